From an optimization exercise on the open Yosys and OpenROAD flow, aimed at small area; shortcuts taken in it are not production practice.
The RTL was checked by simulation tests, not by an equivalence proof against the original design.
Order is by start time. A run may have started before the one above it ended, and the first run may already hold edits.
Not every run is shown, and edits may drop behaviour that the tests do not exercise.

`flow/config.mk`:
```
export PLATFORM = sky130hd
export DESIGN_NAME = mst_fifo_top
export DESIGN_NICKNAME = mst_fifo_top
export VERILOG_FILES = /design/flow/design.v
export SDC_FILE = /design/flow/constraint.sdc
export NUM_CORES = 4
export LEC_CHECK = 0
export CAP_MARGIN = 20
export CORE_MARGIN = 2
export CORE_UTILIZATION = 40
export SLEW_MARGIN = 20
```
`flow/constraint.sdc`:
```
create_clock -name core_clock -period 10.0 [get_ports {CLK}]
set_input_delay 2.0000 -clock core_clock [delete_from_list [all_inputs] [get_ports {CLK}]]
set_output_delay 2.0000 -clock core_clock [all_outputs]
set_load 0.01 [all_outputs]
```
`flow/run.sh`:
```
#!/bin/bash
# synth_recipe.tcl (not shown) runs the flow's synth.tcl, then flattens the netlist and writes it again
# the make line also repeats each setting of config.mk as NAME=value (left out here)
make -C /OpenROAD-flow-scripts/flow DESIGN_CONFIG=/design/flow/config.mk WORK_HOME=/design/flow/orfs CLKGATE_MAP_FILE= SYNTH_SCRIPT=/design/flow/synth_recipe.tcl finish
```
`flow/design.v`:
```
module sp_sram #(
  parameter AW = 5,
  parameter DW = 36
) (
  input  wire          clk,
  input  wire          we,
  input  wire [AW-1:0] a,
  input  wire [DW-1:0] d,
  output reg  [DW-1:0] q
);
  reg [DW-1:0] mem [0:(1<<AW)-1];
  always @(posedge clk)
  begin
    if (we)
    begin
      mem[a] <= d;
      q      <= d;
    end
    else
      q      <= mem[a];
  end
endmodule
module mst_fifo_ctl #(
  parameter AW = 5               
) (
  input  clk,
  input  rst_n,
  input  mltcn, 
  input  fiford,    
  input  [1:0] fifordid,  
  input  fifowr,
  input  [1:0] fifowrid,     
  output reg [3:0] fifoafull,  
  output wire [3:0] fifonempt,  
  input  [35:0] fifo_din,
  output wire [35:0] fifo_dout, 
  output  wire mem_we,           
  output  wire [AW-1:0] mem_a,     
  output  wire [35:0] mem_d,	 
  input   wire [35:0] mem_q	 
  );
localparam [AW:0] AFULL_CH  = (1 << (AW-2)) - 5;  
localparam [AW:0] AFULL_ALL = (1 << AW) - 5;      
wire mem_re;
reg [AW-1:0] wrcnt0;
reg [AW-3:0] wrcnt1;
reg [AW-3:0] wrcnt2;
reg [AW-3:0] wrcnt3;
reg [AW-3:0] wrcnt;
reg [AW-1:0] rdcnt0;
reg [AW-3:0] rdcnt1;
reg [AW-3:0] rdcnt2;
reg [AW-3:0] rdcnt3;
reg [AW-3:0] rdcnt;
wire [AW-1:0] mem_wa;
assign      mem_wa = mltcn ? {fifowrid,wrcnt} : wrcnt0;
wire [AW-1:0] mem_ra;
assign      mem_ra = mltcn ? {fifordid,rdcnt} : rdcnt0;
always @ (*)  
  begin 
  case (fifowrid)
    2'b00: wrcnt = wrcnt0[AW-3:0];
    2'b01: wrcnt = wrcnt1;
    2'b10: wrcnt = wrcnt2;
    2'b11: wrcnt = wrcnt3;
  endcase
  end  
always @ (*)  
  begin 
  case (fifordid)
    2'b00: rdcnt = rdcnt0[AW-3:0];
    2'b01: rdcnt = rdcnt1;
    2'b10: rdcnt = rdcnt2;
    2'b11: rdcnt = rdcnt3;
  endcase
  end 
assign mem_a = mem_we ? mem_wa : mem_ra;
assign mem_d = fifo_din;
assign fifo_dout = mem_q; 
always @(posedge clk or negedge rst_n)
  begin
  if(!rst_n)
    wrcnt0 <= {AW{1'b0}};   
  else if (mem_we & (fifowrid == 2'b00)) 
    wrcnt0 <= wrcnt0 + 1'b1;
  end
always @(posedge clk or negedge rst_n)
  begin
  if(!rst_n)
    wrcnt1 <= {(AW-2){1'b0}};   
  else if (mem_we & (fifowrid == 2'b01)) 
    wrcnt1 <= wrcnt1 + 1'b1;
  end
always @(posedge clk or negedge rst_n)
  begin
  if(!rst_n)
    wrcnt2 <= {(AW-2){1'b0}};   
  else if (mem_we & (fifowrid == 2'b10)) 
    wrcnt2 <= wrcnt2 + 1'b1;
  end
always @(posedge clk or negedge rst_n)
  begin
  if(!rst_n)
    wrcnt3 <= {(AW-2){1'b0}};   
  else if (mem_we & (fifowrid == 2'b11)) 
    wrcnt3 <= wrcnt3 + 1'b1;
  end
always @(posedge clk or negedge rst_n)
  begin
  if(!rst_n)
    rdcnt0 <= {AW{1'b0}};   
  else if (mem_re & (fifordid == 2'b00)) 
    rdcnt0 <= rdcnt0 + 1'b1;
  end
always @(posedge clk or negedge rst_n)
  begin
  if(!rst_n)
    rdcnt1 <= {(AW-2){1'b0}};   
  else if (mem_re & (fifordid == 2'b01)) 
    rdcnt1 <= rdcnt1 + 1'b1;
  end
always @(posedge clk or negedge rst_n)
  begin
  if(!rst_n)
    rdcnt2 <= {(AW-2){1'b0}};   
  else if (mem_re & (fifordid == 2'b10)) 
    rdcnt2 <= rdcnt2 + 1'b1;
  end
always @(posedge clk or negedge rst_n)
  begin
  if(!rst_n)
    rdcnt3 <= {(AW-2){1'b0}};   
  else if (mem_re & (fifordid == 2'b11)) 
    rdcnt3 <= rdcnt3 + 1'b1;
  end
wire [3:0] fifofull;
wire full;
assign full  =   fifofull[fifowrid];
wire notempty;
assign notempty    =   fifonempt[fifordid];
assign mem_we      =   fifowr & (!full);
assign mem_re      =   fiford & (notempty);
reg [AW:0] fifolen0;
reg [AW-2:0] fifolen1;
reg [AW-2:0] fifolen2;
reg [AW-2:0] fifolen3;
assign fifonempt[0] = |fifolen0;
assign fifonempt[1] = |fifolen1;
assign fifonempt[2] = |fifolen2;
assign fifonempt[3] = |fifolen3; 
assign fifofull[0] = mltcn ? fifolen0[AW-2] : fifolen0[AW];
assign fifofull[1] = mltcn ? fifolen1[AW-2] : 1'b0;
assign fifofull[2] = mltcn ? fifolen2[AW-2] : 1'b0; 
assign fifofull[3] = mltcn ? fifolen3[AW-2] : 1'b0; 
always @ (posedge clk or negedge rst_n)
  begin 
    if (!rst_n) 
      fifolen0 <= {(AW+1){1'b0}};
    else if (mem_we & (fifowrid == 2'b00))
      fifolen0 <= fifolen0 + 1'b1;
    else if (mem_re & (fifordid == 2'b00))
      fifolen0 <= fifolen0 - 1'b1;
  end 
always @ (posedge clk or negedge rst_n)
  begin 
    if (!rst_n) 
      fifolen1 <= {(AW-1){1'b0}};
    else if (mem_we & (fifowrid == 2'b01))
      fifolen1 <= fifolen1 + 1'b1;
    else if (mem_re & (fifordid == 2'b01))
      fifolen1 <= fifolen1 - 1'b1;
  end 
always @ (posedge clk or negedge rst_n)
  begin 
    if (!rst_n) 
      fifolen2 <= {(AW-1){1'b0}};
    else if (mem_we & (fifowrid == 2'b10))
      fifolen2 <= fifolen2 + 1'b1;
    else if (mem_re & (fifordid == 2'b10))
      fifolen2 <= fifolen2 - 1'b1;
  end 
always @ (posedge clk or negedge rst_n)
  begin 
    if (!rst_n) 
      fifolen3 <= {(AW-1){1'b0}};
    else if (mem_we & (fifowrid == 2'b11))
      fifolen3 <= fifolen3 + 1'b1;
    else if (mem_re & (fifordid == 2'b11))
      fifolen3 <= fifolen3 - 1'b1;
  end 
always @ (posedge clk or negedge rst_n)
  begin 
    if (!rst_n)
      fifoafull <= 4'h0;
    else if (mltcn) 
      begin
      fifoafull[0] <= (fifolen0 >= AFULL_CH);
      fifoafull[1] <= (fifolen1 >= AFULL_CH);
      fifoafull[2] <= (fifolen2 >= AFULL_CH);
      fifoafull[3] <= (fifolen3 >= AFULL_CH);
      end
    else  
      begin
      fifoafull[0] <= (fifolen0 >= AFULL_ALL);
      fifoafull[1] <= 1'b0;
      fifoafull[2] <= 1'b0; 
      fifoafull[3] <= 1'b0;
      end
  end 
endmodule
module mst_data_gen (
  input rst_n, 
  input clk,
  input clr,      
  input bus16,
  input ch0_req,
  input ch1_req,
  input ch2_req,
  input ch3_req,
  output reg [31:0] ch0_dat,
  output reg [31:0] ch1_dat,
  output reg [31:0] ch2_dat,
  output reg [31:0] ch3_dat 
);
  always @ (posedge clk or negedge rst_n)
  begin
    if (!rst_n)
        ch0_dat <= 32'hFFFF_FFFF;
    else if (clr)
        ch0_dat <= 32'hFFFF_FFFF;
    else if (ch0_req)  
      if (bus16) 
            ch0_dat <= (&ch0_dat[15:0]) ? 32'h0000_0000 : {16'h0000,ch0_dat[15:0] + 1'b1};
      else  
            ch0_dat <= (&ch0_dat) ? 32'h0000_0000 : ch0_dat + 1'b1;
  end 
  always @ (posedge clk or negedge rst_n)
  begin
    if (!rst_n)
        ch1_dat <= 32'hFFFF_FFFF;
    else if (clr)
        ch1_dat <= 32'hFFFF_FFFF;
    else if (ch1_req)  
      if (bus16) 
            ch1_dat <= (&ch1_dat[15:0]) ? 32'h0000_0000 : {16'h0000,ch1_dat[15:0] + 1'b1};
      else  
            ch1_dat <= (&ch1_dat) ? 32'h0000_0000 : ch1_dat + 1'b1;
  end 
  always @ (posedge clk or negedge rst_n)
  begin
    if (!rst_n)
        ch2_dat <= 32'hFFFF_FFFF;
    else if (clr)
        ch2_dat <= 32'hFFFF_FFFF;
    else if (ch2_req)  
      if (bus16) 
            ch2_dat <= (&ch2_dat[15:0]) ? 32'h0000_0000 : {16'h0000,ch2_dat[15:0] + 1'b1};
      else  
            ch2_dat <= (&ch2_dat) ? 32'h0000_0000 : ch2_dat + 1'b1;
  end 
  always @ (posedge clk or negedge rst_n)
  begin
    if (!rst_n)
        ch3_dat <= 32'hFFFF_FFFF;
    else if (clr)
        ch3_dat <= 32'hFFFF_FFFF;
    else if (ch3_req)  
      if (bus16) 
            ch3_dat <= (&ch3_dat[15:0]) ? 32'h0000_0000 : {16'h0000,ch3_dat[15:0] + 1'b1};
      else  
            ch3_dat <= (&ch3_dat) ? 32'h0000_0000 : ch3_dat + 1'b1;
  end
endmodule 
module mst_data_chk (
  input  rst_n, 
  input  clk,
  input  clr,     
  input  bus16,
  input  erdis, 
  input  ch0_vld,
  input  ch1_vld,
  input  ch2_vld,
  input  ch3_vld,
  input  [31:0] rdata,
  output wire [3:0] seq_err 
);
  reg [31:0] cmp0_dat;
  reg [31:0] cmp1_dat;
  reg [31:0] cmp2_dat;
  reg [31:0] cmp3_dat;
  reg cmp0_err;
  reg cmp1_err;
  reg cmp2_err;
  reg cmp3_err;
  assign seq_err = {cmp3_err,cmp2_err,cmp1_err,cmp0_err} & {4{!erdis}};
  always @ (posedge clk or negedge rst_n)
  begin
    if (!rst_n)
      begin 
        cmp0_dat <= 32'h0000_0000;
        cmp0_err <= 1'b0;
      end 
    else if (clr)
      begin 
        cmp0_dat <= 32'h0000_0000;
        cmp0_err <= 1'b0;
      end 
    else if (ch0_vld & (!cmp0_err) & (!erdis))
      if (bus16) 
        if (rdata[15:0] == cmp0_dat[15:0])
          begin  
            cmp0_dat <= (&cmp0_dat[15:0]) ? 32'h0000_0000 : {16'h0000,cmp0_dat[15:0] + 1'b1};
            cmp0_err <= 1'b0;
          end 
        else
          begin 
            cmp0_dat <= cmp0_dat;
            cmp0_err <= 1'b1;
          end 
      else  
        if (rdata == cmp0_dat)
          begin  
            cmp0_dat <= (&cmp0_dat) ? 32'h0000_0000 : cmp0_dat + 1'b1;
            cmp0_err <= 1'b0;
          end 
        else
          begin 
            cmp0_dat <= cmp0_dat;
            cmp0_err <= 1'b1;
          end
  end 
  always @ (posedge clk or negedge rst_n)
  begin
    if (!rst_n)
      begin 
        cmp1_dat <= 32'h0000_0000;
        cmp1_err <= 1'b0;
      end 
    else if (clr)
      begin 
        cmp1_dat <= 32'h0000_0000;
        cmp1_err <= 1'b0;
      end 
    else if (ch1_vld & (!cmp1_err) & (!erdis)) 
      if (bus16) 
        if (rdata[15:0] == cmp1_dat[15:0])
          begin  
            cmp1_dat <= (&cmp1_dat[15:0]) ? 32'h0000_0000 : {16'h0000,cmp1_dat[15:0] + 1'b1};
            cmp1_err <= 1'b0;
          end 
        else
          begin 
            cmp1_dat <= cmp1_dat;
            cmp1_err <= 1'b1;
          end 
      else  
        if (rdata == cmp1_dat)
          begin  
            cmp1_dat <= (&cmp1_dat) ? 32'h0000_0000 : cmp1_dat + 1'b1;
            cmp1_err <= 1'b0;
          end 
        else
          begin 
            cmp1_dat <= cmp1_dat;
            cmp1_err <= 1'b1;
          end
  end 
  always @ (posedge clk or negedge rst_n)
  begin
    if (!rst_n)
      begin 
        cmp2_dat <= 32'h0000_0000;
        cmp2_err <= 1'b0;
      end 
    else if (clr)
      begin 
        cmp2_dat <= 32'h0000_0000;
        cmp2_err <= 1'b0;
      end 
    else if (ch2_vld & (!cmp2_err) & (!erdis)) 
      if (bus16) 
        if (rdata[15:0] == cmp2_dat[15:0])
          begin  
            cmp2_dat <= (&cmp2_dat[15:0]) ? 32'h0000_0000 : {16'h0000,cmp2_dat[15:0] + 1'b1};
            cmp2_err <= 1'b0;
          end 
        else
          begin 
            cmp2_dat <= cmp2_dat;
            cmp2_err <= 1'b1;
          end 
      else  
        if (rdata == cmp2_dat)
          begin  
            cmp2_dat <= (&cmp2_dat) ? 32'h0000_0000 : cmp2_dat + 1'b1;
            cmp2_err <= 1'b0;
          end 
        else
          begin 
            cmp2_dat <= cmp2_dat;
            cmp2_err <= 1'b1;
          end
  end 
  always @ (posedge clk or negedge rst_n)
  begin
    if (!rst_n)
      begin 
        cmp3_dat <= 32'h0000_0000;
        cmp3_err <= 1'b0;
      end 
    else if (clr)
      begin 
        cmp3_dat <= 32'h0000_0000;
        cmp3_err <= 1'b0;
      end 
    else if (ch3_vld & (!cmp3_err) & (!erdis)) 
      if (bus16) 
        if (rdata[15:0] == cmp3_dat[15:0])
          begin  
            cmp3_dat <= (&cmp3_dat[15:0]) ? 32'h0000_0000 : {16'h0000,cmp3_dat[15:0] + 1'b1};
            cmp3_err <= 1'b0;
          end 
        else
          begin 
            cmp3_dat <= cmp3_dat;
            cmp3_err <= 1'b1;
          end 
      else  
        if (rdata == cmp3_dat)
          begin  
            cmp3_dat <= (&cmp3_dat) ? 32'h0000_0000 : cmp3_dat + 1'b1;
            cmp3_err <= 1'b0;
          end 
        else
          begin 
            cmp3_dat <= cmp3_dat;
            cmp3_err <= 1'b1;
          end
  end 
endmodule 
module mst_pre_fet 
    (
     clk,
     rst_n,
     prefena,        
     prefreq,        
     prefmod,	     
     prefchn,	     
     prefnempt,      
     prefdout,       
     ififord,        
     ifnempt,        
     ififodat,       
     gen0req,         
     gen1req,         
     gen2req,         
     gen3req,         
     gen0dat,         
     gen1dat,         
     gen2dat,         
     gen3dat          
     );
parameter ADDRBIT = 2;
parameter LENGTH  = 4;
parameter WIDTH   = 36;
input clk;
input rst_n;
input prefena;      
input prefreq;      
input prefmod;	    
input [1:0]  prefchn;
output[3:0]  prefnempt;      
output[WIDTH -1:0]  prefdout;      
output ififord;
input [3:0] ifnempt;
input [WIDTH -1:0] ififodat; 
output gen0req;
output gen1req;
output gen2req;
output gen3req;
input[WIDTH-5:0]  gen0dat; 
input[WIDTH-5:0]  gen1dat; 
input[WIDTH-5:0]  gen2dat; 
input[WIDTH-5:0]  gen3dat; 
reg     [WIDTH-1:0]     pref_dat0 [LENGTH-1:0];
reg     [WIDTH-1:0]     pref_dat1 [LENGTH-1:0];
reg     [WIDTH-1:0]     pref_dat2 [LENGTH-1:0];
reg     [WIDTH-1:0]     pref_dat3 [LENGTH-1:0];
reg     [ADDRBIT:0]     pref_len0;
reg     [ADDRBIT:0]     pref_len1;
reg     [ADDRBIT:0]     pref_len2;
reg     [ADDRBIT:0]     pref_len3;
reg     [ADDRBIT-1:0]   wrcnt0;
reg     [ADDRBIT-1:0]   wrcnt1;
reg     [ADDRBIT-1:0]   wrcnt2;
reg     [ADDRBIT-1:0]   wrcnt3;
wire    [3:0] prefnempt; 
assign  prefnempt[0]    =   (pref_len0!={1'b0,{ADDRBIT{1'b0}}});
assign  prefnempt[1]    =   (pref_len1!={1'b0,{ADDRBIT{1'b0}}});
assign  prefnempt[2]    =   (pref_len2!={1'b0,{ADDRBIT{1'b0}}});
assign  prefnempt[3]    =   (pref_len3!={1'b0,{ADDRBIT{1'b0}}});
wire    [3:0] preffull;
assign  preffull[0]    =   (pref_len0[ADDRBIT]);
assign  preffull[1]    =   (pref_len1[ADDRBIT]);
assign  preffull[2]    =   (pref_len2[ADDRBIT]);
assign  preffull[3]    =   (pref_len3[ADDRBIT]);
wire    prefwr; 
wire    write;
assign  write       =   (prefwr & !preffull[prefchn]);
wire    read;
assign  read        =   (prefreq & prefnempt[prefchn]);
wire    [ADDRBIT-1:0]   rdcnt0;
wire    [ADDRBIT-1:0]   rdcnt1;
wire    [ADDRBIT-1:0]   rdcnt2;
wire    [ADDRBIT-1:0]   rdcnt3;
assign  rdcnt0       =   wrcnt0 - pref_len0[ADDRBIT-1:0];
assign  rdcnt1       =   wrcnt1 - pref_len1[ADDRBIT-1:0];
assign  rdcnt2       =   wrcnt2 - pref_len2[ADDRBIT-1:0];
assign  rdcnt3       =   wrcnt3 - pref_len3[ADDRBIT-1:0];
integer     i;
reg [WIDTH-1:0] prefdat0 [LENGTH-1:0];
reg [WIDTH-1:0] prefdat1 [LENGTH-1:0];
reg [WIDTH-1:0] prefdat2 [LENGTH-1:0];
reg [WIDTH-1:0] prefdat3 [LENGTH-1:0];
reg [WIDTH-1:0] prefdin; 
always @(posedge clk or negedge rst_n)
begin
  if(!rst_n) 
    for(i=0; i<LENGTH; i=i+1)
    begin 
      prefdat0[i]      <= {WIDTH{1'b0}};
      prefdat1[i]      <= {WIDTH{1'b0}};
      prefdat2[i]      <= {WIDTH{1'b0}};
      prefdat3[i]      <= {WIDTH{1'b0}};
    end 
  else if(write)
    case (prefchn) 
      2'b00 :  prefdat0[wrcnt0] <= prefdin;
      2'b01 :  prefdat1[wrcnt1] <= prefdin;
      2'b10 :  prefdat2[wrcnt2] <= prefdin;
      2'b11 :  prefdat3[wrcnt3] <= prefdin;
    endcase 
end
always @(posedge clk or negedge rst_n)
begin
  if(!rst_n) 
  begin
    wrcnt0 <= {ADDRBIT{1'b0}};
    wrcnt1 <= {ADDRBIT{1'b0}};
    wrcnt2 <= {ADDRBIT{1'b0}};
    wrcnt3 <= {ADDRBIT{1'b0}};
  end 
  else if(write)
    case (prefchn)
      2'b00:  wrcnt0 <= wrcnt0 + 1'b1;
      2'b01:  wrcnt1 <= wrcnt1 + 1'b1;
      2'b10:  wrcnt2 <= wrcnt2 + 1'b1;
      2'b11:  wrcnt3 <= wrcnt3 + 1'b1;
    endcase
end  
always @(posedge clk or negedge rst_n)
begin
  if(!rst_n) pref_len0  <= {1'b0,{ADDRBIT{1'b0}}};
  else if (prefchn == 2'b00)
    case({read,write})
      2'b01:   pref_len0 <= pref_len0 + 1'b1;
      2'b10:   pref_len0 <= pref_len0 - 1'b1;
      default: pref_len0 <= pref_len0;
    endcase
end
always @(posedge clk or negedge rst_n)
begin
  if(!rst_n) pref_len1  <= {1'b0,{ADDRBIT{1'b0}}};
  else if (prefchn == 2'b01)
    case({read,write})
      2'b01:   pref_len1 <= pref_len1 + 1'b1;
      2'b10:   pref_len1 <= pref_len1 - 1'b1;
      default: pref_len1 <= pref_len1;
    endcase
end
always @(posedge clk or negedge rst_n)
begin
  if(!rst_n) pref_len2  <= {1'b0,{ADDRBIT{1'b0}}};
  else if (prefchn == 2'b10)
    case({read,write})
      2'b01:   pref_len2 <= pref_len2 + 1'b1;
      2'b10:   pref_len2 <= pref_len2 - 1'b1;
      default: pref_len2 <= pref_len2;
    endcase
end
always @(posedge clk or negedge rst_n)
begin
  if(!rst_n) pref_len3  <= {1'b0,{ADDRBIT{1'b0}}};
  else if (prefchn == 2'b11)
    case({read,write})
      2'b01:   pref_len3 <= pref_len3 + 1'b1;
      2'b10:   pref_len3 <= pref_len3 - 1'b1;
      default: pref_len3 <= pref_len3;
    endcase
end
wire [WIDTH-1:0] pref_dout[3:0];
assign pref_dout[0] = prefdat0[rdcnt0]; 
assign pref_dout[1] = prefdat1[rdcnt1]; 
assign pref_dout[2] = prefdat2[rdcnt2]; 
assign pref_dout[3] = prefdat3[rdcnt3];
wire [WIDTH-1:0] prefdout;  
assign prefdout = pref_dout[prefchn];
wire[3:0] prenotful; 
assign prenotful[0] = (pref_len0 < 3);
assign prenotful[1] = (pref_len1 < 3);
assign prenotful[2] = (pref_len2 < 3);
assign prenotful[3] = (pref_len3 < 3);
wire datareq;
wire ififord;  
assign datareq = prefena && prenotful[prefchn] && (ifnempt[prefchn] | prefmod) ;
assign ififord = datareq && (!prefmod);  
reg datareq_p1;
always @(posedge clk or negedge rst_n)
begin
  if(!rst_n) 
    datareq_p1 <= 1'b0;
  else
    datareq_p1 <= datareq; 
end
assign prefwr = datareq_p1;
always @(*)  
begin 
  if (!prefmod)
    prefdin = ififodat; 
  else 
    case (prefchn)
      2'b00: prefdin = {4'hf,gen0dat};
      2'b01: prefdin = {4'hf,gen1dat}; 
      2'b10: prefdin = {4'hf,gen2dat}; 
      2'b11: prefdin = {4'hf,gen3dat}; 
    endcase 
end 
wire gen0req;
wire gen1req;
wire gen2req;
wire gen3req;
assign gen0req = datareq & (prefchn == 2'b00) & prefmod; 
assign gen1req = datareq & (prefchn == 2'b01) & prefmod; 
assign gen2req = datareq & (prefchn == 2'b10) & prefmod; 
assign gen3req = datareq & (prefchn == 2'b11) & prefmod;
endmodule 
module mst_fifo_fsm (
  input  rst_n,
  input  clk,
  input  txe_n,
  input  rxf_n,
  input  [31:0] idata,
  input  [3:0]  ibe,
  input  mltcn,
  input  stren,
  input  r_oob,
  input  w_oob,  
  input  [3:0] mst_rd_n,
  input  [3:0] mst_wr_n,
  output  reg [31:0] odata,
  output  reg [3:0]  obe,
  output  reg dt_oe_n,
  output  reg be_oe_n,
  output  wire siwu_n,
  output  reg wr_n,    
  output  reg rd_n,
  output  reg oe_n,
  output  [3:0] tp_debug_sig,  
  output  ch0_vld,
  output  ch1_vld,
  output  ch2_vld,
  output  ch3_vld,
  output  [31:0] chk_data,
  input	  [3:0] chk_err,  
  input  [3:0] ififoafull,  
  input  [3:0] ififonempt, 
  output  ififowr,
  output  [ 1:0] ififowrid,
  output  [35:0] ififo_wdat,
  output wire prefena,
  output wire prefreq,
  output wire prefmod,
  output wire [1:0] prefchn,
  input [ 3:0]  prefnempt, 
  input [35:0]  prefdout
);
  localparam IDLE	= 4'b0001;
  localparam MTRD	= 4'b0010;
  localparam MDLE	= 4'b0100;
  localparam MTWR	= 4'b1000;
  reg [3:0] nxt_state, cur_stap1, cur_stap2, cur_stap3, cur_stap4;
  wire [3:0] cur_state;  
  assign tp_debug_sig[3:0] 	= 4'b1010; 
  assign siwu_n		= 1'b1;
  wire [3:0] imst_rd_n;
  wire [3:0] imst_wr_n;
  reg  [3:0] mst_rd_n_p1;
  reg  [3:0] mst_wr_n_p1;
  reg  [3:0] mst_rd_n_p2;
  reg  [3:0] mst_wr_n_p2;
  reg        mst_wr_n_p3;
  reg        mst_wr_n_p4;
  wire [3:0] ibuf_ful;
  wire [3:0] ibuf_nep;
  reg  [1:0] ichannel;
  reg  [36:0] remain[3:0]; 
  reg  rxf_n_p1;
  reg  txe_n_p1; 
  reg  w_oob_p1;
  reg  w_oob_p2;
  reg  r_oob_p1;
  reg  r_oob_p2;
  reg  r_oob_p3;
  reg  w_1byte;
  reg  w_1flag; 
  assign imst_rd_n = mst_rd_n_p2;
  assign imst_wr_n = mst_wr_n_p2;
  assign ibuf_ful  = ififoafull; 
  assign ibuf_nep  = ififonempt | prefnempt | {remain[3][36],remain[2][36],remain[1][36],remain[0][36]};
  reg [3:0] irxf_n;
  reg [3:0] itxe_n;
  always @ (posedge clk or negedge rst_n)
  begin
    if (~rst_n)
    begin 
      irxf_n	<=	4'hf;
      itxe_n 	<=	4'hf;
    end 
    else if (((cur_stap2 == IDLE) || (cur_stap2 == MDLE)) && (!txe_n) && wr_n)
      begin
        irxf_n    <= mltcn ? idata[15:12] : {3'b111,rxf_n}; 
        itxe_n    <= mltcn ? idata[11:8]  : {3'b111,txe_n}; 
      end
  end
  always @ (posedge clk or negedge rst_n)
  begin
    if (~rst_n)
      w_1byte <= 1'b0;
    else if (r_oob_p2 & (!r_oob_p3))
      w_1byte <= 1'b1;
    else if (w_1byte && (cur_stap1 == IDLE) && (cur_stap2 == MTWR))
      w_1byte <= 1'b0;
    else if (!r_oob_p2)
      w_1byte <= 1'b0; 
  end 
  always @ (posedge clk or negedge rst_n)
  begin
    if (~rst_n)
      w_1flag <= 1'b0;
    else if (!r_oob_p2) 
      w_1flag <= 1'b0;
    else if (w_1byte & (cur_stap2 == MTWR))
      w_1flag <= 1'b1;
  end 
  reg [3:0] ifsm_cond;
  wire r_oobe;
  assign r_oobe = r_oob_p2 | ((!mltcn) & (!wr_n) & (obe != 4'hF)); 
  always @ (posedge clk or negedge rst_n)
  begin
    if (~rst_n)
      ifsm_cond <= 4'h0;
    else if (!mltcn)
    begin
      ifsm_cond[0] <= (cur_stap1 == IDLE) & (!imst_rd_n[0]) & (!rxf_n)& (!ibuf_ful[0]); 
      ifsm_cond[1] <= (cur_state == MTRD) & ( imst_rd_n[0]  | (rxf_n  & (!rxf_n_p1))  | ibuf_ful[0]) ; 
      ifsm_cond[2] <= (cur_state == MDLE) & (!imst_wr_n[0]) & (!txe_n)& (ibuf_nep[0]  | stren | w_1byte) & (!w_1flag);
      ifsm_cond[3] <= (cur_stap3 == MTWR) & ( imst_wr_n[0]  | (txe_n  & (!txe_n_p1))  | r_oobe |
		                            ((!ififonempt[0]) & (!stren) & (!prefnempt[0]))) ; 
    end 
    else 
    begin 
      ifsm_cond[0] <= (!imst_rd_n[ichannel]) & (!irxf_n[ichannel])  & (!ibuf_ful[ichannel]) & (cur_stap3 == IDLE); 
      ifsm_cond[1] <= ( imst_rd_n[ichannel]  | (rxf_n & (!rxf_n_p1))|   ibuf_ful[ichannel]) & (cur_state == MTRD); 
      ifsm_cond[2] <= (!imst_wr_n[ichannel]) & (!itxe_n[ichannel])  & (ibuf_nep[ichannel] | stren) & (cur_stap3 == MDLE);
      ifsm_cond[3] <= ( imst_wr_n[ichannel]  | (rxf_n & (!rxf_n_p1))| 
			((!ififonempt[ichannel]) & (!stren) & (!prefnempt[ichannel]))) & (cur_stap3 == MTWR); 
    end 
  end 
  always @ (posedge clk, negedge rst_n)
  begin
    if (~rst_n) begin
      cur_stap1 <= IDLE;
      cur_stap2 <= IDLE;
      cur_stap3 <= IDLE;
      cur_stap4 <= IDLE;
    end
    else begin
      cur_stap1 <= cur_state;
      cur_stap2 <= cur_stap1; 
      cur_stap3 <= cur_stap2; 
      cur_stap4 <= cur_stap3; 
    end
  end
  assign cur_state = nxt_state;
  always @ (posedge clk, negedge rst_n) 
  begin
    if (~rst_n)
      nxt_state <= IDLE;
    else if (chk_err != 4'b0000)
      nxt_state <= MDLE;
    else 
      case (cur_state)
        IDLE : nxt_state <= ifsm_cond[0] ? MTRD : (((cur_stap4 == IDLE) & (cur_stap3 == IDLE)  & 
                                                 (cur_stap2 == IDLE) & (cur_stap1 == IDLE)) ? MDLE : IDLE); 
        MTRD : nxt_state <= ifsm_cond[1] ? MDLE : MTRD;
        MDLE : nxt_state <= ifsm_cond[2] ? MTWR : (((cur_stap4 == MDLE) & (cur_stap3 == MDLE)  & 
                                                 (cur_stap2 == MDLE) & (cur_stap1 == MDLE)) ? IDLE : MDLE); 
        MTWR : nxt_state <= (ifsm_cond[3] | (r_oobe & (!wr_n))) ? IDLE : MTWR; 
      endcase
  end
  always @ (posedge clk or negedge rst_n)
  begin 
    if (~rst_n) 
      ichannel <= 2'b00;
    else if (!mltcn)
      ichannel <= 2'b00;
    else if ((cur_stap1 == IDLE) & (cur_stap2 != IDLE))
      ichannel <= ichannel + 1'b1; 
  end 
reg  [31:0] rdata;
reg  [3:0] rbe; 
reg  rvalid;
wire [31:0] wdata;
wire [3:0] wbe; 
  always @ (posedge clk or negedge rst_n)
  begin
    if (~rst_n)
    begin 
      odata	<= 32'hFFFF_FFFF;
      obe	<=  4'hF;
    end
    else if ((cur_state == MTWR) || (cur_stap1 == MTWR)) 
      if (!mltcn) 
      begin
        odata <= r_oobe ? 32'h0000_0036 : (remain[0][36] ? remain[0][31:0]  : wdata[31:0]);
        obe   <= r_oobe ? 4'h1          : (remain[0][36] ? remain[0][35:32] : wbe);
      end 
      else 
      begin 
        if ((cur_stap1 != MTWR) | (cur_stap2 != MTWR))
        begin 
          odata[31:16] <= 16'hffff; 
          odata[15:8]  <= odata[15:8];
          odata[7:0]   <= {6'b000000,ichannel} + 1'b1; 
          obe          <= 4'h1;
        end 
        else 
        begin
          odata <= remain[ichannel][36] ? remain[ichannel][31:0]  : wdata[31:0];
          obe   <= remain[ichannel][36] ? remain[ichannel][35:32] : wbe;
        end 
      end 
    else if ((cur_state == MTRD) & mltcn)
      begin 
        odata[31:16] <= 16'hffff; 
        odata[15:8]  <= odata[15:8];
        odata[7:0]   <= {6'b000000,ichannel} + 1'b1; 
        obe	     <= 4'h0;
      end  
    else if ((cur_stap2 == IDLE) | (cur_stap2 == MDLE)) 
    begin 
      odata	<= 32'hFFFF_FFFF;
      obe	<=  4'hF;
    end
  end
  always @ (posedge clk or negedge rst_n)
  begin
    if (~rst_n)
    begin 
      rdata     <= 'b0;
      rbe	<= 'b0; 
      rvalid    <= 'b0; 
    end
    else if (cur_stap1 == MTRD)
    begin
      rdata 	<= idata;
      rbe	<= ibe;
      if (mltcn)
        rvalid	<= (rxf_n | wr_n) ? 1'b0 : 1'b1;
      else    
        rvalid 	<= (rxf_n | rd_n) ? 1'b0 : (!w_oob_p2);   
    end  
    else 
    begin 
      rdata     <= 'b0;
      rbe	<= 'b0; 
      rvalid    <= 'b0; 
    end
  end 
  always @ (posedge clk or negedge rst_n)
  begin
    if (~rst_n)
    begin 
      dt_oe_n	<= 'b1;
      be_oe_n 	<= 'b1;
      wr_n	<= 'b1;     
      rd_n	<= 'b1; 
      oe_n	<= 'b1;
    end
    else
    begin  
      if ((cur_state == IDLE) || (cur_state == MDLE)) 
      begin 
        dt_oe_n	<= mltcn;  
        be_oe_n	<= 'b0;
        wr_n	<= 'b1;     
        rd_n	<= 'b1; 
        oe_n	<= 'b1;
      end
      else if (cur_state == MTRD)
        if (!mltcn) 
        begin
          dt_oe_n 	<= 'b1;
          be_oe_n 	<= 'b1;
          wr_n		<= 'b1;     
          rd_n		<= (rxf_n | oe_n) ? 1'b1 : 1'b0; 
          oe_n		<=  rxf_n         ? 1'b1 : 1'b0; 
        end
        else
        begin
          be_oe_n 	<= !(cur_stap1 == IDLE);  
          wr_n		<= (rxf_n & (!rxf_n_p1)) ? 1'b1 : ((cur_stap1 == IDLE)?  1'b0 : wr_n); 
          rd_n		<= 1'b1; 
          oe_n		<= 1'b1;  
        end
      else if (cur_state == MTWR) 
        if (!mltcn) 
        begin
      	  dt_oe_n	<= 1'b0; 
      	  be_oe_n 	<= 1'b0;
          if ((cur_stap3 == MTWR) && (cur_stap4 == MDLE)) 
            wr_n        <= 1'b0; 
          else if (((!prefnempt[0]) & (!stren)) | r_oobe | txe_n)
	    wr_n 	<= 1'b1;
      	  rd_n		<= 'b1; 
      	  oe_n		<= 'b1;
        end 
        else 
        begin 
          dt_oe_n	<= wr_n;  
          be_oe_n 	<= 1'b0;
          if (rxf_n & (!rxf_n_p1))
            wr_n	<= 1'b1;
          else if (cur_stap1 == MDLE)
            wr_n	<= 1'b0;
          else if ((!rxf_n) & (((!stren) & (!prefnempt[ichannel])) | ifsm_cond[3])) 
            wr_n	<= 1'b1;
          rd_n		<= 1'b1; 
          oe_n		<= 1'b1; 
        end 
    end 
  end
  wire readburst;
  reg  readburst_p1; 
  wire rd245;
  wire rd600; 
  wire rema600;
  assign rd245 = (!mltcn) && (!txe_n) && (prefnempt[0] | stren) && (!r_oobe) && (cur_stap3 == MTWR) 
                          && (!remain[0][36]) && (!mst_wr_n_p4) && prefena;  
  assign rd600 =   mltcn  && (!rxf_n) && (!wr_n) && (prefnempt[ichannel] | stren) && (cur_stap3 == MTWR); 
  assign rema600 = (!remain[ichannel][36]) & (cur_stap2 == MTWR) & (cur_stap3 != MTWR) & mltcn;
  assign readburst  = rd245 | rd600;
  always @ (posedge clk or negedge rst_n)
  begin
    if (~rst_n)
      begin
        remain[0] <= 37'd0;
        remain[1] <= 37'd0;
        remain[2] <= 37'd0;
        remain[3] <= 37'd0;
      end
    else if ((cur_stap3 == MTWR) && (cur_stap4 == MDLE) && (!mltcn))
      remain[ichannel] <= 37'd0;
    else if ((cur_stap2 == MTWR) && (cur_stap3 == MDLE) && mltcn)
      remain[ichannel] <= 37'd0;
    else if (((!wr_n) & txe_n & readburst_p1  & (!mltcn)) |
             ((!wr_n) & rxf_n & readburst_p1  & mltcn)    | 
             ((wr_n) & (!rxf_n) & readburst_p1  & mltcn)  | 
             ((wr_n) & (rxf_n) & readburst_p1  & mltcn))
      remain[ichannel] <= {1'b1,obe,odata};
  end
  always @ (posedge clk or negedge rst_n)
  begin 
    if (~rst_n) 
    begin 
      readburst_p1<= 1'b0;
      rxf_n_p1	  <= 1'b1;
      txe_n_p1	  <= 1'b1;
      w_oob_p1    <= 1'b0;
      w_oob_p2    <= 1'b0;
      r_oob_p1    <= 1'b0;
      r_oob_p2    <= 1'b0;
      r_oob_p3    <= 1'b0;
      mst_rd_n_p1 <= 4'hF;
      mst_wr_n_p1 <= 4'hF;;
      mst_rd_n_p2 <= 4'hF;
      mst_wr_n_p2 <= 4'hF;;
      mst_wr_n_p3 <= 1'b1;;
      mst_wr_n_p4 <= 1'b1;;
    end 
    else
    begin 
      readburst_p1<= readburst;
      rxf_n_p1    <= rxf_n; 
      txe_n_p1    <= txe_n; 
      w_oob_p1    <= w_oob;		
      w_oob_p2    <= w_oob_p1;
      r_oob_p1    <= r_oob;		
      r_oob_p2    <= r_oob_p1;
      r_oob_p3    <= r_oob_p2;
      mst_rd_n_p1 <= mst_rd_n;
      mst_wr_n_p1 <= mst_wr_n;
      mst_rd_n_p2 <= mst_rd_n_p1;
      mst_wr_n_p2 <= mst_wr_n_p1;
      mst_wr_n_p3 <= mst_wr_n_p2[0];
      mst_wr_n_p4 <= mst_wr_n_p3;
    end 
  end
assign ch0_vld = rvalid & stren & (ichannel == 2'b00);
assign ch1_vld = rvalid & stren & (ichannel == 2'b01) & mltcn;
assign ch2_vld = rvalid & stren & (ichannel == 2'b10) & mltcn;
assign ch3_vld = rvalid & stren & (ichannel == 2'b11) & mltcn;
assign chk_data= rdata;
assign prefena = (cur_state == MTWR);
assign prefreq = readburst | rema600;
assign prefmod = stren;
assign prefchn = ichannel;
assign wdata   = prefdout[31:0];
assign wbe     = prefdout[35:32];
assign ififowr  	= rvalid & (!stren);
assign ififowrid 	= ichannel;
assign ififo_wdat 	= {rbe,rdata}; 
endmodule 
module mst_fifo_top (
  input  wire RST_N,
  input  wire MLTCN,  
  input  wire STREN,  
  input  wire ERDIS,  
  input  wire R_OOB,
  input  wire W_OOB,  
  input  wire CLK,
  input  wire [31:0] DATA_I,    
  input  wire [3:0]  BE_I,      
  output wire [31:0] DATA_O,    
  output wire [3:0]  BE_O,      
  output wire DT_OE_N,          
  output wire BE_OE_N,          
  input  wire RXF_N,     
  input  wire TXE_N,
  output wire WR_N,     
  output wire RD_N,
  output wire OE_N,
  output wire [3:0] STRER
);
  localparam AW = 5;
  wire [3:0] tp_seq_err;
  wire [3:0] tp_debug_sig;
  wire tp_siwu_n;
  assign STRER = tp_seq_err;
  wire ch0_vld;
  wire ch1_vld;
  wire ch2_vld;
  wire ch3_vld;
  wire [31:0] chk_data;
  wire ch0_req;
  wire ch1_req;
  wire ch2_req;
  wire ch3_req;
  wire [31:0] ch0_dat;
  wire [31:0] ch1_dat;
  wire [31:0] ch2_dat;
  wire [31:0] ch3_dat;
  wire ififord;
  wire ififowr;
  wire [1:0] ififowrid;
  wire [3:0] ififoafull;
  wire [3:0] ififonempt;
  wire [35:0] ififo_wdat;
  wire [35:0] ififo_rdat;
  wire prefena;
  wire prefreq;
  wire prefmod;
  wire[ 1:0]  prefchn;
  wire[ 3:0]  prefnempt;
  wire[35:0]  prefdout; 
  mst_fifo_fsm i1_fsm (
    .rst_n	(RST_N),
    .clk		(CLK),
    .txe_n	(TXE_N),
    .rxf_n	(RXF_N),
    .idata	(DATA_I),
    .ibe		(BE_I),
    .mltcn	(MLTCN),
    .stren	(STREN),
    .r_oob	(R_OOB),
    .w_oob	(W_OOB),
    .mst_rd_n	(4'h0),
    .mst_wr_n	(4'h0), 
    .odata	(DATA_O),
    .obe		(BE_O),
    .dt_oe_n(DT_OE_N),
    .be_oe_n(BE_OE_N),
    .siwu_n	(tp_siwu_n),
    .wr_n	(WR_N),
    .rd_n	(RD_N),
    .oe_n	(OE_N),
    .tp_debug_sig(tp_debug_sig),
    .ch0_vld	(ch0_vld),
    .ch1_vld	(ch1_vld),
    .ch2_vld	(ch2_vld),
    .ch3_vld	(ch3_vld),
    .chk_data	(chk_data),
    .chk_err	(tp_seq_err),
    .ififoafull	(ififoafull),
    .ififonempt	(ififonempt),
    .ififowr	(ififowr),
    .ififowrid	(ififowrid),
    .ififo_wdat	(ififo_wdat),
    .prefena   (prefena),
    .prefreq   (prefreq),
    .prefmod   (prefmod),
    .prefchn   (prefchn),
    .prefnempt (prefnempt),
    .prefdout  (prefdout)
  );
   mst_pre_fet i2_pref (
    .clk      (CLK),
    .rst_n    (RST_N),
    .prefena  (prefena),    
    .prefreq  (prefreq),    
    .prefmod  (prefmod),
    .prefchn  (prefchn),       
    .prefnempt(prefnempt),     
    .prefdout (prefdout),     
    .ififord  (ififord),
    .ifnempt  (ififonempt),    
    .ififodat (ififo_rdat),  
    .gen0req  (ch0_req),  
    .gen1req  (ch1_req), 
    .gen2req  (ch2_req),
    .gen3req  (ch3_req),
    .gen0dat  (ch0_dat),
    .gen1dat  (ch1_dat),
    .gen2dat  (ch2_dat),
    .gen3dat  (ch3_dat) 
     );
  mst_data_chk i3_chk(
    .rst_n	(RST_N),
    .clk	(CLK),
    .clr	(W_OOB),
    .bus16	(1'b0),
    .erdis 	(ERDIS), 
    .ch0_vld	(ch0_vld),
    .ch1_vld	(ch1_vld),
    .ch2_vld	(ch2_vld),
    .ch3_vld	(ch3_vld),
    .rdata	(chk_data),
    .seq_err	(tp_seq_err) 
  );
  mst_data_gen i4_gen(
    .rst_n	(RST_N),
    .clk	(CLK),
    .clr	(R_OOB),
    .bus16	(1'b0),
    .ch0_req	(ch0_req),
    .ch1_req	(ch1_req),
    .ch2_req	(ch2_req),
    .ch3_req	(ch3_req),
    .ch0_dat	(ch0_dat),
    .ch1_dat	(ch1_dat),
    .ch2_dat	(ch2_dat),
    .ch3_dat	(ch3_dat)
  ); 
  wire mem_w;       
  wire [AW-1:0] mem_a;
  wire [35:0] mem_d;   
  wire [35:0] mem_q; 
  mst_fifo_ctl #(.AW(AW)) i5_ctl(
    .clk	(CLK),
    .rst_n	(RST_N),
    .mltcn	(MLTCN),
    .fiford	(ififord),
    .fifordid	(prefchn),
    .fifowr	(ififowr),
    .fifowrid	(ififowrid),
    .fifoafull	(ififoafull),
    .fifonempt	(ififonempt),
    .fifo_din	(ififo_wdat),
    .fifo_dout	(ififo_rdat), 
    .mem_we	(mem_w),
    .mem_a	(mem_a),
    .mem_d	(mem_d),
    .mem_q	(mem_q) 
    );
  sp_sram #(.AW(AW), .DW(36)) i6_ram (
    .clk	(CLK),
    .we		(mem_w),
    .a		(mem_a),
    .d		(mem_d),
    .q		(mem_q) 
  );
endmodule
```
==> impl_metrics.tcl, run 1 <==
set metrics [dict create \
    grt_pass1_wl_um 451700 \
    async_reset_ff_share_pct 50.51 \
    required_ns 10.77 \
    firstDrtPassIters 8 \
    hold_violations 0 \
    synthFlopType "edfxtp_1" \
    setup_viol 0 \
    fin_crit_sh_pct 57.85 \
    synth_area_leaders "edfxtp_1 34%, dfrtp_1 24%, mux4_2 8.8%" \
    drtIter0Drc 8481 \
    grt_max_degree 178 \
    dieArea_um2 261800 \
    synth_top_family_by_area "compound AO/OA/AOI/OAI gates" \
    grtUsageTotal_pct 22.84 \
    area_delta_synth_final_pct 12.14 \
    synthXorXnorAreaFrac_pct 2.250 \
    synth.mux.area_fraction_pct 10.30 \
    nNetsFinal 7894 \
    remaining_drc_errors 0 \
    path_clk_slew_ns 0.06 \
    h-tree-depth 4 \
    yosys_register_bits 2338 \
    status "no timing/DRC/antenna violations" \
    wl_met2_um 140600 \
    met1_length_um 128500 \
    synth_cells 7857 \
    synth_fp_nets 7961 \
    worstSetupPathType "reg -> reg" \
    ys_seq_area_share_pct 62.55 \
    io_buffer_count 89 \
    clockBufferDepth 3 \
    yosys.area.top_type_share_pct 33.56 \
    synthAdderAreaFrac_pct 0.7744 \
    ctsHoldBuffers 0 \
    tritoncts "built" \
    dp_hpwl_um 188300 \
    drive_gt1_share_pct 16.71 \
    synth.avg_cell_area_um2 13.12 \
    yosysWarningCount 11 \
    yosysMostFrequentCell "edfxtp_1" \
    timing.fmax_mhz 172.9 \
    cp_max_fo 68 \
    cp-start-kind "flop" \
    tns_ns 0 \
    numCtsBuffers 235 \
    relSlewSlack_pct 19.97 \
    synth_commonest_cells "1152 x edfxtp_1, 1053 x nand2_1, 993 x dfrtp_1" \
    grt_pass1_vias 66680 \
    postCtsSetupBuffers 0 \
    hp-class "reg -> reg" \
    multi_input_area_um2 36440 \
    slew_violations 0 \
    synth_compound_area_share_pct 11.68 \
    grt-ovfl-total 0 \
    vias 68680 \
    netlist_area_um2 103100 \
    ys_types 97 \
    clock_latency_ns 0.89 \
    synth_area_leader_cell "edfxtp_1" \
    fin_worst_skew_ns 0.08308 \
    synth-simple-area-share_pct 9.896 \
    die_w_um 511.7 \
    wl_per_cell_um 26.65 \
    drt-vias-per-instance 6.033 \
    top_layer_used "met5" \
    critPathCaptureType "flop" \
    synth_edf_count 1152 \
    io_pins 90 \
    start_util_pct 40.20 \
    critPathArrivalTime_ns 6.56 \
    rsz0062_at_grt "false" \
    fin_crit_ns 5.785 \
    die_h_um 511.7 \
    clock-sinks 2338 \
    place_congestion 0.8966 \
    routed_wl_um 303400 \
    met3_length_um 25170 \
    cap_violations 0 \
    seq_area_um2 64520 \
    fp.coreArea_um2 256500 \
    rows 186 \
    antenna_found_initial 14 \
    final_antenna_net_count 0 \
    n_fill_cell 22760 \
    tightest_slew_ns 1.190 \
    post_cts_resized 0 \
    root_buffer "clkbuf_16" \
    hold_slack_ns 0.3360 \
]
==> cell usage in the layout, fill, tap and decap left out, types with 167 or more instances in the layout <==
cell	instances
dfrtp_1	976
nand2_1	1036
a21oi_1	247
nor2_1	175
mux4_2	402
clkbuf_16	237
o21ai_0	840
buf_4	175
nand3_1	167
edfxtp_1	1152
dfstp_2	188
==> per-stage QoR <==
stage | area, um^2 | cells | utilization [%] | setup WS, ns
5_1_grt | 115600 | 11380 | 45.07 | 3.945
3_5_place_dp | 107800 | 10940 | 42.02 | 3.512
3_3_place_gp | 107700 | 10940 | 42.01 | 3.533
6_report | 115600 | 11380 | 45.08 | 4.215
4_1_cts | 115500 | 11380 | 45.05 | 4.304
2_1_floorplan | 103100 | 7857 | - | 4.214
==> layout make-up <==
cell class | instances | area share, %
clock buffers | 337 | 5.744
repair buffers | 273 | 2.036
well taps | 3384 | 3.663
diodes | 5 | 0.01082
flip-flops and latches | 2338 | 55.81
clock inverters | 105 | 0.9871
multi-input cells | 4871 | 31.52
inverters | 71 | 0.2316
==> sequential cells by signal, summed over array words and instances (netlist names), 32 cells and up, named ones only <==
signal	flops
i3_chk.cmp3_dat	32
i2_pref.prefdat1	144
i3_chk.cmp0_dat	32
i4_gen.ch0_dat	32
i1_fsm.remain	148
i3_chk.cmp2_dat	32
i2_pref.prefdat0	144
i1_fsm.odata	32
i4_gen.ch1_dat	32
i4_gen.ch2_dat	32
i2_pref.prefdat3	144
i4_gen.ch3_dat	32
i2_pref.prefdat2	144
i1_fsm.rdata	32
i6_ram.mem	1152
i3_chk.cmp1_dat	32
==> layer usage <==
metal / vias to the layer above / track usage [%]
met5: - / 0
met4: 2 / 6.768
met3: 468 / 4.223
met2: 2970 / 35.72
met1: 35490 / 32.47
li1: 29750 / -
==> cells by family (layout without fill, tap and decap cells) <==
kind of cell	Yosys count	in the layout
compound gates	1862	1862
other cells	1	6
buf+inv	648	786
simple gates	2139	2139
xor+xnor	255	255
mux	555	555
fa+ha+maj	59	59
flops	2338	2338
==> critical path, stage by stage (launching register included) <==
cell and delay (ns):
dfrtp_1 0.36, buf_4 0.25, inv_1 0.39, ha_2 0.48, buf_4 0.77, clkinv_2 0.86, nor4_1 0.55, and4_1 0.35
a31oi_1 0.12, buf_4 0.26, or3_1 0.77, o41ai_1 0.47
==> final timing paths <==
check                                   start                    to  slack (ns)  depth (start not counted)
min in group asynchronous               RST_N  i1_fsm.remain[1][26]        1.02                          1
hold / removal             i1_fsm.mst_wr_n_p3    i1_fsm.mst_wr_n_p4        0.34                          0
setup reg to reg           i1_fsm.ichannel[0]   i3_chk.cmp0_dat[26]        4.21                         11
hold reg to reg            i1_fsm.mst_wr_n_p3    i1_fsm.mst_wr_n_p4        0.34                          0
max in group asynchronous               RST_N       i1_fsm.w_oob_p1        6.61                          3
setup / recovery           i1_fsm.ichannel[0]   i3_chk.cmp0_dat[26]        4.21                         11
Power of run 1 is not shown: the default activity estimate is doubtful for this run.
==> run 2, diff against run 1 <==
--- a/flow/design.v
+++ b/flow/design.v
@@ -211,437 +211,135 @@
 module mst_data_gen (
-  input rst_n, 
-  input clk,
-  input clr,      
-  input bus16,
-  input ch0_req,
-  input ch1_req,
-  input ch2_req,
-  input ch3_req,
-  output reg [31:0] ch0_dat,
-  output reg [31:0] ch1_dat,
-  output reg [31:0] ch2_dat,
-  output reg [31:0] ch3_dat 
+  input  wire        rst_n,
+  input  wire        clk,
+  input  wire        clr,      
+  input  wire [1:0]  ch,       
+  input  wire        req,      
+  output wire [31:0] dat       
 );
+  reg [31:0] cnt [0:3];
+  reg [3:0]  rst_v;            
+  assign dat = cnt[ch] | {32{rst_v[ch]}};
+  always @ (posedge clk)
+    if (req)
+      cnt[ch] <= dat + 1'b1;
   always @ (posedge clk or negedge rst_n)
-  begin
-    if (!rst_n)
-        ch0_dat <= 32'hFFFF_FFFF;
-    else if (clr)
-        ch0_dat <= 32'hFFFF_FFFF;
-    else if (ch0_req)  
-      if (bus16) 
-            ch0_dat <= (&ch0_dat[15:0]) ? 32'h0000_0000 : {16'h0000,ch0_dat[15:0] + 1'b1};
-      else  
-            ch0_dat <= (&ch0_dat) ? 32'h0000_0000 : ch0_dat + 1'b1;
-  end 
-  always @ (posedge clk or negedge rst_n)
-  begin
-    if (!rst_n)
-        ch1_dat <= 32'hFFFF_FFFF;
-    else if (clr)
-        ch1_dat <= 32'hFFFF_FFFF;
-    else if (ch1_req)  
-      if (bus16) 
-            ch1_dat <= (&ch1_dat[15:0]) ? 32'h0000_0000 : {16'h0000,ch1_dat[15:0] + 1'b1};
-      else  
-            ch1_dat <= (&ch1_dat) ? 32'h0000_0000 : ch1_dat + 1'b1;
-  end 
-  always @ (posedge clk or negedge rst_n)
-  begin
-    if (!rst_n)
-        ch2_dat <= 32'hFFFF_FFFF;
-    else if (clr)
-        ch2_dat <= 32'hFFFF_FFFF;
-    else if (ch2_req)  
-      if (bus16) 
-            ch2_dat <= (&ch2_dat[15:0]) ? 32'h0000_0000 : {16'h0000,ch2_dat[15:0] + 1'b1};
-      else  
-            ch2_dat <= (&ch2_dat) ? 32'h0000_0000 : ch2_dat + 1'b1;
-  end 
-  always @ (posedge clk or negedge rst_n)
-  begin
     if (!rst_n)
-        ch3_dat <= 32'hFFFF_FFFF;
+      rst_v <= 4'hf;
     else if (clr)
-        ch3_dat <= 32'hFFFF_FFFF;
-    else if (ch3_req)  
-      if (bus16) 
-            ch3_dat <= (&ch3_dat[15:0]) ? 32'h0000_0000 : {16'h0000,ch3_dat[15:0] + 1'b1};
-      else  
-            ch3_dat <= (&ch3_dat) ? 32'h0000_0000 : ch3_dat + 1'b1;
-  end
-endmodule 
+      rst_v <= 4'hf;
+    else if (req)
+      rst_v[ch] <= 1'b0;
+endmodule
 module mst_data_chk (
-  input  rst_n, 
-  input  clk,
-  input  clr,     
-  input  bus16,
-  input  erdis, 
-  input  ch0_vld,
-  input  ch1_vld,
-  input  ch2_vld,
-  input  ch3_vld,
-  input  [31:0] rdata,
-  output wire [3:0] seq_err 
+  input  wire        rst_n,
+  input  wire        clk,
+  input  wire        clr,     
+  input  wire        erdis,
+  input  wire [1:0]  ch,      
+  input  wire        vld,     
+  input  wire [31:0] rdata,
+  output wire [3:0]  seq_err
 );
-  reg [31:0] cmp0_dat;
-  reg [31:0] cmp1_dat;
-  reg [31:0] cmp2_dat;
-  reg [31:0] cmp3_dat;
-  reg cmp0_err;
-  reg cmp1_err;
-  reg cmp2_err;
-  reg cmp3_err;
-  assign seq_err = {cmp3_err,cmp2_err,cmp1_err,cmp0_err} & {4{!erdis}};
-  always @ (posedge clk or negedge rst_n)
-  begin
-    if (!rst_n)
-      begin 
-        cmp0_dat <= 32'h0000_0000;
-        cmp0_err <= 1'b0;
-      end 
-    else if (clr)
-      begin 
-        cmp0_dat <= 32'h0000_0000;
-        cmp0_err <= 1'b0;
-      end 
-    else if (ch0_vld & (!cmp0_err) & (!erdis))
-      if (bus16) 
-        if (rdata[15:0] == cmp0_dat[15:0])
-          begin  
-            cmp0_dat <= (&cmp0_dat[15:0]) ? 32'h0000_0000 : {16'h0000,cmp0_dat[15:0] + 1'b1};
-            cmp0_err <= 1'b0;
-          end 
-        else
-          begin 
-            cmp0_dat <= cmp0_dat;
-            cmp0_err <= 1'b1;
-          end 
-      else  
-        if (rdata == cmp0_dat)
-          begin  
-            cmp0_dat <= (&cmp0_dat) ? 32'h0000_0000 : cmp0_dat + 1'b1;
-            cmp0_err <= 1'b0;
-          end 
-        else
-          begin 
-            cmp0_dat <= cmp0_dat;
-            cmp0_err <= 1'b1;
-          end
-  end 
-  always @ (posedge clk or negedge rst_n)
-  begin
-    if (!rst_n)
-      begin 
-        cmp1_dat <= 32'h0000_0000;
-        cmp1_err <= 1'b0;
-      end 
-    else if (clr)
-      begin 
-        cmp1_dat <= 32'h0000_0000;
-        cmp1_err <= 1'b0;
-      end 
-    else if (ch1_vld & (!cmp1_err) & (!erdis)) 
-      if (bus16) 
-        if (rdata[15:0] == cmp1_dat[15:0])
-          begin  
-            cmp1_dat <= (&cmp1_dat[15:0]) ? 32'h0000_0000 : {16'h0000,cmp1_dat[15:0] + 1'b1};
-            cmp1_err <= 1'b0;
-          end 
-        else
-          begin 
-            cmp1_dat <= cmp1_dat;
-            cmp1_err <= 1'b1;
-          end 
-      else  
-        if (rdata == cmp1_dat)
-          begin  
-            cmp1_dat <= (&cmp1_dat) ? 32'h0000_0000 : cmp1_dat + 1'b1;
-            cmp1_err <= 1'b0;
-          end 
-        else
-          begin 
-            cmp1_dat <= cmp1_dat;
-            cmp1_err <= 1'b1;
-          end
-  end 
-  always @ (posedge clk or negedge rst_n)
-  begin
-    if (!rst_n)
-      begin 
-        cmp2_dat <= 32'h0000_0000;
-        cmp2_err <= 1'b0;
-      end 
-    else if (clr)
-      begin 
-        cmp2_dat <= 32'h0000_0000;
-        cmp2_err <= 1'b0;
-      end 
-    else if (ch2_vld & (!cmp2_err) & (!erdis)) 
-      if (bus16) 
-        if (rdata[15:0] == cmp2_dat[15:0])
-          begin  
-            cmp2_dat <= (&cmp2_dat[15:0]) ? 32'h0000_0000 : {16'h0000,cmp2_dat[15:0] + 1'b1};
-            cmp2_err <= 1'b0;
-          end 
-        else
-          begin 
-            cmp2_dat <= cmp2_dat;
-            cmp2_err <= 1'b1;
-          end 
-      else  
-        if (rdata == cmp2_dat)
-          begin  
-            cmp2_dat <= (&cmp2_dat) ? 32'h0000_0000 : cmp2_dat + 1'b1;
-            cmp2_err <= 1'b0;
-          end 
-        else
-          begin 
-            cmp2_dat <= cmp2_dat;
-            cmp2_err <= 1'b1;
-          end
-  end 
+  reg [31:0] cmp [0:3];
+  reg [3:0]  rst_v;           
+  reg [3:0]  err;
+  assign seq_err = err & {4{!erdis}};
+  wire [31:0] exp = cmp[ch] & {32{!rst_v[ch]}};
+  wire        upd = vld & !err[ch] & !erdis;
+  wire        eq  = (rdata == exp);
+  always @ (posedge clk)
+    if (upd & eq)
+      cmp[ch] <= exp + 1'b1;
   always @ (posedge clk or negedge rst_n)
-  begin
     if (!rst_n)
-      begin 
-        cmp3_dat <= 32'h0000_0000;
-        cmp3_err <= 1'b0;
-      end 
+    begin
+      rst_v <= 4'hf;
+      err   <= 4'h0;
+    end
     else if (clr)
-      begin 
-        cmp3_dat <= 32'h0000_0000;
-        cmp3_err <= 1'b0;
-      end 
-    else if (ch3_vld & (!cmp3_err) & (!erdis)) 
-      if (bus16) 
-        if (rdata[15:0] == cmp3_dat[15:0])
-          begin  
-            cmp3_dat <= (&cmp3_dat[15:0]) ? 32'h0000_0000 : {16'h0000,cmp3_dat[15:0] + 1'b1};
-            cmp3_err <= 1'b0;
-          end 
-        else
-          begin 
-            cmp3_dat <= cmp3_dat;
-            cmp3_err <= 1'b1;
-          end 
-      else  
-        if (rdata == cmp3_dat)
-          begin  
-            cmp3_dat <= (&cmp3_dat) ? 32'h0000_0000 : cmp3_dat + 1'b1;
-            cmp3_err <= 1'b0;
-          end 
-        else
-          begin 
-            cmp3_dat <= cmp3_dat;
-            cmp3_err <= 1'b1;
-          end
-  end 
-endmodule 
-module mst_pre_fet 
+    begin
+      rst_v <= 4'hf;
+      err   <= 4'h0;
+    end
+    else if (upd)
+    begin
+      if (eq)
+        rst_v[ch] <= 1'b0;
+      else
+        err[ch]   <= 1'b1;
+    end
+endmodule
+module mst_pre_fet
     (
-     clk,
-     rst_n,
-     prefena,        
-     prefreq,        
-     prefmod,	     
-     prefchn,	     
-     prefnempt,      
-     prefdout,       
-     ififord,        
-     ifnempt,        
-     ififodat,       
-     gen0req,         
-     gen1req,         
-     gen2req,         
-     gen3req,         
-     gen0dat,         
-     gen1dat,         
-     gen2dat,         
-     gen3dat          
+     input  wire        clk,
+     input  wire        rst_n,
+     input  wire        prefena,    
+     input  wire        prefreq,    
+     input  wire        prefmod,    
+     input  wire [1:0]  prefchn,    
+     output wire [3:0]  prefnempt,  
+     output wire [35:0] prefdout,   
+     output wire        ififord,    
+     input  wire [3:0]  ifnempt,    
+     input  wire [35:0] ififodat,   
+     output wire        genreq,     
+     input  wire [31:0] gendat      
      );
-parameter ADDRBIT = 2;
-parameter LENGTH  = 4;
-parameter WIDTH   = 36;
-input clk;
-input rst_n;
-input prefena;      
-input prefreq;      
-input prefmod;	    
-input [1:0]  prefchn;
-output[3:0]  prefnempt;      
-output[WIDTH -1:0]  prefdout;      
-output ififord;
-input [3:0] ifnempt;
-input [WIDTH -1:0] ififodat; 
-output gen0req;
-output gen1req;
-output gen2req;
-output gen3req;
-input[WIDTH-5:0]  gen0dat; 
-input[WIDTH-5:0]  gen1dat; 
-input[WIDTH-5:0]  gen2dat; 
-input[WIDTH-5:0]  gen3dat; 
-reg     [WIDTH-1:0]     pref_dat0 [LENGTH-1:0];
-reg     [WIDTH-1:0]     pref_dat1 [LENGTH-1:0];
-reg     [WIDTH-1:0]     pref_dat2 [LENGTH-1:0];
-reg     [WIDTH-1:0]     pref_dat3 [LENGTH-1:0];
-reg     [ADDRBIT:0]     pref_len0;
-reg     [ADDRBIT:0]     pref_len1;
-reg     [ADDRBIT:0]     pref_len2;
-reg     [ADDRBIT:0]     pref_len3;
-reg     [ADDRBIT-1:0]   wrcnt0;
-reg     [ADDRBIT-1:0]   wrcnt1;
-reg     [ADDRBIT-1:0]   wrcnt2;
-reg     [ADDRBIT-1:0]   wrcnt3;
-wire    [3:0] prefnempt; 
-assign  prefnempt[0]    =   (pref_len0!={1'b0,{ADDRBIT{1'b0}}});
-assign  prefnempt[1]    =   (pref_len1!={1'b0,{ADDRBIT{1'b0}}});
-assign  prefnempt[2]    =   (pref_len2!={1'b0,{ADDRBIT{1'b0}}});
-assign  prefnempt[3]    =   (pref_len3!={1'b0,{ADDRBIT{1'b0}}});
-wire    [3:0] preffull;
-assign  preffull[0]    =   (pref_len0[ADDRBIT]);
-assign  preffull[1]    =   (pref_len1[ADDRBIT]);
-assign  preffull[2]    =   (pref_len2[ADDRBIT]);
-assign  preffull[3]    =   (pref_len3[ADDRBIT]);
-wire    prefwr; 
-wire    write;
-assign  write       =   (prefwr & !preffull[prefchn]);
-wire    read;
-assign  read        =   (prefreq & prefnempt[prefchn]);
-wire    [ADDRBIT-1:0]   rdcnt0;
-wire    [ADDRBIT-1:0]   rdcnt1;
-wire    [ADDRBIT-1:0]   rdcnt2;
-wire    [ADDRBIT-1:0]   rdcnt3;
-assign  rdcnt0       =   wrcnt0 - pref_len0[ADDRBIT-1:0];
-assign  rdcnt1       =   wrcnt1 - pref_len1[ADDRBIT-1:0];
-assign  rdcnt2       =   wrcnt2 - pref_len2[ADDRBIT-1:0];
-assign  rdcnt3       =   wrcnt3 - pref_len3[ADDRBIT-1:0];
-integer     i;
-reg [WIDTH-1:0] prefdat0 [LENGTH-1:0];
-reg [WIDTH-1:0] prefdat1 [LENGTH-1:0];
-reg [WIDTH-1:0] prefdat2 [LENGTH-1:0];
-reg [WIDTH-1:0] prefdat3 [LENGTH-1:0];
-reg [WIDTH-1:0] prefdin; 
-always @(posedge clk or negedge rst_n)
-begin
-  if(!rst_n) 
-    for(i=0; i<LENGTH; i=i+1)
-    begin 
-      prefdat0[i]      <= {WIDTH{1'b0}};
-      prefdat1[i]      <= {WIDTH{1'b0}};
-      prefdat2[i]      <= {WIDTH{1'b0}};
-      prefdat3[i]      <= {WIDTH{1'b0}};
-    end 
-  else if(write)
-    case (prefchn) 
-      2'b00 :  prefdat0[wrcnt0] <= prefdin;
-      2'b01 :  prefdat1[wrcnt1] <= prefdin;
-      2'b10 :  prefdat2[wrcnt2] <= prefdin;
-      2'b11 :  prefdat3[wrcnt3] <= prefdin;
-    endcase 
-end
+reg  [35:0] pdat [0:15];
+reg  [15:0] pwf;
+reg  [11:0] plen;         
+reg  [7:0]  pwc;          
+reg         prefwr;
+wire [2:0] len  = plen[prefchn*3 +: 3];
+wire [1:0] wc   = pwc[prefchn*2 +: 2];
+wire       full = len[2];
+assign prefnempt[0] = |plen[2:0];
+assign prefnempt[1] = |plen[5:3];
+assign prefnempt[2] = |plen[8:6];
+assign prefnempt[3] = |plen[11:9];
+wire write = prefwr & !full;
+wire read  = prefreq & prefnempt[prefchn];
+wire [3:0]  wa = {prefchn, wc};
+wire [3:0]  ra = {prefchn, wc - len[1:0]};
+wire [35:0] prefdin = prefmod ? {4'hf, gendat} : ififodat;
+always @(posedge clk)
+  if (write)
+    pdat[wa] <= prefdin;
 always @(posedge clk or negedge rst_n)
-begin
-  if(!rst_n) 
-  begin
-    wrcnt0 <= {ADDRBIT{1'b0}};
-    wrcnt1 <= {ADDRBIT{1'b0}};
-    wrcnt2 <= {ADDRBIT{1'b0}};
-    wrcnt3 <= {ADDRBIT{1'b0}};
-  end 
-  else if(write)
-    case (prefchn)
-      2'b00:  wrcnt0 <= wrcnt0 + 1'b1;
-      2'b01:  wrcnt1 <= wrcnt1 + 1'b1;
-      2'b10:  wrcnt2 <= wrcnt2 + 1'b1;
-      2'b11:  wrcnt3 <= wrcnt3 + 1'b1;
-    endcase
-end  
-always @(posedge clk or negedge rst_n)
-begin
-  if(!rst_n) pref_len0  <= {1'b0,{ADDRBIT{1'b0}}};
-  else if (prefchn == 2'b00)
-    case({read,write})
-      2'b01:   pref_len0 <= pref_len0 + 1'b1;
-      2'b10:   pref_len0 <= pref_len0 - 1'b1;
-      default: pref_len0 <= pref_len0;
-    endcase
-end
-always @(posedge clk or negedge rst_n)
-begin
-  if(!rst_n) pref_len1  <= {1'b0,{ADDRBIT{1'b0}}};
-  else if (prefchn == 2'b01)
-    case({read,write})
-      2'b01:   pref_len1 <= pref_len1 + 1'b1;
-      2'b10:   pref_len1 <= pref_len1 - 1'b1;
-      default: pref_len1 <= pref_len1;
-    endcase
-end
-always @(posedge clk or negedge rst_n)
-begin
-  if(!rst_n) pref_len2  <= {1'b0,{ADDRBIT{1'b0}}};
-  else if (prefchn == 2'b10)
-    case({read,write})
-      2'b01:   pref_len2 <= pref_len2 + 1'b1;
-      2'b10:   pref_len2 <= pref_len2 - 1'b1;
-      default: pref_len2 <= pref_len2;
-    endcase
-end
-always @(posedge clk or negedge rst_n)
-begin
-  if(!rst_n) pref_len3  <= {1'b0,{ADDRBIT{1'b0}}};
-  else if (prefchn == 2'b11)
-    case({read,write})
-      2'b01:   pref_len3 <= pref_len3 + 1'b1;
-      2'b10:   pref_len3 <= pref_len3 - 1'b1;
-      default: pref_len3 <= pref_len3;
-    endcase
-end
-wire [WIDTH-1:0] pref_dout[3:0];
-assign pref_dout[0] = prefdat0[rdcnt0]; 
-assign pref_dout[1] = prefdat1[rdcnt1]; 
-assign pref_dout[2] = prefdat2[rdcnt2]; 
-assign pref_dout[3] = prefdat3[rdcnt3];
-wire [WIDTH-1:0] prefdout;  
-assign prefdout = pref_dout[prefchn];
-wire[3:0] prenotful; 
-assign prenotful[0] = (pref_len0 < 3);
-assign prenotful[1] = (pref_len1 < 3);
-assign prenotful[2] = (pref_len2 < 3);
-assign prenotful[3] = (pref_len3 < 3);
-wire datareq;
-wire ififord;  
-assign datareq = prefena && prenotful[prefchn] && (ifnempt[prefchn] | prefmod) ;
-assign ififord = datareq && (!prefmod);  
-reg datareq_p1;
+  if (!rst_n)
+    pwf <= 16'h0;
+  else if (write)
+    pwf[wa] <= 1'b1;
+assign prefdout = pdat[ra] & {36{pwf[ra]}};
+genvar g;
+generate
+  for (g = 0; g < 4; g = g + 1)
+  begin : g_len
+    wire sel = (prefchn == g);
+    always @(posedge clk or negedge rst_n)
+      if (!rst_n)
+      begin
+        plen[g*3 +: 3] <= 3'd0;
+        pwc[g*2 +: 2]  <= 2'd0;
+      end
+      else if (sel)
+      begin
+        if (write)
+          pwc[g*2 +: 2] <= wc + 1'b1;
+        if (write & !read)
+          plen[g*3 +: 3] <= len + 1'b1;
+        else if (read & !write)
+          plen[g*3 +: 3] <= len - 1'b1;
+      end
+  end
+endgenerate
+wire datareq = prefena && !(len[2] | (len[1] & len[0])) && (ifnempt[prefchn] | prefmod);
+assign ififord = datareq && (!prefmod);
+assign genreq  = datareq && prefmod;
 always @(posedge clk or negedge rst_n)
-begin
-  if(!rst_n) 
-    datareq_p1 <= 1'b0;
+  if (!rst_n)
+    prefwr <= 1'b0;
   else
-    datareq_p1 <= datareq; 
-end
-assign prefwr = datareq_p1;
-always @(*)  
-begin 
-  if (!prefmod)
-    prefdin = ififodat; 
-  else 
-    case (prefchn)
-      2'b00: prefdin = {4'hf,gen0dat};
-      2'b01: prefdin = {4'hf,gen1dat}; 
-      2'b10: prefdin = {4'hf,gen2dat}; 
-      2'b11: prefdin = {4'hf,gen3dat}; 
-    endcase 
-end 
-wire gen0req;
-wire gen1req;
-wire gen2req;
-wire gen3req;
-assign gen0req = datareq & (prefchn == 2'b00) & prefmod; 
-assign gen1req = datareq & (prefchn == 2'b01) & prefmod; 
-assign gen2req = datareq & (prefchn == 2'b10) & prefmod; 
-assign gen3req = datareq & (prefchn == 2'b11) & prefmod;
-endmodule 
+    prefwr <= datareq;
+endmodule
 module mst_fifo_fsm (
@@ -668,6 +366,3 @@
   output  [3:0] tp_debug_sig,  
-  output  ch0_vld,
-  output  ch1_vld,
-  output  ch2_vld,
-  output  ch3_vld,
+  output  chk_vld,
   output  [31:0] chk_data,
@@ -705,3 +400,3 @@
   reg  [1:0] ichannel;
-  reg  [36:0] remain[3:0]; 
+  wire [36:0] remain[3:0];
   reg  rxf_n_p1;
@@ -865,2 +560,7 @@
   end
+  always @ (posedge clk)
+  begin
+    rdata <= idata;
+    rbe   <= ibe;
+  end
   always @ (posedge clk or negedge rst_n)
@@ -868,23 +568,13 @@
     if (~rst_n)
-    begin 
-      rdata     <= 'b0;
-      rbe	<= 'b0; 
-      rvalid    <= 'b0; 
-    end
+      rvalid    <= 'b0;
     else if (cur_stap1 == MTRD)
     begin
-      rdata 	<= idata;
-      rbe	<= ibe;
       if (mltcn)
         rvalid	<= (rxf_n | wr_n) ? 1'b0 : 1'b1;
-      else    
-        rvalid 	<= (rxf_n | rd_n) ? 1'b0 : (!w_oob_p2);   
-    end  
-    else 
-    begin 
-      rdata     <= 'b0;
-      rbe	<= 'b0; 
-      rvalid    <= 'b0; 
+      else
+        rvalid 	<= (rxf_n | rd_n) ? 1'b0 : (!w_oob_p2);
     end
-  end 
+    else
+      rvalid    <= 'b0;
+  end
   always @ (posedge clk or negedge rst_n)
@@ -962,2 +652,7 @@
   assign readburst  = rd245 | rd600;
+  reg  [3:0] remv;
+  reg  [35:0] remd [3:0];
+  wire rem_clr = ((cur_stap3 == MTWR) && (cur_stap4 == MDLE) && (!mltcn)) ||
+                 ((cur_stap2 == MTWR) && (cur_stap3 == MDLE) && mltcn);
+  wire rem_set = readburst_p1 & (mltcn ? (wr_n | rxf_n) : ((!wr_n) & txe_n));
   always @ (posedge clk or negedge rst_n)
@@ -965,18 +660,15 @@
     if (~rst_n)
-      begin
-        remain[0] <= 37'd0;
-        remain[1] <= 37'd0;
-        remain[2] <= 37'd0;
-        remain[3] <= 37'd0;
-      end
-    else if ((cur_stap3 == MTWR) && (cur_stap4 == MDLE) && (!mltcn))
-      remain[ichannel] <= 37'd0;
-    else if ((cur_stap2 == MTWR) && (cur_stap3 == MDLE) && mltcn)
-      remain[ichannel] <= 37'd0;
-    else if (((!wr_n) & txe_n & readburst_p1  & (!mltcn)) |
-             ((!wr_n) & rxf_n & readburst_p1  & mltcn)    | 
-             ((wr_n) & (!rxf_n) & readburst_p1  & mltcn)  | 
-             ((wr_n) & (rxf_n) & readburst_p1  & mltcn))
-      remain[ichannel] <= {1'b1,obe,odata};
+      remv <= 4'h0;
+    else if (rem_clr)
+      remv[ichannel] <= 1'b0;
+    else if (rem_set)
+      remv[ichannel] <= 1'b1;
   end
+  always @ (posedge clk)
+    if (rem_set)
+      remd[ichannel] <= {obe,odata};
+  assign remain[0] = {remv[0], remd[0]};
+  assign remain[1] = {remv[1], remd[1]};
+  assign remain[2] = {remv[2], remd[2]};
+  assign remain[3] = {remv[3], remd[3]};
   always @ (posedge clk or negedge rst_n)
@@ -1018,6 +710,3 @@
   end
-assign ch0_vld = rvalid & stren & (ichannel == 2'b00);
-assign ch1_vld = rvalid & stren & (ichannel == 2'b01) & mltcn;
-assign ch2_vld = rvalid & stren & (ichannel == 2'b10) & mltcn;
-assign ch3_vld = rvalid & stren & (ichannel == 2'b11) & mltcn;
+assign chk_vld = rvalid & stren;
 assign chk_data= rdata;
@@ -1059,15 +748,6 @@
   assign STRER = tp_seq_err;
-  wire ch0_vld;
-  wire ch1_vld;
-  wire ch2_vld;
-  wire ch3_vld;
+  wire chk_vld;
   wire [31:0] chk_data;
-  wire ch0_req;
-  wire ch1_req;
-  wire ch2_req;
-  wire ch3_req;
-  wire [31:0] ch0_dat;
-  wire [31:0] ch1_dat;
-  wire [31:0] ch2_dat;
-  wire [31:0] ch3_dat;
+  wire gen_req;
+  wire [31:0] gen_dat;
   wire ififord;
@@ -1107,6 +787,3 @@
     .tp_debug_sig(tp_debug_sig),
-    .ch0_vld	(ch0_vld),
-    .ch1_vld	(ch1_vld),
-    .ch2_vld	(ch2_vld),
-    .ch3_vld	(ch3_vld),
+    .chk_vld	(chk_vld),
     .chk_data	(chk_data),
@@ -1137,10 +814,4 @@
     .ififodat (ififo_rdat),  
-    .gen0req  (ch0_req),  
-    .gen1req  (ch1_req), 
-    .gen2req  (ch2_req),
-    .gen3req  (ch3_req),
-    .gen0dat  (ch0_dat),
-    .gen1dat  (ch1_dat),
-    .gen2dat  (ch2_dat),
-    .gen3dat  (ch3_dat) 
+    .genreq   (gen_req),
+    .gendat   (gen_dat)
      );
@@ -1150,10 +821,7 @@
     .clr	(W_OOB),
-    .bus16	(1'b0),
-    .erdis 	(ERDIS), 
-    .ch0_vld	(ch0_vld),
-    .ch1_vld	(ch1_vld),
-    .ch2_vld	(ch2_vld),
-    .ch3_vld	(ch3_vld),
+    .erdis 	(ERDIS),
+    .ch	(prefchn),
+    .vld	(chk_vld),
     .rdata	(chk_data),
-    .seq_err	(tp_seq_err) 
+    .seq_err	(tp_seq_err)
   );
@@ -1163,16 +831,10 @@
     .clr	(R_OOB),
-    .bus16	(1'b0),
-    .ch0_req	(ch0_req),
-    .ch1_req	(ch1_req),
-    .ch2_req	(ch2_req),
-    .ch3_req	(ch3_req),
-    .ch0_dat	(ch0_dat),
-    .ch1_dat	(ch1_dat),
-    .ch2_dat	(ch2_dat),
-    .ch3_dat	(ch3_dat)
-  ); 
-  wire mem_w;       
+    .ch	(prefchn),
+    .req	(gen_req),
+    .dat	(gen_dat)
+  );
+  wire mem_w;
   wire [AW-1:0] mem_a;
-  wire [35:0] mem_d;   
-  wire [35:0] mem_q; 
+  wire [35:0] mem_d;
+  wire [35:0] mem_q;
   mst_fifo_ctl #(.AW(AW)) i5_ctl(
--- a/flow/config.mk
+++ b/flow/config.mk
@@ -9,3 +9,5 @@
 export CORE_MARGIN = 2
-export CORE_UTILIZATION = 40
+export CORE_UTILIZATION = 65
+export CTS_BUF_LIST = sky130_fd_sc_hd__clkbuf_8
+export PLACE_DENSITY = 0.75
 export SLEW_MARGIN = 20
==> impl_metrics.tcl, run 2 <==
set metrics [dict create \
    cap_violations 0 \
    slew_violations 0 \
    slowest_delay_ns 0.75 \
    fin_crit_ns 5.480 \
    worstSetupPathType "reg -> reg" \
    rows 139 \
    rr_startpoint "i1_fsm.ichannel[0]" \
    grt-ovfl-total 0 \
    h-tree-depth 5 \
    cp-start-kind "flop" \
    fin_worst_skew_ns 0.07021 \
    synth.avg_cell_area_um2 19.85 \
    regMostFlops "i6_ram.mem" \
    tightest_slew_ns 1.227 \
    grt_pass1_wl_um 333600 \
    yosys.area.top_type_share_pct 68.18 \
    timing.fmax_mhz 182.5 \
    hp-class "reg -> reg" \
    start_util_pct 65.40 \
    routed_wl_um 229700 \
    synth_commonest_cells "2128 x edfxtp_1, 559 x mux4_2, 224 x nor2_1" \
    final_cell_mix "2128 x edfxtp_1, 559 x mux4_2, 405 x clkbuf_8" \
    mostFrequentLayoutCell "edfxtp_1" \
    crit_chain "buf_4, inv_2, a21oi_1, o221a_2, mux2i_1, o21ai_1, nand3b_1, nor2_4, buf_4" \
    critPathCaptureType "flop" \
    final_cells 7268 \
    status "no timing/DRC/antenna violations" \
    synth_area_leader_cell "edfxtp_1" \
    ys_seq_area_share_pct 74.30 \
    antenna_found_initial 9 \
    ys_types 89 \
    place_congestion 0.8832 \
    grt_pass1_vias 49100 \
    clock_latency_ns 1.05 \
    path_common_cell "buf_4" \
    r2r_slack_ns 4.52 \
    placed_cells 6612 \
    tritoncts "built" \
    synth_fp_nets 4804 \
    yosysWarningCount 6 \
    met3_length_um 25350 \
    tns_ns 0 \
    post_cts_resized 0 \
    synthFlopType "edfxtp_1" \
    r2r-end "i6_ram.mem[12][20]" \
    synth_edf_count 2128 \
    relSlewSlack_pct 18.17 \
    critPathArrivalTime_ns 6.18 \
    die_h_um 383.7 \
    hold_violations 0 \
    crit_end "i6_ram.mem[12][20]" \
    required_ns 10.70 \
    n_fill_cell 8368 \
    wl_met2_um 112100 \
    wl_per_cell_um 31.60 \
    fp.coreArea_um2 143300 \
    crit_start "i1_fsm.ichannel[0]" \
    drive_gt1_share_pct 26.12 \
    firstDrtPassIters 6 \
    area_delta_synth_final_pct 11.28 \
    cp_num_buf_inv 3 \
    async_reset_ff_share_pct 8.171 \
    remaining_drc_errors 0 \
    path_clk_slew_ns 0.06 \
    path_delay_family "buffers and inverters" \
    die_w_um 383.7 \
    yosysMostFrequentCell "edfxtp_1" \
    dieArea_um2 147200 \
    rsz0062_at_grt "false" \
    drtIter0Drc 6513 \
    root_buffer "clkbuf_8" \
    rr_worst_depth 9 \
    postCtsSetupBuffers 0 \
    cp.depth 9 \
    grt_max_degree 142 \
    yosys_register_bits 2362 \
    io_pins 90 \
    fin_util_pct 72.77 \
    clockBufferDepth 4 \
    cp_max_fo 44 \
    final_antenna_net_count 0 \
    ctsHoldBuffers 0 \
    numCtsBuffers 375 \
    drt-vias-per-instance 6.789 \
    dp_hpwl_um 137800 \
    synth_cells 4721 \
    io_buffer_count 89 \
    nNetsFinal 5175 \
    met1_length_um 84430 \
    synth_area_leaders "edfxtp_1 68%, mux4_2 13%, dfrtp_1 3.3%" \
    vias 49340 \
    clock-sinks 2362 \
    netlist_area_um2 93720 \
    fin_crit_sh_pct 54.80 \
    top_regs "i6_ram.mem: 1152 flops, i2_pref.pdat: 576 flops, i1_fsm.remd: 144 flops" \
    grtUsageTotal_pct 31.73 \
    top_layer_used "met5" \
    cp_slowest_cell "buf_4" \
    largest_reg_flops 1152 \
    setup_viol 0 \
]
==> run 2: cell count changes in the layout (fill, tap and decap cells not counted), moves of 109 or more <==
cell and delta:
inv_1 +109, dfstp_2 -120, clkbuf_8 +372, a22o_1 -143
edfxtp_1 +976, clkbuf_16 -237, dfrtp_1 -853, nand3_1 -119
mux4_2 +157, a21oi_1 -167, o21ai_0 -714, nand2_1 -914
==> run 2: layout make-up <==
type / count / area (um^2) / share of cell area (%)
Inverter: 56 / 210.2 / 0.2016
Timing Repair Buffer: 240 / 2191 / 2.101
Antenna cell: 2 / 5.005 / 0.004799
Clock inverter: 244 / 1072 / 1.028
Sequential cell: 2362 / 69680 / 66.81
Tap cell: 1903 / 2381 / 2.283
Clock buffer: 404 / 5560 / 5.332
Multi-Input combinational cell: 2057 / 23190 / 22.24
==> run 2: metrics by stage <==
| step | worst slack (ns) | instance area (um^2) | hold WS, ns |
|---|---|---|---|
| after global placement | 3.745 | 97400 | 0.3399 |
| after detailed placement | 3.684 | 97510 | 0.3386 |
| after floorplan | 4.411 | 93720 | 0.3312 |
| after CTS | 4.445 | 104100 | 0.3562 |
| final | 4.520 | 104300 | 0.3561 |
| after global routing | 4.185 | 104300 | 0.3592 |
==> run 2: how the worst min path moves through the flow <==
| stage | from | cells past startpoint | endpoint | slack, ns |
|---|---|---|---|---|
| 2_1_floorplan | i1_fsm.r_oob_p1 | 0 | i1_fsm.r_oob_p2 | 0.33 |
| 3_3_place_gp | i1_fsm.w_oob_p1 | 0 | i1_fsm.w_oob_p2 | 0.34 |
| 3_5_place_dp | i1_fsm.w_oob_p1 | 0 | i1_fsm.w_oob_p2 | 0.34 |
| 4_1_cts | i1_fsm.w_oob_p1 | 0 | i1_fsm.w_oob_p2 | 0.36 |
| 5_1_grt | i1_fsm.mst_wr_n_p3 | 0 | i1_fsm.mst_wr_n_p4 | 0.36 |
| 6_report | i1_fsm.mst_rd_n_p1[2] | 0 | i1_fsm.mst_rd_n_p2[2] | 0.36 |
==> run 2: cells by family after synthesis <==
logic type,Yosys count,synth area share (%)
muxes,697,14.97
xor gates and xnor gates,116,1.144
and+or+nand+nor,620,3.303
AOI/OAI and AO/OA,585,4.370
other,1,0.004001
DFF,2362,74.30
adders and majority gates,38,0.5474
buffers and inverters,302,1.358
==> run 2: metal layers <==
metal,vias to the layer above,track usage [%]
met2,2996,50.02
met4,6,11.79
met1,25570,43.87
li1,20320,-
met5,-,0
met3,446,7.816
Power of run 2 is not shown: the default activity estimate is doubtful for this run.
==> run 3, diff against run 2 <==
--- a/flow/design.v
+++ b/flow/design.v
@@ -6,5 +6,6 @@
   input  wire          we,
-  input  wire [AW-1:0] a,
+  input  wire [AW-1:0] wa,
   input  wire [DW-1:0] d,
-  output reg  [DW-1:0] q
+  input  wire [AW-1:0] ra,
+  output wire [DW-1:0] q
 );
@@ -12,11 +13,14 @@
   always @(posedge clk)
-  begin
     if (we)
-    begin
-      mem[a] <= d;
-      q      <= d;
-    end
-    else
-      q      <= mem[a];
+      mem[wa] <= d;
+  wire [(1<<AW)-1:0] rsel = {{((1<<AW)-1){1'b0}}, 1'b1} << ra;
+  reg  [DW-1:0] qq;
+  integer i;
+  always @(*)
+  begin
+    qq = {DW{1'b0}};
+    for (i = 0; i < (1<<AW); i = i + 1)
+      qq = qq | (mem[i] & {DW{rsel[i]}});
   end
+  assign q = qq;
 endmodule
@@ -27,7 +31,7 @@
   input  rst_n,
-  input  mltcn, 
-  input  fiford,    
-  input  [1:0] fifordid,  
+  input  mltcn,
+  input  fiford,
+  input  [1:0] fifordid,         
   input  fifowr,
-  input  [1:0] fifowrid,     
+  input  [1:0] fifowrid,
   output reg [3:0] fifoafull,  
@@ -35,3 +39,3 @@
   input  [35:0] fifo_din,
-  output wire [35:0] fifo_dout, 
+  output wire [35:0] fifo_dout,
   output  wire mem_we,           
@@ -43,154 +47,69 @@
 localparam [AW:0] AFULL_ALL = (1 << AW) - 5;      
-wire mem_re;
-reg [AW-1:0] wrcnt0;
-reg [AW-3:0] wrcnt1;
-reg [AW-3:0] wrcnt2;
-reg [AW-3:0] wrcnt3;
-reg [AW-3:0] wrcnt;
-reg [AW-1:0] rdcnt0;
-reg [AW-3:0] rdcnt1;
-reg [AW-3:0] rdcnt2;
-reg [AW-3:0] rdcnt3;
-reg [AW-3:0] rdcnt;
-wire [AW-1:0] mem_wa;
-assign      mem_wa = mltcn ? {fifowrid,wrcnt} : wrcnt0;
-wire [AW-1:0] mem_ra;
-assign      mem_ra = mltcn ? {fifordid,rdcnt} : rdcnt0;
-always @ (*)  
-  begin 
-  case (fifowrid)
-    2'b00: wrcnt = wrcnt0[AW-3:0];
-    2'b01: wrcnt = wrcnt1;
-    2'b10: wrcnt = wrcnt2;
-    2'b11: wrcnt = wrcnt3;
-  endcase
-  end  
-always @ (*)  
-  begin 
-  case (fifordid)
-    2'b00: rdcnt = rdcnt0[AW-3:0];
-    2'b01: rdcnt = rdcnt1;
-    2'b10: rdcnt = rdcnt2;
-    2'b11: rdcnt = rdcnt3;
+wire [1:0] ch = fifowrid;
+reg [AW-1:0] wrcnt0, rdcnt0;
+reg [AW:0]   fifolen0;
+reg [AW-3:0] wrcnt1, wrcnt2, wrcnt3;
+reg [AW-3:0] rdcnt1, rdcnt2, rdcnt3;
+reg [AW-2:0] fifolen1, fifolen2, fifolen3;
+reg [AW-1:0] wrcnt, rdcnt;
+reg [AW:0]   fifolen;
+always @(*)
+  case (ch)
+    2'b00: begin wrcnt = wrcnt0; rdcnt = rdcnt0; fifolen = fifolen0; end
+    2'b01: begin wrcnt = {2'b00, wrcnt1}; rdcnt = {2'b00, rdcnt1}; fifolen = {2'b00, fifolen1}; end
+    2'b10: begin wrcnt = {2'b00, wrcnt2}; rdcnt = {2'b00, rdcnt2}; fifolen = {2'b00, fifolen2}; end
+    default: begin wrcnt = {2'b00, wrcnt3}; rdcnt = {2'b00, rdcnt3}; fifolen = {2'b00, fifolen3}; end
   endcase
-  end 
-assign mem_a = mem_we ? mem_wa : mem_ra;
+assign fifonempt[0] = |fifolen0;
+assign fifonempt[1] = |fifolen1;
+assign fifonempt[2] = |fifolen2;
+assign fifonempt[3] = |fifolen3;
+wire full     = mltcn ? fifolen[AW-2] : fifolen[AW];
+wire notempty = |fifolen;
+assign mem_we = fifowr & (!full);
+wire   mem_re = fiford & notempty;
+wire [AW-1:0] wrinc = wrcnt + 1'b1;
+wire [AW-1:0] rdinc = rdcnt + 1'b1;
+wire [AW:0]   lennx = mem_we ? fifolen + 1'b1 : fifolen - 1'b1;
+wire          lenup = mem_we | mem_re;
+assign mem_a = mltcn ? {ch, mem_we ? wrcnt[AW-3:0] : rdcnt[AW-3:0]}
+                     : (mem_we ? wrcnt0 : rdcnt0);
 assign mem_d = fifo_din;
-assign fifo_dout = mem_q; 
-always @(posedge clk or negedge rst_n)
-  begin
-  if(!rst_n)
-    wrcnt0 <= {AW{1'b0}};   
-  else if (mem_we & (fifowrid == 2'b00)) 
-    wrcnt0 <= wrcnt0 + 1'b1;
-  end
-always @(posedge clk or negedge rst_n)
-  begin
-  if(!rst_n)
-    wrcnt1 <= {(AW-2){1'b0}};   
-  else if (mem_we & (fifowrid == 2'b01)) 
-    wrcnt1 <= wrcnt1 + 1'b1;
-  end
-always @(posedge clk or negedge rst_n)
-  begin
-  if(!rst_n)
-    wrcnt2 <= {(AW-2){1'b0}};   
-  else if (mem_we & (fifowrid == 2'b10)) 
-    wrcnt2 <= wrcnt2 + 1'b1;
-  end
-always @(posedge clk or negedge rst_n)
-  begin
-  if(!rst_n)
-    wrcnt3 <= {(AW-2){1'b0}};   
-  else if (mem_we & (fifowrid == 2'b11)) 
-    wrcnt3 <= wrcnt3 + 1'b1;
-  end
-always @(posedge clk or negedge rst_n)
-  begin
-  if(!rst_n)
-    rdcnt0 <= {AW{1'b0}};   
-  else if (mem_re & (fifordid == 2'b00)) 
-    rdcnt0 <= rdcnt0 + 1'b1;
-  end
-always @(posedge clk or negedge rst_n)
-  begin
-  if(!rst_n)
-    rdcnt1 <= {(AW-2){1'b0}};   
-  else if (mem_re & (fifordid == 2'b01)) 
-    rdcnt1 <= rdcnt1 + 1'b1;
-  end
+assign fifo_dout = mem_q;
 always @(posedge clk or negedge rst_n)
+  if (!rst_n)
   begin
-  if(!rst_n)
-    rdcnt2 <= {(AW-2){1'b0}};   
-  else if (mem_re & (fifordid == 2'b10)) 
-    rdcnt2 <= rdcnt2 + 1'b1;
+    wrcnt0 <= {AW{1'b0}};   rdcnt0 <= {AW{1'b0}};   fifolen0 <= {(AW+1){1'b0}};
+    wrcnt1 <= {(AW-2){1'b0}}; rdcnt1 <= {(AW-2){1'b0}}; fifolen1 <= {(AW-1){1'b0}};
+    wrcnt2 <= {(AW-2){1'b0}}; rdcnt2 <= {(AW-2){1'b0}}; fifolen2 <= {(AW-1){1'b0}};
+    wrcnt3 <= {(AW-2){1'b0}}; rdcnt3 <= {(AW-2){1'b0}}; fifolen3 <= {(AW-1){1'b0}};
   end
-always @(posedge clk or negedge rst_n)
-  begin
-  if(!rst_n)
-    rdcnt3 <= {(AW-2){1'b0}};   
-  else if (mem_re & (fifordid == 2'b11)) 
-    rdcnt3 <= rdcnt3 + 1'b1;
-  end
-wire [3:0] fifofull;
-wire full;
-assign full  =   fifofull[fifowrid];
-wire notempty;
-assign notempty    =   fifonempt[fifordid];
-assign mem_we      =   fifowr & (!full);
-assign mem_re      =   fiford & (notempty);
-reg [AW:0] fifolen0;
-reg [AW-2:0] fifolen1;
-reg [AW-2:0] fifolen2;
-reg [AW-2:0] fifolen3;
-assign fifonempt[0] = |fifolen0;
-assign fifonempt[1] = |fifolen1;
-assign fifonempt[2] = |fifolen2;
-assign fifonempt[3] = |fifolen3; 
-assign fifofull[0] = mltcn ? fifolen0[AW-2] : fifolen0[AW];
-assign fifofull[1] = mltcn ? fifolen1[AW-2] : 1'b0;
-assign fifofull[2] = mltcn ? fifolen2[AW-2] : 1'b0; 
-assign fifofull[3] = mltcn ? fifolen3[AW-2] : 1'b0; 
-always @ (posedge clk or negedge rst_n)
-  begin 
-    if (!rst_n) 
-      fifolen0 <= {(AW+1){1'b0}};
-    else if (mem_we & (fifowrid == 2'b00))
-      fifolen0 <= fifolen0 + 1'b1;
-    else if (mem_re & (fifordid == 2'b00))
-      fifolen0 <= fifolen0 - 1'b1;
-  end 
-always @ (posedge clk or negedge rst_n)
-  begin 
-    if (!rst_n) 
-      fifolen1 <= {(AW-1){1'b0}};
-    else if (mem_we & (fifowrid == 2'b01))
-      fifolen1 <= fifolen1 + 1'b1;
-    else if (mem_re & (fifordid == 2'b01))
-      fifolen1 <= fifolen1 - 1'b1;
-  end 
-always @ (posedge clk or negedge rst_n)
-  begin 
-    if (!rst_n) 
-      fifolen2 <= {(AW-1){1'b0}};
-    else if (mem_we & (fifowrid == 2'b10))
-      fifolen2 <= fifolen2 + 1'b1;
-    else if (mem_re & (fifordid == 2'b10))
-      fifolen2 <= fifolen2 - 1'b1;
-  end 
-always @ (posedge clk or negedge rst_n)
-  begin 
-    if (!rst_n) 
-      fifolen3 <= {(AW-1){1'b0}};
-    else if (mem_we & (fifowrid == 2'b11))
-      fifolen3 <= fifolen3 + 1'b1;
-    else if (mem_re & (fifordid == 2'b11))
-      fifolen3 <= fifolen3 - 1'b1;
-  end 
+  else
+    case (ch)
+      2'b00: begin
+        if (mem_we) wrcnt0 <= wrinc;
+        if (mem_re) rdcnt0 <= rdinc;
+        if (lenup)  fifolen0 <= lennx;
+      end
+      2'b01: begin
+        if (mem_we) wrcnt1 <= wrinc[AW-3:0];
+        if (mem_re) rdcnt1 <= rdinc[AW-3:0];
+        if (lenup)  fifolen1 <= lennx[AW-2:0];
+      end
+      2'b10: begin
+        if (mem_we) wrcnt2 <= wrinc[AW-3:0];
+        if (mem_re) rdcnt2 <= rdinc[AW-3:0];
+        if (lenup)  fifolen2 <= lennx[AW-2:0];
+      end
+      default: begin
+        if (mem_we) wrcnt3 <= wrinc[AW-3:0];
+        if (mem_re) rdcnt3 <= rdinc[AW-3:0];
+        if (lenup)  fifolen3 <= lennx[AW-2:0];
+      end
+    endcase
 always @ (posedge clk or negedge rst_n)
-  begin 
+  begin
     if (!rst_n)
       fifoafull <= 4'h0;
-    else if (mltcn) 
+    else if (mltcn)
       begin
@@ -201,3 +120,3 @@
       end
-    else  
+    else
       begin
@@ -205,6 +124,6 @@
       fifoafull[1] <= 1'b0;
-      fifoafull[2] <= 1'b0; 
+      fifoafull[2] <= 1'b0;
       fifoafull[3] <= 1'b0;
       end
-  end 
+  end
 endmodule
@@ -216,10 +135,7 @@
   input  wire        req,      
+  input  wire [31:0] q,        
   output wire [31:0] dat       
 );
-  reg [31:0] cnt [0:3];
   reg [3:0]  rst_v;            
-  assign dat = cnt[ch] | {32{rst_v[ch]}};
-  always @ (posedge clk)
-    if (req)
-      cnt[ch] <= dat + 1'b1;
+  assign dat = q | {32{rst_v[ch]}};
   always @ (posedge clk or negedge rst_n)
@@ -240,5 +156,7 @@
   input  wire [31:0] rdata,
+  input  wire [31:0] q,       
+  output wire [31:0] exp,     
+  output wire        adv,     
   output wire [3:0]  seq_err
 );
-  reg [31:0] cmp [0:3];
   reg [3:0]  rst_v;           
@@ -246,8 +164,6 @@
   assign seq_err = err & {4{!erdis}};
-  wire [31:0] exp = cmp[ch] & {32{!rst_v[ch]}};
+  assign exp = q & {32{!rst_v[ch]}};
   wire        upd = vld & !err[ch] & !erdis;
   wire        eq  = (rdata == exp);
-  always @ (posedge clk)
-    if (upd & eq)
-      cmp[ch] <= exp + 1'b1;
+  assign adv = upd & eq;
   always @ (posedge clk or negedge rst_n)
@@ -312,3 +228,12 @@
     pwf[wa] <= 1'b1;
-assign prefdout = pdat[ra] & {36{pwf[ra]}};
+wire [15:0] rsel = (16'h1 << ra) & pwf;
+reg  [35:0] pout;
+integer i;
+always @(*)
+begin
+  pout = 36'h0;
+  for (i = 0; i < 16; i = i + 1)
+    pout = pout | (pdat[i] & {36{rsel[i]}});
+end
+assign prefdout = pout;
 genvar g;
@@ -381,8 +306,8 @@
 );
-  localparam IDLE	= 4'b0001;
-  localparam MTRD	= 4'b0010;
-  localparam MDLE	= 4'b0100;
-  localparam MTWR	= 4'b1000;
-  reg [3:0] nxt_state, cur_stap1, cur_stap2, cur_stap3, cur_stap4;
-  wire [3:0] cur_state;  
+  localparam IDLE	= 2'b00;
+  localparam MDLE	= 2'b01;
+  localparam MTRD	= 2'b10;
+  localparam MTWR	= 2'b11;
+  reg [1:0] nxt_state, cur_stap1, cur_stap2, cur_stap3, cur_stap4;
+  wire [1:0] cur_state;  
   assign tp_debug_sig[3:0] 	= 4'b1010; 
@@ -519,10 +444,5 @@
 wire [3:0] wbe; 
-  always @ (posedge clk or negedge rst_n)
+  always @ (posedge clk)
   begin
-    if (~rst_n)
-    begin 
-      odata	<= 32'hFFFF_FFFF;
-      obe	<=  4'hF;
-    end
-    else if ((cur_state == MTWR) || (cur_stap1 == MTWR)) 
+    if ((cur_state == MTWR) || (cur_stap1 == MTWR)) 
       if (!mltcn) 
@@ -817,2 +737,6 @@
      );
+  wire [31:0] mem_q32;
+  wire [31:0] chk_exp;
+  wire        chk_adv;
+  wire [AW-1:0] seq_a = {{(AW-3){1'b0}}, chk_vld, prefchn};
   mst_data_chk i3_chk(
@@ -825,2 +749,5 @@
     .rdata	(chk_data),
+    .q	(mem_q32),
+    .exp	(chk_exp),
+    .adv	(chk_adv),
     .seq_err	(tp_seq_err)
@@ -833,4 +760,7 @@
     .req	(gen_req),
+    .q	(mem_q32),
     .dat	(gen_dat)
   );
+  wire [31:0] seq_nxt = (chk_vld ? chk_exp : gen_dat) + 1'b1;
+  wire        seq_we  = chk_adv | gen_req;
   wire mem_w;
@@ -839,2 +769,5 @@
   wire [35:0] mem_q;
+  reg  [AW-1:0] mem_ar;    
+  always @(posedge CLK)
+    mem_ar <= mem_a;
   mst_fifo_ctl #(.AW(AW)) i5_ctl(
@@ -850,3 +783,3 @@
     .fifo_din	(ififo_wdat),
-    .fifo_dout	(ififo_rdat), 
+    .fifo_dout	(ififo_rdat),
     .mem_we	(mem_w),
@@ -854,3 +787,3 @@
     .mem_d	(mem_d),
-    .mem_q	(mem_q) 
+    .mem_q	(mem_q)
     );
@@ -858,7 +791,9 @@
     .clk	(CLK),
-    .we		(mem_w),
-    .a		(mem_a),
-    .d		(mem_d),
-    .q		(mem_q) 
+    .we		(mem_w | seq_we),
+    .wa		(STREN ? seq_a : mem_a),
+    .d		({mem_d[35:32], STREN ? seq_nxt : mem_d[31:0]}),
+    .ra		(STREN ? seq_a : mem_ar),
+    .q		(mem_q)
   );
+  assign mem_q32 = mem_q[31:0];
 endmodule
--- a/flow/config.mk
+++ b/flow/config.mk
@@ -11,2 +11,4 @@
 export CTS_BUF_LIST = sky130_fd_sc_hd__clkbuf_8
+export CTS_CLUSTER_DIAMETER = 45
+export CTS_CLUSTER_SIZE = 16
 export PLACE_DENSITY = 0.75
==> impl_metrics.tcl, run 3 <==
set metrics [dict create \
    synth_edf_count 1908 \
    n_fill_cell 8013 \
    regMostFlops "i6_ram.mem" \
    setup_viol 0 \
    required_ns 10.60 \
    cp-start-kind "input port" \
    nNetsFinal 5406 \
    rows 131 \
    synth_area_leaders "edfxtp_1 69%, dfrtp_1 3.6%, mux2i_1 2.7%" \
    grtUsageTotal_pct 40.35 \
    yosys.area.top_type_share_pct 68.93 \
    grt_max_degree 90 \
    clock_latency_ns 1.00 \
    start_util_pct 65.35 \
    h-tree-depth 4 \
    place_congestion 0.9997 \
    timing.fmax_mhz 127.5 \
    ys_seq_area_share_pct 74.38 \
    critPathCaptureType "flop" \
    tns_ns 0 \
    root_buffer "clkbuf_8" \
    holdPathEnd "i1_fsm.w_oob_p2" \
    fp.coreArea_um2 127200 \
    fin_worst_skew_ns 0.05970 \
    vias 53050 \
    grt-ovfl-total 0 \
    worstSetupPathType "in -> reg" \
    hold_violations 0 \
    remaining_drc_errors 0 \
    status "no timing/DRC/antenna violations" \
    critPathArrivalTime_ns 8.44 \
    rr_worst_depth 14 \
    synth_commonest_cells "1908 x edfxtp_1, 311 x nand2_1, 264 x a22oi_1" \
    r2r_slack_ns 2.80 \
    final_antenna_net_count 0 \
    hp-class "reg -> reg" \
    ctsHoldBuffers 0 \
    hp-start "i1_fsm.w_oob_p1" \
    mostFrequentLayoutCell "edfxtp_1" \
    grt_pass1_vias 50100 \
    postCtsSetupBuffers 0 \
    synthFlopType "edfxtp_1" \
    yosys_register_bits 2096 \
    wl_per_cell_um 36.98 \
    tightest_slew_ns 1.222 \
    pre_cts_ws_ns 1.529 \
    die_w_um 361.6 \
    routed_wl_um 264700 \
    path_clk_slew_ns 0.09 \
    tritoncts "built" \
    antenna_found_initial 5 \
    io_pins 90 \
    rr_startpoint "mem_ar[3]" \
    die_h_um 361.6 \
    grt_pass1_wl_um 370000 \
    clockBufferDepth 3 \
    synth_area_leader_cell "edfxtp_1" \
    io_buffer_count 89 \
    top_regs "i6_ram.mem: 1152 flops, i2_pref.pdat: 576 flops, i1_fsm.remd: 144 flops" \
    final_cells 7158 \
    synth_cells 5227 \
    slew_violations 0 \
    rsz0062_at_grt "false" \
    min_path_cells 0 \
    dieArea_um2 130800 \
    drtIter0Drc 9909 \
    async_reset_ff_share_pct 7.013 \
    area_delta_synth_final_pct 8.768 \
    netlist_area_um2 83130 \
    clock-sinks 2096 \
    yosysMostFrequentCell "edfxtp_1" \
    r2r-end "i6_ram.mem[5][3]" \
    numCtsBuffers 180 \
    post_cts_resized 0 \
    drt-vias-per-instance 7.412 \
    drive_gt1_share_pct 13.73 \
    cp_max_fo 43 \
    fin_crit_ns 7.844 \
    synth_fp_nets 5291 \
    cap_violations 0 \
    synth.avg_cell_area_um2 15.90 \
    fin_area_um2 90410 \
    placed_cells 6822 \
    dp_hpwl_um 157500 \
    yosysWarningCount 7 \
    fin_crit_sh_pct 78.44 \
    firstDrtPassIters 12 \
    largest_reg_flops 1152 \
    worst_slack_ns 2.156 \
    relSlewSlack_pct 18.50 \
    ys_types 110 \
    final_cell_mix "1908 x edfxtp_1, 311 x nand2_1, 263 x a22oi_1" \
    postPlaceCellArea_um2 86430 \
]
==> run 3: cell count changes after synthesis, moves of 67 or more <==
| cell | previous run | this run |
|---|---|---|
| mux4_2 | 559 | 15 |
| o22ai_1 | 3 | 75 |
| a22oi_1 | 55 | 264 |
| nand3_1 | 48 | 115 |
| a221oi_1 | 32 | 110 |
| mux2i_1 | 91 | 225 |
| a22o_1 | 3 | 150 |
| edfxtp_1 | 2128 | 1908 |
| nand2_1 | 122 | 311 |
==> run 3: layout make-up <==
| class | instances | area (um^2) | area share [%] |
|---|---|---|---|
| Sequential cell | 2096 | 61840 | 68.40 |
| Multi-Input combinational cell | 2756 | 20100 | 22.23 |
| Clock buffer | 183 | 2519 | 2.786 |
| Timing Repair Buffer | 262 | 2250 | 2.488 |
| Tap cell | 1662 | 2079 | 2.300 |
| Clock inverter | 147 | 1439 | 1.591 |
| Inverter | 46 | 172.7 | 0.1910 |
| Antenna cell | 6 | 15.01 | 0.01661 |
==> run 3: how the worst max path moves through the flow <==
stage	startpoint	endpoint	cells past startpoint
floorplan	STREN	i6_ram.mem[29][0]	14
global placement	STREN	i6_ram.mem[6][25]	14
detailed placement	STREN	i6_ram.mem[6][25]	14
CTS	STREN	i6_ram.mem[5][11]	14
global route	STREN	i6_ram.mem[6][21]	13
finish	STREN	i6_ram.mem[5][3]	14
==> run 3: critical path, cell delays in order <==
cell,delay (ns)
buf_4,0.32
nor4b_2,1.06
or2_4,0.70
buf_4,0.50
a22oi_1,0.17
a31o_2,0.27
nand4_1,0.52
nand2_1,0.12
o22ai_1,0.17
a22oi_1,0.16
nor4_1,0.54
nand4_1,0.76
a21oi_4,0.34
buf_4,0.61
==> run 3: per-stage QoR <==
stage	hold WS, ns	util [%]
2_1_floorplan	0.3312	-
3_3_place_gp	0.3311	67.93
3_5_place_dp	0.3364	67.95
4_1_cts	0.3613	71.06
5_1_grt	0.3587	71.08
6_report	0.3579	71.08
==> run 3: routing by layer <==
metal	wire length [um]	vias to the layer above	part of all wire [%]	GRT usage [%]
met5	13	-	0.0049	0
met4	19420	2	7.3	24.54
met3	37460	941	14	9.993
met2	117900	4601	45	60.29
met1	89910	26210	34	54.24
li1	-	21300	-	-
==> run 3: kinds of logic (layout without fill, tap and decap cells) <==
| logic type | count (synthesis) | after routing | synth area share, % |
|---|---|---|---|
| flip-flops | 2096 | 2096 | 74.38 |
| AO/OA/AOI/OAI | 1365 | 1365 | 12.25 |
| AND/OR/NAND/NOR | 986 | 986 | 5.961 |
| buffers and inverters | 375 | 638 | 2.166 |
| multiplexers | 325 | 325 | 4.270 |
| XOR/XNOR | 60 | 60 | 0.6668 |
| adder cells (fa/ha/maj) | 19 | 19 | 0.3040 |
| other | 1 | 7 | 0.004511 |
Power of run 3 is not shown: the default activity estimate is doubtful for this run.
==> run 4, diff against run 3 <==
--- a/flow/design.v
+++ b/flow/design.v
@@ -8,3 +8,3 @@
   input  wire [DW-1:0] d,
-  input  wire [AW-1:0] ra,
+  input  wire [AW-1:0] ra_nx,    
   output wire [DW-1:0] q
@@ -15,3 +15,5 @@
       mem[wa] <= d;
-  wire [(1<<AW)-1:0] rsel = {{((1<<AW)-1){1'b0}}, 1'b1} << ra;
+  reg  [(1<<AW)-1:0] rsel;
+  always @(posedge clk)
+    rsel <= {{((1<<AW)-1){1'b0}}, 1'b1} << ra_nx;
   reg  [DW-1:0] qq;
@@ -292,2 +294,3 @@
   output  chk_vld,
+  output  [2:0] seq_a_nx,    
   output  [31:0] chk_data,
@@ -430,11 +433,12 @@
   end
+  wire [1:0] ichannel_nx = (!mltcn) ? 2'b00 :
+                           ((cur_stap1 == IDLE) & (cur_stap2 != IDLE)) ? ichannel + 1'b1 :
+                           ichannel;
   always @ (posedge clk or negedge rst_n)
-  begin 
-    if (~rst_n) 
-      ichannel <= 2'b00;
-    else if (!mltcn)
+  begin
+    if (~rst_n)
       ichannel <= 2'b00;
-    else if ((cur_stap1 == IDLE) & (cur_stap2 != IDLE))
-      ichannel <= ichannel + 1'b1; 
-  end 
+    else
+      ichannel <= ichannel_nx;
+  end
 reg  [31:0] rdata;
@@ -485,2 +489,4 @@
   end
+  wire rvalid_nx = (cur_stap1 == MTRD) &
+                   (mltcn ? !(rxf_n | wr_n) : (!(rxf_n | rd_n) & !w_oob_p2));
   always @ (posedge clk or negedge rst_n)
@@ -489,11 +495,4 @@
       rvalid    <= 'b0;
-    else if (cur_stap1 == MTRD)
-    begin
-      if (mltcn)
-        rvalid	<= (rxf_n | wr_n) ? 1'b0 : 1'b1;
-      else
-        rvalid 	<= (rxf_n | rd_n) ? 1'b0 : (!w_oob_p2);
-    end
     else
-      rvalid    <= 'b0;
+      rvalid    <= rvalid_nx;
   end
@@ -631,2 +630,3 @@
 assign chk_vld = rvalid & stren;
+assign seq_a_nx = {rvalid_nx, ichannel_nx};
 assign chk_data= rdata;
@@ -708,2 +708,3 @@
     .chk_vld	(chk_vld),
+    .seq_a_nx	(seq_a_nx),
     .chk_data	(chk_data),
@@ -741,2 +742,3 @@
   wire [AW-1:0] seq_a = {{(AW-3){1'b0}}, chk_vld, prefchn};
+  wire [2:0]    seq_a_nx;
   mst_data_chk i3_chk(
@@ -769,5 +771,2 @@
   wire [35:0] mem_q;
-  reg  [AW-1:0] mem_ar;    
-  always @(posedge CLK)
-    mem_ar <= mem_a;
   mst_fifo_ctl #(.AW(AW)) i5_ctl(
@@ -794,3 +793,3 @@
     .d		({mem_d[35:32], STREN ? seq_nxt : mem_d[31:0]}),
-    .ra		(STREN ? seq_a : mem_ar),
+    .ra_nx	(STREN ? {{(AW-3){1'b0}}, seq_a_nx} : mem_a),
     .q		(mem_q)
==> impl_metrics.tcl, run 4 <==
set metrics [dict create \
    status "no timing/DRC/antenna violations" \
    async_reset_ff_share_pct 6.924 \
    h-tree-depth 4 \
    holdPathEnd "i1_fsm.mst_rd_n_p2[2]" \
    start_util_pct 65.69 \
    fin_crit_ns 6.009 \
    drive_gt1_share_pct 13.60 \
    setup_viol 0 \
    firstDrtPassIters 6 \
    final_antenna_net_count 0 \
    nNetsFinal 4951 \
    antenna_found_initial 7 \
    final_cell_mix "1908 x edfxtp_1, 569 x a22oi_1, 188 x clkbuf_8" \
    path_clk_slew_ns 0.09 \
    top_regs "i6_ram.mem: 1152 flops, i2_pref.pdat: 576 flops, i1_fsm.remd: 144 flops" \
    dp_hpwl_um 129300 \
    slew_violations 0 \
    synth_edf_count 1908 \
    min_path_cells 0 \
    clock-sinks 2123 \
    relSlewSlack_pct 26.52 \
    yosysMostFrequentCell "edfxtp_1" \
    ys_seq_area_share_pct 77.70 \
    die_w_um 355.4 \
    post_cts_resized 0 \
    wl_per_cell_um 34.91 \
    yosys_register_bits 2123 \
    synth_cells 4759 \
    yosys.area.top_type_share_pct 71.38 \
    clock_latency_ns 0.97 \
    remaining_drc_errors 0 \
    slowest_delay_ns 0.81 \
    root_buffer "clkbuf_8" \
    tritoncts "built" \
    ctsHoldBuffers 0 \
    drt-vias-per-instance 7.387 \
    path_common_cell "buf_4" \
    numCtsBuffers 178 \
    cp_max_fo 29 \
    rr_startpoint "i6_ram.rsel[3]" \
    r2r_slack_ns 3.99 \
    fin_crit_sh_pct 60.09 \
    fp.coreArea_um2 122200 \
    grt-ovfl-total 0 \
    critPathCaptureType "flop" \
    rsz0062_at_grt "false" \
    rr_worst_depth 11 \
    fin_util_pct 71.31 \
    largest_reg_flops 1152 \
    synthFlopType "edfxtp_1" \
    regMostFlops "i6_ram.mem" \
    postCtsSetupBuffers 0 \
    synth_commonest_cells "1908 x edfxtp_1, 569 x a22oi_1, 166 x nor2_1" \
    crit_chain "buf_4, a22o_1, a221oi_1, nand4_1, or3_1, a2111oi_0, a31oi_1, nor4_2, nand4_4, a211oi_4, buf_4" \
    place_congestion 0.8969 \
    cp-start-kind "flop" \
    routed_wl_um 231800 \
    synth_fp_nets 4824 \
    hold_slack_ns 0.3638 \
    die_h_um 355.4 \
    grt_pass1_wl_um 330000 \
    dieArea_um2 126300 \
    hp-class "reg -> reg" \
    worstSetupPathType "reg -> reg" \
    area_delta_synth_final_pct 8.560 \
    synth.avg_cell_area_um2 16.87 \
    postPlaceCellArea_um2 83390 \
    tns_ns 0 \
    grt_max_degree 80 \
    hold_violations 0 \
    vias 49050 \
    io_buffer_count 89 \
    grtUsageTotal_pct 36.84 \
    synth_area_leaders "edfxtp_1 71%, a22oi_1 5.3%, dfrtp_1 3.7%" \
    r2r-end "i6_ram.mem[7][32]" \
    yosysWarningCount 6 \
    cp_slowest_cell "a211oi_4" \
    io_pins 90 \
    grt_pass1_vias 46690 \
    netlist_area_um2 80270 \
    synth_area_leader_cell "edfxtp_1" \
    tightest_slew_ns 1.097 \
    critPathArrivalTime_ns 6.59 \
    mostFrequentLayoutCell "edfxtp_1" \
    rows 128 \
    timing.fmax_mhz 166.4 \
    hp-start "i1_fsm.mst_rd_n_p1[2]" \
    fin_area_um2 87140 \
    required_ns 10.58 \
    clockBufferDepth 3 \
    drtIter0Drc 8592 \
    n_fill_cell 7442 \
    fin_worst_skew_ns 0.04564 \
    ys_types 93 \
    cap_violations 0 \
]
[run 4: cell types whose count changed in the layout (fill, tap and decap cells not counted), moves of 26 or more]
cell,change
mux2i_1,-204
nand4_1,+114
a221oi_1,+30
o22ai_1,-68
dfxtp_2,+31
a221o_1,-34
nand3_1,-44
o211ai_1,-28
o22a_1,-26
nand2_1,-160
o21ai_0,-30
a22oi_1,+306
[run 4: layout make-up]
| type | count | area [um^2] | share of cell area (%) |
|---|---|---|---|
| sequential | 2123 | 62410 | 71.62 |
| tap | 1625 | 2033 | 2.333 |
| antenna | 2 | 5.005 | 0.005743 |
| inverter | 43 | 161.4 | 0.1852 |
| clock inverter | 119 | 1151 | 1.321 |
| clock buffer | 188 | 2587 | 2.969 |
| timing repair buffer | 238 | 2007 | 2.303 |
| multi-input combinational | 2302 | 16790 | 19.26 |
[run 4: kinds of logic (layout without fill, tap and decap cells)]
logic type,after synthesis,count (layout),synth area share (%)
adders and majority gates,20,20,0.3305
and+or+nand+nor,765,765,5.239
AOI/OAI and AO/OA,1369,1369,12.70
DFF,2123,2123,77.70
xor gates and xnor gates,55,55,0.6001
muxes,92,92,1.411
other,1,3,0.004672
buffers and inverters,334,588,2.015
[run 4: worst max path at each step]
stage               cells after the start                from  slack, ns            endpoint
floorplan                              10               STREN       2.78   i6_ram.mem[22][0]
detailed placement                     11               MLTCN       2.82   i6_ram.mem[7][30]
global placement                       12               MLTCN       2.59  i6_ram.mem[20][34]
global route                           11  i1_fsm.ichannel[1]       3.86   i6_ram.mem[7][35]
finish                                 11      i6_ram.rsel[3]       3.99   i6_ram.mem[7][32]
CTS                                    11  i1_fsm.ichannel[1]       3.83   i6_ram.mem[7][30]
[run 4: critical path, delay by kind of cell (launching register included)]
family	cells	cell delay [ns]
buffers and inverters	2	1.12
AO/OA/AOI/OAI	5	2.32
AND/OR/NAND/NOR	4	1.46
flip-flops	1	0.62
[run 4: metrics by stage]
step	cells	setup slack (ns)
floorplan	4759	2.780
global placement	6330	2.595
detailed placement	6331	2.820
CTS	6638	3.828
global route	6640	3.855
finish	6640	3.991
[run 4: layer usage]
layer / wire [um] / part of all wire (%) / track usage (%)
met3: 32080 / 14 / 8.713
met4: 12200 / 5.3 / 16.90
met5: 29 / 0.013 / 0
met1: 79250 / 34 / 49.64
met2: 108200 / 47 / 57.85
Power of run 4 is not shown: the default activity estimate is doubtful for this run.
==> run 5, diff against run 4 <==
--- a/flow/design.v
+++ b/flow/design.v
@@ -328,3 +328,4 @@
   reg  [1:0] ichannel;
-  wire [36:0] remain[3:0];
+  wire [3:0] remv;           
+  reg  [35:0] remd [3:0];    
   reg  rxf_n_p1;
@@ -341,3 +342,3 @@
   assign ibuf_ful  = ififoafull; 
-  assign ibuf_nep  = ififonempt | prefnempt | {remain[3][36],remain[2][36],remain[1][36],remain[0][36]};
+  assign ibuf_nep  = ififonempt | prefnempt | remv;
   reg [3:0] irxf_n;
@@ -453,4 +454,4 @@
       begin
-        odata <= r_oobe ? 32'h0000_0036 : (remain[0][36] ? remain[0][31:0]  : wdata[31:0]);
-        obe   <= r_oobe ? 4'h1          : (remain[0][36] ? remain[0][35:32] : wbe);
+        odata <= r_oobe ? 32'h0000_0036 : (remv[0] ? remd[0][31:0]  : wdata[31:0]);
+        obe   <= r_oobe ? 4'h1          : (remv[0] ? remd[0][35:32] : wbe);
       end 
@@ -467,4 +468,4 @@
         begin
-          odata <= remain[ichannel][36] ? remain[ichannel][31:0]  : wdata[31:0];
-          obe   <= remain[ichannel][36] ? remain[ichannel][35:32] : wbe;
+          odata <= remv[ichannel] ? remd[ichannel][31:0]  : wdata[31:0];
+          obe   <= remv[ichannel] ? remd[ichannel][35:32] : wbe;
         end 
@@ -567,8 +568,6 @@
   assign rd245 = (!mltcn) && (!txe_n) && (prefnempt[0] | stren) && (!r_oobe) && (cur_stap3 == MTWR) 
-                          && (!remain[0][36]) && (!mst_wr_n_p4) && prefena;  
+                          && (!remv[0]) && (!mst_wr_n_p4) && prefena;  
   assign rd600 =   mltcn  && (!rxf_n) && (!wr_n) && (prefnempt[ichannel] | stren) && (cur_stap3 == MTWR); 
-  assign rema600 = (!remain[ichannel][36]) & (cur_stap2 == MTWR) & (cur_stap3 != MTWR) & mltcn;
+  assign rema600 = (!remv[ichannel]) & (cur_stap2 == MTWR) & (cur_stap3 != MTWR) & mltcn;
   assign readburst  = rd245 | rd600;
-  reg  [3:0] remv;
-  reg  [35:0] remd [3:0];
   wire rem_clr = ((cur_stap3 == MTWR) && (cur_stap4 == MDLE) && (!mltcn)) ||
@@ -576,11 +575,22 @@
   wire rem_set = readburst_p1 & (mltcn ? (wr_n | rxf_n) : ((!wr_n) & txe_n));
-  always @ (posedge clk or negedge rst_n)
-  begin
-    if (~rst_n)
-      remv <= 4'h0;
-    else if (rem_clr)
-      remv[ichannel] <= 1'b0;
-    else if (rem_set)
-      remv[ichannel] <= 1'b1;
-  end
+  genvar gr;
+  generate
+    for (gr = 0; gr < 4; gr = gr + 1)
+    begin : g_remv
+      reg v;
+      always @ (posedge clk or negedge rst_n)
+      begin
+        if (~rst_n)
+          v <= 1'b0;
+        else if (ichannel == gr)
+        begin
+          if (rem_clr)
+            v <= 1'b0;
+          else if (rem_set)
+            v <= 1'b1;
+        end
+      end
+      assign remv[gr] = v;
+    end
+  endgenerate
   always @ (posedge clk)
@@ -588,6 +598,2 @@
       remd[ichannel] <= {obe,odata};
-  assign remain[0] = {remv[0], remd[0]};
-  assign remain[1] = {remv[1], remd[1]};
-  assign remain[2] = {remv[2], remd[2]};
-  assign remain[3] = {remv[3], remd[3]};
   always @ (posedge clk or negedge rst_n)
==> flow/flow/run.sh (new file) <==
#!/bin/bash
# Own layout flow: the standard layout (standard.sh) with two changes.
#  1. Synthesis is the standard synthesis script except that the final
#     ABC technology mapping uses flow/area.abc (Yosys's default ABC mapping
#     with more area recovery, under the clock-period delay target) instead
#     of ORFS's speed script.
#     Registers are mapped by the same dfflibmap step before ABC, so their
#     names and cell types are the standard synthesis's.
#  2. Clock tree synthesis does not insert dummy loads.
#  3. Port buffers (every input and output still gets one) are the
#     smallest buffer, buf_1, instead of the resizer's pick.
# Each step's full output is in orfs/logs/ (ORFS writes one log per step);
# make's own output is in flow_make.log.
set -euo pipefail
W=$(pwd)
mkdir -p "$W/myflow"
# synthesis script: synth_recipe.tcl sourcing a copy of ORFS's synth.tcl
sed "s#^  log_cmd abc {\\*}\$abc_args#  log_cmd abc -script $W/flow/area.abc {*}[lrange \$abc_args 2 end]#" \
  "$FLOW_HOME/scripts/synth.tcl" > "$W/myflow/synth.tcl"
grep -q "log_cmd abc -script $W/flow/area.abc" "$W/myflow/synth.tcl"
sed "s#source \$::env(SCRIPTS_DIR)/synth.tcl#source $W/myflow/synth.tcl#" \
  "$W/synth_recipe.tcl" > "$W/myflow/synth_recipe.tcl"
grep -q "source $W/myflow/synth.tcl" "$W/myflow/synth_recipe.tcl"
#
CTS="-sink_clustering_enable -repair_clock_nets -dont_use_dummy_load"
CTS="$CTS -sink_clustering_size 16 -sink_clustering_max_diameter 45"
CTS="$CTS -buf_list sky130_fd_sc_hd__clkbuf_8"
bash "$W/standard.sh" "SYNTH_SCRIPT=$W/myflow/synth_recipe.tcl" "CTS_ARGS=$CTS" \
  "BUFFER_PORTS_ARGS=-buffer_cell sky130_fd_sc_hd__buf_1" finish \
  > "$W/flow_make.log" 2>&1
test -s "$W/out/final.def"
==> flow/flow/area.abc (new file) <==
strash
&get -n
&fraig -x
&put
scorr
dc2
dretime
strash
&get -n
&dch -f
&nf -R 1000
&put
==> flow/standard.sh (new file) <==
#!/bin/bash
# synth_recipe.tcl (not shown) runs the flow's synth.tcl, then flattens the netlist and writes it again
# the make line also repeats each setting of config.mk as NAME=value (left out here)
make -C /OpenROAD-flow-scripts/flow DESIGN_CONFIG=/design/flow/config.mk WORK_HOME=/design/flow/orfs CLKGATE_MAP_FILE= SYNTH_SCRIPT=/design/flow/synth_recipe.tcl "${@:-finish}"
removed: flow/run.sh
==> impl_metrics.tcl, run 5 <==
set metrics [dict create \
    critPathArrivalTime_ns 8.86 \
    holdPathEnd "i1_fsm.w_oob_p2" \
    fin_crit_ns 8.278 \
    fin_area_um2 84400 \
    synth_cells 4332 \
    clockBufferDepth 3 \
    path_clk_slew_ns 0.08 \
    synth_commonest_cells "1908 x edfxtp_1, 406 x a222oi_1, 284 x nand2_1" \
    status "no timing/DRC/antenna violations" \
    crit_chain "clkbuf_4, nand2_1, buf_4, o22ai_1, nand2b_1, nor2_1, or4b_1, or3_1, or3_1, or3_1, or3_1, or4_1, or3_1, or3_1, or3_1, or4b_1, xnor2_1, a21oi_4" \
    clock-sinks 2123 \
    synth_edf_count 1908 \
    numCtsBuffers 180 \
    slowest_delay_ns 0.63 \
    cp_slowest_cell "a21oi_4" \
    path_common_cell "or3_1" \
    min_path_cells 0 \
    io_pins 90 \
    h-tree-depth 4 \
    io_buffer_count 89 \
    antenna_found_initial 6 \
    synth_compound_area_share_pct 10.82 \
    clock_latency_ns 0.93 \
    cp_num_buf_inv 2 \
    critPathCaptureType "flop" \
    nNetsFinal 4856 \
    postPlaceCellArea_um2 81780 \
    tns_ns 0 \
    place_congestion 0.9633 \
    synthXorXnorAreaFrac_pct 0.7905 \
    vias 48510 \
    postCtsSetupBuffers 0 \
    post_cts_resized 0 \
    routed_wl_um 237900 \
    rr_startpoint "i6_ram.rsel[19]" \
    synth_top_family_by_area "compound AO/OA/AOI/OAI gates" \
    timing.fmax_mhz 120.8 \
    fin_crit_sh_pct 82.78 \
    setup_viol 0 \
    grt_pass1_wl_um 331300 \
    pre_cts_ws_ns 0.6972 \
    largest_reg_flops 1152 \
    hold_slack_ns 0.3552 \
    drive_gt1_share_pct 12.00 \
    slew_violations 0 \
    synthFlopType "edfxtp_1" \
    synthAdderAreaFrac_pct 0.3259 \
    grt_pass1_vias 46420 \
    area_delta_synth_final_pct 8.822 \
    firstDrtPassIters 10 \
    die_h_um 349.4 \
    cp-start-kind "input port" \
    ys_types 63 \
    hp-class "reg -> reg" \
    netlist_area_um2 77560 \
    r2r-end "i6_ram.mem[30][30]" \
    root_buffer "clkbuf_8" \
    top_regs "i6_ram.mem: 1152 flops, i2_pref.pdat: 576 flops, i1_fsm.remd: 144 flops" \
    synth_area_leaders "edfxtp_1 74%, a222oi_1 5.2%, dfrtp_1 3.9%" \
    regMostFlops "i6_ram.mem" \
    dp_hpwl_um 138200 \
    hold_violations 0 \
    async_reset_ff_share_pct 6.924 \
    mostFrequentLayoutCell "edfxtp_1" \
    yosys_register_bits 2123 \
    grtUsageTotal_pct 38.90 \
    synth_area_leader_cell "edfxtp_1" \
    synth.avg_cell_area_um2 17.90 \
    worstSetupPathType "in -> reg" \
    required_ns 10.58 \
    relSlewSlack_pct 15.99 \
    final_antenna_net_count 0 \
    dieArea_um2 122100 \
    remaining_drc_errors 0 \
    die_w_um 349.4 \
    tightest_slew_ns 1.251 \
    synth.mux.area_fraction_pct 1.663 \
    ys_seq_area_share_pct 80.41 \
    grt_max_degree 72 \
    rows 126 \
    r2r_slack_ns 1.77 \
    yosysWarningCount 6 \
    wl_per_cell_um 37.58 \
    final_cell_mix "1908 x edfxtp_1, 406 x a222oi_1, 284 x nand2_1" \
    ctsHoldBuffers 0 \
    rr_worst_depth 21 \
    yosys.area.top_type_share_pct 73.87 \
    fp.coreArea_um2 118200 \
    tritoncts "built" \
    cap_violations 0 \
    cp_max_fo 32 \
    hp-start "i1_fsm.w_oob_p1" \
    worst_slack_ns 1.722 \
    fin_worst_skew_ns 0.09280 \
    drtIter0Drc 9735 \
    start_util_pct 65.60 \
    synth_fp_nets 4396 \
    yosysMostFrequentCell "edfxtp_1" \
    drt-vias-per-instance 7.662 \
    grt-ovfl-total 0 \
    path_delay_family "simple AND/OR/NAND/NOR gates" \
    synth-simple-area-share_pct 5.791 \
    rsz0062_at_grt "false" \
]
[run 5: cell count changes after synthesis, sizes merged, moves of 106 or more]
cell	change
a22oi	-404
a221oi	-106
nand2	+133
a222oi	+355
a22o	-118
clkbuf	-120
buf	-171
[run 5: through the flow]
stage,utilization [%],instances
6_report,71.38,6331
5_1_grt,71.38,6327
4_1_cts,71.26,6324
3_5_place_dp,69.17,6144
3_3_place_gp,69.10,6142
2_1_floorplan,-,4332
[run 5: how the worst max path moves through the flow]
stage | startpoint | to | depth (start not counted)
4_1_cts | i1_fsm.ichannel[0] | i6_ram.mem[2][30] | 20
6_report | STREN | i6_ram.mem[30][30] | 18
3_3_place_gp | STREN | i6_ram.mem[21][30] | 18
3_5_place_dp | STREN | i6_ram.mem[23][30] | 18
2_1_floorplan | i1_fsm.ichannel[0] | i6_ram.mem[0][30] | 20
5_1_grt | i6_ram.rsel[25] | i6_ram.mem[30][30] | 23
[run 5: cells by family (layout without fill, tap and decap cells)]
family / count (synthesis) / count (layout)
buffers and inverters: 39 / 497
AND/OR/NAND/NOR: 934 / 934
AO/OA/AOI/OAI: 1073 / 1073
other: 1 / 6
flip-flops: 2123 / 2123
XOR/XNOR: 70 / 70
multiplexers: 73 / 73
adder cells (fa/ha/maj): 19 / 19
[run 5: metal layers]
| layer | wire [um] | GRT usage, % | vias up | part of all wire, % |
|---|---|---|---|---|
| li1 | - | - | 19240 | - |
| met1 | 78360 | 52.75 | 23990 | 33 |
| met2 | 104100 | 57.30 | 4452 | 44 |
| met3 | 39870 | 11.88 | 814 | 17 |
| met4 | 15510 | 21.16 | 10 | 6.5 |
| met5 | 75 | 0 | - | 0.032 |
[run 5: layout make-up]
class	instances	area (um^2)
fill	7289	33840
multi-input combinational	2170	15590
sequential	2123	62420
inverter	39	146.4
clock buffer	180	2477
tap	1536	1922
timing repair buffer	278	1832
antenna	5	12.51
Power of run 5 is not shown: the default activity estimate is doubtful for this run.
==> run 6, diff against run 5 <==
--- a/flow/design.v
+++ b/flow/design.v
@@ -50,8 +50,7 @@
 wire [1:0] ch = fifowrid;
-reg [AW-1:0] wrcnt0, rdcnt0;
+reg [AW-1:0] wrcnt0;
 reg [AW:0]   fifolen0;
 reg [AW-3:0] wrcnt1, wrcnt2, wrcnt3;
-reg [AW-3:0] rdcnt1, rdcnt2, rdcnt3;
 reg [AW-2:0] fifolen1, fifolen2, fifolen3;
-reg [AW-1:0] wrcnt, rdcnt;
+reg [AW-1:0] wrcnt;
 reg [AW:0]   fifolen;
@@ -59,6 +58,6 @@
   case (ch)
-    2'b00: begin wrcnt = wrcnt0; rdcnt = rdcnt0; fifolen = fifolen0; end
-    2'b01: begin wrcnt = {2'b00, wrcnt1}; rdcnt = {2'b00, rdcnt1}; fifolen = {2'b00, fifolen1}; end
-    2'b10: begin wrcnt = {2'b00, wrcnt2}; rdcnt = {2'b00, rdcnt2}; fifolen = {2'b00, fifolen2}; end
-    default: begin wrcnt = {2'b00, wrcnt3}; rdcnt = {2'b00, rdcnt3}; fifolen = {2'b00, fifolen3}; end
+    2'b00: begin wrcnt = wrcnt0; fifolen = fifolen0; end
+    2'b01: begin wrcnt = {2'b00, wrcnt1}; fifolen = {2'b00, fifolen1}; end
+    2'b10: begin wrcnt = {2'b00, wrcnt2}; fifolen = {2'b00, fifolen2}; end
+    default: begin wrcnt = {2'b00, wrcnt3}; fifolen = {2'b00, fifolen3}; end
   endcase
@@ -73,3 +72,3 @@
 wire [AW-1:0] wrinc = wrcnt + 1'b1;
-wire [AW-1:0] rdinc = rdcnt + 1'b1;
+wire [AW-1:0] rdcnt = wrcnt - fifolen[AW-1:0];
 wire [AW:0]   lennx = mem_we ? fifolen + 1'b1 : fifolen - 1'b1;
@@ -77,3 +76,3 @@
 assign mem_a = mltcn ? {ch, mem_we ? wrcnt[AW-3:0] : rdcnt[AW-3:0]}
-                     : (mem_we ? wrcnt0 : rdcnt0);
+                     : (mem_we ? wrcnt0 : rdcnt);
 assign mem_d = fifo_din;
@@ -83,6 +82,6 @@
   begin
-    wrcnt0 <= {AW{1'b0}};   rdcnt0 <= {AW{1'b0}};   fifolen0 <= {(AW+1){1'b0}};
-    wrcnt1 <= {(AW-2){1'b0}}; rdcnt1 <= {(AW-2){1'b0}}; fifolen1 <= {(AW-1){1'b0}};
-    wrcnt2 <= {(AW-2){1'b0}}; rdcnt2 <= {(AW-2){1'b0}}; fifolen2 <= {(AW-1){1'b0}};
-    wrcnt3 <= {(AW-2){1'b0}}; rdcnt3 <= {(AW-2){1'b0}}; fifolen3 <= {(AW-1){1'b0}};
+    wrcnt0 <= {AW{1'b0}};     fifolen0 <= {(AW+1){1'b0}};
+    wrcnt1 <= {(AW-2){1'b0}}; fifolen1 <= {(AW-1){1'b0}};
+    wrcnt2 <= {(AW-2){1'b0}}; fifolen2 <= {(AW-1){1'b0}};
+    wrcnt3 <= {(AW-2){1'b0}}; fifolen3 <= {(AW-1){1'b0}};
   end
@@ -92,3 +91,2 @@
         if (mem_we) wrcnt0 <= wrinc;
-        if (mem_re) rdcnt0 <= rdinc;
         if (lenup)  fifolen0 <= lennx;
@@ -97,3 +95,2 @@
         if (mem_we) wrcnt1 <= wrinc[AW-3:0];
-        if (mem_re) rdcnt1 <= rdinc[AW-3:0];
         if (lenup)  fifolen1 <= lennx[AW-2:0];
@@ -102,3 +99,2 @@
         if (mem_we) wrcnt2 <= wrinc[AW-3:0];
-        if (mem_re) rdcnt2 <= rdinc[AW-3:0];
         if (lenup)  fifolen2 <= lennx[AW-2:0];
@@ -107,3 +103,2 @@
         if (mem_we) wrcnt3 <= wrinc[AW-3:0];
-        if (mem_re) rdcnt3 <= rdinc[AW-3:0];
         if (lenup)  fifolen3 <= lennx[AW-2:0];
@@ -387,7 +382,7 @@
     begin
-      ifsm_cond[0] <= (cur_stap1 == IDLE) & (!imst_rd_n[0]) & (!rxf_n)& (!ibuf_ful[0]); 
-      ifsm_cond[1] <= (cur_state == MTRD) & ( imst_rd_n[0]  | (rxf_n  & (!rxf_n_p1))  | ibuf_ful[0]) ; 
-      ifsm_cond[2] <= (cur_state == MDLE) & (!imst_wr_n[0]) & (!txe_n)& (ibuf_nep[0]  | stren | w_1byte) & (!w_1flag);
+      ifsm_cond[0] <= (cur_stap1 == IDLE) & (!imst_rd_n[0]) & (!rxf_n)& (!ibuf_ful[ichannel]); 
+      ifsm_cond[1] <= (cur_state == MTRD) & ( imst_rd_n[0]  | (rxf_n  & (!rxf_n_p1))  | ibuf_ful[ichannel]) ; 
+      ifsm_cond[2] <= (cur_state == MDLE) & (!imst_wr_n[0]) & (!txe_n)& (ibuf_nep[ichannel]  | stren | w_1byte) & (!w_1flag);
       ifsm_cond[3] <= (cur_stap3 == MTWR) & ( imst_wr_n[0]  | (txe_n  & (!txe_n_p1))  | r_oobe |
-		                            ((!ififonempt[0]) & (!stren) & (!prefnempt[0]))) ; 
+		                            ((!ififonempt[ichannel]) & (!stren) & (!prefnempt[ichannel]))) ; 
     end 
@@ -454,4 +449,4 @@
       begin
-        odata <= r_oobe ? 32'h0000_0036 : (remv[0] ? remd[0][31:0]  : wdata[31:0]);
-        obe   <= r_oobe ? 4'h1          : (remv[0] ? remd[0][35:32] : wbe);
+        odata <= r_oobe ? 32'h0000_0036 : (remv[ichannel] ? remd[ichannel][31:0]  : wdata[31:0]);
+        obe   <= r_oobe ? 4'h1          : (remv[ichannel] ? remd[ichannel][35:32] : wbe);
       end 
@@ -542,3 +537,3 @@
             wr_n        <= 1'b0; 
-          else if (((!prefnempt[0]) & (!stren)) | r_oobe | txe_n)
+          else if (((!prefnempt[ichannel]) & (!stren)) | r_oobe | txe_n)
 	    wr_n 	<= 1'b1;
@@ -567,4 +562,4 @@
   wire rema600;
-  assign rd245 = (!mltcn) && (!txe_n) && (prefnempt[0] | stren) && (!r_oobe) && (cur_stap3 == MTWR) 
-                          && (!remv[0]) && (!mst_wr_n_p4) && prefena;  
+  assign rd245 = (!mltcn) && (!txe_n) && (prefnempt[ichannel] | stren) && (!r_oobe) && (cur_stap3 == MTWR) 
+                          && (!remv[ichannel]) && (!mst_wr_n_p4) && prefena;  
   assign rd600 =   mltcn  && (!rxf_n) && (!wr_n) && (prefnempt[ichannel] | stren) && (cur_stap3 == MTWR); 
--- a/flow/config.mk
+++ b/flow/config.mk
@@ -7,3 +7,3 @@
 export LEC_CHECK = 0
-export CAP_MARGIN = 20
+export CAP_MARGIN = 10
 export CORE_MARGIN = 2
@@ -14,2 +14,2 @@
 export PLACE_DENSITY = 0.75
-export SLEW_MARGIN = 20
+export SLEW_MARGIN = 10
==> impl_metrics.tcl, run 6 <==
set metrics [dict create \
    status "no timing/DRC/antenna violations" \
    top_regs "i6_ram.mem: 1152 flops, i2_pref.pdat: 576 flops, i1_fsm.remd: 144 flops" \
    drtIter0Drc 9839 \
    drt-vias-per-instance 7.657 \
    ys_types 59 \
    remaining_drc_errors 0 \
    synth_area_leaders "edfxtp_1 75%, a222oi_1 5.3%, dfrtp_1 3.5%" \
    hold_violations 0 \
    tns_ns 0 \
    cp_num_buf_inv 1 \
    clock-sinks 2109 \
    final_cells 6084 \
    yosysWarningCount 6 \
    h-tree-depth 4 \
    ctsHoldBuffers 0 \
    die_h_um 346.8 \
    start_util_pct 65.63 \
    synth.avg_cell_area_um2 18.48 \
    grt-ovfl-total 0 \
    fin_crit_sh_pct 83.08 \
    drive_gt1_share_pct 11.62 \
    relSlewSlack_pct 14.38 \
    numCtsBuffers 176 \
    placed_cells 5902 \
    setup_viol 0 \
    cap_violations 0 \
    synth_fp_nets 4201 \
    netlist_area_um2 76370 \
    timing.fmax_mhz 120.4 \
    clock_latency_ns 0.96 \
    grtUsageTotal_pct 37.66 \
    yosysMostFrequentCell "edfxtp_1" \
    cp-start-kind "flop" \
    critPathCaptureType "flop" \
    path_clk_slew_ns 0.09 \
    tightest_slew_ns 1.281 \
    worstSetupPathType "reg -> reg" \
    post_cts_resized 0 \
    postCtsSetupBuffers 0 \
    path_common_cell "or3_1" \
    antenna_found_initial 6 \
    place_congestion 0.9664 \
    synth_edf_count 1908 \
    die_w_um 346.8 \
    fin_crit_ns 8.308 \
    largest_reg_flops 1152 \
    final_antenna_net_count 0 \
    fin_worst_skew_ns 0.09790 \
    async_reset_ff_share_pct 6.306 \
    hp-class "reg -> reg" \
    rsz0062_at_grt "false" \
    synthFlopType "edfxtp_1" \
    nNetsFinal 4624 \
    dp_hpwl_um 128500 \
    critPathArrivalTime_ns 8.86 \
    io_buffer_count 89 \
    crit_chain "a22o_1, a221oi_1, nand4_1, or3_1, nor2b_1, o22ai_1, clkinv_1, ha_1, nand2b_1, nor2_1, nand3b_1, or3_1, or3_1, or2_0, or3_1, or2_0, or3_1, or3_1, or3_1, or3_1, or4_1, xnor2_1, a21oi_2" \
    yosys.area.top_type_share_pct 75.02 \
    root_buffer "clkbuf_8" \
    grt_pass1_vias 44730 \
    routed_wl_um 227500 \
    fp.coreArea_um2 116400 \
    grt_pass1_wl_um 319200 \
    final_cell_mix "1908 x edfxtp_1, 406 x a222oi_1, 216 x nand2_1" \
    dieArea_um2 120200 \
    grt_max_degree 68 \
    cp_max_fo 32 \
    io_pins 90 \
    path_delay_family "simple AND/OR/NAND/NOR gates" \
    area_delta_synth_final_pct 8.328 \
    yosys_register_bits 2109 \
    ys_seq_area_share_pct 81.21 \
    fin_util_pct 71.10 \
    vias 46590 \
    clockBufferDepth 3 \
    cp_slowest_cell "dfxtp_2" \
    slowest_delay_ns 1.08 \
    firstDrtPassIters 13 \
    required_ns 10.55 \
    synth_commonest_cells "1908 x edfxtp_1, 406 x a222oi_1, 223 x nor2_1" \
    wl_per_cell_um 37.40 \
    rows 125 \
    regMostFlops "i6_ram.mem" \
    synth_area_leader_cell "edfxtp_1" \
    slew_violations 0 \
    tritoncts "built" \
    synth_cells 4133 \
    mostFrequentLayoutCell "edfxtp_1" \
]
[run 6: layer usage]
layer	global-route usage, %	up-vias	wire length, um
met5	0	-	45
met1	49.36	22890	73670
met3	10.61	905	35610
met2	58.44	4356	104000
met4	19.36	8	14220
li1	-	18430	-
[run 6: area by class of cell]
type	count	area, um^2
tap	1524	1907
fill	7065	33630
inverter	30	112.6
sequential	2109	62070
clock buffer	176	2422
timing repair buffer	245	1514
antenna	6	15.01
multi-input combinational	1994	14690
[run 6: logic make-up after synthesis]
family,synth area share (%)
xor gates and xnor gates,0.7569
AOI/OAI and AO/OA,10.40
adders and majority gates,0.4063
and+or+nand+nor,5.315
other,0.004910
buffers and inverters,0.1475
muxes,1.760
DFF,81.21
[run 6: stage by stage]
stage	hold slack, ns	area (um^2)	worst slack (ns)
2_1_floorplan	0.3312	76370	0.5954
3_3_place_gp	0.3311	80240	1.122
3_5_place_dp	0.3347	80240	1.107
4_1_cts	0.3563	82670	1.840
5_1_grt	0.3624	82720	1.240
6_report	0.3553	82730	1.692
[run 6: worst paths after layout]
| check | start | endpoint | slack [ns] | cells past startpoint |
|---|---|---|---|---|
| worst max-delay path | i6_ram.rsel[9] | i6_ram.mem[20][30] | 1.69 | 23 |
| worst min-delay path | i1_fsm.r_oob_p1 | i1_fsm.r_oob_p2 | 0.36 | 0 |
| worst max register to register | i6_ram.rsel[9] | i6_ram.mem[20][30] | 1.69 | 23 |
| worst min register to register | i1_fsm.r_oob_p1 | i1_fsm.r_oob_p2 | 0.36 | 0 |
| max in group asynchronous | RST_N | i1_fsm.ichannel[1] | 7.29 | 2 |
| min in group asynchronous | RST_N | i1_fsm.w_1byte | 1.26 | 1 |
Power of run 6 is not shown: the default activity estimate is doubtful for this run.
==> run 7, diff against run 6 <==
--- a/flow/design.v
+++ b/flow/design.v
@@ -192,2 +192,3 @@
      input  wire [1:0]  prefchn,    
+     input  wire        prefmask,   
      output wire [3:0]  prefnempt,  
@@ -225,3 +226,3 @@
     pwf[wa] <= 1'b1;
-wire [15:0] rsel = (16'h1 << ra) & pwf;
+wire [15:0] rsel = (16'h1 << ra) & pwf & {16{!prefmask}};
 reg  [35:0] pout;
@@ -302,3 +303,4 @@
   input [ 3:0]  prefnempt, 
-  input [35:0]  prefdout
+  input [35:0]  prefdout,     
+  output        prefmask      
 );
@@ -444,2 +446,11 @@
 wire [3:0] wbe; 
+  assign prefmask = remv[ichannel];
+  reg [35:0] wsel;
+  integer k;
+  always @(*)
+  begin
+    wsel = {wbe, wdata};
+    for (k = 0; k < 4; k = k + 1)
+      wsel = wsel | (remd[k] & {36{remv[k] & (ichannel == k)}});
+  end
   always @ (posedge clk)
@@ -449,4 +460,4 @@
       begin
-        odata <= r_oobe ? 32'h0000_0036 : (remv[ichannel] ? remd[ichannel][31:0]  : wdata[31:0]);
-        obe   <= r_oobe ? 4'h1          : (remv[ichannel] ? remd[ichannel][35:32] : wbe);
+        odata <= r_oobe ? 32'h0000_0036 : wsel[31:0];
+        obe   <= r_oobe ? 4'h1          : wsel[35:32];
       end 
@@ -463,4 +474,4 @@
         begin
-          odata <= remv[ichannel] ? remd[ichannel][31:0]  : wdata[31:0];
-          obe   <= remv[ichannel] ? remd[ichannel][35:32] : wbe;
+          odata <= wsel[31:0];
+          obe   <= wsel[35:32];
         end 
@@ -685,3 +696,4 @@
   wire[ 3:0]  prefnempt;
-  wire[35:0]  prefdout; 
+  wire[35:0]  prefdout;
+  wire        prefmask;
   mst_fifo_fsm i1_fsm (
@@ -722,3 +734,4 @@
     .prefnempt (prefnempt),
-    .prefdout  (prefdout)
+    .prefdout  (prefdout),
+    .prefmask  (prefmask)
   );
@@ -730,3 +743,4 @@
     .prefmod  (prefmod),
-    .prefchn  (prefchn),       
+    .prefchn  (prefchn),
+    .prefmask (prefmask),
     .prefnempt(prefnempt),     
==> flow/run.sh (new file) <==
#!/bin/bash
# synth_recipe.tcl (not shown) runs the flow's synth.tcl, then flattens the netlist and writes it again
# the make line also repeats each setting of config.mk as NAME=value (left out here)
make -C /OpenROAD-flow-scripts/flow DESIGN_CONFIG=/design/flow/config.mk WORK_HOME=/design/flow/orfs CLKGATE_MAP_FILE= SYNTH_SCRIPT=/design/flow/synth_recipe.tcl finish
--- a/flow/config.mk
+++ b/flow/config.mk
@@ -7,3 +7,3 @@
 export LEC_CHECK = 0
-export CAP_MARGIN = 10
+export CAP_MARGIN = 20
 export CORE_MARGIN = 2
@@ -14,2 +14,2 @@
 export PLACE_DENSITY = 0.75
-export SLEW_MARGIN = 10
+export SLEW_MARGIN = 20
removed: flow/flow/run.sh
removed: flow/flow/area.abc
removed: flow/standard.sh
==> impl_metrics.tcl, run 7 <==
set metrics [dict create \
    cp-start-kind "flop" \
    synthFlopType "edfxtp_1" \
    final_antenna_net_count 0 \
    area_delta_synth_final_pct 9.230 \
    slew_violations 0 \
    postCtsSetupBuffers 0 \
    synth_fp_nets 4758 \
    yosysMostFrequentCell "edfxtp_1" \
    required_ns 10.55 \
    firstDrtPassIters 9 \
    final_cell_mix "1908 x edfxtp_1, 778 x a22oi_1, 197 x nand2_1" \
    drive_gt1_share_pct 13.78 \
    status "no timing/DRC/antenna violations" \
    synth.avg_cell_area_um2 16.83 \
    netlist_area_um2 78910 \
    numCtsBuffers 180 \
    hp-class "reg -> reg" \
    synth_commonest_cells "1908 x edfxtp_1, 778 x a22oi_1, 197 x nand2_1" \
    grtUsageTotal_pct 38.43 \
    grtUsageMet3_pct 9.552 \
    dieArea_um2 124200 \
    mostFrequentLayoutCell "edfxtp_1" \
    io_buffer_count 89 \
    r2r_slack_ns 2.51 \
    grt_pass1_vias 47180 \
    rr_worst_depth 16 \
    nNetsFinal 4915 \
    min_path_cells 0 \
    fin_worst_skew_ns 0.07618 \
    yosys.area.top_type_share_pct 72.61 \
    synth_area_leaders "edfxtp_1 73%, a22oi_1 7.4%, dfrtp_1 3.4%" \
    ys_types 84 \
    cap_violations 0 \
    relSlewSlack_pct 23.09 \
    cp_max_fo 33 \
    worstSetupPathType "reg -> reg" \
    clock_latency_ns 0.96 \
    setup_viol 0 \
    grt-ovfl-total 0 \
    ctsHoldBuffers 0 \
    tightest_slew_ns 1.154 \
    holdPathEnd "i1_fsm.w_oob_p2" \
    largest_reg_flops 1152 \
    ys_seq_area_share_pct 78.59 \
    clockBufferDepth 3 \
    hp-start "i1_fsm.w_oob_p1" \
    die_h_um 352.4 \
    routed_wl_um 239400 \
    critPathCaptureType "flop" \
    synth_cells 4690 \
    start_util_pct 65.69 \
    yosys_register_bits 2109 \
    grt.busiest_layer "met2" \
    top_regs "i6_ram.mem: 1152 flops, i2_pref.pdat: 576 flops, i1_fsm.remd: 144 flops" \
    fin_crit_sh_pct 74.86 \
    place_congestion 0.9173 \
    tns_ns 0 \
    post_cts_resized 0 \
    drt-vias-per-instance 7.415 \
    antenna_found_initial 4 \
    fp.coreArea_um2 120100 \
    wl_per_cell_um 36.26 \
    remaining_drc_errors 0 \
    io_pins 90 \
    rows 127 \
    async_reset_ff_share_pct 6.306 \
    yosysWarningCount 6 \
    grt_util_met2_pct 59.96 \
    fin_area_um2 86200 \
    critPathArrivalTime_ns 8.04 \
    tritoncts "built" \
    die_w_um 352.4 \
    rr_startpoint "i1_fsm.ichannel[0]" \
    hold_violations 0 \
    postPlaceCellArea_um2 82250 \
    path_clk_slew_ns 0.09 \
    r2r-end "i6_ram.mem[18][13]" \
    regMostFlops "i6_ram.mem" \
    synth_edf_count 1908 \
    root_buffer "clkbuf_8" \
    drtIter0Drc 8383 \
    timing.fmax_mhz 133.6 \
    fin_crit_ns 7.486 \
    synth_area_leader_cell "edfxtp_1" \
    rsz0062_at_grt "false" \
    vias 48950 \
    dp_hpwl_um 131900 \
    grt_max_degree 79 \
    h-tree-depth 4 \
    clock-sinks 2109 \
    grt_use_met1_pct 50.44 \
    grt_pass1_wl_um 338300 \
]
==> run 7: changes by cell type in the layout (fill, tap and decap cells not counted), moves of 22 or more <==
cell	change
buf_1	-86
mux4_2	-36
nand4_1	+80
mux2_1	-26
clkdlybuf4s50_1	+87
clkinv_1	-22
nor2_4	-24
mux2_2	+50
a222oi_1	-360
inv_1	+72
a22oi_1	+618
o21ai_0	-22
nor2_1	-31
==> run 7: routing by layer <==
layer | part of all wire, % | up-vias | wire, um
li1 | - | 19430 | -
met1 | 33 | 24250 | 79390
met2 | 46 | 4378 | 110300
met3 | 14 | 885 | 34460
met4 | 6.3 | 4 | 15180
met5 | 0.014 | - | 34
==> run 7: cell families (layout without fill, tap and decap cells) <==
family          count (synthesis)  in the layout  share of synthesized area (%)
flops                        2109           2109                          78.59
compound gates               1229           1229                          11.40
simple gates                  885            885                          6.016
buf+inv                       315            611                          1.811
mux                            75             75                          1.157
xor+xnor                       53             53                         0.6247
fa+ha+maj                      23             23                         0.3932
other cells                     1              5                       0.004752
==> run 7: final cells by class <==
cell class | instances | area, um^2
fillers | 7444 | 33940
clock inverters | 129 | 1242
repair buffers | 254 | 2168
clock buffers | 192 | 2643
flip-flops and latches | 2109 | 62060
well taps | 1612 | 2017
multi-input cells | 2266 | 15920
diodes | 4 | 10.01
inverters | 36 | 135.1
==> run 7: worst max path at each step <==
stage / startpoint / to / slack [ns]
after CTS: i1_fsm.ichannel[0] / i6_ram.mem[18][13] / 2.66
after global routing: i1_fsm.ichannel[0] / i6_ram.mem[18][33] / 2.03
after detailed placement: i1_fsm.ichannel[0] / i6_ram.mem[18][13] / 2.68
final: i1_fsm.ichannel[0] / i6_ram.mem[18][13] / 2.51
after floorplan: i1_fsm.ichannel[1] / i6_ram.mem[2][0] / 2.29
after global placement: i1_fsm.ichannel[0] / i6_ram.mem[21][13] / 2.72
==> run 7: worst max-delay path, cell delays in order, from the launching register on <==
cell and delay [ns]:
dfrtp_2 0.72, inv_1 0.41, ha_1 0.77, a222oi_1 0.23, a21oi_1 0.56, ha_1 0.27, inv_1 0.06, fa_1 0.46
a21o_1 0.20, a21oi_1 0.24, a21o_1 0.16, a32oi_1 0.05, a221oi_1 0.81, o2111ai_1 0.57, nor2_1 0.32, a21boi_4 0.71
buf_4 0.56
==> run 7: through the flow <==
step	worst slack, ns	hold WS, ns	utilization (%)	instances
global route	2.029	0.3671	71.75	6599
floorplan	2.291	0.3312	-	4690
global placement	2.719	0.3333	68.43	6275
finish	2.514	0.3543	71.75	6602
CTS	2.662	0.3564	71.70	6597
detailed placement	2.676	0.3393	68.47	6276
Power of run 7 is not shown: the default activity estimate is doubtful for this run.
==> run 8, diff against run 7 <==
--- a/flow/design.v
+++ b/flow/design.v
@@ -202,3 +202,3 @@
 reg  [35:0] pdat [0:15];
-reg  [15:0] pwf;
+wire [3:0]  pwrap;        
 reg  [11:0] plen;         
@@ -221,7 +221,20 @@
     pdat[wa] <= prefdin;
-always @(posedge clk or negedge rst_n)
-  if (!rst_n)
-    pwf <= 16'h0;
-  else if (write)
-    pwf[wa] <= 1'b1;
+wire [15:0] pwf;
+genvar gw, gk;
+generate
+  for (gw = 0; gw < 4; gw = gw + 1)
+  begin : g_pwf
+    reg wrapped;
+    always @(posedge clk or negedge rst_n)
+      if (!rst_n)
+        wrapped <= 1'b0;
+      else if (write & (wc == 2'd3) & (prefchn == gw))
+        wrapped <= 1'b1;
+    assign pwrap[gw] = wrapped;
+    for (gk = 0; gk < 4; gk = gk + 1)
+    begin : g_k
+      assign pwf[gw*4 + gk] = pwrap[gw] | (pwc[gw*2 +: 2] > gk);
+    end
+  end
+endgenerate
 wire [15:0] rsel = (16'h1 << ra) & pwf & {16{!prefmask}};
==> flow/flow/run.sh (new file) <==
#!/bin/bash
# Own layout flow: the standard layout (standard.sh) with two changes.
#  1. Synthesis is the standard synthesis script except that the final
#     ABC technology mapping uses flow/area.abc (Yosys's default ABC mapping
#     with more area recovery, under the clock-period delay target) instead
#     of ORFS's speed script.
#     Registers are mapped by the same dfflibmap step before ABC, so their
#     names and cell types are the standard synthesis's.
#  2. Clock tree synthesis does not insert dummy loads.
#  3. Port buffers (every input and output still gets one) are the
#     smallest buffer, buf_1, instead of the resizer's pick.
# Each step's full output is in orfs/logs/ (ORFS writes one log per step);
# make's own output is in flow_make.log.
set -euo pipefail
W=$(pwd)
mkdir -p "$W/myflow"
# synthesis script: synth_recipe.tcl sourcing a copy of ORFS's synth.tcl
sed "s#^  log_cmd abc {\\*}\$abc_args#  log_cmd abc -script $W/flow/area.abc {*}[lrange \$abc_args 2 end]#" \
  "$FLOW_HOME/scripts/synth.tcl" > "$W/myflow/synth.tcl"
grep -q "log_cmd abc -script $W/flow/area.abc" "$W/myflow/synth.tcl"
sed "s#source \$::env(SCRIPTS_DIR)/synth.tcl#source $W/myflow/synth.tcl#" \
  "$W/synth_recipe.tcl" > "$W/myflow/synth_recipe.tcl"
grep -q "source $W/myflow/synth.tcl" "$W/myflow/synth_recipe.tcl"
#
CTS="-sink_clustering_enable -repair_clock_nets -dont_use_dummy_load"
CTS="$CTS -sink_clustering_size 16 -sink_clustering_max_diameter 45"
CTS="$CTS -buf_list sky130_fd_sc_hd__clkbuf_8"
bash "$W/standard.sh" "SYNTH_SCRIPT=$W/myflow/synth_recipe.tcl" "CTS_ARGS=$CTS" \
  "BUFFER_PORTS_ARGS=-buffer_cell sky130_fd_sc_hd__buf_1" finish \
  > "$W/flow_make.log" 2>&1
test -s "$W/out/final.def"
==> flow/flow/area.abc (new file) <==
strash
&get -n
&fraig -x
&put
scorr
dc2
dretime
strash
&get -n
&dch -f
&nf -R 1000
&put
==> flow/standard.sh (new file) <==
#!/bin/bash
# synth_recipe.tcl (not shown) runs the flow's synth.tcl, then flattens the netlist and writes it again
# the make line also repeats each setting of config.mk as NAME=value (left out here)
make -C /OpenROAD-flow-scripts/flow DESIGN_CONFIG=/design/flow/config.mk WORK_HOME=/design/flow/orfs CLKGATE_MAP_FILE= SYNTH_SCRIPT=/design/flow/synth_recipe.tcl "${@:-finish}"
removed: flow/run.sh
==> impl_metrics.tcl, run 8 <==
set metrics [dict create \
    met3_length_um 36540 \
    grt_max_degree 86 \
    rsz0062_at_grt "false" \
    synthFlopType "edfxtp_1" \
    critPathCaptureType "flop" \
    r2r-end "i6_ram.mem[20][28]" \
    crit_start "i6_ram.rsel[2]" \
    synth_edf_count 1908 \
    io_pins 90 \
    cp.depth 23 \
    synth_cells 4133 \
    die_h_um 345.0 \
    clock_latency_ns 0.93 \
    remaining_drc_errors 0 \
    required_ns 10.61 \
    yosysMostFrequentCell "edfxtp_1" \
    ctsHoldBuffers 0 \
    top_regs "i6_ram.mem: 1152 flops, i2_pref.pdat: 576 flops, i1_fsm.remd: 144 flops" \
    netlist_area_um2 75600 \
    cap_violations 0 \
    seq_area_um2 61760 \
    clock-sinks 2097 \
    rows 125 \
    grt_pass1_vias 45000 \
    vias 46800 \
    synth_area_leaders "edfxtp_1 76%, a222oi_1 5.7%, dfrtp_1 3.1%" \
    multi_input_area_um2 14260 \
    ys_types 61 \
    h-tree-depth 4 \
    tns_ns 0 \
    synthXorXnorAreaFrac_pct 0.7299 \
    fin_crit_sh_pct 77.32 \
    fin_crit_ns 7.732 \
    tightest_slew_ns 1.210 \
    numCtsBuffers 174 \
    path_delay_family "simple AND/OR/NAND/NOR gates" \
    grtUsageTotal_pct 38.34 \
    n_fill_cell 7056 \
    crit_end "i6_ram.mem[20][28]" \
    grt_pass1_wl_um 323000 \
    r2r_slack_ns 2.27 \
    relSlewSlack_pct 18.46 \
    top_layer_used "met5" \
    cp_max_fo 32 \
    root_buffer "clkbuf_8" \
    critPathArrivalTime_ns 8.35 \
    nNetsFinal 4634 \
    mostFrequentLayoutCell "edfxtp_1" \
    rr_worst_depth 23 \
    slew_violations 0 \
    timing.fmax_mhz 129.3 \
    firstDrtPassIters 11 \
    postCtsSetupBuffers 0 \
    slowest_delay_ns 0.98 \
    grt-ovfl-total 0 \
    place_congestion 0.9509 \
    path_clk_slew_ns 0.08 \
    final_cell_mix "1908 x edfxtp_1, 433 x a222oi_1, 276 x nand2_1" \
    worstSetupPathType "reg -> reg" \
    area_delta_synth_final_pct 8.615 \
    regMostFlops "i6_ram.mem" \
    wl_per_cell_um 37.71 \
    wl_met2_um 104500 \
    die_w_um 345.0 \
    ys_seq_area_share_pct 81.64 \
    dp_hpwl_um 129900 \
    hold_violations 0 \
    synth_area_leader_cell "edfxtp_1" \
    synth_fp_nets 4201 \
    yosys_register_bits 2097 \
    antenna_found_initial 12 \
    synth_compound_area_share_pct 10.57 \
    largest_reg_flops 1152 \
    synth_top_family_by_area "compound AO/OA/AOI/OAI gates" \
    fin_worst_skew_ns 0.09923 \
    start_util_pct 65.32 \
    yosys.area.top_type_share_pct 75.79 \
    rr_startpoint "i6_ram.rsel[2]" \
    synthAdderAreaFrac_pct 0.4105 \
    yosysWarningCount 6 \
    dieArea_um2 119000 \
    cp_slowest_cell "dfxtp_2" \
    met1_length_um 73950 \
    status "no timing/DRC/antenna violations" \
    final_antenna_net_count 0 \
    synth-simple-area-share_pct 5.718 \
    post_cts_resized 0 \
    async_reset_ff_share_pct 5.770 \
    synth_commonest_cells "1908 x edfxtp_1, 433 x a222oi_1, 276 x nand2_1" \
    tritoncts "built" \
    drtIter0Drc 10010 \
    synth.mux.area_fraction_pct 0.7332 \
    cp-start-kind "flop" \
    fp.coreArea_um2 115700 \
    hp-class "reg -> reg" \
    clockBufferDepth 3 \
    drive_gt1_share_pct 11.09 \
    setup_viol 0 \
    cp_num_buf_inv 1 \
    io_buffer_count 89 \
    routed_wl_um 229800 \
    synth.avg_cell_area_um2 18.29 \
    crit_chain "buf_4, a222oi_1, nand2_1, a221oi_1, nand4_1, nor3_1, or2_0, a32o_1, nor2_1, nor4b_1, nand2b_1, or2_0, nand2b_1, or2_0, or3_1, or2_0, or3_1, or3_1, or3_1, nor3_1, nand2_1, xnor2_1, a21oi_4" \
    drt-vias-per-instance 7.679 \
]
-- run 8: cell count changes in the layout (fill, tap and decap cells not counted), sizes merged, moves of 30 or more --
cell,before,now
and3,33,3
clkdlybuf4s50,87,0
nand2,197,276
nand4,180,107
nor4,51,21
a222oi,46,433
inv,95,0
a22oi,780,156
buf,167,254
-- run 8: worst register-to-register path, stage by stage, from the launching register on --
cell	delay (ns)
dfxtp_2	0.98
buf_4	0.47
a222oi_1	0.18
nand2_1	0.10
a221oi_1	0.06
nand4_1	0.18
nor3_1	0.13
or2_0	0.27
a32o_1	0.31
nor2_1	0.12
nor4b_1	0.37
nand2b_1	0.15
or2_0	0.26
nand2b_1	0.18
or2_0	0.26
or3_1	0.40
or2_0	0.30
or3_1	0.41
or3_1	0.44
or3_1	0.48
nor3_1	0.45
nand2_1	0.13
xnor2_1	0.20
a21oi_4	0.62
-- run 8: area by class of cell --
| type | count | share of cell area [%] |
|---|---|---|
| diodes | 6 | 0.01829 |
| clock buffers | 174 | 2.917 |
| inverters | 38 | 0.1737 |
| multi-input cells | 1998 | 17.37 |
| flip-flops and latches | 2097 | 75.22 |
| well taps | 1524 | 2.322 |
| repair buffers | 257 | 1.983 |
-- run 8: kinds of logic after synthesis --
family | Yosys count
muxes | 42
and+or+nand+nor | 892
xor gates and xnor gates | 63
other | 1
DFF | 2097
buffers and inverters | 38
AOI/OAI and AO/OA | 977
adders and majority gates | 23
-- run 8: metal layers --
| layer | up-vias | track usage [%] |
|---|---|---|
| li1 | 18450 | - |
| met1 | 22980 | 50.32 |
| met2 | 4433 | 59.04 |
| met3 | 918 | 11.11 |
| met4 | 14 | 20.09 |
| met5 | - | 0 |
-- run 8: worst min path at each step --
stage          depth (start not counted)  slack [ns]         endpoint             from
3_3_place_gp                           0        0.33  i1_fsm.w_oob_p2  i1_fsm.w_oob_p1
4_1_cts                                0        0.34  i1_fsm.w_oob_p2  i1_fsm.w_oob_p1
6_report                               0        0.35  i1_fsm.r_oob_p2  i1_fsm.r_oob_p1
2_1_floorplan                          0        0.33  i1_fsm.r_oob_p2  i1_fsm.r_oob_p1
5_1_grt                                0        0.34  i1_fsm.w_oob_p2  i1_fsm.w_oob_p1
3_5_place_dp                           0        0.34  i1_fsm.r_oob_p2  i1_fsm.r_oob_p1
-- run 8: per-stage QoR --
| step | hold slack, ns | cells | utilization (%) | worst slack (ns) | instance area (um^2) |
|---|---|---|---|---|---|
| after detailed placement | 0.3381 | 5913 | 68.80 | 1.740 | 79620 |
| after CTS | 0.3425 | 6087 | 70.86 | 2.292 | 82020 |
| after global routing | 0.3375 | 6089 | 70.93 | 2.098 | 82100 |
| after global placement | 0.3330 | 5913 | 68.76 | 1.753 | 79580 |
| after floorplan | 0.3312 | 4133 | - | 2.349 | 75600 |
| final | 0.3508 | 6094 | 70.94 | 2.268 | 82110 |
Power of run 8 is not shown: the default activity estimate is doubtful for this run.
==> run 9, diff against run 8 <==
--- a/flow/design.v
+++ b/flow/design.v
@@ -130,2 +130,3 @@
   input  wire        clr,      
+  input  wire        en,       
   input  wire [1:0]  ch,       
@@ -136,3 +137,3 @@
   reg [3:0]  rst_v;            
-  assign dat = q | {32{rst_v[ch]}};
+  assign dat = q | {32{en & rst_v[ch]}};    
   always @ (posedge clk or negedge rst_n)
@@ -217,3 +218,3 @@
 wire [3:0]  ra = {prefchn, wc - len[1:0]};
-wire [35:0] prefdin = prefmod ? {4'hf, gendat} : ififodat;
+wire [35:0] prefdin = {ififodat[35:32] | {4{prefmod}}, gendat};
 always @(posedge clk)
@@ -788,2 +789,3 @@
     .clr	(R_OOB),
+    .en	(STREN),
     .ch	(prefchn),
--- a/flow/config.mk
+++ b/flow/config.mk
@@ -7,3 +7,3 @@
 export LEC_CHECK = 0
-export CAP_MARGIN = 20
+export CAP_MARGIN = 10
 export CORE_MARGIN = 2
@@ -14,2 +14,2 @@
 export PLACE_DENSITY = 0.75
-export SLEW_MARGIN = 20
+export SLEW_MARGIN = 10
==> impl_metrics.tcl, run 9 <==
set metrics [dict create \
    dp_hpwl_um 126100 \
    fin_area_um2 82070 \
    timing.fmax_mhz 121.7 \
    fin_crit_sh_pct 82.17 \
    largest_reg_flops 1152 \
    clock_latency_ns 0.96 \
    place_congestion 0.9377 \
    synthFlopType "edfxtp_1" \
    numCtsBuffers 177 \
    cp-start-kind "flop" \
    rsz0062_at_grt "false" \
    synth_area_leader_cell "edfxtp_1" \
    postCtsSetupBuffers 0 \
    multi_input_area_um2 14230 \
    relSlewSlack_pct 12.93 \
    fin_worst_skew_ns 0.08637 \
    die_h_um 344.9 \
    io_buffer_count 89 \
    cap_violations 0 \
    regMostFlops "i6_ram.mem" \
    setup_viol 0 \
    start_util_pct 65.27 \
    dieArea_um2 119000 \
    ys_seq_area_share_pct 81.70 \
    seq_area_um2 61760 \
    area_delta_synth_final_pct 8.637 \
    drt-vias-per-instance 7.641 \
    yosys_register_bits 2097 \
    nNetsFinal 4610 \
    io_pins 90 \
    async_reset_ff_share_pct 5.770 \
    fin_crit_ns 8.217 \
    drive_gt1_share_pct 11.17 \
    cp_slowest_cell "a21oi_2" \
    grt_pass1_vias 44640 \
    path_clk_slew_ns 0.10 \
    rows 125 \
    synth_fp_nets 4178 \
    h-tree-depth 4 \
    path_common_cell "or3_1" \
    fin_util_pct 70.91 \
    drtIter0Drc 9003 \
    grtUsageTotal_pct 38.40 \
    critPathArrivalTime_ns 8.75 \
    n_fill_cell 7197 \
    slew_violations 0 \
    grt_max_degree 77 \
    grt_pass1_wl_um 317600 \
    hold_violations 0 \
    hp-class "reg -> reg" \
    tritoncts "built" \
    worstSetupPathType "reg -> reg" \
    critPathCaptureType "flop" \
    root_buffer "clkbuf_8" \
    clock-sinks 2097 \
    hold_slack_ns 0.3611 \
    firstDrtPassIters 10 \
    vias 46340 \
    mostFrequentLayoutCell "edfxtp_1" \
    top_regs "i6_ram.mem: 1152 flops, i2_pref.pdat: 576 flops, i1_fsm.remd: 144 flops" \
    tightest_slew_ns 1.303 \
    clockBufferDepth 3 \
    path_delay_family "simple AND/OR/NAND/NOR gates" \
    ys_types 55 \
    status "no timing/DRC/antenna violations" \
    synth.avg_cell_area_um2 18.38 \
    grt-ovfl-total 0 \
    yosysMostFrequentCell "edfxtp_1" \
    cp_max_fo 32 \
    synth_area_leaders "edfxtp_1 76%, a222oi_1 5.8%, dfrtp_1 3.1%" \
    ctsHoldBuffers 0 \
    netlist_area_um2 75540 \
    tns_ns 0 \
    yosys.area.top_type_share_pct 75.84 \
    slowest_delay_ns 0.89 \
    antenna_found_initial 5 \
    post_cts_resized 0 \
    final_cell_mix "1908 x edfxtp_1, 435 x a222oi_1, 255 x nand2_1" \
    fp.coreArea_um2 115700 \
    final_antenna_net_count 0 \
    synth_commonest_cells "1908 x edfxtp_1, 435 x a222oi_1, 255 x nand2_1" \
    yosysWarningCount 6 \
    required_ns 10.54 \
    synth_cells 4110 \
    routed_wl_um 227800 \
    die_w_um 344.9 \
    remaining_drc_errors 0 \
    crit_chain "buf_4, a222oi_1, and4_1, nand4_1, or2_0, a21oi_1, clkinv_1, nand3_1, nor3_1, nand3_1, or3_1, or3_1, or3_1, or3_1, or3_1, or4_1, or2_0, nor3_1, xor2_1, a21oi_2" \
    postPlaceCellArea_um2 79530 \
    synth_edf_count 1908 \
    wl_per_cell_um 37.56 \
    cp_num_buf_inv 2 \
]
run 9: changes by cell type after synthesis, moves of 9 or more:
cell / change
nand2b_1: -22
or3_1: +11
and3_1: +13
o22ai_1: -16
nand3_1: +11
or2_0: +17
nor3_1: -9
nand2_1: -21
nand4_1: -13
run 9: final timing paths:
check                                            from            endpoint  slack (ns)  depth (start not counted)
worst max register to register        i6_ram.rsel[13]  i6_ram.mem[26][28]        1.78                         20
min in group asynchronous                       RST_N     i1_fsm.r_oob_p3        1.12                          1
worst min register to register  i1_fsm.mst_rd_n_p2[2]  i1_fsm.mst_wr_n_p3        0.36                          0
worst max-delay path                  i6_ram.rsel[13]  i6_ram.mem[26][28]        1.78                         20
max in group asynchronous                       RST_N    i5_ctl.wrcnt0[3]        7.41                          2
worst min-delay path            i1_fsm.mst_rd_n_p2[2]  i1_fsm.mst_wr_n_p3        0.36                          0
run 9: cell type report:
type,instances,area share [%]
Timing Repair Buffer,253,1.958
Tap cell,1524,2.323
Sequential cell,2097,75.25
Multi-Input combinational cell,1978,17.34
Antenna cell,1,0.003049
Clock buffer,177,2.968
Inverter,35,0.1601
run 9: kinds of logic (layout without fill, tap and decap cells):
group                      Yosys count  in the layout  synth area share [%]
DFF                               2097           2097                 81.70
AOI/OAI and AO/OA                  964            964                 10.50
and+or+nand+nor                    881            881                 5.674
xor gates and xnor gates            63             63                0.7304
muxes                               46             46                0.8099
buffers and inverters               35            465                0.1739
adders and majority gates           23             23                0.4108
other                                1              2              0.004964
run 9: stage by stage:
| step | worst slack, ns | std cells |
|---|---|---|
| global route | 1.355 | 6065 |
| floorplan | 1.921 | 4110 |
| detailed placement | 0.9794 | 5886 |
| finish | 1.783 | 6065 |
| CTS | 1.920 | 6063 |
| global placement | 1.116 | 5886 |
run 9: worst reg2reg max path: cells and delay by family (launching register included):
family | cells | cell delay [ns]
and+or+nand+nor | 14 | 5.00
AOI/OAI and AO/OA | 3 | 1.23
buffers and inverters | 2 | 0.59
DFF | 1 | 0.85
xor gates and xnor gates | 1 | 0.12
run 9: metal layers:
layer / vias to the layer above / track usage, % / part of all wire [%]
li1: 18320 / - / -
met1: 22720 / 51.22 / 32
met5: - / 0 / 0.019
met3: 848 / 10.36 / 16
met2: 4442 / 59.58 / 46
met4: 8 / 18.57 / 5.9
Power of run 9 is not shown: the default activity estimate is doubtful for this run.
==> run 10, diff against run 9 <==
--- a/flow/flow/run.sh
+++ b/flow/flow/run.sh
@@ -25,3 +25,3 @@
 CTS="-sink_clustering_enable -repair_clock_nets -dont_use_dummy_load"
-CTS="$CTS -sink_clustering_size 16 -sink_clustering_max_diameter 45"
+CTS="$CTS -sink_clustering_size 18 -sink_clustering_max_diameter 45"
 CTS="$CTS -buf_list sky130_fd_sc_hd__clkbuf_8"
--- a/flow/config.mk
+++ b/flow/config.mk
@@ -12,3 +12,3 @@
 export CTS_CLUSTER_DIAMETER = 45
-export CTS_CLUSTER_SIZE = 16
+export CTS_CLUSTER_SIZE = 18
 export PLACE_DENSITY = 0.75
==> impl_metrics.tcl, run 10 <==
set metrics [dict create \
    clock-sinks 2097 \
    timing.fmax_mhz 121.5 \
    dieArea_um2 119000 \
    r2r-end "i6_ram.mem[29][28]" \
    synth_cells 4110 \
    io_pins 90 \
    final_cell_mix "1908 x edfxtp_1, 435 x a222oi_1, 255 x nand2_1" \
    antenna_found_initial 6 \
    die_h_um 344.9 \
    ys_types 55 \
    path_clk_slew_ns 0.09 \
    remaining_drc_errors 0 \
    fin_worst_skew_ns 0.1135 \
    met1_length_um 73540 \
    cap_violations 0 \
    synth_commonest_cells "1908 x edfxtp_1, 435 x a222oi_1, 255 x nand2_1" \
    routed_wl_um 227400 \
    synth.avg_cell_area_um2 18.38 \
    relSlewSlack_pct 11.24 \
    slew_violations 0 \
    met3_length_um 36140 \
    yosysMostFrequentCell "edfxtp_1" \
    rows 125 \
    rsz0062_at_grt "false" \
    fin_crit_ns 8.231 \
    die_w_um 344.9 \
    clockBufferDepth 3 \
    required_ns 10.48 \
    hp-class "reg -> reg" \
    drtIter0Drc 9330 \
    postPlaceCellArea_um2 79530 \
    critPathArrivalTime_ns 8.71 \
    largest_reg_flops 1152 \
    path_common_cell "or3_1" \
    grt-ovfl-total 0 \
    grt_max_degree 77 \
    tns_ns 0 \
    grt_pass1_wl_um 317000 \
    io_buffer_count 89 \
    postCtsSetupBuffers 0 \
    synth_area_leader_cell "edfxtp_1" \
    setup_viol 0 \
    worstSetupPathType "in -> reg" \
    critPathCaptureType "flop" \
    area_delta_synth_final_pct 8.493 \
    nNetsFinal 4601 \
    numCtsBuffers 168 \
    regMostFlops "i6_ram.mem" \
    post_cts_resized 0 \
    multi_input_area_um2 14230 \
    cp-start-kind "input port" \
    yosys_register_bits 2097 \
    rr_startpoint "i6_ram.rsel[23]" \
    tritoncts "built" \
    dp_hpwl_um 126100 \
    synth_edf_count 1908 \
    synth_fp_nets 4178 \
    hold_violations 0 \
    tightest_slew_ns 1.321 \
    cp_slowest_cell "a21oi_2" \
    place_congestion 0.9377 \
    ys_seq_area_share_pct 81.70 \
    hp-start "i1_fsm.mst_rd_n_p1[2]" \
    seq_area_um2 61760 \
    holdPathEnd "i1_fsm.mst_rd_n_p2[2]" \
    firstDrtPassIters 10 \
    synth_area_leaders "edfxtp_1 76%, a222oi_1 5.8%, dfrtp_1 3.1%" \
    root_buffer "clkbuf_8" \
    yosys.area.top_type_share_pct 75.84 \
    grtUsageTotal_pct 38.31 \
    drive_gt1_share_pct 11.01 \
    fp.coreArea_um2 115700 \
    mostFrequentLayoutCell "edfxtp_1" \
    wl_met2_um 104900 \
    grt_pass1_vias 44520 \
    fin_area_um2 81960 \
    fin_crit_sh_pct 82.31 \
    r2r_slack_ns 1.82 \
    vias 46180 \
    crit_chain "clkbuf_4, and2_0, buf_4, or2_0, o21ai_0, nor2_1, nand3_1, nor3_1, nand3_1, or3_1, or3_1, or3_1, or3_1, or3_1, or4_1, or2_0, nor3_1, xor2_1, a21oi_2" \
    n_fill_cell 7187 \
    slowest_delay_ns 0.88 \
    netlist_area_um2 75540 \
    wl_per_cell_um 37.53 \
    min_path_cells 0 \
    async_reset_ff_share_pct 5.770 \
    top_regs "i6_ram.mem: 1152 flops, i2_pref.pdat: 576 flops, i1_fsm.remd: 144 flops" \
    drt-vias-per-instance 7.620 \
    status "no timing/DRC/antenna violations" \
    synthFlopType "edfxtp_1" \
    top_layer_used "met5" \
    final_antenna_net_count 0 \
    rr_worst_depth 21 \
    cp_max_fo 32 \
    yosysWarningCount 6 \
    h-tree-depth 4 \
    clock_latency_ns 0.92 \
    ctsHoldBuffers 0 \
    start_util_pct 65.27 \
]
run 10: cell counts after synthesis:
Identical to the previous run, type by type.
run 10: layout make-up:
type | instances | share of cell area [%]
clock buffers | 168 | 2.821
flip-flops and latches | 2097 | 75.35
repair buffers | 253 | 1.960
inverters | 35 | 0.1603
well taps | 1524 | 2.327
diodes | 5 | 0.01527
multi-input cells | 1978 | 17.37
run 10: worst max path at each step:
stage          slack [ns]   from  cells after the start                  to
2_1_floorplan        1.92  STREN                     17   i6_ram.mem[0][28]
3_3_place_gp         1.12  STREN                     19   i6_ram.mem[0][30]
5_1_grt              1.28  STREN                     19   i6_ram.mem[0][28]
6_report             1.77  STREN                     19  i6_ram.mem[29][28]
4_1_cts              1.92  STREN                     19  i6_ram.mem[27][30]
3_5_place_dp         0.98  STREN                     19  i6_ram.mem[31][30]
run 10: cells by family (layout without fill, tap and decap cells):
logic type | count (synthesis) | in the layout | share of synthesized area, %
buffers and inverters | 35 | 456 | 0.1739
AOI/OAI and AO/OA | 964 | 964 | 10.50
DFF | 2097 | 2097 | 81.70
and+or+nand+nor | 881 | 881 | 5.674
adders and majority gates | 23 | 23 | 0.4108
xor gates and xnor gates | 63 | 63 | 0.7304
other | 1 | 6 | 0.004964
muxes | 46 | 46 | 0.8099
run 10: per-stage QoR:
step | instances | setup slack (ns) | util [%] | hold slack [ns]
floorplan | 4110 | 1.921 | - | 0.3312
global placement | 5886 | 1.116 | 68.71 | 0.3319
detailed placement | 5886 | 0.9794 | 68.71 | 0.3371
CTS | 6054 | 1.922 | 70.71 | 0.3610
global route | 6060 | 1.278 | 70.82 | 0.3654
finish | 6060 | 1.769 | 70.82 | 0.3602
run 10: critical path, delay by kind of cell:
kind	cells	cell delay, ns
xor+xnor	1	0.12
compound gates	2	1.20
buf+inv	2	0.56
simple gates	14	4.77
run 10: routing by layer:
layer / vias up / global-route usage [%]
met5: - / 0
met4: 4 / 17.65
met3: 828 / 9.526
met2: 4310 / 60.05
met1: 22730 / 51.48
li1: 18310 / -
Power of run 10 is not shown: the default activity estimate is doubtful for this run.
==> run 11, diff against run 10 <==
--- a/flow/flow/run.sh
+++ b/flow/flow/run.sh
@@ -25,3 +25,3 @@
 CTS="-sink_clustering_enable -repair_clock_nets -dont_use_dummy_load"
-CTS="$CTS -sink_clustering_size 18 -sink_clustering_max_diameter 45"
+CTS="$CTS -sink_clustering_size 20 -sink_clustering_max_diameter 45"
 CTS="$CTS -buf_list sky130_fd_sc_hd__clkbuf_8"
--- a/flow/config.mk
+++ b/flow/config.mk
@@ -12,3 +12,3 @@
 export CTS_CLUSTER_DIAMETER = 45
-export CTS_CLUSTER_SIZE = 18
+export CTS_CLUSTER_SIZE = 20
 export PLACE_DENSITY = 0.75
==> impl_metrics.tcl, run 11 <==
set metrics [dict create \
    synth_fp_nets 4178 \
    ys_types 55 \
    yosys.area.top_type_share_pct 75.84 \
    holdPathEnd "i1_fsm.mst_rd_n_p2[2]" \
    synthFlopType "edfxtp_1" \
    fin_crit_sh_pct 82.19 \
    die_h_um 344.9 \
    synth_area_leaders "edfxtp_1 76%, a222oi_1 5.8%, dfrtp_1 3.1%" \
    dp_hpwl_um 126100 \
    critPathArrivalTime_ns 8.72 \
    status "no timing/DRC/antenna violations" \
    placed_cells 5886 \
    rr_worst_depth 21 \
    clock-sinks 2097 \
    nNetsFinal 4596 \
    synth.avg_cell_area_um2 18.38 \
    n_fill_cell 7212 \
    grt-ovfl-total 0 \
    netlist_area_um2 75540 \
    r2r-end "i6_ram.mem[0][28]" \
    hp-class "reg -> reg" \
    ctsHoldBuffers 0 \
    cp_slowest_cell "a21oi_2" \
    worstSetupPathType "in -> reg" \
    critPathCaptureType "flop" \
    slew_violations 0 \
    tritoncts "built" \
    synth_top_family_by_area "compound AO/OA/AOI/OAI gates" \
    io_pins 90 \
    synth.mux.area_fraction_pct 0.8099 \
    hold_violations 0 \
    yosys_register_bits 2097 \
    cp-start-kind "input port" \
    path_clk_slew_ns 0.09 \
    die_w_um 344.9 \
    synth-simple-area-share_pct 5.674 \
    io_buffer_count 89 \
    grt_max_degree 77 \
    dieArea_um2 119000 \
    grt_pass1_wl_um 316700 \
    largest_reg_flops 1152 \
    numCtsBuffers 163 \
    clockBufferDepth 3 \
    start_util_pct 65.27 \
    tightest_slew_ns 1.276 \
    synthXorXnorAreaFrac_pct 0.7304 \
    drtIter0Drc 9392 \
    path_common_cell "or3_1" \
    relSlewSlack_pct 14.78 \
    grtUsageTotal_pct 38.29 \
    synth_edf_count 1908 \
    slowest_delay_ns 0.88 \
    final_cells 6052 \
    rsz0062_at_grt "false" \
    cap_violations 0 \
    clock_latency_ns 0.94 \
    hp-start "i1_fsm.mst_rd_n_p1[2]" \
    synth_commonest_cells "1908 x edfxtp_1, 435 x a222oi_1, 255 x nand2_1" \
    r2r_slack_ns 1.80 \
    drive_gt1_share_pct 10.91 \
    final_antenna_net_count 0 \
    routed_wl_um 227000 \
    grt_pass1_vias 44520 \
    fin_util_pct 70.75 \
    antenna_found_initial 9 \
    wl_per_cell_um 37.50 \
    firstDrtPassIters 14 \
    drt-vias-per-instance 7.655 \
    mostFrequentLayoutCell "edfxtp_1" \
    rr_startpoint "i6_ram.rsel[23]" \
    yosysMostFrequentCell "edfxtp_1" \
    required_ns 10.50 \
    tns_ns 0 \
    yosysWarningCount 6 \
    ys_seq_area_share_pct 81.70 \
    postCtsSetupBuffers 0 \
    async_reset_ff_share_pct 5.770 \
    seq_area_um2 61760 \
    crit_start "STREN" \
    final_cell_mix "1908 x edfxtp_1, 435 x a222oi_1, 255 x nand2_1" \
    min_path_cells 0 \
    setup_viol 0 \
    synth_cells 4110 \
    regMostFlops "i6_ram.mem" \
    root_buffer "clkbuf_8" \
    fin_crit_ns 8.219 \
    cp_max_fo 32 \
    top_regs "i6_ram.mem: 1152 flops, i2_pref.pdat: 576 flops, i1_fsm.remd: 144 flops" \
    multi_input_area_um2 14230 \
    synth_area_leader_cell "edfxtp_1" \
    synth_compound_area_share_pct 10.50 \
    place_congestion 0.9377 \
    crit_chain "clkbuf_4, and2_0, buf_4, or2_0, o21ai_0, nor2_1, nand3_1, nor3_1, nand3_1, or3_1, or3_1, or3_1, or3_1, or3_1, or4_1, or2_0, nor3_1, xor2_1, a21oi_2" \
    post_cts_resized 0 \
    rows 125 \
    timing.fmax_mhz 121.7 \
    h-tree-depth 4 \
    vias 46330 \
    area_delta_synth_final_pct 8.392 \
    remaining_drc_errors 0 \
    fp.coreArea_um2 115700 \
    fin_worst_skew_ns 0.1190 \
    synthAdderAreaFrac_pct 0.4108 \
]
[run 11: logic make-up after synthesis]
group,count (synthesis)
DFF,2097
AOI/OAI and AO/OA,964
and+or+nand+nor,881
xor gates and xnor gates,63
muxes,46
buffers and inverters,35
adders and majority gates,23
other,1
[run 11: per-stage QoR]
stage / setup WS (ns) / area [um^2] / hold slack [ns]
6_report: 1.781 / 81880 / 0.3600
5_1_grt: 1.303 / 81880 / 0.3654
4_1_cts: 1.916 / 81770 / 0.3611
3_5_place_dp: 0.9794 / 79530 / 0.3371
3_3_place_gp: 1.116 / 79530 / 0.3319
2_1_floorplan: 1.921 / 75540 / 0.3312
[run 11: worst max path at each step]
| stage | depth (start not counted) | slack, ns | end |
|---|---|---|---|
| CTS | 19 | 1.92 | i6_ram.mem[27][30] |
| floorplan | 17 | 1.92 | i6_ram.mem[0][28] |
| global placement | 19 | 1.12 | i6_ram.mem[0][30] |
| finish | 19 | 1.78 | i6_ram.mem[0][28] |
| global route | 19 | 1.30 | i6_ram.mem[0][28] |
| detailed placement | 19 | 0.98 | i6_ram.mem[31][30] |
[run 11: critical path: cells and delay by family]
family                 cells  cell delay (ns)
AO/OA/AOI/OAI              2             1.20
XOR/XNOR                   1             0.12
buffers and inverters      2             0.57
AND/OR/NAND/NOR           14             4.81
[run 11: routing by layer]
metal / vias to the layer above / part of all wire [%] / global-route usage (%)
li1: 18310 / - / -
met1: 22750 / 32 / 51.14
met2: 4406 / 46 / 59.82
met3: 850 / 16 / 9.949
met4: 10 / 5.9 / 18.06
met5: - / 0.044 / 0
[run 11: layout make-up]
| cell class | instances | share of cell area (%) |
|---|---|---|
| Antenna cell | 2 | 0.006112 |
| Clock buffer | 163 | 2.740 |
| Inverter | 35 | 0.1604 |
| Multi-Input combinational cell | 1978 | 17.38 |
| Sequential cell | 2097 | 75.42 |
| Tap cell | 1524 | 2.329 |
| Timing Repair Buffer | 253 | 1.962 |
Power of run 11 is not shown: the default activity estimate is doubtful for this run.
==> run 12, diff against run 11 <==
--- a/flow/flow/run.sh
+++ b/flow/flow/run.sh
@@ -25,3 +25,3 @@
 CTS="-sink_clustering_enable -repair_clock_nets -dont_use_dummy_load"
-CTS="$CTS -sink_clustering_size 20 -sink_clustering_max_diameter 45"
+CTS="$CTS -sink_clustering_size 18 -sink_clustering_max_diameter 45"
 CTS="$CTS -buf_list sky130_fd_sc_hd__clkbuf_8"
--- a/flow/config.mk
+++ b/flow/config.mk
@@ -7,3 +7,3 @@
 export LEC_CHECK = 0
-export CAP_MARGIN = 10
+export CAP_MARGIN = 5
 export CORE_MARGIN = 2
@@ -12,4 +12,4 @@
 export CTS_CLUSTER_DIAMETER = 45
-export CTS_CLUSTER_SIZE = 20
+export CTS_CLUSTER_SIZE = 18
 export PLACE_DENSITY = 0.75
-export SLEW_MARGIN = 10
+export SLEW_MARGIN = 5
==> impl_metrics.tcl, run 12 <==
set metrics [dict create \
    synth.mux.area_fraction_pct 0.8099 \
    rr_worst_depth 21 \
    die_h_um 344.9 \
    status "no timing/DRC/antenna violations" \
    io_pins 90 \
    regMostFlops "i6_ram.mem" \
    async_reset_ff_share_pct 5.770 \
    fin_crit_sh_pct 82.06 \
    fin_area_um2 81920 \
    synth_fp_nets 4178 \
    netlist_area_um2 75540 \
    mostFrequentLayoutCell "edfxtp_1" \
    relSlewSlack_pct 3.144 \
    synthXorXnorAreaFrac_pct 0.7304 \
    cap_violations 0 \
    remaining_drc_errors 0 \
    crit_start "STREN" \
    synth_cells 4110 \
    largest_reg_flops 1152 \
    vias 46270 \
    yosys_register_bits 2097 \
    synth_area_leaders "edfxtp_1 76%, a222oi_1 5.8%, dfrtp_1 3.1%" \
    synth.avg_cell_area_um2 18.38 \
    ys_types 55 \
    place_congestion 0.9377 \
    ys_seq_area_share_pct 81.70 \
    dieArea_um2 119000 \
    multi_input_area_um2 14220 \
    clock_latency_ns 0.93 \
    synth_edf_count 1908 \
    tritoncts "built" \
    worstSetupPathType "in -> reg" \
    drive_gt1_share_pct 10.99 \
    cp-start-kind "input port" \
    critPathArrivalTime_ns 8.69 \
    tightest_slew_ns 1.449 \
    nNetsFinal 4600 \
    hp-class "reg -> reg" \
    start_util_pct 65.27 \
    drt-vias-per-instance 7.633 \
    clock-sinks 2097 \
    synth_commonest_cells "1908 x edfxtp_1, 435 x a222oi_1, 255 x nand2_1" \
    yosysMostFrequentCell "edfxtp_1" \
    synth-simple-area-share_pct 5.674 \
    seq_area_um2 61760 \
    fin_util_pct 70.79 \
    cp_max_fo 32 \
    critPathCaptureType "flop" \
    yosys.area.top_type_share_pct 75.84 \
    synth_compound_area_share_pct 10.50 \
    antenna_found_initial 6 \
    worst_slack_ns 1.794 \
    final_cell_mix "1908 x edfxtp_1, 435 x a222oi_1, 255 x nand2_1" \
    tns_ns 0 \
    die_w_um 344.9 \
    fp.coreArea_um2 115700 \
    clockBufferDepth 3 \
    drtIter0Drc 9254 \
    root_buffer "clkbuf_8" \
    fin_worst_skew_ns 0.1178 \
    setup_viol 0 \
    synthFlopType "edfxtp_1" \
    required_ns 10.48 \
    grtUsageTotal_pct 38.31 \
    h-tree-depth 4 \
    rr_startpoint "i6_ram.rsel[23]" \
    path_clk_slew_ns 0.09 \
    slew_violations 0 \
    firstDrtPassIters 10 \
    r2r_slack_ns 1.81 \
    grt_max_degree 77 \
    rsz0062_at_grt "false" \
    synth_area_leader_cell "edfxtp_1" \
    hold_violations 0 \
    routed_wl_um 227300 \
    fin_crit_ns 8.206 \
    n_fill_cell 7195 \
    post_cts_resized 0 \
    grt_pass1_vias 44520 \
    dp_hpwl_um 126100 \
    grt-ovfl-total 0 \
    crit_end "i6_ram.mem[25][28]" \
    postPlaceCellArea_um2 79530 \
    synth_top_family_by_area "compound AO/OA/AOI/OAI gates" \
    final_antenna_net_count 0 \
    top_regs "i6_ram.mem: 1152 flops, i2_pref.pdat: 576 flops, i1_fsm.remd: 144 flops" \
    pre_cts_ws_ns 0.9794 \
    rows 125 \
    io_buffer_count 89 \
    postCtsSetupBuffers 0 \
    numCtsBuffers 168 \
    area_delta_synth_final_pct 8.447 \
    grt_pass1_wl_um 317000 \
    r2r-end "i6_ram.mem[25][28]" \
    wl_per_cell_um 37.49 \
    yosysWarningCount 6 \
    ctsHoldBuffers 0 \
    timing.fmax_mhz 121.9 \
    synthAdderAreaFrac_pct 0.4108 \
]
## run 12: cell counts after synthesis
No cell type changed its count.
## run 12: critical path: stages
cell	delay, ns
clkbuf_4	0.31
and2_0	0.21
buf_4	0.24
or2_0	0.62
o21ai_0	0.32
nor2_1	0.19
nand3_1	0.13
nor3_1	0.31
nand3_1	0.19
or3_1	0.46
or3_1	0.44
or3_1	0.43
or3_1	0.41
or3_1	0.41
or4_1	0.45
or2_0	0.30
nor3_1	0.24
xor2_1	0.12
a21oi_2	0.87
## run 12: cells by family after synthesis
kind of cell	count (synthesis)
simple gates	881
fa+ha+maj	23
compound gates	964
buf+inv	35
mux	46
xor+xnor	63
other cells	1
flops	2097
## run 12: cell type report
type                       count  area share, %
sequential                  2097          75.38
multi-input combinational   1978          17.35
clock buffer                 168          2.822
tap                         1524          2.328
timing repair buffer         252          1.927
inverter                      35         0.1604
antenna                        8        0.02444
## run 12: layer usage
metal,vias to the layer above,share of wire (%),global-route usage (%)
met2,4464,46,60.05
met1,22670,32,51.48
li1,18310,-,-
met4,6,5.6,17.65
met5,-,0.056,0
met3,827,16,9.526
## run 12: how the worst min path moves through the flow
stage,startpoint,to,cells past startpoint
floorplan,i1_fsm.r_oob_p1,i1_fsm.r_oob_p2,0
global placement,i1_fsm.r_oob_p1,i1_fsm.r_oob_p2,0
detailed placement,i1_fsm.w_oob_p1,i1_fsm.w_oob_p2,0
CTS,i1_fsm.mst_rd_n_p1[2],i1_fsm.mst_rd_n_p2[2],0
global route,i1_fsm.mst_rd_n_p1[2],i1_fsm.mst_rd_n_p2[2],0
finish,i1_fsm.mst_rd_n_p1[2],i1_fsm.mst_rd_n_p2[2],0
## run 12: stage by stage
step | hold slack [ns] | std cells
floorplan | 0.3312 | 4110
CTS | 0.3610 | 6054
global route | 0.3654 | 6059
finish | 0.3601 | 6062
detailed placement | 0.3371 | 5886
global placement | 0.3319 | 5886
Power of run 12 is not shown: the default activity estimate is doubtful for this run.

-- port drivers added, routing unchanged --
In the flow no input, the clock included, has a driving cell. The finished layouts below were timed again as built, in two steps.
Step 1 (the two cells are an assumption about what drives the block):
set clk [get_ports {CLK}]
set_driving_cell -lib_cell sky130_fd_sc_hd__clkbuf_16 $clk
set_driving_cell -lib_cell sky130_fd_sc_hd__buf_2 [delete_from_list [all_inputs] $clk]
Step 2 adds t to the input delays and takes it off the output delays; t is the mean of the earliest and latest rising clock arrival at the registers after step 1. Input paths then give back, and output paths get back, about the clock's delay inside the block.
Slacks: no drivers / after step 1 / after step 2; pairs: no drivers / after step 1.
run | t, ns | slack for setup (ns) | pins driven straight from the clock port
run 1 | 0.946 | 4.215 / 4.215 / 3.419 | 1
run 2 | 1.091 | 4.520 / 4.520 / 3.616 | 1
run 3 | 1.046 | 2.156 / 2.141 / 1.095 | 1
run 4 | 1.017 | 3.991 / 3.991 / 3.103 | 1
run 5 | 0.960 | 1.722 / 1.769 / 0.822 | 1
run 6 | 0.976 | 1.692 / 1.692 / 0.862 | 1
run 7 | 0.991 | 2.514 / 2.514 / 2.514 | 1
run 8 | 0.955 | 2.268 / 2.268 / 1.761 | 1
run 9 | 0.986 | 1.783 / 1.783 / 0.843 | 1
run 10 | 0.942 | 1.769 / 1.804 / 0.863 | 1
run 11 | 0.954 | 1.781 / 1.804 / 0.859 | 1
run 12 | 0.946 | 1.794 / 1.811 / 0.881 | 1
After both steps every run listed still meets setup and hold. For run 3, which loses most, drivers alone change the setup slack by -0.015 ns; drivers and shift together by -1.061 ns.
